What follows belongs to an exercise in optimizing a design on an open flow for small area; a production flow would make more cautious choices.
Function was checked by simulation only, so behaviour that the tests miss may differ from the original.
Order is by start time. A run may have started before the one above it ended, and the first run may already hold edits.
Not every run is shown, and edits may drop behaviour that the tests do not exercise.
Power and IR drop assume default switching activity.

### flow/run.sh
#!/bin/bash
# synth_recipe.tcl (not shown) runs the flow's synth.tcl, then flattens the netlist and writes it again
# the make line also repeats each setting of config.mk as NAME=value (left out here)
make -C /OpenROAD-flow-scripts/flow DESIGN_CONFIG=/design/flow/config.mk WORK_HOME=/design/flow/orfs CLKGATE_MAP_FILE= SYNTH_SCRIPT=/design/flow/synth_recipe.tcl finish
### flow/config.mk
export PLATFORM = sky130hd
export DESIGN_NAME = NBOARD869V1_TOP
export DESIGN_NICKNAME = NBOARD869V1_TOP
export VERILOG_FILES = /design/flow/design.v
export SDC_FILE = /design/flow/constraint.sdc
export NUM_CORES = 4
export LEC_CHECK = 0
export CAP_MARGIN = 20
export CORE_MARGIN = 2
export CORE_UTILIZATION = 35
export PLACE_DENSITY = 0.5
export SLEW_MARGIN = 20
### flow/constraint.sdc
create_clock -name core_clock -period 20.0 [get_ports {clk}]
set_input_delay 4.0000 -clock core_clock [delete_from_list [all_inputs] [get_ports {clk}]]
set_output_delay 4.0000 -clock core_clock [all_outputs]
set_load 0.01 [all_outputs]
### flow/design.v
`timescale 1 ns / 1 ps
module IO_INPUT (output reg data, input IO_pin, input clk);
reg [2:0] data_sampled;
always @(posedge clk)		{data, data_sampled} <= {data_sampled, IO_pin};
endmodule
module IO_OUTPUT (output reg IO_pin, input data, input clk);
always @(posedge clk)		IO_pin <= data;
endmodule
`timescale 1 ns / 1 ps
module Debounce (
	input      in  ,
	output reg out ,
	input      rst ,
	input      clk
);
parameter DEBOUNCE_LENGTH = 3;
reg [DEBOUNCE_LENGTH - 1 : 0] input_pipe;
always @(posedge clk or posedge rst)
begin
	if (rst)
		{input_pipe, out} <= 0;
	else begin
		input_pipe <= {input_pipe, in};
		if      (input_pipe == {DEBOUNCE_LENGTH {1'b1}})		out <= 1   ;
		else if (input_pipe == {DEBOUNCE_LENGTH {1'b0}})		out <= 0   ;
		else                                                    out <= out ;
	end
end
endmodule
`timescale 1 ns / 1 ps
module UART_RX (
	input            uart_rx            ,
	output reg [7:0] data_out,
	output reg       data_out_valid,
	output reg   	 uart_rx_busy,
	input            enable             ,
	input            rst                ,
	input            clk
);
parameter	CLK_FRQ_MHZ   =   24 ,
			BAUD_RATE     = 9600 ,
			LSB_FIRST     =    1 ;
localparam	integer BAUD_RATE_CLK_RATIO = ((CLK_FRQ_MHZ * 1000000 + BAUD_RATE / 2) / BAUD_RATE);
localparam	integer CNT_WIDTH           = (BAUD_RATE_CLK_RATIO < 256) ? 8 : (BAUD_RATE_CLK_RATIO < 4096) ? 12 : 32;		 
localparam				UART_DATA_WIDTH	    =   10 ,		 
          			START_BIT           = 1'b0 ,
          			STOP_BIT            = 1'b1 ;
reg  [3:0]  uart_rx_cnt;
reg  [CNT_WIDTH - 1 : 0]	baud_rate_cnt;
reg   		sample_rate;
reg   		baud_rate_pulse;
always @(posedge clk or posedge rst)
begin
	if (rst)
		{sample_rate, baud_rate_pulse, uart_rx_busy, baud_rate_cnt, uart_rx_cnt} <= 0;
	else if (!enable)
		{sample_rate, baud_rate_pulse, uart_rx_busy, baud_rate_cnt} <= 0;
	else  begin
		sample_rate     <=  baud_rate_cnt == (BAUD_RATE_CLK_RATIO / 2);
		baud_rate_pulse <=  baud_rate_cnt == (BAUD_RATE_CLK_RATIO - 1);
		if      (sample_rate & ~uart_rx_busy)		uart_rx_busy  <= 1;							 
		else if (data_out_valid) 					uart_rx_busy  <= 0;							 
		if      (baud_rate_pulse)					baud_rate_cnt <= 0;							 
		else if (uart_rx_busy)						baud_rate_cnt <= baud_rate_cnt + 1;			 
		else if (!uart_rx)							baud_rate_cnt <= baud_rate_cnt + 1;			 
		else 										baud_rate_cnt <= 0;							 
		if (!uart_rx_busy)							uart_rx_cnt <= 0;							 
		else if (sample_rate)						uart_rx_cnt <= uart_rx_cnt + 1;
	end
end
always @(posedge clk or posedge rst)
begin
	if (rst)
		{data_out, data_out_valid}  <= 0;
	else if (!enable)
		{data_out, data_out_valid}  <= 0;
	else begin
		data_out_valid <= baud_rate_pulse & (uart_rx_cnt == UART_DATA_WIDTH - 2);				 
		if (sample_rate)
			data_out <= LSB_FIRST ? {data_out, uart_rx} : {uart_rx, data_out[7:1]};				 
	end
end
endmodule
`timescale 1 ns / 1 ps
module UART_TX (
	input [7:0] data_in          ,			 
	input       data_in_valid    ,			 
	output      uart_tx          ,			 
	output reg  uart_tx_busy,			 
	input       enable           ,
	input       rst              ,
	input       clk
);
parameter	CLK_FRQ_MHZ   =   24 ,
			BAUD_RATE     = 9600 ,
			LSB_FIRST     =    1 ;
localparam	integer BAUD_RATE_CLK_RATIO = ((CLK_FRQ_MHZ * 1000000 + BAUD_RATE / 2) / BAUD_RATE) ;
localparam	integer CNT_WIDTH           = (BAUD_RATE_CLK_RATIO < 256) ? 8 : (BAUD_RATE_CLK_RATIO < 4096) ? 12 : 32;		 
localparam	     			UART_DATA_WIDTH	    =   11 ,		 
                			START_BIT           = 1'b0 ,
                			STOP_BIT            = 1'b1 ;
reg  [UART_DATA_WIDTH - 3 : 0]	uart_tx_data;
reg  [3:0]  uart_tx_cnt;
reg  [CNT_WIDTH - 1 : 0]	baud_rate_cnt;
reg   		baud_rate_pulse;
assign uart_tx = uart_tx_data [UART_DATA_WIDTH - 3];
always @(posedge clk or posedge rst)
begin
	if (rst)
		{baud_rate_pulse, baud_rate_cnt} <= 0;
	else if (!enable)
		{baud_rate_pulse, baud_rate_cnt} <= 0;
	else  begin
		baud_rate_pulse <=  baud_rate_cnt == (BAUD_RATE_CLK_RATIO - 1);
		baud_rate_cnt   <= (baud_rate_pulse |~ uart_tx_busy) ? 0 : baud_rate_cnt + 1;
	end
end
always @(posedge clk or posedge rst)
begin
	if (rst)									uart_tx_data <= {(UART_DATA_WIDTH - 2) {STOP_BIT}};
	else if (!enable)							uart_tx_data <= {(UART_DATA_WIDTH - 2) {STOP_BIT}};
	else if (data_in_valid &~ uart_tx_busy) 	uart_tx_data <= {START_BIT, data_in};
	else if (baud_rate_pulse)					uart_tx_data <= {uart_tx_data, STOP_BIT};
end
always @(posedge clk or posedge rst)
begin
	if (rst)
	   {uart_tx_busy, uart_tx_cnt}  <= 0;
	else if (!enable)
	   {uart_tx_busy, uart_tx_cnt}  <= 0;
	else begin
		if (~uart_tx_busy)								uart_tx_cnt <= 0;								 
		else if (baud_rate_pulse)						uart_tx_cnt <= uart_tx_cnt + 1;					 
		if (uart_tx_cnt == UART_DATA_WIDTH)				uart_tx_busy <= 0;								 
		else if (data_in_valid &~ uart_tx_busy)			uart_tx_busy <= 1;								 
	end
end
endmodule
`timescale 1 ns / 1 ps
module I2C_SLAVE (
	input             I2C_sda_in                 ,			 
	output            I2C_sda_out                ,			 
	input             I2C_scl                    ,
	output reg [ 5:0] register_address,
	input      [31:0] data_from_register         ,
	output reg        data_from_register_rd,
	output reg [31:0] data_to_register,
	output reg        data_to_register_wr,
	input             rst                        ,
	input             clk
);
parameter	FPGA_I2C_ADDR =   7'h5E ;
localparam	SDA_OUT_PIPE     = 10 ;
reg                           sda_sampled;
reg                           scl_sampled;
reg                           i2c_start;
reg                           i2c_stop;
reg                           i2c_clk;
reg                           i2c_process;
reg                           i2c_change_data;
reg [35:0]                    data_out;
reg [8:0]                     data_in;
reg [SDA_OUT_PIPE - 1 : 0]    sda_out;
reg                           ack_cycle;
reg                           ack_valid;
reg [3:0]                     bit_cnt;					 
reg [2:0]                     byte_cnt;
reg                           byte_valid;
reg                           i2c_write_cycle;
reg                           i2c_read_cycle;
wire                          register_rd_next;
Debounce SDA_DEBOUNCE (.in (I2C_sda_in),	.out (sda_int), 	.rst (rst), 	.clk (clk));
Debounce SCL_DEBOUNCE (.in (I2C_scl),	.out (scl_int), 	.rst (rst), 	.clk (clk));
assign   I2C_sda_out = sda_out [SDA_OUT_PIPE - 1];
always @(posedge clk or posedge rst)
begin
	if (rst)				{sda_sampled, scl_sampled } <= 0;
	else 				  	{sda_sampled, scl_sampled } <= {sda_int, scl_int} ;
end
always @(posedge clk or posedge rst)
begin
	if (rst) begin
		{i2c_start, i2c_clk, i2c_change_data, i2c_process, data_in} <= 0;
		i2c_stop <= 1;
	end else begin
		i2c_start       <=  scl_int &  sda_sampled &~ sda_int ;     
		i2c_stop        <=  scl_int & ~sda_sampled &  sda_int ;     
		i2c_clk         <=  scl_int & ~scl_sampled            ;     
		i2c_change_data <= ~scl_int &  scl_sampled            ;     
		if (i2c_clk)			data_in     <= {data_in, sda_int};	
		if      (i2c_stop)		i2c_process <=  0;
		else if (i2c_start)		i2c_process <=  1;	  
  end
end
always @(posedge clk or posedge rst)
begin
	if (rst)
		{bit_cnt, byte_cnt} <= 0;
	else begin
		if      ((i2c_change_data & (bit_cnt == 9)) | ~i2c_process | i2c_start)		bit_cnt     <= 0;
		else if (i2c_clk)															bit_cnt     <= bit_cnt  + 1;      
		if      (~i2c_process | i2c_start)											byte_cnt    <= 0;
		else if (byte_valid  )														byte_cnt    <= byte_cnt + 1;      
  end
end    
always @(posedge clk or posedge rst)
begin
	if (rst)
		{ack_cycle, ack_valid, i2c_write_cycle, i2c_read_cycle} <= 0;
	else begin
		if      (i2c_change_data & (bit_cnt == 8))												ack_cycle   <=  1;
		else if (i2c_change_data & (bit_cnt == 9))												ack_cycle   <=  0;
		if      (i2c_write_cycle)																ack_valid   <= 1;
		else if (i2c_read_cycle & i2c_change_data & (byte_cnt == 0)) 							ack_valid   <= 1;
		else if (i2c_change_data)																ack_valid   <= 0;
		if (~i2c_process)                                           	                        {i2c_write_cycle, i2c_read_cycle} <= 0;
		else if ((byte_cnt == 0) & (bit_cnt == 8) & (data_in[7:1] == FPGA_I2C_ADDR))			{i2c_write_cycle, i2c_read_cycle} <= {~data_in[0], data_in[0]};
	end
end
always @(posedge clk or posedge rst)
begin
	if (rst)  
		{data_out, sda_out} <= ~0;	  
	else begin
		if (register_rd_next)
			data_out <= {data_from_register [ 7 :  0], 1'b0,             
						 data_from_register [15 :  8], 1'b0,
						 data_from_register [23 : 16], 1'b0,
						 data_from_register [31 : 24], 1'b1};
		else if (i2c_change_data)                                               
			data_out <= {data_out, 1'b1};
		if      (i2c_change_data)										sda_out[0]  <= data_out [35];
		else if (ack_cycle & ack_valid)									sda_out[0]  <= 1'b0;
		else if (~i2c_process | ~i2c_read_cycle | (byte_cnt == 0) )		sda_out[0]  <= 1'b1;
		sda_out [SDA_OUT_PIPE - 1 : 1] <= sda_out [SDA_OUT_PIPE - 2 : 0];
	end
end
assign register_rd_next = i2c_read_cycle  & byte_valid & (byte_cnt == 0);
always @(posedge clk or posedge rst)
begin
	if (rst)
		{byte_valid, register_address, data_to_register, data_to_register_wr, data_from_register_rd} <= 0;
	else begin
		byte_valid             <= i2c_clk & (bit_cnt == 8) ;
		data_to_register_wr    <= i2c_write_cycle & i2c_stop   & (byte_cnt != 2);
		data_from_register_rd  <= register_rd_next;
		if (byte_valid) 		data_to_register    <= {data_in[8:1], data_to_register [31:8]};
		if (byte_valid & i2c_write_cycle & (byte_cnt == 1))
			register_address    <= data_in [8:1];
	end
end
endmodule
`timescale 1 ns / 1 ps
module MCU_INTERFACE (
	input              uart_rx               ,			 
	output             uart_tx               ,			 
	output       [7:0] uart_rx_data_out      ,			 
	output             uart_rx_data_out_valid,			 
	input        [7:0] uart_tx_data_in       ,			 
	input              uart_tx_data_wr       ,			 
	output             uart_tx_busy          ,			 
	input              uart_enable           ,           
	input             I2C_sda_in             ,			 
	output            I2C_sda_out            ,			 
	input             I2C_scl                ,			 
	output       [5:0] register_address      ,			 
	output      [31:0] data_to_register      ,			 
	output             data_to_register_wr   ,			 
	input       [31:0] data_from_register    ,			 
	output             data_from_register_rd ,			 
	input              rst                   ,
	input              clk
);
parameter	CLK_FRQ_MHZ		=     24 ,
			BAUD_RATE		= 115200 ,
			FPGA_I2C_ADDR	=  7'h5E ;
localparam  LSB_FIRST		=      1 ;
wire        uart_tx_int			;			 
wire        uart_rx_int			;			 
IO_INPUT  IO_CPU_UART_TX (
	.IO_pin                  (uart_rx                ),
	.data                    (uart_rx_int            ),
	.clk                     (clk                    )
);
UART_RX #(
	.CLK_FRQ_MHZ             (CLK_FRQ_MHZ            ),
	.BAUD_RATE               (BAUD_RATE              ),
	.LSB_FIRST               (LSB_FIRST              )
) CPU_UART_RX_J1708 (                                      
	.uart_rx                 (uart_rx_int            ),
	.data_out                (uart_rx_data_out       ),
	.data_out_valid          (uart_rx_data_out_valid ),
	.uart_rx_busy            (                       ),
	.enable                  (1'b1         ),
	.rst                     (rst                    ),
	.clk                     (clk                    )
);                          
UART_TX #(                  
	.CLK_FRQ_MHZ             (CLK_FRQ_MHZ            ),
	.BAUD_RATE               (BAUD_RATE              ),
	.LSB_FIRST               (LSB_FIRST              )
) CPU_UART_TX_J1708 (                                     
	.data_in                 (uart_tx_data_in        ),
	.data_in_valid           (uart_tx_data_wr        ),
	.uart_tx                 (uart_tx_int            ),
	.uart_tx_busy            (uart_tx_busy           ),
	.enable                  (1'b1         ),	
	.rst                     (rst                    ),
	.clk                     (clk                    )
);
IO_OUTPUT IO_CPU_UART_RX (
	.IO_pin                  (uart_tx                ),
	.data                    (uart_tx_int            ),
	.clk                     (clk                    )
);
I2C_SLAVE #(
	.FPGA_I2C_ADDR           (FPGA_I2C_ADDR          )
) CPU_I2C_SLAVE (                                    
	.I2C_sda_in              (I2C_sda_in             ),
	.I2C_sda_out             (I2C_sda_out            ),	
	.I2C_scl                 (I2C_scl                ),
	.register_address        (register_address       ),
	.data_from_register      (data_from_register     ),
	.data_from_register_rd   (data_from_register_rd  ),
	.data_to_register        (data_to_register       ),
	.data_to_register_wr     (data_to_register_wr    ),
	.rst                     (rst                    ),
	.clk                     (clk                    )
);
endmodule
`timescale 1 ns / 1 ps
module FIFO_512x8 (
	input  [7 : 0]              data_in     ,
	input                       write       ,
	input                       read        ,
	output [7 : 0]              data_out    ,
	output reg                  full,
	output reg                  empty,
	input  [7 : 0]              phase       ,			 
	input                       enable      ,
	input                       rst         ,
	input                       clk
);
localparam	DATA_WIDTH = 8,
			ADDR_WIDTH = 8,
			DEPTH      = (1 << ADDR_WIDTH),
			SLOTS      = DEPTH - 1;
reg [ADDR_WIDTH - 1 : 0] wr_last;			 
reg [ADDR_WIDTH - 1 : 0] rd_slot;			 
reg [ADDR_WIDTH - 1 : 0] data_cnt;
wire rd = read  &~ empty ;
wire wr = write &~ full  ;
always @(posedge clk or posedge rst)
begin
	if (rst) begin
		{rd_slot, data_cnt, full} <= 0;
		wr_last <= SLOTS - 1;
		empty <= 1;
	end else begin
		if      (!enable)	      wr_last <= SLOTS - 1;
		else if (wr     )	      wr_last <= (wr_last == SLOTS - 1) ? 0 : wr_last + 1;
		if      (!enable)	      rd_slot <= 0;
		else if (rd     )	      rd_slot <= (rd_slot == SLOTS - 1) ? 0 : rd_slot + 1;
		if      (!enable )        data_cnt   <= 0           ;
		else if (wr &~ rd)        data_cnt   <= data_cnt + 1;
		else if (rd &~ wr)        data_cnt   <= data_cnt - 1;
		if      (!enable    )                               full  <= 0 ;
		else if (read  &~ wr)                               full  <= 0;
		else if (write &~ read  & (data_cnt == DEPTH - 2))  full  <= 1;
		if      (!enable    )                               empty  <= 1;
		else if (write &~ rd)                               empty  <= 0;
		else if (read  &~ write & (data_cnt == 1))          empty  <= 1;
	end
end
reg [DATA_WIDTH - 1 : 0] ring [0 : SLOTS - 1];
reg [DATA_WIDTH - 1 : 0] wbuf;			 
reg                      pend;
reg [DATA_WIDTH - 1 : 0] P;				 
reg                      pv;
reg [DATA_WIDTH - 1 : 0] ram_rdata;
wire                     commit = pend & (phase == wr_last);
wire [DATA_WIDTH - 1 : 0] tap   = commit ? wbuf : ring [0];
wire                     direct = wr & (empty | (rd & (data_cnt == 1)));		 
wire                     fetch  = ~pv & ~empty & (phase == rd_slot);
assign data_out = ram_rdata;
integer i;
always @(posedge clk)
begin
	for (i = 0; i < SLOTS - 1; i = i + 1)
		ring [i] <= ring [i + 1];
	ring [SLOTS - 1] <= tap;
end
always @(posedge clk or posedge rst)
begin
	if (rst)
		{pend, pv} <= 0;
	else if (!enable)
		{pend, pv} <= 0;
	else begin
		if (direct)
			pv   <= 1;
		else if (rd)
			pv   <= 0;
		else if (fetch)
			pv   <= 1;
		if (wr &~ direct)
			pend <= 1;
		else if (commit)
			pend <= 0;
	end
end
always @(posedge clk)
begin
	if (enable & direct)
		P <= data_in;
	else if (enable & ~rd & fetch)
		P <= tap;
	if (enable & wr)
		wbuf <= data_in;
	if (rd)
		ram_rdata <= P;
end
endmodule
module FIFO_1x8 (
	input  [7 : 0]              data_in     ,
	input                       write       ,
	input                       read        ,
	output reg [7 : 0]          data_out    ,
	output reg                  empty,
	input                       enable      ,
	input                       rst         ,
	input                       clk
);
wire rd = read  &~ empty ;
always @(posedge clk or posedge rst)
begin
	if (rst)
		empty <= 1;
	else if (!enable)
		empty <= 1;
	else if (write &~ rd)
		empty <= 0;
	else if (read &~ write &~ empty)
		empty <= 1;
end
always @(posedge clk)
begin
	if (write)
		data_out <= data_in;
end
endmodule
`timescale 1 ns / 1 ps
module SMALL_FIFO #(parameter 
	DATA_WIDTH = 8,
	FIFO_DEPTH = 20,
	DIRECT_IN  = 0				 
) (
	input        [DATA_WIDTH - 1 : 0]  data_in            ,
	input                              write              ,
	input                              read               ,
	output reg   [DATA_WIDTH - 1 : 0]  data_out,
	output reg                         data_out_valid,
	output                             empty              ,
	output                             full               ,
	input                              enable             ,
	input                              rst,
	input                              clk
);
integer i;
reg [DATA_WIDTH - 1 : 0] mem_data  [0 : FIFO_DEPTH];		 
reg                      mem_wr_en [0 : FIFO_DEPTH];
wire [DATA_WIDTH - 1 : 0] last_data = DIRECT_IN ? data_in : mem_data [FIFO_DEPTH];
wire   wr = write &~ full ;
wire   rd = read &~ empty;
assign empty = ~mem_wr_en [0];
assign full  =  mem_wr_en [FIFO_DEPTH - 1] &  mem_wr_en [FIFO_DEPTH - 2] ;
always @(posedge clk or posedge rst)
begin
	if (rst)
		for (i = 0; i <= FIFO_DEPTH; i = i + 1)
			mem_wr_en [i] <= 0;
	else if (!enable)
		for (i = 0; i <= FIFO_DEPTH; i = i + 1)
			mem_wr_en [i] <= 0;	
	else begin			
		if (rd || (mem_wr_en [0] == 0))
			mem_wr_en [0] <= mem_wr_en [1];
		for (i = 1; i < FIFO_DEPTH; i = i + 1)
			if (rd || (mem_wr_en  [i-1] == 0) || (mem_wr_en [i] == 0))
				mem_wr_en [i] <= mem_wr_en [i + 1];
		mem_wr_en [FIFO_DEPTH] <= wr;
	end
end
always @(posedge clk)
begin
	if (enable) begin
		if (rd || (mem_wr_en [0] == 0))
			mem_data  [0] <= mem_data  [1];
		for (i = 1; i < FIFO_DEPTH - 1; i = i + 1)
			if (rd || (mem_wr_en  [i-1] == 0) || (mem_wr_en [i] == 0))
				mem_data  [i] <= mem_data  [i + 1];
		if (rd || (mem_wr_en  [FIFO_DEPTH - 2] == 0) || (mem_wr_en [FIFO_DEPTH - 1] == 0))
			mem_data  [FIFO_DEPTH - 1] <= last_data;
		mem_data  [FIFO_DEPTH] <= data_in;
	end
end
always @(posedge clk or posedge rst)
begin
	if (rst)
		{data_out_valid, data_out} <= 0;
	else begin
		data_out_valid <= enable & rd;
		if (enable & rd)
			data_out <= mem_data[0];
	end
end
endmodule
`timescale 1 ns / 1 ps
module J1708_TX_SM (
	input        [7:0] message_length        ,			 
	input        [2:0] message_priority      ,			 
	input              message_new           ,			 
	output             message_length_read   ,			 
	input              fifo_data_empty       ,			 
	output reg         message_done,			 
	output             message_next_data     ,			 
	output reg         message_process,			 
	output             J1708_tx_enable       ,			 
	input              J1708_line_idle       ,			 
	input              J1708_data_collision  ,			 
	input              J1708_tx_ready        ,   		 
	input              J1708_rx_ready        ,   		 
	input              enable                ,
	input              rst                   ,
	input              clk
);
parameter	CLK_FRQ_MHZ          =   24 ;
localparam	BIT_PERIOD           = (105 * CLK_FRQ_MHZ) ;		 
localparam	
			STATE_RESET          = 0 ,
			STATE_IDLE           = 1 ,
			STATE_PRIORITY_DELAY = 2 ,
			STATE_GET_MID        = 3 ,
			STATE_LOAD_MID       = 4 ,
			STATE_READ_MID       = 5 ,
			STATE_CHECK_MID      = 6 ,
			STATE_RANDOM_DELAY   = 7 ,
			STATE_READ_DATA      = 8 ,
			STATE_LOAD_DATA      = 9 ,
			STATE_SEND_DATA      = 10;
reg         mid_loaded;
reg  [1 :0] delay_value;
reg  [15:0] cnt_delay_time;					 
reg  [7 :0] cnt_msg_length;
reg         delay_time_over;
reg         data_cnt_done;
reg  [3:0]  sm;
wire        cnt_msg_enable      ;
assign J1708_tx_enable       =  (sm == STATE_LOAD_MID) || (sm == STATE_LOAD_DATA);
assign cnt_msg_enable        =  ((sm == STATE_GET_MID  ) &~ mid_loaded)     ||
								 (sm == STATE_LOAD_DATA)                     ;
assign message_length_read   =  ((sm == STATE_GET_MID  ) &~ mid_loaded)     ;
assign message_next_data     =  ((sm == STATE_GET_MID  ) &~ mid_loaded    &~ fifo_data_empty) || 
								((sm == STATE_READ_DATA) &~ data_cnt_done &~ fifo_data_empty) ;
always @(posedge clk or posedge rst)
begin
	if        (rst)				sm <= STATE_RESET;
	else if   (!enable)			sm <= STATE_RESET;
	else case (sm)
		STATE_RESET          :	sm <= J1708_line_idle                               ? STATE_IDLE           : STATE_RESET ;
		STATE_IDLE           :	sm <= (J1708_line_idle & 
									  (message_new |  mid_loaded) ) 			? STATE_PRIORITY_DELAY : STATE_IDLE ;
		STATE_PRIORITY_DELAY :	sm <= (J1708_line_idle & delay_time_over) 			? STATE_GET_MID        : 
								delay_time_over                             		? STATE_IDLE           :		 
																					  STATE_PRIORITY_DELAY ;
		STATE_GET_MID        :	sm <= ~fifo_data_empty 								? STATE_LOAD_MID :
																					  STATE_GET_MID  ;
		STATE_LOAD_MID       :	sm <= STATE_READ_MID      ;
		STATE_READ_MID       :	sm <=  J1708_tx_ready & J1708_rx_ready             	 ? STATE_CHECK_MID     : STATE_READ_MID   ;
		STATE_CHECK_MID      :	sm <= J1708_data_collision                         	? STATE_RANDOM_DELAY   : STATE_READ_DATA   ;
		STATE_RANDOM_DELAY   :	sm <= delay_time_over                               ? STATE_IDLE           : STATE_RANDOM_DELAY;
		STATE_READ_DATA      :	sm <= data_cnt_done                                 ? STATE_IDLE           : 
								~fifo_data_empty                               		? STATE_LOAD_DATA      :
																					  STATE_READ_DATA      ;
		STATE_LOAD_DATA      :	sm <= STATE_SEND_DATA ;
		STATE_SEND_DATA      :	sm <= J1708_tx_ready  & J1708_rx_ready             	? STATE_READ_DATA      : STATE_SEND_DATA ;
		default              :	sm <= STATE_RESET;
	endcase 
end
always @(posedge clk or posedge rst)
begin
	if (rst)
		{delay_time_over, cnt_delay_time, delay_value} <= 0;
	else if (!enable)
		{delay_time_over, cnt_delay_time} <= 0;
	else begin
		delay_value <= delay_value + 1;						 
		if ( sm == STATE_IDLE    )													cnt_delay_time <= (message_priority + 1) * (2 * BIT_PERIOD);	 
		if ((sm == STATE_CHECK_MID) & J1708_data_collision)							cnt_delay_time <= (delay_value      + 1) * (2 * BIT_PERIOD);	 
		else if ((sm == STATE_RANDOM_DELAY) || (sm == STATE_PRIORITY_DELAY))		cnt_delay_time <= cnt_delay_time - 1;
		delay_time_over <= (cnt_delay_time == 2);
	end
end
always @(posedge clk or posedge rst)
begin
	if (rst)
		{message_process, mid_loaded, cnt_msg_length, data_cnt_done, message_done}  <= 0;
	else if (!enable)
		{message_process, mid_loaded, cnt_msg_length, data_cnt_done, message_done}  <= 0;
	else begin
		if (sm == STATE_LOAD_MID)												message_process <= 	1;
		else if ((sm == STATE_IDLE) || (sm == STATE_RANDOM_DELAY))				message_process <= 	0;
		if (sm == STATE_LOAD_MID)												mid_loaded      <= 	1;
		else if (message_done)													mid_loaded      <= 	0;
		if (sm == STATE_IDLE)													cnt_msg_length  <= 0;
		else if (cnt_msg_enable) 												cnt_msg_length  <= cnt_msg_length + 1;
		data_cnt_done      <=    cnt_msg_length == message_length;
		message_done       <=    (sm == STATE_READ_DATA) &&  data_cnt_done ;
	end
end
endmodule
`timescale 1 ns / 1 ps
module J1708_RX_SM (
	output reg   [7:0] message_length,
	output reg         message_done,
	output reg   [7:0] message_byte,
	output reg         message_byte_valid,
	input              J1708_line_idle        ,
	input    	   [7:0] J1708_rx_byte        ,
	input              J1708_rx_byte_valid    ,
	input              tx_message_process     ,
	input              rst                    ,
	input              enable                 ,
	input              clk
);
localparam	
			STATE_RESET             = 0 ,
			STATE_IDLE              = 1 ,
			STATE_GET_MID           = 2 ,
			STATE_GET_BYTE          = 3 ,
			STATE_WAIT_FOR_TX_IDLE  = 4 ,
			STATE_DONE              = 5 ;
reg  [2:0]  sm;
reg  [2:0]  J1708_rx_byte_valid_sampled;
always @(posedge clk or posedge rst)
begin
	if (rst)					  sm <= STATE_RESET;
	else if   (!enable)			  sm <= STATE_RESET;
	else case (sm)
		STATE_RESET    			: sm <= J1708_line_idle    ? STATE_IDLE : STATE_RESET ;    
		STATE_IDLE     			: sm <= J1708_line_idle    ? STATE_IDLE : 
										tx_message_process ? STATE_WAIT_FOR_TX_IDLE :
															 STATE_GET_MID ;
		STATE_GET_MID  			: sm <=  J1708_rx_byte_valid ? STATE_GET_BYTE     : STATE_GET_MID  ;
		STATE_GET_BYTE 			: sm <=  J1708_line_idle & (message_length == 1)  ? STATE_IDLE     :
								         J1708_line_idle                          ? STATE_DONE     : 
																				    STATE_GET_BYTE ;
		STATE_WAIT_FOR_TX_IDLE : sm <= J1708_line_idle ? STATE_IDLE : STATE_WAIT_FOR_TX_IDLE ;
		STATE_DONE             : sm <= STATE_IDLE;
		default                : sm <= STATE_RESET;
	endcase 
end
always @(posedge clk or posedge rst)
begin
	if (rst)
		{message_length, message_byte, message_byte_valid, message_done, J1708_rx_byte_valid_sampled}  <= 0;
	else if (!enable)		
		{message_length, message_byte, message_byte_valid, message_done, J1708_rx_byte_valid_sampled}  <= 0;
	else begin	
		if (sm == STATE_IDLE)					message_length <= 0;			
		else if (J1708_rx_byte_valid)				message_length <= message_length + 1;
		message_byte_valid <=    (sm == STATE_DONE) || ((sm == STATE_GET_BYTE) & J1708_rx_byte_valid) ;
		message_done       <=     sm == STATE_DONE ;
		J1708_rx_byte_valid_sampled <= {J1708_rx_byte_valid_sampled, J1708_rx_byte_valid};
		if (J1708_rx_byte_valid_sampled [2])
  		  message_byte <= J1708_rx_byte ;
	end
end
endmodule
`timescale 1 ns / 1 ps
module J1708_TOP (
	input        [7:0] tx_message_byte          ,			 
	input              tx_message_byte_valid    ,  			 
	input        [7:0] tx_message_length        ,			 
	input        [2:0] tx_message_priority      ,			 
	input              tx_message_new           ,			 
	output             tx_done                  ,			 
	input              rx_message_byte_read     ,   		 
	output       [7:0] rx_message_byte          ,			 
	output reg         rx_message_byte_valid,			 
	output             rx_message_new_byte      ,			 
	input              rx_message_length_read   ,			 
	output       [7:0] rx_message_length        ,			 
	output             rx_message_length_valid  ,			 
	output             rx_message_length_exist  ,			 
	output             J1708_tx                 ,			 
	input              J1708_rx                 ,			 
	input        [7:0] phase                    ,			 
	input              enable                   ,	
	input              rst                      ,
	input              clk
);
parameter	CLK_FRQ_MHZ   =   24 ;
localparam	BAUD_RATE     = 9600 ,
			LSB_FIRST     =    1 ,
			TIMER_1100_US = (1110 * CLK_FRQ_MHZ) ;		 
wire        J1708_tx_int			;			 
wire        J1708_rx_int			;			 
wire [7:0]  tx_process_length       ;			 
wire        tx_fifo_len_empty       ;
wire        tx_fifo_len_full        ;
wire        tx_message_length_read  ;
wire [7:0]  tx_message_byte_out     ;
wire        tx_message_byte_read    ;
wire        tx_message_process      ;
wire        tx_fifo_data_empty      ;
wire        J1708_tx_enable         ;
wire        J1708_tx_busy           ;
wire        J1708_rx_busy           ;
wire [7:0]  J1708_rx_byte           ;
wire        J1708_rx_byte_valid     ;
wire [7:0]  rx_internal_byte        ;
wire        rx_internal_byte_valid  ;
wire        rx_data_fifo_empty      ;
wire [7:0]  rx_message_len_to_fifo  ;
wire        rx_fifo_len_empty       ;
wire        rx_message_done         ;
reg  [14:0] cnt_idle;						 
reg         cnt_idle_clear;
reg         J1708_line_idle;
reg         J1708_data_collision;
FIFO_512x8 J1708_TX_DATA_FIFO (
	.data_in               (tx_message_byte         ),
	.write                 (tx_message_byte_valid   ),
	.read                  (tx_message_byte_read    ),
	.data_out              (tx_message_byte_out     ),
	.full                  (                        ),
	.empty                 (tx_fifo_data_empty      ),
	.phase                 (phase                   ),
	.enable                (enable                  ),
	.rst                   (rst                     ),
	.clk                   (clk                     )
);
SMALL_FIFO #(
	.DATA_WIDTH (8),
	.FIFO_DEPTH (10),
	.DIRECT_IN  (1)				 
) J1708_TX_LEN_FIFO (
	.data_in               (tx_message_length      ),
	.write                 (tx_message_new         ),
	.read                  (tx_message_length_read ),
	.data_out              (tx_process_length      ),
	.data_out_valid        (                       ),
	.full                  (tx_fifo_len_full       ),
	.empty                 (tx_fifo_len_empty      ),
	.enable                (enable                 ),
	.rst                   (rst                    ),
	.clk                   (clk                    )
);
J1708_TX_SM #(
	.CLK_FRQ_MHZ           (CLK_FRQ_MHZ             )
) J1708_TX_SM (                                     
	.message_length        (tx_process_length       ),
	.message_priority      (tx_message_priority     ),
	.message_new           (~tx_fifo_len_empty      ),
	.message_length_read   (tx_message_length_read  ),
	.fifo_data_empty       (tx_fifo_data_empty      ),
	.message_done          (                        ),
	.message_next_data     (tx_message_byte_read    ),
	.message_process       (tx_message_process      ),
	.J1708_tx_enable       (J1708_tx_enable         ),
	.J1708_line_idle       (J1708_line_idle         ),
	.J1708_data_collision  (J1708_data_collision    ),
	.J1708_tx_ready        (~J1708_tx_busy          ),
	.J1708_rx_ready        (~J1708_rx_busy          ),
	.enable                (enable                  ),
	.rst                   (rst                     ),
	.clk                   (clk                     )
);
UART_TX #(
	.CLK_FRQ_MHZ           (CLK_FRQ_MHZ             ),
	.BAUD_RATE             (BAUD_RATE               ),
	.LSB_FIRST             (LSB_FIRST               )
) J1708_TX_UART (        
	.data_in               (tx_message_byte_out     ),
	.data_in_valid         (J1708_tx_enable         ),
	.uart_tx               (J1708_tx_int            ),
	.uart_tx_busy          (J1708_tx_busy           ),
	.enable                (enable                  ),
	.rst                   (rst                     ),
	.clk                   (clk                     )
);
IO_OUTPUT  IO_J1708_TX (
	.IO_pin                  (J1708_tx              ),
	.data                    (~J1708_tx_int         ),
	.clk                     (clk                   )
);
IO_INPUT  IO_J1708_RX (
	.IO_pin                  (J1708_rx             ),
	.data                    (J1708_rx_int         ),
	.clk                     (clk                  )
);
 UART_RX #(
	.CLK_FRQ_MHZ           (CLK_FRQ_MHZ            ),
	.BAUD_RATE             (BAUD_RATE              ),
	.LSB_FIRST             (LSB_FIRST              )
) J1708_RX_UART (
	.uart_rx               (J1708_rx_int           ),
	.data_out              (J1708_rx_byte          ),
	.data_out_valid        (J1708_rx_byte_valid    ),
	.uart_rx_busy          (J1708_rx_busy          ),
	.enable                (enable                 ),
	.rst                   (rst                    ),
	.clk                   (clk                    )
);
J1708_RX_SM J1708_RX_SM (
	.message_length        (rx_message_len_to_fifo ),
	.message_done          (rx_message_done        ),
	.message_byte          (rx_internal_byte       ),
	.message_byte_valid    (rx_internal_byte_valid ),
	.J1708_line_idle       (J1708_line_idle        ),
	.J1708_rx_byte         (J1708_rx_byte          ),
	.J1708_rx_byte_valid   (J1708_rx_byte_valid    ),
	.tx_message_process    (tx_message_process     ),
	.enable                (enable                 ),
	.rst                   (rst                    ),
	.clk                   (clk                    )
);
FIFO_1x8 J1708_RX_DATA_FIFO (
	.data_in               (rx_internal_byte       ),
	.write                 (rx_internal_byte_valid ),
	.read                  (rx_message_byte_read   ),
	.data_out              (rx_message_byte        ),
	.empty                 (rx_data_fifo_empty     ),
	.enable                (enable                 ),
	.rst                   (rst                    ),
	.clk                   (clk                    )
);
SMALL_FIFO #(
	.DATA_WIDTH (8),
	.FIFO_DEPTH (10)
) J1708_RX_LEN_FIFO (
	.data_in               (rx_message_len_to_fifo ),
	.write                 (rx_message_done        ),
	.read                  (rx_message_length_read ),
	.data_out              (rx_message_length      ),
	.data_out_valid        (rx_message_length_valid),
	.full                  (                       ),
	.empty                 (rx_fifo_len_empty      ),
	.enable                (enable                 ),
	.rst                   (rst                    ),
	.clk                   (clk                    )
);
assign rx_message_new_byte     = !rx_data_fifo_empty;
assign rx_message_length_exist = !rx_fifo_len_empty ;
assign tx_done                 =  tx_fifo_len_full  ;
always @(posedge clk or posedge rst)
begin
	if (rst) begin
		{J1708_line_idle, cnt_idle, J1708_data_collision} <= 0;
		cnt_idle_clear <= 1;
	end else if (!enable) begin
		{J1708_line_idle, cnt_idle, J1708_data_collision} <= 0;
		cnt_idle_clear <= 1;
	end else begin
		cnt_idle_clear  <= tx_message_process | ~J1708_rx;
		J1708_line_idle <= (cnt_idle == TIMER_1100_US - 1) || (cnt_idle == TIMER_1100_US);
		if      (cnt_idle_clear)								cnt_idle <= 0;
		else if (J1708_line_idle) 								cnt_idle <= TIMER_1100_US;
		else 													cnt_idle <= cnt_idle + 1;
		if (J1708_line_idle)									J1708_data_collision <= 0;
		else if (J1708_rx_byte_valid)							J1708_data_collision <= (J1708_rx_byte != tx_message_byte_out);
	end
end
always @(posedge clk or posedge rst)
begin
	if (rst)
		rx_message_byte_valid <= 0;
	else
		rx_message_byte_valid <= rx_message_byte_read;
end
endmodule
`timescale 1 ns / 1 ps
module REGISTERS (
	input        [31:0] data_in               ,
	input               data_in_valid         ,
	input        [ 5:0] address               ,
	output reg   [31:0] data_out,			 
	output reg          interrupt,
	input               register_read         ,
	output reg   [ 7:0] led1_dutycycle,
	output reg   [ 7:0] led1_red,
	output reg   [ 7:0] led1_green,
	output reg   [ 7:0] led1_blue,
	output reg   [ 7:0] led2_dutycycle,
	output reg   [ 7:0] led2_red,
	output reg   [ 7:0] led2_green,
	output reg   [ 7:0] led2_blue,
	output reg   [ 7:0] led3_dutycycle,
	output reg   [ 7:0] led3_red,
	output reg   [ 7:0] led3_green,
	output reg   [ 7:0] led3_blue,
	output reg          J1708_enable,
	output reg   [ 7:0] J1708_TX_len,
	output reg   [ 2:0] J1708_TX_prio,
	output reg          J1708_TX_new,
	input               J1708_TX_done         ,
	input        [ 7:0] J1708_RX_len          ,			 
	input               J1708_RX_len_valid    ,			 
	input               J1708_RX_len_exist    ,			 
	output              J1708_RX_len_read     ,			 
	output              OneWire_dataToSend     ,
	input               OneWire_dataRecieved   ,
	input               OneWire_shift          ,
	input               OneWire_ready          ,
	input               OneWire_done           ,
	output reg          OneWire_enable         ,
	output reg          OneWire_startResetPulse,
	output reg          OneWire_startDataWrite ,
	output reg          OneWire_startDataRead  ,
	input               OneWire_presentStatus  ,
	input               rst,
	input               clk
);
parameter  FPGA_VERSION_TYPE  = "A" ,
           FPGA_VERSION_MAJOR =  0  ,
           FPGA_VERSION_MINOR =  0  ,
           FPGA_VERSION_DEBUG =  0  ;
localparam ADDR_VERSION     = 6'h00,
           ADDR_IRQ_STATUS  = 6'h01,
           ADDR_IRQ_MASK    = 6'h02,
           ADDR_LED1_RGB    = 6'h10,
           ADDR_LED2_RGB    = 6'h11,
           ADDR_LED3_RGB    = 6'h12,
           ADDR_J1708_CNTRL = 6'h20,
           ADDR_J1708_TX    = 6'h21,
           ADDR_J1708_RX    = 6'h22,
           ADDR_1WIRE_CNTRL = 6'h30,
           ADDR_1WIRE_TX    = 6'h31,
           ADDR_1WIRE_RX    = 6'h32;
wire [ 7:0] fpga_version_type  = FPGA_VERSION_TYPE  ;
wire [ 7:0] fpga_version_major = FPGA_VERSION_MAJOR ;
wire [ 7:0] fpga_version_minor = FPGA_VERSION_MINOR ;
wire [ 7:0] fpga_version_debug = FPGA_VERSION_DEBUG ;
reg  [ 7:0] J1708_RX_len_register;
reg         J1708_RX_new;
reg  [ 1:0] irq_status;						 
reg  [31:0] irq_mask;	
wire [31:0] irq_trigger               ;	
reg  [ 7:0] OneWire_TX_reg;
reg  [ 7:0] OneWire_RX_reg;
assign OneWire_dataToSend = OneWire_TX_reg [0];
always @(posedge clk or posedge rst)
begin
	if (rst) begin
		{led1_dutycycle, led1_red, led1_green, led1_blue } <= 0;
		{led2_dutycycle, led2_red, led2_green, led2_blue } <= 0;
		{led3_dutycycle, led3_red, led3_green, led3_blue } <= 0;
		{J1708_enable,   J1708_TX_len, J1708_TX_prio     } <= 0;
		irq_mask <= 0;
	end else if (data_in_valid)
		case (address)
			ADDR_IRQ_MASK     :  irq_mask                                          <= data_in ;
			ADDR_LED1_RGB     : {led1_dutycycle, led1_red, led1_green, led1_blue } <= data_in ;
			ADDR_LED2_RGB     : {led2_dutycycle, led2_red, led2_green, led2_blue } <= data_in ;
			ADDR_LED3_RGB     : {led3_dutycycle, led3_red, led3_green, led3_blue } <= data_in ;
			ADDR_J1708_CNTRL  : begin
								 J1708_TX_prio                                     <= data_in [7:5];
								 J1708_enable                                      <= data_in [0];
								end
			ADDR_J1708_TX     : J1708_TX_len                                       <= data_in [7:0] ;
		endcase
end
always @(*)
begin
	 data_out = 0;
	 case (address)
	     ADDR_VERSION    : data_out = {fpga_version_type, fpga_version_major, fpga_version_minor, fpga_version_debug};
	     ADDR_IRQ_STATUS : data_out = {30'd0, irq_status};
 	     ADDR_IRQ_MASK   : data_out = irq_mask;
	     ADDR_LED1_RGB   : data_out = {led1_dutycycle, led1_red, led1_green, led1_blue } ;
	     ADDR_LED2_RGB   : data_out = {led2_dutycycle, led2_red, led2_green, led2_blue } ;
	     ADDR_LED3_RGB   : data_out = {led3_dutycycle, led3_red, led3_green, led3_blue } ;
		 ADDR_J1708_CNTRL: begin
	                       data_out [31 :  8] = 0              ;
	                       data_out [7  :  5] = J1708_TX_prio  ;
	                       data_out [4  :  1] = 0              ;
	                       data_out [0]       = J1708_enable   ;
	                      end
	     ADDR_J1708_TX   : begin
	                       data_out [31]      = J1708_TX_done  ;
	                       data_out [30 :  8] = 0              ;
	                       data_out [7  :  0] = J1708_TX_len   ;
	                      end
	     ADDR_J1708_RX   : begin
	                       data_out [31]      = J1708_RX_new   ;
	                       data_out [30 :  8] = 0              ;
	                       data_out [7  :  0] = J1708_RX_len_register;
	                      end
	     ADDR_1WIRE_CNTRL: begin
							data_out [31:8] = 0;
							data_out [7]    = OneWire_ready;
							data_out [6]    = OneWire_presentStatus;
							data_out [5:1]  = 0;
							data_out [0]    = OneWire_enable;	
						end
	     ADDR_1WIRE_RX   : data_out = OneWire_RX_reg;
		 default	     :  data_out = 0 ;
	  endcase
end
always @(posedge clk or posedge rst)
begin
	if (rst)
		{J1708_TX_new, J1708_RX_new, J1708_RX_len_register} <= 0 ;
	else begin
		if (J1708_RX_len_valid)                          			J1708_RX_len_register <= J1708_RX_len ;
		J1708_TX_new <= data_in_valid & (address == ADDR_J1708_TX);
		if (register_read && (address == ADDR_J1708_RX))            J1708_RX_new  <= 0 ;
		else if (J1708_RX_len_valid)                     			J1708_RX_new  <= 1 ;
	end
end
assign J1708_RX_len_read = J1708_RX_len_exist & ~J1708_RX_new &~ J1708_RX_len_valid  ;	 
always @(posedge clk or posedge rst)
begin
	if (rst)
		{OneWire_enable, OneWire_startResetPulse, OneWire_startDataWrite, OneWire_startDataRead, OneWire_TX_reg, OneWire_RX_reg} <= 0;
	else begin
		if ((address == ADDR_1WIRE_CNTRL) & data_in_valid) begin
			OneWire_enable          <= data_in [0];
			OneWire_startResetPulse <= data_in [1];
			OneWire_startDataWrite  <= data_in [2];
			OneWire_startDataRead   <= data_in [3];
		end else 
			{OneWire_startResetPulse, OneWire_startDataWrite, OneWire_startDataRead} <= 0;
		if ((address == ADDR_1WIRE_TX) & data_in_valid)
			OneWire_TX_reg <= data_in [7:0];
		else if (OneWire_shift)
			OneWire_TX_reg <= {1'b0, OneWire_TX_reg [7:1]};
		if (OneWire_shift)
			OneWire_RX_reg <= {OneWire_dataRecieved, OneWire_RX_reg [7:1]};
	end
end
assign irq_trigger [0]    = J1708_RX_len_valid;
assign irq_trigger [1]    = OneWire_done;
assign irq_trigger [31:2] = 0;
always @(posedge clk or posedge rst)
begin
	if (rst) 
		{interrupt, irq_status} <= 0;
	else begin
		interrupt <= |(irq_trigger & irq_mask);
		if   (register_read && (address == ADDR_IRQ_STATUS))		irq_status    <= 0 ;
		else begin
			if (irq_trigger[0])										irq_status[0] <= 1 ;
			if (irq_trigger[1])										irq_status[1] <= 1 ;
		end
	end
end
endmodule
`timescale 1 ns / 1 ps
module LEDS (
	output reg    led1_red         , led2_red         , led3_red         ,
	output reg    led1_green       , led2_green       , led3_green       ,
	output reg    led1_blue        , led2_blue        , led3_blue        ,
	input  [7:0]  led1_red_value   , led2_red_value   , led3_red_value   ,
	input  [7:0]  led1_green_value , led2_green_value , led3_green_value ,
	input  [7:0]  led1_blue_value  , led2_blue_value  , led3_blue_value  ,
	input  [7:0]  led1_DC_value    , led2_DC_value    , led3_DC_value    ,
	output [7:0]  phase            ,			 
	input         rst              ,
	input         clk
);
localparam	CLK_FRQ_MHZ                = 24  ,
			COLOR_CNT_MAX_VALUE        = 255 ,
			PULSE_PER_SECOND           = (CLK_FRQ_MHZ * 1024),							 
			BRIGHTNESS_FACTOR          =  8  ,											 
			BRIGHTNESS_TIME_RESOLUTION = (PULSE_PER_SECOND / BRIGHTNESS_FACTOR) ;		 
reg  [ 7:0] cnt_time_q;
reg  [ 3:0] cnt_time_r;
wire [11:0] cnt_time = {cnt_time_r, cnt_time_q};
reg  [ 7:0] cnt_color;
assign phase = cnt_color;
reg         led1_red_int;
reg         led1_green_int;
reg         led1_blue_int;
reg         led1_dc_int;
reg         led2_red_int;
reg         led2_green_int;
reg         led2_blue_int;
reg         led2_dc_int;
reg         led3_red_int;
reg         led3_green_int;
reg         led3_blue_int;
reg         led3_dc_int;
always @(posedge clk or posedge rst)
begin
	if (rst)
		{cnt_color, cnt_time_q, cnt_time_r} <= 0;
	else begin
		if (cnt_color ==   COLOR_CNT_MAX_VALUE       - 1)			cnt_color <= 0;
		else														cnt_color <= cnt_color + 1;
		if (cnt_time_r == 11) begin
			cnt_time_r <= 0;
			cnt_time_q <= cnt_time_q + 1;							 
		end else
			cnt_time_r <= cnt_time_r + 1;
	end
end
always @(posedge clk or posedge rst)
begin
	if (rst) begin
		{led1_red_int, led1_green_int, led1_blue_int, led1_dc_int} <= 0;
		{led2_red_int, led2_green_int, led2_blue_int, led2_dc_int} <= 0;
		{led3_red_int, led3_green_int, led3_blue_int, led3_dc_int} <= 0;
	end else begin		
		led1_red_int <= (cnt_color == led1_red_value) ? 0 : (cnt_color == 0) ? 1 : led1_red_int;
		led1_green_int <= (cnt_color == led1_green_value) ? 0 : (cnt_color == 0) ? 1 : led1_green_int;
		led1_blue_int <= (cnt_color == led1_blue_value) ? 0 : (cnt_color == 0) ? 1 : led1_blue_int;
		led1_dc_int <= (cnt_time == led1_DC_value) ? 0 : (cnt_time == 0) ? 1 : led1_dc_int;		 
		led2_red_int <= (cnt_color == led2_red_value) ? 0 : (cnt_color == 0) ? 1 : led2_red_int;
		led2_green_int <= (cnt_color == led2_green_value) ? 0 : (cnt_color == 0) ? 1 : led2_green_int;
		led2_blue_int <= (cnt_color == led2_blue_value) ? 0 : (cnt_color == 0) ? 1 : led2_blue_int;
		led2_dc_int <= (cnt_time == led2_DC_value) ? 0 : (cnt_time == 0) ? 1 : led2_dc_int;		 
		led3_red_int <= (cnt_color == led3_red_value) ? 0 : (cnt_color == 0) ? 1 : led3_red_int;
		led3_green_int <= (cnt_color == led3_green_value) ? 0 : (cnt_color == 0) ? 1 : led3_green_int;
		led3_blue_int <= (cnt_color == led3_blue_value) ? 0 : (cnt_color == 0) ? 1 : led3_blue_int;
		led3_dc_int <= (cnt_time == led3_DC_value) ? 0 : (cnt_time == 0) ? 1 : led3_dc_int;		 
	end
end
always @(posedge clk or posedge rst)
begin
	if (rst) begin
		{led1_red, led1_green, led1_blue } <= 0;
		{led2_red, led2_green, led2_blue } <= 0;
		{led3_red, led3_green, led3_blue } <= 0;
	end else begin
		led1_red   <= led1_dc_int & led1_red_int    ;
		led1_green <= led1_dc_int & led1_green_int  ;
		led1_blue  <= led1_dc_int & led1_blue_int   ;
		led2_red   <= led2_dc_int & led2_red_int    ;
		led2_green <= led2_dc_int & led2_green_int  ;
		led2_blue  <= led2_dc_int & led2_blue_int   ;
		led3_red   <= led3_dc_int & led3_red_int    ;
		led3_green <= led3_dc_int & led3_green_int  ;
		led3_blue  <= led3_dc_int & led3_blue_int   ;
	end
end
endmodule
`timescale 1 ns / 1 ps
module OneWireMaster (
	input      dataToSend,
	output reg dataRecieved,
	input      enable           ,
	input      startResetPulse  ,
	input      startDataWrite   ,
	input      startDataRead    ,
	output reg presentStatus,
	output reg shift,
	output reg ready,
	output reg done,
	input      oneWireRx        ,
	output reg oneWireTx,
	input      rst              ,
	input      clk              
);
parameter	CLK_FRQ_MHZ   =   24 ;
localparam 
TIME_1uSec               =	 (1 * CLK_FRQ_MHZ - 2),
TIMESTAMP_START_PULSE    =	  12,
TIMESTAMP_SAMPLE_RX      =	  20,
TIMESTAMP_TIMESLOT       =	  55,
TIMESTAMP_RECOVERY       =	  60,
TIMESTAMP_RESET          =	 480,
TIMESTAMP_SAMPLE_PRESENT =	 580,
TIMESTAMP_RESET_DONE     =	 720;
reg  [4:0]  freeTimerCnt;						 
reg  [10:0] microsecCnt;
reg         microSecTick;
reg  [3:0]  bitCnt;								 
reg         resetPulse;
reg         resetPulseDone;
reg         presentSample;
reg         presentPulse;
reg         presentPulseDone;
reg         startPulse;
reg         startPulseDone;
reg         timeslot;
reg         newTimeSlot;
reg         timeslotDone;
reg         recoveryTime;
reg         recoveryDone;
reg         write_cycle;
reg         read_cycle;
reg         dataSample;
reg         dataTx;
reg         enabled_sampled;
wire lastDataBitFlag = bitCnt[3];
always @(posedge clk or posedge rst)
begin
	if      (rst)							freeTimerCnt    <= 0;
	else if (microSecTick | ready | !enable)			freeTimerCnt    <= 0;
	else 								freeTimerCnt    <= freeTimerCnt + 1;
end
always @(posedge clk or posedge rst)
begin
	if (rst)
		{microsecCnt, microSecTick, bitCnt} <= 0;
	else begin
		if (ready | !enable | recoveryDone)
			microsecCnt <= 0;
		else if (microSecTick)
			microsecCnt <= microsecCnt + 1;
		if (ready | !enable)
			bitCnt <= 0;
		else if (shift)
			bitCnt <= bitCnt + 1;
		microSecTick  <= freeTimerCnt == TIME_1uSec;
	end
end
always @(posedge clk or posedge rst)
begin
	if (rst)
		{resetPulseDone, presentPulseDone, presentSample, resetPulse, presentPulse, presentStatus } <= 0;
	else if (done | !enable)
		{resetPulseDone, presentPulseDone, presentSample, resetPulse, presentPulse} <= 0;
	else begin
		resetPulseDone   <= microSecTick & (microsecCnt == TIMESTAMP_RESET          );
		presentPulseDone <= microSecTick & (microsecCnt == TIMESTAMP_RESET_DONE     );
		presentSample    <= microSecTick & (microsecCnt == TIMESTAMP_SAMPLE_PRESENT );
		resetPulse       <= resetPulseDone   ? 1'b0      : startResetPulse ? 1'b1    : resetPulse   ;		 
		presentPulse     <= presentPulseDone ? 1'b0      : resetPulseDone  ? 1'b1    : presentPulse ;		 
		presentStatus    <= presentSample    ? oneWireRx : presentStatus;									 
	end
end
always @(posedge clk or posedge rst)
begin
	if (rst)
		{newTimeSlot, timeslot, timeslotDone, startPulse, startPulseDone, 
		 recoveryTime, recoveryDone, write_cycle, read_cycle, dataSample} <= 0;
	else if (done | !enable)
		{newTimeSlot, timeslot, timeslotDone, startPulse, startPulseDone, 
		 recoveryTime, recoveryDone, write_cycle, read_cycle, dataSample} <= 0;
	else begin
		newTimeSlot    <= startDataWrite | startDataRead | (recoveryDone &~ lastDataBitFlag);
		timeslot       <= timeslotDone ? 1'b0 : newTimeSlot  ? 1'b1 : timeslot    ;
		timeslotDone   <= timeslot     & microSecTick & (microsecCnt == TIMESTAMP_TIMESLOT    );
		startPulse     <= startPulseDone ? 1'b0 : newTimeSlot  ? 1'b1 : startPulse  ;
		startPulseDone <= timeslot     & microSecTick & (microsecCnt == TIMESTAMP_START_PULSE );		
		recoveryTime   <= recoveryDone ? 1'b0 : timeslotDone ? 1'b1 : recoveryTime;
		recoveryDone   <= recoveryTime & microSecTick & (microsecCnt == TIMESTAMP_RECOVERY    );
		if (startDataWrite &~ startResetPulse &~ startDataRead)
			write_cycle <= 1;
		if (startDataRead  &~ startResetPulse &~ startDataWrite)
			read_cycle  <= 1;
		dataSample     <= timeslot & microSecTick & (microsecCnt == TIMESTAMP_SAMPLE_RX   );
	end
end
always @(posedge clk or posedge rst)
begin
	if (rst)
		{enabled_sampled, done, ready, shift, dataTx, oneWireTx, dataRecieved} <= 0;
	else begin
		enabled_sampled <= enable;
		shift           <= timeslotDone;
		done            <= enable & ((lastDataBitFlag & microSecTick) | presentPulseDone);
		if (!enable | startResetPulse | startDataWrite | startDataRead)
			ready <= 0;
		else if (done | ~enabled_sampled)
			ready <= 1;
		if (startPulse)
			dataTx <= 0;
		else if (!enable | timeslotDone | (timeslot & read_cycle ))
			dataTx <= 1;			
		else if (timeslot & write_cycle) 
			dataTx <= dataToSend;
		dataRecieved    <= dataSample ? !oneWireRx : dataRecieved;
		oneWireTx       <= enable & (resetPulse | ~dataTx);
	end
end
endmodule
`timescale 1 ns / 1 ps
module NBOARD869V1_TOP (
	input  CPU_UART_rx   ,				 
	output CPU_UART_tx   ,				 
	input  J1708_UART_rx ,				 
	output J1708_UART_tx ,				 
	input  CPU_I2C0_scl   ,				 
	input  CPU_I2C1_scl   ,				 
	input  CPU_I2C1_sda_in ,			 
	output CPU_I2C1_sda_out,			 
	output led1_red       ,
	output led1_green     ,
	output led1_blue      ,
	output led2_red       ,
	output led2_green     ,
	output led2_blue      ,
	output led3_red       ,
	output led3_green     ,
	output led3_blue      ,
	input  OneWire_Rx     ,				 
	output OneWire_Tx     ,				 
	input  [7:1] gpio_in  ,
	output       gpio_test,
	output irq            ,				 
	input  rst            ,				 
	input  clk
);
localparam	CLK_FRQ_MHZ          = 26     ,
			CPU_UART_BAUD_RATE   = 115200 ,
			J1708_UART_BAUD_RATE = 9600   ,
			FPGA_I2C_ADDR        = 7'h5E  ;
localparam	FPGA_VERSION_TYPE    = "A"    ,
			FPGA_VERSION_MAJOR   =  0     ,
			FPGA_VERSION_MINOR   =  0     ,
			FPGA_VERSION_DEBUG   =  3     ;
wire irq_int      ;
wire J1708_enable ;
wire [ 7:0] J1708_tx_message_byte          ;
wire        J1708_tx_message_byte_valid    ;
wire [ 7:0] J1708_tx_message_length        ;
wire [ 2:0] J1708_tx_message_priority      ;
wire        J1708_tx_message_new           ;
wire        J1708_tx_done                  ;
wire        CPU_UART_tx_busy               ;
wire [ 7:0] J1708_rx_message_byte          ;
wire        J1708_rx_message_byte_valid    ;
wire        J1708_rx_message_new_byte      ;
wire        J1708_rx_message_byte_read     ;
wire        J1708_rx_message_length_read   ;
wire [ 7:0] J1708_rx_message_length        ;
wire        J1708_rx_message_length_valid  ;
wire        J1708_rx_message_length_exist  ;
wire [ 5:0] register_address               ;
wire [31:0] register_data_out              ;
wire [31:0] register_data_in               ;
wire        register_data_in_valid         ;
wire        data_from_register_rd          ;
wire [ 7:0] led1_dutycycle_value ,  led2_dutycycle_value ,  led3_dutycycle_value ;
wire [ 7:0] led1_red_value       ,  led2_red_value       ,  led3_red_value       ;
wire [ 7:0] led1_green_value     ,  led2_green_value     ,  led3_green_value     ;
wire [ 7:0] led1_blue_value      ,  led2_blue_value      ,  led3_blue_value      ;
wire        OneWire_dataToSend; 
wire        OneWire_dataRecieved;
wire        OneWire_enable;
wire        OneWire_startResetPulse;
wire        OneWire_startDataWrite;
wire        OneWire_startDataRead;
wire        OneWire_presentStatus;
wire        OneWire_shift;
wire        OneWire_ready;
wire        OneWire_done;
wire [ 7:0] phase;
IO_OUTPUT IO_IRQ         (.IO_pin (irq), .data (irq_int), .clk (clk) );
assign gpio_test    = (&gpio_in) & CPU_I2C0_scl;		 
MCU_INTERFACE #(
	.CLK_FRQ_MHZ             (CLK_FRQ_MHZ                  ),
	.BAUD_RATE               (CPU_UART_BAUD_RATE           ),
	.FPGA_I2C_ADDR           (FPGA_I2C_ADDR                )	
) MCU_INTERFACE (
	.uart_rx                 (CPU_UART_rx                  ),
	.uart_tx                 (CPU_UART_tx                  ),			
	.I2C_sda_in              (CPU_I2C1_sda_in              ),
	.I2C_sda_out             (CPU_I2C1_sda_out             ),
	.I2C_scl                 (CPU_I2C1_scl                 ),
	.uart_rx_data_out        (J1708_tx_message_byte        ),
	.uart_rx_data_out_valid  (J1708_tx_message_byte_valid  ),
	.uart_tx_data_in         (J1708_rx_message_byte        ),
	.uart_tx_data_wr         (J1708_rx_message_byte_valid  ),
	.uart_tx_busy            (CPU_UART_tx_busy             ),
	.uart_enable             (J1708_enable                 ),
	.register_address        (register_address             ),
	.data_from_register      (register_data_out            ),
	.data_from_register_rd   (data_from_register_rd        ),
	.data_to_register        (register_data_in             ),
	.data_to_register_wr     (register_data_in_valid       ),
	.rst                     (rst                          ),
	.clk                     (clk                          )
);
J1708_TOP #(
	.CLK_FRQ_MHZ             (CLK_FRQ_MHZ                  )
) J1708_TOP (
	.tx_message_byte         (J1708_tx_message_byte        ),
	.tx_message_byte_valid   (J1708_tx_message_byte_valid  ),
	.tx_message_length       (J1708_tx_message_length      ),
	.tx_message_priority     (J1708_tx_message_priority    ),
	.tx_message_new          (J1708_tx_message_new         ),
	.tx_done                 (J1708_tx_done                ),
	.rx_message_byte_read    (J1708_rx_message_byte_read   ),
	.rx_message_byte         (J1708_rx_message_byte        ),
	.rx_message_byte_valid   (J1708_rx_message_byte_valid  ),
	.rx_message_new_byte     (J1708_rx_message_new_byte    ),
	.rx_message_length_read  (J1708_rx_message_length_read ),
	.rx_message_length       (J1708_rx_message_length      ),
	.rx_message_length_valid (J1708_rx_message_length_valid),
	.rx_message_length_exist (J1708_rx_message_length_exist),
	.J1708_tx                (J1708_UART_tx                ),
	.J1708_rx                (J1708_UART_rx                ),
	.phase                   (phase                        ),
	.enable                  (J1708_enable                 ),
	.rst                     (rst                          ),
	.clk                     (clk                          )
);
REGISTERS #(
	.FPGA_VERSION_TYPE       (FPGA_VERSION_TYPE            ),
	.FPGA_VERSION_MAJOR      (FPGA_VERSION_MAJOR           ),
	.FPGA_VERSION_MINOR      (FPGA_VERSION_MINOR           ),
	.FPGA_VERSION_DEBUG      (FPGA_VERSION_DEBUG           ) 
) REGISTERS (                                            
	.data_in                 (register_data_in             ),
	.data_in_valid           (register_data_in_valid       ),
	.address                 (register_address             ),
	.data_out                (register_data_out            ),
	.interrupt               (irq_int                      ),
	.register_read           (data_from_register_rd        ),
	.led1_dutycycle          (led1_dutycycle_value         ),
	.led1_red                (led1_red_value               ),
	.led1_green              (led1_green_value             ),
	.led1_blue               (led1_blue_value              ),
	.led2_dutycycle          (led2_dutycycle_value         ),
	.led2_red                (led2_red_value               ),
	.led2_green              (led2_green_value             ),
	.led2_blue               (led2_blue_value              ),
	.led3_dutycycle          (led3_dutycycle_value         ),
	.led3_red                (led3_red_value               ),
	.led3_green              (led3_green_value             ),
	.led3_blue               (led3_blue_value              ),
	.J1708_enable            (J1708_enable                 ),
	.J1708_TX_len            (J1708_tx_message_length      ),
	.J1708_TX_prio           (J1708_tx_message_priority    ),
	.J1708_TX_new            (J1708_tx_message_new         ),
	.J1708_TX_done           (J1708_tx_done                ),
	.J1708_RX_len_read       (J1708_rx_message_length_read ),
	.J1708_RX_len            (J1708_rx_message_length      ),
	.J1708_RX_len_valid      (J1708_rx_message_length_valid),
	.J1708_RX_len_exist      (J1708_rx_message_length_exist),
	.OneWire_dataToSend      (OneWire_dataToSend           ),
	.OneWire_dataRecieved    (OneWire_dataRecieved         ),  
	.OneWire_enable          (OneWire_enable               ),       
	.OneWire_startResetPulse (OneWire_startResetPulse      ),        
	.OneWire_startDataWrite  (OneWire_startDataWrite       ),      
	.OneWire_startDataRead   (OneWire_startDataRead        ),
	.OneWire_presentStatus   (OneWire_presentStatus        ),
	.OneWire_shift           (OneWire_shift                ),
	.OneWire_ready           (OneWire_ready                ),
	.OneWire_done            (OneWire_done                 ),
	.rst                     (rst                          ),
	.clk                     (clk                          )
);
LEDS LEDS (                            
	.led1_DC_value           (led1_dutycycle_value         ),
	.led1_red_value          (led1_red_value               ),
	.led1_green_value        (led1_green_value             ),
	.led1_blue_value         (led1_blue_value              ),
	.led1_red                (led1_red                     ),
	.led1_green              (led1_green                   ),
	.led1_blue               (led1_blue                    ),
	.led2_DC_value           (led2_dutycycle_value         ),
	.led2_red_value          (led2_red_value               ),
	.led2_green_value        (led2_green_value             ),
	.led2_blue_value         (led2_blue_value              ),
	.led2_red                (led2_red                     ),
	.led2_green              (led2_green                   ),
	.led2_blue               (led2_blue                    ),
	.led3_DC_value           (led3_dutycycle_value         ),
	.led3_red_value          (led3_red_value               ),
	.led3_green_value        (led3_green_value             ),
	.led3_blue_value         (led3_blue_value              ),
	.led3_red                (led3_red                     ),
	.led3_green              (led3_green                   ),
	.led3_blue               (led3_blue                    ),
	.phase                   (phase                        ),
	.rst                     (rst                          ),
	.clk                     (clk                          )
);
OneWireMaster #(
	.CLK_FRQ_MHZ             (CLK_FRQ_MHZ                  )
) OneWireMaster (
	.dataToSend              (OneWire_dataToSend           ),
	.dataRecieved            (OneWire_dataRecieved         ),
	.enable                  (OneWire_enable               ),
	.startResetPulse         (OneWire_startResetPulse      ),
	.startDataWrite          (OneWire_startDataWrite       ),
	.startDataRead           (OneWire_startDataRead        ),
	.presentStatus           (OneWire_presentStatus        ),
	.shift                   (OneWire_shift                ),
	.ready                   (OneWire_ready                ),
	.done                    (OneWire_done                 ),
	.oneWireRx               (OneWire_Rx                   ),
	.oneWireTx               (OneWire_Tx                   ),
	.rst                     (rst                          ),
	.clk                     (clk                          )
);
assign J1708_rx_message_byte_read = J1708_rx_message_new_byte & ~CPU_UART_tx_busy;
endmodule
==> qor.csv, run 1 <==
stage;metric;value;unit
setup_path;crit-path max FO;1;
synthesis;Synth Area in Compound Gates;3.93;%
timing;relative slew slack;24.3;%
placement;I/O Buffers;29;
global_route;first-pass GRT wire length;199;mm
floorplanning;Ports;30;
final_layout;Design Area, Final;90700;µm²
clock_tree;clock slew at reported path FFs;0.06;ns
drt;DRC;0;
global_route;M1 GR Usage;15.8;%
clock_tree;clk buf depth;4;
synthesis;multiplexer area fraction after synthesis;4.38;%
synthesis;Post-synth ARST share;21.8;%
final_layout;layout cells sized above 1;15.2;%
floorplanning;die width;473;µm
drt;DR WL/cell;14.6;µm
power;Reg power frac;50.4;%
timing;RSZ-0062 raised after global routing;no;
power;Psw;2.26;mW
placement;DP Wirelength;65.0;mm
clock_tree;CTS Buf Count;306;
timing;Final Skew;0.0692;ns
timing;Final Hold Violating Endpoints;0;
global_route;largest net degree at the start of global routing;169;
final_layout;Synth-to-Final Area Change;18.0;%
hold_path;min-delay src;J1708_TOP.J1708_TX_DATA_FIFO.ring[245][7];
timing;# setup viols final;0;
synthesis;Synth Register Bits;2877;
timing;Final min period;9.25;ns
drt;vias post-DR;35359;
placement;Placed Area;80400;µm²
clock_tree;post_cts resized;0;
synthesis;Yosys top cell by area;dfxtp_1;
clock_tree;worst skew pair latency;0.90;ns
synthesis;Post-Syn Area;76900;µm²
power;Clock power frac;48.6;%
setup_path;CP Launch Point;CPU_I2C0_scl;
final_layout;Layout Nets;5234;
clock_tree;CTS Sinks;2877;
final_layout;Layout Cells excl Fill;8258;
setup_path;Critical Path RT;16.00;ns
job;# Max-Cap Violations;0;
global_route;total grt overflow;0;
synthesis;post-synthesis adder-cell area fraction;0.944;%
global_route;All-Layer GR Usage;10.9;%
power;Power Density;129;nW/µm²
timing;Worst Hold Slack;0.254;ns
power;Sw Share;19.3;%
hold_path;HP Class;reg -> reg;
placement;Inst Count DP;7723;
clock_tree;Clock Tree Root;clkbuf_16;
floorplanning;# rows;172;
drt;Via density;4.28;
timing;Slew @ Worst Pin;1.14;ns
clock_tree;Post-CTS Setup Bufs;0;
synthesis;EDFF count, synth;200;
power;peak supply drop;0.0929;mV
drt;Post-Route WL;121;mm
setup_path;WS Path Type;in -> out;
synthesis;synth warn;25;
floorplanning;initial core utilization;35.1;%
run_status;outcome;complete, no violations;
global_route;initial antenna violation count;3;
setup_path;Setup crit start kind;primary input;
final_layout;Util after Layout;41.4;%
final_layout;Largest register FFs;2040;
final_layout;Top reg by flops;J1708_TOP.J1708_TX_DATA_FIFO.ring;
power;P_leak;36.6;nW
synthesis;XOR/XNOR share of the synthesized area;2.67;%
setup_path;WP data arrival;5.25;ns
synthesis;largest family of logic cells by synthesized area;simple AND/OR/NAND/NOR gates;
timing;setup TNS;0;ns
setup_path;Reg-to-Reg Start;MCU_INTERFACE.CPU_I2C_SLAVE.register_address[4];
drt;Starting DRT DRC Count;1812;
timing;Final period util;46.3;%
synthesis;post-synth net total;5015;
timing;max-slew violation total from the final report;0;
global_route;routing usage on met2;15.5;%
power;combinational power share;0.9;%
drt;DRT Pass-1 Iters;5;
placement;routability cong.;0.781;
clock_tree;H-tree Lvls;5;
clock_tree;CTS tree;done;
clock_tree;Hold-fix buffers, CTS;0;
synthesis;Avg Cell Area, Syn;15.6;µm²
synthesis;ys flop type;dfxtp_1;
drt;DRT antenna net count;0;
synthesis;top post-synthesis cells by area;dfxtp_1 53%, dfrtp_1 18%, edfxtp_1 7.8%;
synthesis;Netlist cell types;89;
synthesis;register area share after synthesis;81.7;%
global_route;GRT Max-Usage Layer;met1;
floorplanning;core area;219000;µm²
timing;f_max;108;MHz
global_route;number of global-route vias before repair;36129;
global_route;met3 Use GR;2.61;%
synthesis;share of the synthesized area in the top cell type;53.4;%
synthesis;Syn Inst Count;4942;
floorplanning;Die Ht;473;µm
final_layout;largest registers;J1708_TOP.J1708_TX_DATA_FIFO.ring: 2040 flops, J1708_TOP.J1708_RX_LEN_FIFO.mem_data: 88 flops, J1708_TOP.J1708_TX_LEN_FIFO.mem_data: 80 flops;
floorplanning;die area;223000;µm²
power;Int Power;9.45;mW
setup_path;CP Capture Type;output port;
synthesis;Post-Synth Simple-Gate Area;5.10;%
[critical path: stages]
cell and delay (ns):
clkdlybuf4s50_1 0.47, nand4_1 0.10, nor2_1 0.13, clkdlybuf4s50_1 0.55
[path summary, 6_finish.rpt]
path                                                        endpoint  slack, ns  depth (start not counted)
min reg2reg                J1708_TOP.J1708_TX_DATA_FIFO.ring[244][7]       0.25                          0
min in group asynchronous                      J1708_TOP.cnt_idle[0]       3.75                          3
max                                                        gpio_test      10.75                          4
max reg2reg                                  REGISTERS.led3_green[4]      16.54                          4
max in group asynchronous                REGISTERS.OneWire_TX_reg[2]      13.42                          6
min                        J1708_TOP.J1708_TX_DATA_FIFO.ring[244][7]       0.25                          0
[metrics by stage]
step | setup WS (ns) | power (mW)
2_1_floorplan | 7.51 | 6.10
3_3_place_gp | 10.72 | 6.13
3_5_place_dp | 10.73 | 6.14
4_1_cts | 10.73 | 11.9
5_1_grt | 10.70 | 12.2
6_report | 10.75 | 11.7
[layer usage]
layer	routed length, µm	up-vias
met5	0	-
met4	4410	0
met3	5290	338
met2	49800	577
met1	61100	17350
li1	-	17094
[layout by cell type (no fill, tap or decap), types with 45 or more instances in the layout]
master,n
xor2_1,169
xnor2_1,65
dfstp_2,74
dfxtp_1,2051
inv_1,88
mux2i_1,60
clkbuf_1,53
o21ai_0,92
a21oi_1,131
ha_1,58
clkinv_2,46
edfxtp_1,200
nor2_1,240
a22oi_1,75
clkbuf_16,316
clkbuf_8,52
nand2_1,136
mux2_2,206
dfrtp_1,551
nand3_1,76
a31oi_1,45
[power by group through the flow]
stage | sequential (mW) | clock [mW] | combinational [mW]
floorplan | 6.01 | 0 | 0.0829
global placement | 6.02 | 0 | 0.109
detailed placement | 6.03 | 0 | 0.112
CTS | 5.90 | 5.89 | 0.112
global route | 5.91 | 6.14 | 0.125
finish | 5.90 | 5.70 | 0.109
[synth_stat cells, types with 20 or more instances]
master        n
a21oi_1     132
a22oi_1      75
a2bb2oi_1    21
a31oi_1      45
and2_1       27
and3_1       28
buf_1        20
buf_2        57
clkbuf_1     63
dfrtp_1     552
dfstp_2      74
dfxtp_1    2051
edfxtp_1    200
ha_1         58
inv_1        89
mux2_1       40
mux2_2      206
mux2i_1      60
nand2_1     136
nand2b_1     26
nand3_1      76
nand4_1      37
nor2_1      241
nor2b_1      26
nor3_1       42
nor4_1       39
o21ai_0      93
xnor2_1      65
xor2_1      169
[kinds of logic (layout without fill, tap and decap cells)]
kind of cell	count (synthesis)	in the layout
DFF	2877	2877
adders and majority gates	58	58
buffers and inverters	235	677
and+or+nand+nor	765	765
other	0	3
muxes	306	306
AOI/OAI and AO/OA	467	467
xor gates and xnor gates	234	234
[final cells by class]
| cell class | instances | area, µm² |
|---|---|---|
| Fill cell | 19800 | 128000 |
| Timing Repair Buffer | 55 | 514 |
| Inverter | 91 | 345 |
| Sequential cell | 2877 | 62800 |
| Multi-Input combinational cell | 1830 | 13100 |
| Antenna cell | 3 | 7.51 |
| Clock buffer | 421 | 8820 |
| Tap cell | 2871 | 3590 |
| Clock inverter | 110 | 1500 |
==> run 2: changes to the inputs <==
--- a/flow/config.mk
+++ b/flow/config.mk
@@ -7,6 +7,7 @@
 export LEC_CHECK = 0
 export CAP_MARGIN = 20
 export CORE_MARGIN = 2
-export CORE_UTILIZATION = 35
-export PLACE_DENSITY = 0.5
+export CORE_UTILIZATION = 60
+export CTS_BUF_LIST = sky130_fd_sc_hd__clkbuf_4 sky130_fd_sc_hd__clkbuf_8
+export PLACE_DENSITY = 0.75
 export SLEW_MARGIN = 20
==> run 2 against run 1 <==
  * Final cell count decreased by 13%
  * Routed wire length down 0.72%
  * Sequential power barely moved
  * Highest routed layer unchanged
  * Still clean on timing, DRC and antenna
  * Non-clock buffer count decreased by 8
  * Global-route usage grew 7.9 points
  * Critical path type unchanged
  * Clock power decreased by 18%
==> qor.csv, run 2 <==
stage;metric;value;unit;change
run_status;outcome;complete, no violations;;unchanged
global_route;routing usage on met2;28.6;%;was 15.5%
timing;max-slew violation total from the final report;0;;unchanged
power;Sw Share;19.9;%;was 19.3%
setup_path;Setup crit start kind;primary input;;unchanged
synthesis;Yosys top cell by area;dfxtp_1;;unchanged
clock_tree;Hold-fix buffers, CTS;0;;unchanged
final_layout;layout cells sized above 1;18.8;%;was 15.2%
synthesis;register area share after synthesis;81.7;%;unchanged
synthesis;post-synth net total;5015;;unchanged
final_layout;largest registers;J1708_TOP.J1708_TX_DATA_FIFO.ring: 2040 flops, J1708_TOP.J1708_RX_LEN_FIFO.mem_data: 88 flops, J1708_TOP.J1708_TX_LEN_FIFO.mem_data: 80 flops;;unchanged
synthesis;share of the synthesized area in the top cell type;53.4;%;unchanged
drt;Post-Route WL;120;mm;was 121 mm
clock_tree;post_cts resized;0;;unchanged
clock_tree;H-tree Lvls;5;;unchanged
synthesis;Post-synth ARST share;21.8;%;unchanged
global_route;number of global-route vias before repair;38009;;was 36129
setup_path;crit-path max FO;1;;unchanged
power;Power Density;122;nW/µm²;was 129 nW/µm²
placement;Place WS;10.68;ns;was 10.73 ns
synthesis;Synth Register Bits;2877;;unchanged
drt;DRC;0;;unchanged
drt;Via density;5.02;;was 4.28
drt;DR WL/cell;16.6;µm;was 14.6 µm
global_route;initial antenna violation count;2;;was 3
global_route;M1 GR Usage;26.2;%;was 15.8%
timing;Final Hold Violating Endpoints;0;;unchanged
floorplanning;initial core utilization;60.4;%;was 35.1%
power;peak supply drop;0.0694;mV;was 0.0929 mV
global_route;total grt overflow;0;;unchanged
final_layout;commonest non-fill, non-tap cell in the layout;dfxtp_1;;unchanged
clock_tree;Clock Tree Root;clkbuf_8;;was clkbuf_16
power;Reg power frac;55.3;%;was 50.4%
clock_tree;CTS tree;done;;unchanged
setup_path;WP data arrival;5.28;ns;was 5.25 ns
timing;RSZ-0062 raised after global routing;no;;unchanged
setup_path;CP Capture Type;output port;;unchanged
synthesis;synth warn;25;;unchanged
floorplanning;Die Ht;362;µm;was 473 µm
clock_tree;clk buf depth;4;;unchanged
job;# Max-Cap Violations;0;;unchanged
drt;DRT Pass-1 Iters;6;;was 5
power;Psw;2.12;mW;was 2.26 mW
synthesis;Netlist cell types;89;;unchanged
synthesis;Post-Syn Area;76900;µm²;unchanged
final_layout;Top reg by flops;J1708_TOP.J1708_TX_DATA_FIFO.ring;;unchanged
power;combinational power share;1.0;%;was 0.9%
power;overall power;10.7;mW;was 11.7 mW
placement;I/O Buffers;29;;unchanged
global_route;first-pass GRT wire length;199;mm;about the same
power;Int Power;8.56;mW;was 9.45 mW
clock_tree;clock slew at reported path FFs;0.06;ns;about the same
clock_tree;worst skew pair latency;0.99;ns;was 0.90 ns
timing;f_max;108;MHz;about the same
synthesis;Avg Cell Area, Syn;15.6;µm²;unchanged
setup_path;Critical Path RT;16.00;ns;about the same
synthesis;ys flop type;dfxtp_1;;unchanged
floorplanning;die width;362;µm;was 473 µm
global_route;GRT Max-Usage Layer;met2;;was met1
global_route;largest net degree at the start of global routing;183;;was 169
floorplanning;Ports;30;;unchanged
floorplanning;# rows;131;;was 172
clock_tree;CTS Sinks;2877;;unchanged
final_layout;Synth-to-Final Area Change;13.6;%;was 18.0%
synthesis;Syn Inst Count;4942;;unchanged
timing;setup TNS;0;ns;unchanged
clock_tree;CTS Buf Count;411;;was 306
final_layout;Largest register FFs;2040;;unchanged
floorplanning;die area;131000;µm²;was 223000 µm²
placement;routability cong.;0.838;;was 0.781
global_route;met3 Use GR;4.39;%;was 2.61%
timing;Slew @ Worst Pin;1.12;ns;was 1.14 ns
clock_tree;Post-CTS Setup Bufs;0;;unchanged
power;P_leak;36.0;nW;was 36.6 nW
floorplanning;core area;127000;µm²;was 219000 µm²
setup_path;WS Path Type;in -> out;;unchanged
power;Clock power frac;43.7;%;was 48.6%
timing;final worst setup slack;10.72;ns;was 10.75 ns
timing;Final min period;9.28;ns;was 9.25 ns
drt;vias post-DR;36280;;was 35359
hold_path;HP Class;reg -> reg;;unchanged
final_layout;most frequent cells in the layout;2051 x dfxtp_1, 550 x dfrtp_1, 499 x clkbuf_8, 240 x nor2_1, 206 x mux2_2;;was 2051 x dfxtp_1, 551 x dfrtp_1, 316 x clkbuf_16, 240 x nor2_1, 206 x mux2_2
synthesis;count leader, synth;dfxtp_1;;unchanged
final_layout;Layout Nets;5331;;was 5234
timing;# setup viols final;0;;unchanged
synthesis;EDFF count, synth;200;;unchanged
synthesis;top post-synthesis cells by area;dfxtp_1 53%, dfrtp_1 18%, edfxtp_1 7.8%;;unchanged
placement;DP Wirelength;63.8;mm;was 65.0 mm
setup_path;FF-to-FF setup slack;16.60;ns;was 16.54 ns
synthesis;Synth top cells by count;2051 x dfxtp_1, 552 x dfrtp_1, 241 x nor2_1;;unchanged
drt;Starting DRT DRC Count;2321;;was 1812
timing;relative slew slack;25.6;%;was 24.3%
timing;Final Skew;0.0708;ns;was 0.0692 ns
global_route;All-Layer GR Usage;18.8;%;was 10.9%
drt;DRT antenna net count;0;;unchanged
timing;Final period util;46.4;%;was 46.3%
final_layout;Util after Layout;68.6;%;was 41.4%
[run 2: logic make-up after synthesis]
kind of cell	count (synthesis)	share of synthesized area, %
AOI/OAI and AO/OA	467	3.93
xor gates and xnor gates	234	2.67
adders and majority gates	58	0.944
buffers and inverters	235	1.26
DFF	2877	81.7
muxes	306	4.38
and+or+nand+nor	765	5.10
[run 2: critical path, stage by stage]
cell	delay (ns)
clkdlybuf4s50_1	0.47
nand4_1	0.11
nor2_1	0.15
clkdlybuf4s50_1	0.56
[run 2: metrics by stage]
step	cell area [µm²]	cells	hold WS, ns
3_5_place_dp	78800	6507	0.312
6_report	87400	7223	0.255
4_1_cts	87300	7222	0.251
2_1_floorplan	76900	4942	0.310
5_1_grt	87400	7223	0.255
3_3_place_gp	78800	6507	0.311
[run 2: power groups by stage]
| stage | Combinational, mW | Clock [mW] | Sequential (mW) |
|---|---|---|---|
| detailed placement | 0.110 | 0 | 6.03 |
| global route | 0.123 | 5.05 | 5.91 |
| finish | 0.109 | 4.67 | 5.90 |
| floorplan | 0.0829 | 0 | 6.01 |
| CTS | 0.110 | 4.80 | 5.90 |
| global placement | 0.106 | 0 | 6.02 |
[run 2: path summary, 6_finish.rpt]
kind | from | endpoint | cells past startpoint
max | gpio_in[5] | gpio_test | 4
min | J1708_TOP.J1708_TX_DATA_FIFO.ring[13][0] | J1708_TOP.J1708_TX_DATA_FIFO.ring[12][0] | 0
max reg2reg | MCU_INTERFACE.CPU_I2C_SLAVE.register_address[4] | REGISTERS.irq_mask[23] | 4
min reg2reg | J1708_TOP.J1708_TX_DATA_FIFO.ring[13][0] | J1708_TOP.J1708_TX_DATA_FIFO.ring[12][0] | 0
max in group asynchronous | rst | REGISTERS.led2_green[7] | 5
min in group asynchronous | rst | J1708_TOP.J1708_RX_SM.message_length[4] | 3
[run 2: layer usage]
layer  wire length, µm  up-vias
met2             54800      841
met4              3520        0
li1                  -    17324
met5                 0        -
met1             55500    17815
met3              5820      300
[run 2: area by class of cell]
type                       count  area (µm²)
inverter                      91         345
multi-input combinational   1830       13100
timing repair buffer          47         453
antenna                        1        2.50
clock buffer                 658        8060
tap                         1662        2080
fill                        8208       40000
sequential                  2877       62800
clock inverter                57         497
==> run 3: changes to the inputs <==
==> flow/flow/run.sh (new file) <==
#!/bin/bash
# The standard layout, with clock tree synthesis told not to add dummy loads
# and to use small clock buffers. Each tool's output is logged by standard.sh
# under orfs/logs; this script's own output goes to run.log.
set -e
exec > run.log 2>&1
cp standard.sh standard_sh.log
export CTS_ARGS="-sink_clustering_enable -repair_clock_nets -dont_use_dummy_load -buf_list {sky130_fd_sc_hd__clkbuf_4 sky130_fd_sc_hd__clkbuf_8}"
bash standard.sh finish
==> flow/standard.sh (new file) <==
#!/bin/bash
# synth_recipe.tcl (not shown) runs the flow's synth.tcl, then flattens the netlist and writes it again
# the make line also repeats each setting of config.mk as NAME=value (left out here)
make -C /OpenROAD-flow-scripts/flow DESIGN_CONFIG=/design/flow/config.mk WORK_HOME=/design/flow/orfs CLKGATE_MAP_FILE= SYNTH_SCRIPT=/design/flow/synth_recipe.tcl "${@:-finish}"
--- a/flow/config.mk
+++ b/flow/config.mk
@@ -8,6 +8,5 @@
 export CAP_MARGIN = 20
 export CORE_MARGIN = 2
 export CORE_UTILIZATION = 60
-export CTS_BUF_LIST = sky130_fd_sc_hd__clkbuf_4 sky130_fd_sc_hd__clkbuf_8
 export PLACE_DENSITY = 0.75
 export SLEW_MARGIN = 20
removed: flow/run.sh
==> run 3 against run 2 <==
  * Non-clock buffer count unchanged
  * Still clean on timing, DRC and antenna
  * Routed wire length decreased by 2.4%
  * Register-to-register slack about the same
  * Core utilization decreased by 2.3 points
  * Via count decreased by 1.5%
  * Highest routed layer unchanged
  * Critical endpoint unchanged
==> qor.csv, run 3 <==
stage;metric;value;unit;change
timing;Final Hold Violating Endpoints;0;;unchanged
synthesis;post-synth net total;5015;;unchanged
final_layout;Util after Layout;66.3;%;was 68.6%
final_layout;Design Area, Final;84500;µm²;was 87400 µm²
final_layout;Largest register FFs;2040;;unchanged
synthesis;synth warn;25;;unchanged
floorplanning;Die Ht;362;µm;unchanged
clock_tree;Post-CTS Setup Bufs;0;;unchanged
global_route;largest net degree at the start of global routing;183;;unchanged
synthesis;EDFF count, synth;200;;unchanged
placement;routability cong.;0.838;;unchanged
drt;Starting DRT DRC Count;2306;;was 2321
clock_tree;post_cts resized;0;;unchanged
synthesis;post-synthesis adder-cell area fraction;0.944;%;unchanged
setup_path;crit-path max FO;1;;unchanged
final_layout;most frequent cells in the layout;2051 x dfxtp_1, 550 x dfrtp_1, 411 x clkbuf_8, 240 x nor2_1, 206 x mux2_2;;was 2051 x dfxtp_1, 550 x dfrtp_1, 499 x clkbuf_8, 240 x nor2_1, 206 x mux2_2
final_layout;Top reg by flops;J1708_TOP.J1708_TX_DATA_FIFO.ring;;unchanged
drt;Via density;5.16;;was 5.02
clock_tree;CTS Buf Count;411;;unchanged
final_layout;largest registers;J1708_TOP.J1708_TX_DATA_FIFO.ring: 2040 flops, J1708_TOP.J1708_RX_LEN_FIFO.mem_data: 88 flops, J1708_TOP.J1708_TX_LEN_FIFO.mem_data: 80 flops;;unchanged
timing;relative slew slack;26.6;%;was 25.6%
final_layout;Layout Nets;5331;;unchanged
synthesis;Syn Inst Count;4942;;unchanged
placement;Placed Area;78800;µm²;unchanged
floorplanning;initial core utilization;60.4;%;unchanged
clock_tree;CTS Sinks;2877;;unchanged
global_route;number of global-route vias before repair;37323;;was 38009
setup_path;WP data arrival;5.29;ns;was 5.28 ns
final_layout;Multi-input gate area;13100;µm²;unchanged
drt;Post-Route WL;117;mm;was 120 mm
synthesis;top post-synthesis cells by area;dfxtp_1 53%, dfrtp_1 18%, edfxtp_1 7.8%;;unchanged
setup_path;Critical Path RT;16.00;ns;about the same
timing;f_max;108;MHz;about the same
hold_path;HP Class;reg -> reg;;unchanged
drt;DRT antenna net count;0;;unchanged
setup_path;Setup crit start kind;primary input;;unchanged
timing;Final Skew;0.0807;ns;was 0.0708 ns
final_layout;Layout Cells excl Fill;6924;;was 7223
global_route;total grt overflow;0;;unchanged
floorplanning;die area;131000;µm²;unchanged
global_route;first-pass GRT wire length;194;mm;was 199 mm
synthesis;ys flop type;dfxtp_1;;unchanged
final_layout;Synth-to-Final Area Change;9.88;%;was 13.6%
final_layout;fillers;8567;;was 8208
global_route;All-Layer GR Usage;18.3;%;was 18.8%
power;Power Density;114;nW/µm²;was 122 nW/µm²
synthesis;Avg Cell Area, Syn;15.6;µm²;unchanged
synthesis;largest family of logic cells by synthesized area;simple AND/OR/NAND/NOR gates;;unchanged
clock_tree;clk buf depth;4;;unchanged
placement;DP Wirelength;63.8;mm;unchanged
power;peak supply drop;0.0677;mV;was 0.0694 mV
synthesis;Netlist cell types;89;;unchanged
drt;vias post-DR;35730;;was 36280
final_layout;commonest non-fill, non-tap cell in the layout;dfxtp_1;;unchanged
synthesis;Post-synth ARST share;21.8;%;unchanged
placement;Inst Count DP;6507;;unchanged
floorplanning;core area;127000;µm²;unchanged
global_route;initial antenna violation count;5;;was 2
clock_tree;clock slew at reported path FFs;0.05;ns;was 0.06 ns
final_layout;FF/Latch Area;62800;µm²;unchanged
synthesis;Synth top cells by count;2051 x dfxtp_1, 552 x dfrtp_1, 241 x nor2_1;;unchanged
drt;DRC;0;;unchanged
run_status;outcome;complete, no violations;;unchanged
synthesis;Synth Register Bits;2877;;unchanged
timing;Final min period;9.29;ns;was 9.28 ns
clock_tree;H-tree Lvls;5;;unchanged
placement;I/O Buffers;29;;unchanged
synthesis;register area share after synthesis;81.7;%;unchanged
floorplanning;Ports;30;;unchanged
timing;Slew @ Worst Pin;1.10;ns;was 1.12 ns
synthesis;share of the synthesized area in the top cell type;53.4;%;unchanged
setup_path;CP Capture Type;output port;;unchanged
floorplanning;die width;362;µm;unchanged
timing;setup TNS;0;ns;unchanged
clock_tree;CTS tree;done;;unchanged
timing;max-slew violation total from the final report;0;;unchanged
final_layout;layout cells sized above 1;14.4;%;was 18.8%
synthesis;Yosys top cell by area;dfxtp_1;;unchanged
synthesis;XOR/XNOR share of the synthesized area;2.67;%;unchanged
drt;DR WL/cell;16.9;µm;was 16.6 µm
clock_tree;worst skew pair latency;0.98;ns;was 0.99 ns
timing;Final period util;46.4;%;about the same
synthesis;Post-Synth Simple-Gate Area;5.10;%;unchanged
power;P_leak;34.4;nW;was 36.0 nW
clock_tree;Clock Tree Root;clkbuf_8;;unchanged
job;# Max-Cap Violations;0;;unchanged
synthesis;Synth Area in Compound Gates;3.93;%;unchanged
synthesis;count leader, synth;dfxtp_1;;unchanged
timing;# setup viols final;0;;unchanged
synthesis;Post-Syn Area;76900;µm²;unchanged
drt;DRT Pass-1 Iters;6;;unchanged
setup_path;WS Path Type;in -> out;;unchanged
synthesis;multiplexer area fraction after synthesis;4.38;%;unchanged
floorplanning;# rows;131;;unchanged
power;overall power;9.65;mW;was 10.7 mW
timing;RSZ-0062 raised after global routing;no;;unchanged
clock_tree;Hold-fix buffers, CTS;0;;unchanged
==> run 3: changes by cell type in the layout (fill, tap and decap cells not counted), sizes merged <==
cell      before  now
bufinv         8    0
clkbuf       658  411
clkinvlp       4    1
diode          1    6
inv           93   89
clkinv        43    1
==> run 3: worst paths after layout <==
| kind | slack, ns | cells after the start | to | start |
|---|---|---|---|---|
| setup / recovery | 10.71 | 4 | gpio_test | CPU_I2C0_scl |
| hold / removal | 0.25 | 0 | J1708_TOP.J1708_TX_DATA_FIFO.ring[12][0] | J1708_TOP.J1708_TX_DATA_FIFO.ring[13][0] |
| setup reg to reg | 16.59 | 4 | REGISTERS.irq_mask[22] | MCU_INTERFACE.CPU_I2C_SLAVE.register_address[4] |
| hold reg to reg | 0.25 | 0 | J1708_TOP.J1708_TX_DATA_FIFO.ring[12][0] | J1708_TOP.J1708_TX_DATA_FIFO.ring[13][0] |
| max in group asynchronous | 14.02 | 5 | REGISTERS.led2_green[7] | rst |
| min in group asynchronous | 3.60 | 3 | J1708_TOP.J1708_RX_SM.message_length[6] | rst |
==> run 3: cell type report <==
type                    instances  area share [%]
inverters                      91           0.409
repair buffers                 47           0.536
flip-flops and latches       2877            74.4
diodes                          6          0.0178
multi-input cells            1830            15.5
clock buffers                 411            6.70
well taps                    1662            2.46
==> run 3: cells by family (layout without fill, tap and decap cells) <==
logic type,count (synthesis),after routing
AO/OA/AOI/OAI,467,467
buffers and inverters,235,549
XOR/XNOR,234,234
other,0,6
flip-flops,2877,2877
AND/OR/NAND/NOR,765,765
adder cells (fa/ha/maj),58,58
multiplexers,306,306
==> run 3: metrics by stage <==
step	setup slack (ns)	hold slack, ns
6_report	10.71	0.249
5_1_grt	10.68	0.245
4_1_cts	10.68	0.244
3_5_place_dp	10.68	0.312
3_3_place_gp	10.74	0.311
2_1_floorplan	7.51	0.310
==> run 3: metal layers <==
metal / global-route usage (%) / routed length, µm / up-vias
met4: 7.56 / 3450 / 0
met5: 0 / 0 / -
met3: 4.03 / 5770 / 304
met1: 26.0 / 54600 / 17579
li1: - / - / 17035
met2: 27.6 / 53100 / 812
==> run 3: where the power goes <==
group          leakage, nW  switching (mW)  internal (mW)
registers             26.0          0.0307           5.88
clock network         2.96            1.82           1.81
logic                 5.42          0.0652         0.0433
total                 34.4            1.92           7.73
==> run 3: worst max-delay path, stage by stage <==
cell and delay (ns):
clkdlybuf4s50_1 0.46, nand4_1 0.12, nor2_1 0.15, clkdlybuf4s50_1 0.56
==> run 4: changes to the inputs <==
==> flow/run.sh (new file) <==
#!/bin/bash
# synth_recipe.tcl (not shown) runs the flow's synth.tcl, then flattens the netlist and writes it again
# the make line also repeats each setting of config.mk as NAME=value (left out here)
make -C /OpenROAD-flow-scripts/flow DESIGN_CONFIG=/design/flow/config.mk WORK_HOME=/design/flow/orfs CLKGATE_MAP_FILE= SYNTH_SCRIPT=/design/flow/synth_recipe.tcl finish
--- a/flow/config.mk
+++ b/flow/config.mk
@@ -8,5 +8,8 @@
 export CAP_MARGIN = 20
 export CORE_MARGIN = 2
 export CORE_UTILIZATION = 60
+export CTS_BUF_LIST = sky130_fd_sc_hd__clkbuf_8
+export CTS_CLUSTER_DIAMETER = 50
+export CTS_CLUSTER_SIZE = 20
 export PLACE_DENSITY = 0.75
 export SLEW_MARGIN = 20
removed: flow/flow/run.sh
removed: flow/standard.sh
==> run 4 against run 3 <==
  * Register-to-register slack better by 0.04 ns
  * Maximum frequency barely moved
  * Clock skew decreased by 0.024 ns
  * Critical path type unchanged
==> qor.csv, run 4 <==
stage;metric;value;unit;change
run_status;outcome;complete, no violations;;unchanged
power;Reg power frac;67.4;%;was 61.2%
global_route;All-Layer GR Usage;17.3;%;was 18.3%
power;combinational power share;1.2;%;was 1.1%
setup_path;Critical Path RT;16.00;ns;about the same
final_layout;commonest non-fill, non-tap cell in the layout;dfxtp_1;;unchanged
synthesis;Post-Syn Area;76900;µm²;unchanged
clock_tree;clock slew at reported path FFs;0.11;ns;was 0.05 ns
global_route;first-pass GRT wire length;184;mm;was 194 mm
timing;relative slew slack;26.2;%;was 26.6%
setup_path;Reg-to-Reg Start;MCU_INTERFACE.CPU_I2C_SLAVE.register_address[4];;unchanged
power;Psw;1.86;mW;was 1.92 mW
hold_path;min-delay src;J1708_TOP.J1708_TX_DATA_FIFO.ring[243][0];;was J1708_TOP.J1708_TX_DATA_FIFO.ring[13][0]
setup_path;CP Launch Point;CPU_I2C0_scl;;unchanged
power;Int Power;6.89;mW;was 7.73 mW
drt;DRT Pass-1 Iters;6;;unchanged
synthesis;largest family of logic cells by synthesized area;simple AND/OR/NAND/NOR gates;;unchanged
setup_path;slowest stage delay, CP;0.56;ns;about the same
final_layout;largest registers;J1708_TOP.J1708_TX_DATA_FIFO.ring: 2040 flops, J1708_TOP.J1708_RX_LEN_FIFO.mem_data: 88 flops, J1708_TOP.J1708_TX_LEN_FIFO.mem_data: 80 flops;;unchanged
setup_path;crit path max-delay cell type;clkdlybuf4s50_1;;unchanged
setup_path;CP most frequent cell;clkdlybuf4s50_1;;unchanged
hold_path;HP Class;reg -> reg;;unchanged
global_route;number of global-route vias before repair;34899;;was 37323
hold_path;hold worst-path end;J1708_TOP.J1708_TX_DATA_FIFO.ring[242][0];;was J1708_TOP.J1708_TX_DATA_FIFO.ring[12][0]
placement;I/O Buffers;29;;unchanged
job;# Max-Cap Violations;0;;unchanged
drt;vias post-DR;34584;;was 35730
final_layout;Util after Layout;64.6;%;was 66.3%
synthesis;count leader, synth;dfxtp_1;;unchanged
synthesis;ys flop type;dfxtp_1;;unchanged
floorplanning;die area;131000;µm²;unchanged
clock_tree;clk buf depth;3;;was 4
setup_path;worst flop-to-flop path endpoint;REGISTERS.irq_mask[3];;was REGISTERS.irq_mask[22]
setup_path;WP buf/inv;2;;unchanged
synthesis;EDFF count, synth;200;;unchanged
setup_path;FF-to-FF path depth;4;;unchanged
synthesis;Synth top cells by count;2051 x dfxtp_1, 552 x dfrtp_1, 241 x nor2_1;;unchanged
clock_tree;post_cts resized;0;;unchanged
clock_tree;CTS Sinks;2877;;unchanged
setup_path;CP Capture Type;output port;;unchanged
synthesis;register area share after synthesis;81.7;%;unchanged
synthesis;top post-synthesis cells by area;dfxtp_1 53%, dfrtp_1 18%, edfxtp_1 7.8%;;unchanged
clock_tree;Hold-fix buffers, CTS;0;;unchanged
drt;DRT antenna net count;0;;unchanged
synthesis;synth warn;25;;unchanged
global_route;initial antenna violation count;4;;was 5
timing;f_max;108;MHz;about the same
final_layout;Design Area, Final;82300;µm²;was 84500 µm²
drt;DR WL/cell;16.3;µm;was 16.9 µm
timing;Final min period;9.28;ns;was 9.29 ns
floorplanning;Die Ht;362;µm;unchanged
setup_path;delay-heaviest family, CP;buffers and inverters;;unchanged
placement;Placed Area;78800;µm²;unchanged
clock_tree;H-tree Lvls;4;;was 5
final_layout;Largest register FFs;2040;;unchanged
drt;Post-Route WL;111;mm;was 117 mm
floorplanning;Ports;30;;unchanged
synthesis;XOR/XNOR share of the synthesized area;2.67;%;unchanged
placement;Place WS;10.68;ns;unchanged
placement;DP Wirelength;63.8;mm;unchanged
timing;Slew @ Worst Pin;1.11;ns;was 1.10 ns
setup_path;WS Path Type;in -> out;;unchanged
floorplanning;core area;127000;µm²;unchanged
floorplanning;die width;362;µm;unchanged
timing;final worst setup slack;10.72;ns;was 10.71 ns
clock_tree;Clock Tree Root;clkbuf_8;;unchanged
synthesis;Post-Synth Simple-Gate Area;5.10;%;unchanged
timing;# setup viols final;0;;unchanged
synthesis;post-synthesis adder-cell area fraction;0.944;%;unchanged
power;Clock power frac;31.4;%;was 37.6%
floorplanning;# rows;131;;unchanged
clock_tree;worst skew pair latency;0.96;ns;was 0.98 ns
floorplanning;initial core utilization;60.4;%;unchanged
power;Sw Share;21.3;%;was 19.9%
synthesis;share of the synthesized area in the top cell type;53.4;%;unchanged
setup_path;crit-path max FO;1;;unchanged
placement;routability cong.;0.838;;unchanged
drt;Via density;5.10;;was 5.16
setup_path;Cell Chain, Critical Path;clkdlybuf4s50_1 > nand4_1 > nor2_1 > clkdlybuf4s50_1;;unchanged
synthesis;Post-synth ARST share;21.8;%;unchanged
clock_tree;CTS Buf Count;188;;was 411
final_layout;layout cells sized above 1;11.8;%;was 14.4%
setup_path;FF-to-FF setup slack;16.63;ns;was 16.59 ns
timing;Worst Hold Slack;0.303;ns;was 0.249 ns
final_layout;Top reg by flops;J1708_TOP.J1708_TX_DATA_FIFO.ring;;unchanged
drt;DRC;0;;unchanged
setup_path;WP data arrival;5.28;ns;was 5.29 ns
global_route;total grt overflow;0;;unchanged
timing;Final period util;46.4;%;about the same
clock_tree;Post-CTS Setup Bufs;0;;unchanged
synthesis;post-synth net total;5015;;unchanged
hold_path;WHS Path Cells;0;;unchanged
power;Power Density;106;nW/µm²;was 114 nW/µm²
final_layout;most frequent cells in the layout;2051 x dfxtp_1, 550 x dfrtp_1, 240 x nor2_1, 206 x mux2_2, 200 x edfxtp_1;;was 2051 x dfxtp_1, 550 x dfrtp_1, 411 x clkbuf_8, 240 x nor2_1, 206 x mux2_2
timing;RSZ-0062 raised after global routing;no;;unchanged
final_layout;Synth-to-Final Area Change;7.06;%;was 9.88%
clock_tree;CTS tree;done;;unchanged
placement;Inst Count DP;6507;;unchanged
power;P_leak;33.3;nW;was 34.4 nW
synthesis;Synth Register Bits;2877;;unchanged
setup_path;Setup crit start kind;primary input;;unchanged
timing;setup TNS;0;ns;unchanged
power;overall power;8.76;mW;was 9.65 mW
timing;Final Skew;0.0563;ns;was 0.0807 ns
timing;max-slew violation total from the final report;0;;unchanged
synthesis;Yosys top cell by area;dfxtp_1;;unchanged
final_layout;Layout Nets;5108;;was 5331
final_layout;Layout Cells excl Fill;6783;;was 6924
global_route;largest net degree at the start of global routing;183;;unchanged
synthesis;Synth Area in Compound Gates;3.93;%;unchanged
timing;Final Hold Violating Endpoints;0;;unchanged
power;peak supply drop;0.0639;mV;was 0.0677 mV
drt;Starting DRT DRC Count;2509;;was 2306
synthesis;Syn Inst Count;4942;;unchanged
synthesis;Netlist cell types;89;;unchanged
synthesis;multiplexer area fraction after synthesis;4.38;%;unchanged
synthesis;Avg Cell Area, Syn;15.6;µm²;unchanged
-- run 4: cell count changes in the layout (fill, tap and decap cells not counted), sizes merged --
cell	before	now
bufinv	0	3
clkbuf	411	191
clkinv	1	18
clkinvlp	1	13
diode	6	2
inv	89	140
-- run 4: worst max-delay path by stage --
stage	endpoint	slack, ns	cells past startpoint
after floorplan	J1708_TOP.J1708_RX_LEN_FIFO.data_out[0]	7.51	1
after global placement	gpio_test	10.74	4
after detailed placement	gpio_test	10.68	4
after CTS	gpio_test	10.68	4
after global routing	gpio_test	10.68	4
final	gpio_test	10.72	4
-- run 4: cell type report --
type / instances / area (µm²)
Clock inverter: 83 / 867
Fill cell: 8856 / 45000
Antenna cell: 2 / 5.00
Sequential cell: 2877 / 62800
Tap cell: 1662 / 2080
Clock buffer: 191 / 2630
Timing Repair Buffer: 47 / 453
Inverter: 91 / 345
Multi-Input combinational cell: 1830 / 13100
-- run 4: logic make-up (layout without fill, tap and decap cells) --
family          count (synthesis)  in the layout
xor+xnor                      234            234
mux                           306            306
other cells                     0              2
fa+ha+maj                      58             58
flops                        2877           2877
buf+inv                       235            412
compound gates                467            467
simple gates                  765            765
-- run 4: power by group through the flow --
stage                     registers [mW]  logic, mW  clock network (mW)
after floorplan                     6.01     0.0829                   0
after global placement              6.02      0.106                   0
after detailed placement            6.03      0.110                   0
after CTS                           5.90      0.110                2.85
after global routing                5.91      0.123                3.05
final                               5.90      0.108                2.75
-- run 4: layer usage --
layer | part of all wire [%] | GRT usage (%) | routed length, µm
met1 | 49 | 25.6 | 54300
met2 | 43 | 25.3 | 48200
met3 | 4.7 | 3.62 | 5200
met4 | 2.9 | 6.52 | 3200
met5 | 0.0063 | 0 | 7
==> run 5: changes to the inputs <==
--- a/flow/design.v
+++ b/flow/design.v
@@ -347,13 +347,15 @@
 			SLOTS      = DEPTH - 1;
 reg [ADDR_WIDTH - 1 : 0] wr_last;			 
 reg [ADDR_WIDTH - 1 : 0] rd_slot;			 
-reg [ADDR_WIDTH - 1 : 0] data_cnt;
+wire [ADDR_WIDTH : 0]     wr_last_2 = wr_last + 2;
+wire cnt_is_1   = (wr_last == rd_slot);
+wire cnt_is_254 = (wr_last_2 == {1'b0, rd_slot}) | (wr_last_2 == SLOTS + rd_slot);
 wire rd = read  &~ empty ;
 wire wr = write &~ full  ;
 always @(posedge clk or posedge rst)
 begin
 	if (rst) begin
-		{rd_slot, data_cnt, full} <= 0;
+		{rd_slot, full} <= 0;
 		wr_last <= SLOTS - 1;
 		empty <= 1;
 	end else begin
@@ -361,15 +363,12 @@
 		else if (wr     )	      wr_last <= (wr_last == SLOTS - 1) ? 0 : wr_last + 1;
 		if      (!enable)	      rd_slot <= 0;
 		else if (rd     )	      rd_slot <= (rd_slot == SLOTS - 1) ? 0 : rd_slot + 1;
-		if      (!enable )        data_cnt   <= 0           ;
-		else if (wr &~ rd)        data_cnt   <= data_cnt + 1;
-		else if (rd &~ wr)        data_cnt   <= data_cnt - 1;
 		if      (!enable    )                               full  <= 0 ;
 		else if (read  &~ wr)                               full  <= 0;
-		else if (write &~ read  & (data_cnt == DEPTH - 2))  full  <= 1;
+		else if (write &~ read  & cnt_is_254)  full  <= 1;
 		if      (!enable    )                               empty  <= 1;
 		else if (write &~ rd)                               empty  <= 0;
-		else if (read  &~ write & (data_cnt == 1))          empty  <= 1;
+		else if (read  &~ write & cnt_is_1)          empty  <= 1;
 	end
 end
 reg [DATA_WIDTH - 1 : 0] ring [0 : SLOTS - 1];
@@ -380,7 +379,7 @@
 reg [DATA_WIDTH - 1 : 0] ram_rdata;
 wire                     commit = pend & (phase == wr_last);
 wire [DATA_WIDTH - 1 : 0] tap   = commit ? wbuf : ring [0];
-wire                     direct = wr & (empty | (rd & (data_cnt == 1)));		 
+wire                     direct = wr & (empty | (rd & cnt_is_1));		 
 wire                     fetch  = ~pv & ~empty & (phase == rd_slot);
 assign data_out = ram_rdata;
 integer i;
==> run 5 against run 4 <==
  * Still clean on timing, DRC and antenna
  * Total power shrank 0.41%
  * Combinational power fell by 8%
  * Final area down 0.16%
  * Sequential cell count is 8 lower
  * Largest power group unchanged
==> qor.csv, run 5 <==
stage;metric;value;unit;change
synthesis;Synth top cells by count;2051 x dfxtp_1, 544 x dfrtp_1, 259 x nor2_1;;was 2051 x dfxtp_1, 552 x dfrtp_1, 241 x nor2_1
power;Clock power frac;31.3;%;was 31.4%
power;Int Power;6.89;mW;about the same
clock_tree;clk buf depth;3;;unchanged
floorplanning;# rows;131;;unchanged
drt;Via density;5.06;;was 5.10
drt;Starting DRT DRC Count;2348;;was 2509
drt;DRT antenna net count;0;;unchanged
run_status;outcome;complete, no violations;;unchanged
timing;Slew @ Worst Pin;1.10;ns;was 1.11 ns
power;combinational power share;1.1;%;was 1.2%
clock_tree;worst skew pair latency;0.92;ns;was 0.96 ns
setup_path;delay-heaviest family, CP;buffers and inverters;;unchanged
setup_path;WP buf/inv;2;;unchanged
setup_path;Cell Chain, Critical Path;clkdlybuf4s50_1 > nand4_1 > nor2_1 > clkdlybuf4s50_1;;unchanged
timing;relative slew slack;26.7;%;was 26.2%
setup_path;crit path max-delay cell type;clkdlybuf4s50_1;;unchanged
hold_path;WHS Path Cells;0;;unchanged
global_route;All-Layer GR Usage;16.8;%;was 17.3%
final_layout;largest registers;J1708_TOP.J1708_TX_DATA_FIFO.ring: 2040 flops, J1708_TOP.J1708_RX_LEN_FIFO.mem_data: 88 flops, J1708_TOP.J1708_TX_LEN_FIFO.mem_data: 80 flops;;unchanged
clock_tree;Hold-fix buffers, CTS;0;;unchanged
placement;routability cong.;0.873;;was 0.838
synthesis;ys flop type;dfxtp_1;;unchanged
setup_path;CP Capture Type;output port;;unchanged
final_layout;most frequent cells in the layout;2051 x dfxtp_1, 542 x dfrtp_1, 259 x nor2_1, 241 x mux2_2, 200 x edfxtp_1;;was 2051 x dfxtp_1, 550 x dfrtp_1, 240 x nor2_1, 206 x mux2_2, 200 x edfxtp_1
synthesis;Syn Inst Count;4968;;was 4942
clock_tree;H-tree Lvls;4;;unchanged
drt;DRC;0;;unchanged
synthesis;largest family of logic cells by synthesized area;simple AND/OR/NAND/NOR gates;;unchanged
final_layout;Top reg by flops;J1708_TOP.J1708_TX_DATA_FIFO.ring;;unchanged
synthesis;Synth Register Bits;2869;;was 2877
setup_path;crit-path max FO;1;;unchanged
global_route;largest net degree at the start of global routing;172;;was 183
timing;# setup viols final;0;;unchanged
synthesis;top post-synthesis cells by area;dfxtp_1 54%, dfrtp_1 18%, edfxtp_1 7.8%;;was dfxtp_1 53%, dfrtp_1 18%, edfxtp_1 7.8%
synthesis;register area share after synthesis;81.7;%;about the same
floorplanning;core area;127000;µm²;about the same
timing;setup TNS;0;ns;unchanged
final_layout;Layout Nets;5131;;was 5108
floorplanning;die area;131000;µm²;about the same
floorplanning;die width;361;µm;was 362 µm
clock_tree;clock slew at reported path FFs;0.11;ns;about the same
timing;f_max;109;MHz;was 108 MHz
synthesis;Post-Syn Area;76600;µm²;was 76900 µm²
job;# Max-Cap Violations;0;;unchanged
final_layout;Layout Cells excl Fill;6824;;was 6783
drt;Post-Route WL;108;mm;was 111 mm
clock_tree;CTS Sinks;2869;;was 2877
power;Psw;1.83;mW;was 1.86 mW
synthesis;Avg Cell Area, Syn;15.4;µm²;was 15.6 µm²
timing;Final Skew;0.0448;ns;was 0.0563 ns
global_route;number of global-route vias before repair;34260;;was 34899
final_layout;Largest register FFs;2040;;unchanged
setup_path;Critical Path RT;16.00;ns;about the same
timing;Final Hold Violating Endpoints;0;;unchanged
setup_path;WS Path Type;in -> out;;unchanged
synthesis;share of the synthesized area in the top cell type;53.6;%;was 53.4%
drt;DRT Pass-1 Iters;8;;was 6
synthesis;EDFF count, synth;200;;unchanged
synthesis;count leader, synth;dfxtp_1;;unchanged
hold_path;min-delay src;J1708_TOP.J1708_TX_DATA_FIFO.ring[32][0];;was J1708_TOP.J1708_TX_DATA_FIFO.ring[243][0]
placement;I/O Buffers;29;;unchanged
global_route;first-pass GRT wire length;178;mm;was 184 mm
setup_path;Setup crit start kind;primary input;;unchanged
setup_path;Reg-to-Reg Start;MCU_INTERFACE.CPU_I2C_SLAVE.register_address[4];;unchanged
hold_path;hold worst-path end;J1708_TOP.J1708_TX_DATA_FIFO.ring[31][0];;was J1708_TOP.J1708_TX_DATA_FIFO.ring[242][0]
power;Power Density;106;nW/µm²;about the same
setup_path;worst flop-to-flop path endpoint;REGISTERS.led3_red[1];;was REGISTERS.irq_mask[3]
clock_tree;post_cts resized;0;;unchanged
placement;Inst Count DP;6537;;was 6507
final_layout;layout cells sized above 1;12.4;%;was 11.8%
synthesis;Yosys top cell by area;dfxtp_1;;unchanged
timing;max-slew violation total from the final report;0;;unchanged
power;overall power;8.72;mW;was 8.76 mW
setup_path;FF-to-FF setup slack;16.63;ns;about the same
synthesis;post-synthesis adder-cell area fraction;0.849;%;was 0.944%
setup_path;CP Launch Point;CPU_I2C0_scl;;unchanged
timing;Final min period;9.19;ns;was 9.28 ns
power;Sw Share;21.0;%;was 21.3%
drt;DR WL/cell;15.9;µm;was 16.3 µm
clock_tree;Clock Tree Root;clkbuf_8;;unchanged
floorplanning;Ports;30;;unchanged
synthesis;post-synth net total;5035;;was 5015
setup_path;slowest stage delay, CP;0.54;ns;was 0.56 ns
timing;Final period util;46.0;%;was 46.4%
final_layout;Synth-to-Final Area Change;7.23;%;was 7.06%
power;peak supply drop;0.0705;mV;was 0.0639 mV
clock_tree;CTS Buf Count;187;;was 188
global_route;total grt overflow;0;;unchanged
timing;RSZ-0062 raised after global routing;no;;unchanged
floorplanning;Die Ht;361;µm;was 362 µm
hold_path;HP Class;reg -> reg;;unchanged
power;P_leak;33.1;nW;was 33.3 nW
synthesis;Post-synth ARST share;21.5;%;was 21.8%
global_route;initial antenna violation count;3;;was 4
setup_path;FF-to-FF path depth;5;;was 4
setup_path;CP most frequent cell;clkdlybuf4s50_1;;unchanged
placement;DP Wirelength;62.9;mm;was 63.8 mm
synthesis;XOR/XNOR share of the synthesized area;2.91;%;was 2.67%
synthesis;Synth Area in Compound Gates;3.80;%;was 3.93%
clock_tree;Post-CTS Setup Bufs;0;;unchanged
synthesis;Netlist cell types;85;;was 89
final_layout;commonest non-fill, non-tap cell in the layout;dfxtp_1;;unchanged
synthesis;synth warn;25;;unchanged
synthesis;multiplexer area fraction after synthesis;4.40;%;was 4.38%
clock_tree;CTS tree;done;;unchanged
power;Reg power frac;67.5;%;was 67.4%
drt;vias post-DR;34524;;was 34584
floorplanning;initial core utilization;60.3;%;was 60.4%
setup_path;WP data arrival;5.19;ns;was 5.28 ns
synthesis;Post-Synth Simple-Gate Area;5.08;%;was 5.10%
-- run 5: area by class of cell --
type | count | area [µm²]
tap | 1662 | 2080
inverter | 97 | 368
multi-input combinational | 1857 | 13100
clock buffer | 193 | 2660
clock inverter | 91 | 866
antenna | 3 | 7.51
sequential | 2869 | 62600
fill | 8902 | 45000
timing repair buffer | 52 | 492
-- run 5: how the worst max path moves through the flow --
stage                                                    to  cells past startpoint
floorplan           J1708_TOP.J1708_RX_LEN_FIFO.data_out[0]                      1
global placement                                  gpio_test                      4
detailed placement                                gpio_test                      4
CTS                                               gpio_test                      4
global route                                      gpio_test                      4
finish                                            gpio_test                      4
-- run 5: worst register-to-register path, delay by kind of cell, from the launching register on --
family / cells / cell delay (ns)
DFF: 1 / 0.54
muxes: 1 / 0.57
and+or+nand+nor: 4 / 2.15
-- run 5: logic make-up (layout without fill, tap and decap cells) --
family                     after synthesis  in the layout
DFF                                   2869           2869
buffers and inverters                  242            433
adders and majority gates               52             52
other                                    0              3
and+or+nand+nor                        783            783
xor gates and xnor gates               251            251
muxes                                  307            307
AOI/OAI and AO/OA                      464            464
-- run 5: metrics by stage --
step	util, %	area [µm²]	hold WS (ns)	setup slack, ns
after CTS	64.6	82200	0.298	10.80
after global placement	61.8	78600	0.310	10.77
after global routing	64.6	82200	0.300	10.77
after floorplan	-	76600	0.310	7.63
final	64.6	82200	0.299	10.81
after detailed placement	61.8	78600	0.312	10.80
-- run 5: metal layers --
layer / routed length [µm] / global-route usage, %
met1: 54000 / 24.9
met2: 46300 / 24.4
met3: 4910 / 3.38
met4: 3220 / 6.58
met5: 0 / 0
-- run 5: power by group through the flow --
stage	Combinational, mW	Clock, mW	Sequential [mW]
after CTS	0.101	2.83	5.89
after global placement	0.0975	0	6.02
after floorplan	0.0820	0	6.00
after detailed placement	0.101	0	6.02
final	0.0991	2.73	5.89
after global routing	0.114	3.04	5.90
==> run 6: changes to the inputs <==
==> flow/flow/run.sh (new file) <==
#!/bin/bash
# The standard layout (standard.sh), with clock tree synthesis told not to
# add dummy loads and to cluster the flip-flops around fewer, smaller clock buffers.
# standard.sh logs each tool's output under orfs/logs; this script's output goes to run.log.
set -e
exec > run.log 2>&1
export CTS_ARGS="-sink_clustering_enable -repair_clock_nets -dont_use_dummy_load -buf_list {sky130_fd_sc_hd__clkbuf_8} -sink_clustering_size 16 -sink_clustering_max_diameter 45"
bash standard.sh finish
==> flow/standard.sh (new file) <==
#!/bin/bash
# synth_recipe.tcl (not shown) runs the flow's synth.tcl, then flattens the netlist and writes it again
# the make line also repeats each setting of config.mk as NAME=value (left out here)
make -C /OpenROAD-flow-scripts/flow DESIGN_CONFIG=/design/flow/config.mk WORK_HOME=/design/flow/orfs CLKGATE_MAP_FILE= SYNTH_SCRIPT=/design/flow/synth_recipe.tcl "${@:-finish}"
--- a/flow/config.mk
+++ b/flow/config.mk
@@ -8,8 +8,5 @@
 export CAP_MARGIN = 20
 export CORE_MARGIN = 2
 export CORE_UTILIZATION = 60
-export CTS_BUF_LIST = sky130_fd_sc_hd__clkbuf_8
-export CTS_CLUSTER_DIAMETER = 50
-export CTS_CLUSTER_SIZE = 20
 export PLACE_DENSITY = 0.75
 export SLEW_MARGIN = 20
removed: flow/run.sh
==> run 6 against run 5 <==
  * Clock skew grew 0.056 ns
  * First-iteration DRC count shrank 11%
  * Die area is the same
  * Largest cell class unchanged
  * Largest power group unchanged
==> qor.csv, run 6 <==
stage;metric;value;unit;change
clock_tree;clk buf depth;3;;unchanged
final_layout;FF/Latch Area;62600;µm²;unchanged
power;Power Density;105;nW/µm²;was 106 nW/µm²
synthesis;Yosys top cell by area;dfxtp_1;;unchanged
floorplanning;Ports;30;;unchanged
power;Psw;1.68;mW;was 1.83 mW
synthesis;EDFF count, synth;200;;unchanged
timing;Final Hold Violating Endpoints;0;;unchanged
setup_path;worst flop-to-flop path endpoint;REGISTERS.led3_red[7];;was REGISTERS.led3_red[1]
floorplanning;die width;361;µm;unchanged
setup_path;crit-path max FO;1;;unchanged
power;Reg power frac;68.8;%;was 67.5%
clock_tree;clock slew at reported path FFs;0.09;ns;was 0.11 ns
run_status;outcome;complete, no violations;;unchanged
synthesis;share of the synthesized area in the top cell type;53.6;%;unchanged
final_layout;layout cells sized above 1;11.8;%;was 12.4%
drt;Starting DRT DRC Count;2089;;was 2348
setup_path;Cell Chain, Critical Path;clkdlybuf4s50_1 > nand4_1 > nor2_1 > clkdlybuf4s50_1;;unchanged
drt;Via density;5.11;;was 5.06
setup_path;CP Capture Type;output port;;unchanged
timing;Final Skew;0.101;ns;was 0.0448 ns
setup_path;Critical Path RT;16.00;ns;about the same
synthesis;ys flop type;dfxtp_1;;unchanged
timing;max-slew violation total from the final report;0;;unchanged
drt;DR WL/cell;16.0;µm;was 15.9 µm
timing;Final period util;46.0;%;unchanged
hold_path;hold worst-path end;J1708_TOP.J1708_TX_DATA_FIFO.ring[198][6];;was J1708_TOP.J1708_TX_DATA_FIFO.ring[31][0]
global_route;total grt overflow;0;;unchanged
power;Clock power frac;30.0;%;was 31.3%
setup_path;Setup crit start kind;primary input;;unchanged
synthesis;Synth Register Bits;2869;;unchanged
clock_tree;Post-CTS Setup Bufs;0;;unchanged
timing;relative slew slack;26.9;%;was 26.7%
clock_tree;Hold-fix buffers, CTS;0;;unchanged
final_layout;most frequent cells in the layout;2051 x dfxtp_1, 542 x dfrtp_1, 259 x nor2_1, 241 x mux2_2, 220 x clkbuf_8;;was 2051 x dfxtp_1, 542 x dfrtp_1, 259 x nor2_1, 241 x mux2_2, 200 x edfxtp_1
power;combinational power share;1.2;%;was 1.1%
drt;DRC;0;;unchanged
synthesis;Post-synth ARST share;21.5;%;unchanged
placement;Inst Count DP;6537;;unchanged
clock_tree;CTS Sinks;2869;;unchanged
final_layout;Layout Nets;5164;;was 5131
synthesis;top post-synthesis cells by area;dfxtp_1 54%, dfrtp_1 18%, edfxtp_1 7.8%;;unchanged
job;# Max-Cap Violations;0;;unchanged
final_layout;largest registers;J1708_TOP.J1708_TX_DATA_FIFO.ring: 2040 flops, J1708_TOP.J1708_RX_LEN_FIFO.mem_data: 88 flops, J1708_TOP.J1708_TX_LEN_FIFO.mem_data: 80 flops;;unchanged
drt;Post-Route WL;108;mm;about the same
synthesis;Syn Inst Count;4968;;unchanged
timing;f_max;109;MHz;unchanged
clock_tree;H-tree Lvls;4;;unchanged
hold_path;HP Class;reg -> reg;;unchanged
synthesis;count leader, synth;dfxtp_1;;unchanged
floorplanning;Die Ht;361;µm;unchanged
setup_path;FF-to-FF path depth;5;;unchanged
synthesis;Synth top cells by count;2051 x dfxtp_1, 544 x dfrtp_1, 259 x nor2_1;;unchanged
setup_path;slowest stage delay, CP;0.54;ns;about the same
clock_tree;post_cts resized;0;;unchanged
setup_path;FF-to-FF setup slack;16.58;ns;was 16.63 ns
floorplanning;die area;131000;µm²;unchanged
global_route;initial antenna violation count;3;;unchanged
final_layout;commonest non-fill, non-tap cell in the layout;dfxtp_1;;unchanged
clock_tree;CTS tree;done;;unchanged
synthesis;post-synth net total;5035;;unchanged
final_layout;Util after Layout;64.2;%;was 64.6%
synthesis;synth warn;25;;unchanged
placement;routability cong.;0.873;;unchanged
final_layout;Synth-to-Final Area Change;6.58;%;was 7.23%
setup_path;WS Path Type;in -> out;;unchanged
placement;I/O Buffers;29;;unchanged
global_route;All-Layer GR Usage;16.8;%;about the same
clock_tree;Clock Tree Root;clkbuf_8;;unchanged
power;P_leak;32.8;nW;was 33.1 nW
floorplanning;initial core utilization;60.3;%;unchanged
timing;Slew @ Worst Pin;1.09;ns;was 1.10 ns
global_route;number of global-route vias before repair;34467;;was 34260
final_layout;Multi-input gate area;13100;µm²;unchanged
final_layout;Top reg by flops;J1708_TOP.J1708_TX_DATA_FIFO.ring;;unchanged
power;Sw Share;19.7;%;was 21.0%
clock_tree;worst skew pair latency;0.92;ns;about the same
setup_path;Reg-to-Reg Start;MCU_INTERFACE.CPU_I2C_SLAVE.register_address[4];;unchanged
drt;DRT antenna net count;0;;unchanged
power;Int Power;6.87;mW;was 6.89 mW
global_route;first-pass GRT wire length;179;mm;was 178 mm
timing;Final min period;9.19;ns;unchanged
final_layout;fillers;8942;;was 8902
power;peak supply drop;0.0758;mV;was 0.0705 mV
hold_path;min-delay src;J1708_TOP.J1708_TX_DATA_FIFO.ring[199][6];;was J1708_TOP.J1708_TX_DATA_FIFO.ring[32][0]
final_layout;Largest register FFs;2040;;unchanged
clock_tree;CTS Buf Count;220;;was 187
floorplanning;# rows;131;;unchanged
setup_path;CP most frequent cell;clkdlybuf4s50_1;;unchanged
setup_path;WP data arrival;5.19;ns;about the same
timing;RSZ-0062 raised after global routing;no;;unchanged
synthesis;register area share after synthesis;81.7;%;unchanged
placement;DP Wirelength;62.9;mm;unchanged
timing;# setup viols final;0;;unchanged
synthesis;Netlist cell types;85;;unchanged
global_route;largest net degree at the start of global routing;172;;unchanged
setup_path;crit path max-delay cell type;clkdlybuf4s50_1;;unchanged
floorplanning;core area;127000;µm²;unchanged
hold_path;WHS Path Cells;0;;unchanged
drt;DRT Pass-1 Iters;6;;was 8
final_layout;Layout Cells excl Fill;6761;;was 6824
synthesis;Avg Cell Area, Syn;15.4;µm²;unchanged
timing;setup TNS;0;ns;unchanged
drt;vias post-DR;34543;;was 34524
synthesis;Post-Syn Area;76600;µm²;unchanged
## run 6: power by group through the flow
stage | sequential (mW) | combinational, mW | clock, mW
finish | 5.89 | 0.0992 | 2.57
detailed placement | 6.02 | 0.101 | 0
floorplan | 6.00 | 0.0820 | 0
global route | 5.90 | 0.114 | 2.88
global placement | 6.02 | 0.0975 | 0
CTS | 5.89 | 0.101 | 2.67
## run 6: layout make-up
cell class | count | area share (%)
Clock buffer | 220 | 3.71
Timing Repair Buffer | 52 | 0.602
Sequential cell | 2869 | 76.7
Antenna cell | 4 | 0.0123
Multi-Input combinational cell | 1857 | 16.0
Tap cell | 1662 | 2.55
Inverter | 97 | 0.450
## run 6: cell families after synthesis
family / share of synthesized area (%)
buffers and inverters: 1.25
AND/OR/NAND/NOR: 5.08
multiplexers: 4.40
XOR/XNOR: 2.91
adder cells (fa/ha/maj): 0.849
AO/OA/AOI/OAI: 3.80
flip-flops: 81.7
## run 6: worst max-delay path: cells and delay by family
| kind | cells | cell delay (ns) |
|---|---|---|
| and+or+nand+nor | 2 | 0.20 |
| buffers and inverters | 2 | 0.99 |
## run 6: per-layer routing
metal	global-route usage (%)	vias to the layer above	share of wire, %
met1	24.7	16905	49
met4	7.08	0	3.2
met5	0	-	0
met2	24.5	702	43
met3	3.46	253	4.8
li1	-	16683	-
## run 6: how the worst max path moves through the flow
stage / slack, ns / start / to
2_1_floorplan: 7.63 / rst / J1708_TOP.J1708_RX_LEN_FIFO.data_out[0]
3_3_place_gp: 10.77 / gpio_in[7] / gpio_test
3_5_place_dp: 10.80 / gpio_in[7] / gpio_test
4_1_cts: 10.80 / gpio_in[7] / gpio_test
5_1_grt: 10.77 / gpio_in[7] / gpio_test
6_report: 10.81 / CPU_I2C0_scl / gpio_test
## run 6: per-stage QoR
| step | power [mW] | hold WS [ns] | setup WS [ns] | cell area (µm²) |
|---|---|---|---|---|
| 2_1_floorplan | 6.09 | 0.310 | 7.63 | 76600 |
| 3_3_place_gp | 6.11 | 0.310 | 10.77 | 78600 |
| 3_5_place_dp | 6.12 | 0.312 | 10.80 | 78600 |
| 4_1_cts | 8.66 | 0.268 | 10.80 | 81700 |
| 5_1_grt | 8.89 | 0.268 | 10.77 | 81700 |
| 6_report | 8.56 | 0.270 | 10.81 | 81700 |
==> run 7: changes to the inputs <==
==> flow/flow/run.sh (replaced) <==
#!/bin/bash
# The standard layout (standard.sh), with clock tree synthesis told not to
# add dummy loads and to cluster the flip-flops around fewer clock buffers.
# standard.sh logs each tool's output under orfs/logs; this script's output goes to run.log.
set -e
exec > run.log 2>&1
export CTS_ARGS="-sink_clustering_enable -repair_clock_nets -dont_use_dummy_load -buf_list {sky130_fd_sc_hd__clkbuf_16} -sink_clustering_size 32 -sink_clustering_max_diameter 60"
bash standard.sh finish
==> run 7 against run 6 <==
  * Still clean
  * Maximum frequency did not move
  * Total power rose by 3.4%
  * Global-route usage rose by 0.074 points
  * Clock power rose by 11%
  * Sequential share of layout area fell by 0.46 points
  * Non-clock buffer count did not move
  * Register-to-register slack improved by 0.02 ns
  * Die area did not move
  * Core utilization rose by 0.39 points
  * Final cell count fell by 1.2%
  * Final area rose by 0.60%
  * Area after synthesis did not move
==> qor.csv, run 7 <==
stage;metric;value;unit;change
clock_tree;CTS Buf Count;141;;was 220
placement;I/O Buffers;29;;unchanged
floorplanning;die area;131000;µm²;unchanged
global_route;largest net degree at the start of global routing;172;;unchanged
timing;setup TNS;0;ns;unchanged
final_layout;Largest register FFs;2040;;unchanged
final_layout;Synth-to-Final Area Change;7.23;%;was 6.58%
global_route;initial antenna violation count;2;;was 3
synthesis;ys flop type;dfxtp_1;;unchanged
synthesis;top post-synthesis cells by area;dfxtp_1 54%, dfrtp_1 18%, edfxtp_1 7.8%;;unchanged
timing;Worst Hold Slack;0.271;ns;was 0.270 ns
setup_path;WP data arrival;5.19;ns;about the same
clock_tree;Post-CTS Setup Bufs;0;;unchanged
power;Sw Share;19.1;%;was 19.7%
power;peak supply drop;0.0852;mV;was 0.0758 mV
floorplanning;Die Ht;361;µm;unchanged
timing;max-slew violation total from the final report;0;;unchanged
synthesis;Syn Inst Count;4968;;unchanged
final_layout;largest registers;J1708_TOP.J1708_TX_DATA_FIFO.ring: 2040 flops, J1708_TOP.J1708_RX_LEN_FIFO.mem_data: 88 flops, J1708_TOP.J1708_TX_LEN_FIFO.mem_data: 80 flops;;unchanged
synthesis;Synth top cells by count;2051 x dfxtp_1, 544 x dfrtp_1, 259 x nor2_1;;unchanged
synthesis;Yosys top cell by area;dfxtp_1;;unchanged
timing;final worst setup slack;10.81;ns;unchanged
final_layout;Layout Cells excl Fill;6679;;was 6761
synthesis;Netlist cell types;85;;unchanged
timing;relative slew slack;28.1;%;was 26.9%
setup_path;WS Path Type;in -> out;;unchanged
synthesis;share of the synthesized area in the top cell type;53.6;%;unchanged
hold_path;HP Class;reg -> reg;;unchanged
power;Reg power frac;66.6;%;was 68.8%
clock_tree;Clock Tree Root;clkbuf_16;;was clkbuf_8
placement;Place WS;10.80;ns;unchanged
setup_path;Critical Path RT;16.00;ns;about the same
global_route;total grt overflow;0;;unchanged
power;P_leak;33.0;nW;was 32.8 nW
setup_path;FF-to-FF setup slack;16.60;ns;was 16.58 ns
clock_tree;post_cts resized;0;;unchanged
timing;Final Skew;0.0702;ns;was 0.101 ns
drt;Via density;5.11;;about the same
drt;Starting DRT DRC Count;2330;;was 2089
floorplanning;initial core utilization;60.3;%;unchanged
clock_tree;Hold-fix buffers, CTS;0;;unchanged
setup_path;crit-path max FO;1;;unchanged
placement;Placed Area;78600;µm²;unchanged
timing;RSZ-0062 raised after global routing;no;;unchanged
job;# Max-Cap Violations;0;;unchanged
synthesis;EDFF count, synth;200;;unchanged
drt;DRC;0;;unchanged
synthesis;Synth Register Bits;2869;;unchanged
final_layout;Util after Layout;64.6;%;was 64.2%
final_layout;Layout Nets;5085;;was 5164
synthesis;Post-synth ARST share;21.5;%;unchanged
final_layout;most frequent cells in the layout;2051 x dfxtp_1, 542 x dfrtp_1, 259 x nor2_1, 241 x mux2_2, 200 x edfxtp_1;;was 2051 x dfxtp_1, 542 x dfrtp_1, 259 x nor2_1, 241 x mux2_2, 220 x clkbuf_8
drt;DRT Pass-1 Iters;6;;unchanged
floorplanning;# rows;131;;unchanged
power;combinational power share;1.1;%;was 1.2%
power;overall power;8.85;mW;was 8.56 mW
clock_tree;H-tree Lvls;4;;unchanged
power;Power Density;108;nW/µm²;was 105 nW/µm²
synthesis;synth warn;25;;unchanged
final_layout;Top reg by flops;J1708_TOP.J1708_TX_DATA_FIFO.ring;;unchanged
drt;Post-Route WL;109;mm;was 108 mm
clock_tree;CTS Sinks;2869;;unchanged
floorplanning;die width;361;µm;unchanged
final_layout;commonest non-fill, non-tap cell in the layout;dfxtp_1;;unchanged
setup_path;crit path max-delay cell type;clkdlybuf4s50_1;;unchanged
clock_tree;clk buf depth;3;;unchanged
timing;Final min period;9.19;ns;unchanged
setup_path;CP most frequent cell;clkdlybuf4s50_1;;unchanged
placement;DP Wirelength;62.9;mm;unchanged
power;Clock power frac;32.3;%;was 30.0%
global_route;number of global-route vias before repair;33875;;was 34467
timing;Final period util;46.0;%;unchanged
final_layout;layout cells sized above 1;10.4;%;was 11.8%
timing;# setup viols final;0;;unchanged
timing;Final Hold Violating Endpoints;0;;unchanged
power;Int Power;7.16;mW;was 6.87 mW
placement;Inst Count DP;6537;;unchanged
setup_path;Setup crit start kind;primary input;;unchanged
setup_path;Cell Chain, Critical Path;clkdlybuf4s50_1 > nand4_1 > nor2_1 > clkdlybuf4s50_1;;unchanged
timing;Slew @ Worst Pin;1.08;ns;was 1.09 ns
synthesis;post-synth net total;5035;;unchanged
placement;routability cong.;0.873;;unchanged
timing;f_max;109;MHz;unchanged
global_route;first-pass GRT wire length;179;mm;about the same
setup_path;slowest stage delay, CP;0.54;ns;about the same
power;Psw;1.69;mW;was 1.68 mW
synthesis;count leader, synth;dfxtp_1;;unchanged
drt;DRT antenna net count;0;;unchanged
run_status;outcome;complete, no violations;;unchanged
synthesis;register area share after synthesis;81.7;%;unchanged
clock_tree;CTS tree;done;;unchanged
final_layout;fillers;8858;;was 8942
setup_path;CP Capture Type;output port;;unchanged
floorplanning;Ports;30;;unchanged
global_route;All-Layer GR Usage;16.9;%;was 16.8%
final_layout;Design Area, Final;82200;µm²;was 81700 µm²
floorplanning;core area;127000;µm²;unchanged
clock_tree;worst skew pair latency;0.80;ns;was 0.92 ns
drt;vias post-DR;34160;;was 34543
clock_tree;clock slew at reported path FFs;0.09;ns;about the same
synthesis;Post-Syn Area;76600;µm²;unchanged
drt;DR WL/cell;16.3;µm;was 16.0 µm
synthesis;Avg Cell Area, Syn;15.4;µm²;unchanged
## run 7: cell counts after synthesis
Identical to the previous run, type by type.
## run 7: layout make-up
cell class	instances	area, µm²	area share, %
sequential	2869	62600	76.2
multi-input combinational	1857	13100	15.9
clock buffer	141	3530	4.29
tap	1662	2080	2.53
timing repair buffer	52	492	0.598
inverter	97	368	0.448
antenna	1	2.50	0.00305
## run 7: per-layer routing
layer  vias up  global-route usage, %  share of wire [%]
li1      16575                      -                  -
met1     16733                   24.9                 49
met2       634                   25.1                 43
met3       216                   3.05                4.4
met4         2                   6.50                3.1
met5         -                      0              0.012
## run 7: power by group through the flow
stage | Sequential, mW | Combinational [mW] | Clock (mW)
detailed placement | 6.02 | 0.101 | 0
floorplan | 6.00 | 0.0820 | 0
global placement | 6.02 | 0.0975 | 0
finish | 5.89 | 0.0991 | 2.86
CTS | 5.89 | 0.101 | 2.95
global route | 5.90 | 0.114 | 3.16
## run 7: worst max-delay path: cells and delay by family
kind	cells	cell delay (ns)
buffers and inverters	2	0.99
AND/OR/NAND/NOR	2	0.20
## run 7: cells by family (layout without fill, tap and decap cells)
| family | Yosys count | count (layout) | synth area share, % |
|---|---|---|---|
| AOI/OAI and AO/OA | 464 | 464 | 3.80 |
| xor gates and xnor gates | 251 | 251 | 2.91 |
| adders and majority gates | 52 | 52 | 0.849 |
| buffers and inverters | 242 | 290 | 1.25 |
| DFF | 2869 | 2869 | 81.7 |
| muxes | 307 | 307 | 4.40 |
| other | 0 | 1 | 0 |
| and+or+nand+nor | 783 | 783 | 5.08 |
## run 7: path summary, 6_finish.rpt
path,start,to,cells after the start
setup reg to reg,MCU_INTERFACE.CPU_I2C_SLAVE.register_address[4],REGISTERS.led3_dutycycle[7],5
hold reg to reg,J1708_TOP.J1708_TX_DATA_FIFO.ring[17][0],J1708_TOP.J1708_TX_DATA_FIFO.ring[16][0],0
setup / recovery,CPU_I2C0_scl,gpio_test,4
max in group asynchronous,rst,MCU_INTERFACE.CPU_I2C_SLAVE.i2c_change_data,6
hold / removal,J1708_TOP.J1708_TX_DATA_FIFO.ring[17][0],J1708_TOP.J1708_TX_DATA_FIFO.ring[16][0],0
min in group asynchronous,rst,J1708_TOP.J1708_RX_UART.baud_rate_cnt[0],3
==> run 8: changes to the inputs <==
==> flow/flow/run.sh (replaced) <==
#!/bin/bash
# The standard layout (standard.sh), with clock tree synthesis told not to
# add dummy loads and to cluster the flip-flops around small clock buffers.
# standard.sh logs each tool's output under orfs/logs; this script's output goes to run.log.
set -e
exec > run.log 2>&1
export CTS_ARGS="-sink_clustering_enable -repair_clock_nets -dont_use_dummy_load -buf_list {sky130_fd_sc_hd__clkbuf_4} -sink_clustering_size 10 -sink_clustering_max_diameter 35"
bash standard.sh finish
==> run 8 against run 7 <==
  * Combinational power hardly changed
  * Total power decreased by 4.1%
  * Final cell count is 3.7% higher
  * Largest cell class unchanged
  * Highest routed layer unchanged
  * Synthesized cell count unchanged
  * Via count rose by 4.1%
  * Clock skew is 0.064 ns higher
  * Sequential power is essentially flat
==> qor.csv, run 8 <==
stage;metric;value;unit;change
power;Clock power frac;29.5;%;was 32.3%
timing;Final min period;9.19;ns;unchanged
clock_tree;Hold-fix buffers, CTS;0;;unchanged
setup_path;worst flop-to-flop path endpoint;REGISTERS.led3_dutycycle[2];;was REGISTERS.led3_dutycycle[7]
synthesis;Synth top cells by count;2051 x dfxtp_1, 544 x dfrtp_1, 259 x nor2_1;;unchanged
timing;Final Skew;0.134;ns;was 0.0702 ns
clock_tree;worst skew pair latency;1.25;ns;was 0.80 ns
final_layout;Top reg by flops;J1708_TOP.J1708_TX_DATA_FIFO.ring;;unchanged
clock_tree;clk buf depth;4;;was 3
final_layout;Largest register FFs;2040;;unchanged
setup_path;WP data arrival;5.19;ns;about the same
timing;relative slew slack;27.7;%;was 28.1%
drt;DRC;0;;unchanged
placement;routability cong.;0.873;;unchanged
synthesis;Avg Cell Area, Syn;15.4;µm²;unchanged
global_route;All-Layer GR Usage;17.1;%;was 16.9%
drt;DR WL/cell;15.8;µm;was 16.3 µm
floorplanning;Die Ht;361;µm;unchanged
setup_path;CP Launch Point;CPU_I2C0_scl;;unchanged
hold_path;HP Class;reg -> reg;;unchanged
placement;Place WS;10.80;ns;unchanged
placement;I/O Buffers;29;;unchanged
floorplanning;Ports;30;;unchanged
final_layout;largest registers;J1708_TOP.J1708_TX_DATA_FIFO.ring: 2040 flops, J1708_TOP.J1708_RX_LEN_FIFO.mem_data: 88 flops, J1708_TOP.J1708_TX_LEN_FIFO.mem_data: 80 flops;;unchanged
timing;RSZ-0062 raised after global routing;no;;unchanged
global_route;first-pass GRT wire length;182;mm;was 179 mm
timing;max-slew violation total from the final report;0;;unchanged
floorplanning;die width;361;µm;unchanged
global_route;largest net degree at the start of global routing;172;;unchanged
global_route;total grt overflow;0;;unchanged
global_route;number of global-route vias before repair;35918;;was 33875
floorplanning;die area;131000;µm²;unchanged
final_layout;Synth-to-Final Area Change;6.39;%;was 7.23%
drt;Starting DRT DRC Count;2071;;was 2330
synthesis;Post-synth ARST share;21.5;%;unchanged
floorplanning;# rows;131;;unchanged
final_layout;Layout Nets;5326;;was 5085
setup_path;Setup crit start kind;primary input;;unchanged
final_layout;most frequent cells in the layout;2051 x dfxtp_1, 542 x dfrtp_1, 382 x clkbuf_4, 259 x nor2_1, 241 x mux2_2;;was 2051 x dfxtp_1, 542 x dfrtp_1, 259 x nor2_1, 241 x mux2_2, 200 x edfxtp_1
drt;Via density;5.13;;was 5.11
synthesis;synth warn;25;;unchanged
setup_path;WS Path Type;in -> out;;unchanged
placement;Inst Count DP;6537;;unchanged
timing;f_max;109;MHz;unchanged
timing;Final Hold Violating Endpoints;0;;unchanged
drt;DRT Pass-1 Iters;6;;unchanged
synthesis;Post-Syn Area;76600;µm²;unchanged
setup_path;CP Capture Point;gpio_test;;unchanged
setup_path;Critical Path RT;16.00;ns;about the same
synthesis;post-synth net total;5035;;unchanged
final_layout;fillers;9087;;was 8858
drt;vias post-DR;35544;;was 34160
run_status;outcome;complete, no violations;;unchanged
power;combinational power share;1.2;%;was 1.1%
synthesis;ys flop type;dfxtp_1;;unchanged
power;P_leak;33.0;nW;about the same
clock_tree;CTS Sinks;2869;;unchanged
synthesis;Synth Register Bits;2869;;unchanged
setup_path;FF-to-FF path depth;5;;unchanged
timing;Final period util;46.0;%;unchanged
final_layout;Layout Cells excl Fill;6928;;was 6679
timing;setup TNS;0;ns;unchanged
clock_tree;clock slew at reported path FFs;0.09;ns;about the same
setup_path;crit-path max FO;1;;unchanged
synthesis;share of the synthesized area in the top cell type;53.6;%;unchanged
final_layout;commonest non-fill, non-tap cell in the layout;dfxtp_1;;unchanged
power;Power Density;104;nW/µm²;was 108 nW/µm²
floorplanning;initial core utilization;60.3;%;unchanged
power;Reg power frac;69.4;%;was 66.6%
synthesis;Syn Inst Count;4968;;unchanged
setup_path;CP Capture Type;output port;;unchanged
global_route;initial antenna violation count;4;;was 2
floorplanning;core area;127000;µm²;unchanged
drt;Post-Route WL;110;mm;was 109 mm
placement;DP Wirelength;62.9;mm;unchanged
job;# Max-Cap Violations;0;;unchanged
power;Int Power;6.78;mW;was 7.16 mW
synthesis;Netlist cell types;85;;unchanged
timing;final worst setup slack;10.81;ns;unchanged
clock_tree;CTS Buf Count;382;;was 141
timing;Slew @ Worst Pin;1.08;ns;about the same
power;peak supply drop;0.0624;mV;was 0.0852 mV
synthesis;Yosys top cell by area;dfxtp_1;;unchanged
clock_tree;Post-CTS Setup Bufs;0;;unchanged
final_layout;layout cells sized above 1;14.6;%;was 10.4%
clock_tree;Clock Tree Root;clkbuf_4;;was clkbuf_16
timing;Worst Hold Slack;0.229;ns;was 0.271 ns
clock_tree;H-tree Lvls;5;;was 4
synthesis;count leader, synth;dfxtp_1;;unchanged
clock_tree;post_cts resized;0;;unchanged
synthesis;top post-synthesis cells by area;dfxtp_1 54%, dfrtp_1 18%, edfxtp_1 7.8%;;unchanged
setup_path;Reg-to-Reg Start;MCU_INTERFACE.CPU_I2C_SLAVE.register_address[4];;unchanged
synthesis;register area share after synthesis;81.7;%;unchanged
drt;DRT antenna net count;0;;unchanged
power;Sw Share;20.2;%;was 19.1%
timing;# setup viols final;0;;unchanged
power;Psw;1.71;mW;was 1.69 mW
setup_path;FF-to-FF setup slack;16.53;ns;was 16.60 ns
clock_tree;CTS tree;done;;unchanged
synthesis;EDFF count, synth;200;;unchanged
==> run 8: changes by cell type in the layout (fill, tap and decap cells not counted), sizes merged <==
cell	previous run	this run
diode	1	9
clkbuf	141	382
==> run 8: logic make-up (layout without fill, tap and decap cells) <==
family,count (synthesis),in the layout,share of synthesized area (%)
DFF,2869,2869,81.7
and+or+nand+nor,783,783,5.08
xor gates and xnor gates,251,251,2.91
AOI/OAI and AO/OA,464,464,3.80
muxes,307,307,4.40
adders and majority gates,52,52,0.849
other,0,9,0
buffers and inverters,242,531,1.25
==> run 8: worst max-delay path: stages <==
cell and delay, ns:
clkdlybuf4s50_1 0.45, nand4_1 0.09, nor2_1 0.11, clkdlybuf4s50_1 0.54
==> run 8: worst min-delay path by stage <==
| stage | depth (start not counted) | from | end |
|---|---|---|---|
| after global routing | 0 | J1708_TOP.J1708_TX_DATA_FIFO.ring[32][0] | J1708_TOP.J1708_TX_DATA_FIFO.ring[31][0] |
| final | 0 | J1708_TOP.J1708_TX_DATA_FIFO.ring[32][0] | J1708_TOP.J1708_TX_DATA_FIFO.ring[31][0] |
| after global placement | 0 | J1708_TOP.J1708_TX_DATA_FIFO.ring[254][2] | J1708_TOP.J1708_TX_DATA_FIFO.ring[253][2] |
| after detailed placement | 0 | J1708_TOP.J1708_TX_DATA_FIFO.ring[1][7] | J1708_TOP.J1708_TX_DATA_FIFO.ring[0][7] |
| after floorplan | 0 | J1708_TOP.IO_J1708_RX.data_sampled[2] | J1708_TOP.IO_J1708_RX.data |
| after CTS | 0 | J1708_TOP.J1708_TX_DATA_FIFO.ring[32][0] | J1708_TOP.J1708_TX_DATA_FIFO.ring[31][0] |
==> run 8: cell type report <==
cell class	instances	area, µm²	share of cell area [%]
Clock buffer	382	2870	3.52
Timing Repair Buffer	52	492	0.603
Inverter	97	368	0.451
Multi-Input combinational cell	1857	13100	16.0
Sequential cell	2869	62600	76.8
Antenna cell	9	22.5	0.0276
Tap cell	1662	2080	2.55
==> run 8: metal layers <==
| layer | wire length [µm] | vias up | GRT usage [%] |
|---|---|---|---|
| met4 | 4100 | 2 | 8.49 |
| met5 | 13 | - | 0 |
| li1 | - | 17146 | - |
| met1 | 53000 | 17197 | 24.6 |
| met2 | 47100 | 867 | 24.7 |
| met3 | 5420 | 332 | 3.71 |
==> run 8: power by group through the flow <==
stage | Clock [mW] | Combinational, mW | Sequential [mW]
floorplan | 0 | 0.0820 | 6.00
global placement | 0 | 0.0975 | 6.02
detailed placement | 0 | 0.101 | 6.02
CTS | 2.62 | 0.101 | 5.89
global route | 2.86 | 0.114 | 5.90
finish | 2.50 | 0.0990 | 5.89
==> run 8: metrics by stage <==
stage	cell area, µm²	total power, mW	util (%)
2_1_floorplan	76600	6.09	-
3_3_place_gp	78600	6.11	61.8
3_5_place_dp	78600	6.12	61.8
4_1_cts	81500	8.61	64.1
5_1_grt	81500	8.87	64.1
6_report	81500	8.49	64.1

## afterwards: timing with drivers on the ports
No port has a modelled driver above. Below, the same layouts with a new extraction and two added sets of constraints. Step 1 sets driving cells, clkbuf_16 on the clock port and buf_2 on the other inputs (assumed; they add their load-dependent delay and slew). Step 2 times the ports against the registers' clock, not the clock port: input delays grow and output delays shrink by t, the midpoint of the rising clock arrivals with the driver on. a / b / c = no drivers / after step 1 / after step 2; a / b = the first two.
run	shift t [ns]	slack for setup (ns)	worst data-port slew with drivers (ns)	pins driven straight from the clock port
run 1	0.956	10.747 / 10.719 / 10.719	0.03	1
run 2	1.031	10.719 / 10.683 / 10.683	0.05	1
run 3	1.026	10.713 / 10.675 / 10.675	0.05	1
run 4	0.995	10.716 / 10.692 / 10.692	0.05	1
run 5	0.978	10.809 / 10.782 / 10.782	0.05	1
run 6	0.932	10.809 / 10.782 / 10.782	0.05	1
run 7	0.827	10.809 / 10.782 / 10.782	0.05	1
run 8	1.265	10.809 / 10.782 / 10.782	0.05	1
After both steps setup and hold are still met in every run listed. For run 3, which loses most, drivers alone change the setup slack by -0.038 ns; drivers and shift together by -0.038 ns.
